Context: an optimization exercise on an open-source flow, tuned for small area. The choices shown serve that exercise and are no tape-out recipe. At most, simulation tests tie the RTL to the original design; equivalence was not proved. Order is by start time. A run may have started before the one above it ended, and the first run may already hold edits. Some runs may be left out. An edit can pass the tests and still lose a function that they never use. Only the layout flow was run in run 3; the RTL was not checked for function there. In run 9 the design's own scripts or RTL, not TritonCTS, make the clock network. No driver is modelled on the clock port, so clock power and skew are understated where the tree is cut down; a real chip needs a root buffer or a tree. Power figures rest on the tool's default switching activity, not on a simulated workload.

==> design.v <==
`timescale 1ns / 1ps
module seq_mult(input wire clk,input wire rst, input [3:0] a, input [3:0] b, output reg [7:0] p, output reg rdy);
reg[3:0] operand_b, shift_count;
reg[7:0] partial_product, multiplicand;
reg [2:0] PS, NS;
parameter s0_idle = 0, s1_multiply = 1, s2_update_r = 2, s3_done = 3;
always@(posedge clk)
begin 
	if(rst) 
	PS<= s0_idle; 
	else
	PS <= NS;
end 
always@(posedge clk) begin
	if(rst) begin
		partial_product <= 8'b0;
		shift_count <= 4'b0;
		multiplicand <= 8'b0;
		operand_b <= 4'b0;
		p <= 8'b0;
		rdy <= 1'b0;
	end
	else begin
		case (PS)
		s0_idle: begin
			partial_product <= 8'b0;
			shift_count <= 4'b0;
			multiplicand <= {4'b0, a};  
			operand_b <= b;
			p <= 8'b0;
			rdy <= 1'b0;
		end
		s1_multiply: begin
			if(operand_b[0] == 0 && shift_count < 4) begin
				partial_product <= partial_product;
				multiplicand <= multiplicand << 1;
				shift_count <= shift_count + 1;
				operand_b <= operand_b >> 1;
			end
			else if (operand_b[0] == 1 && shift_count < 4) begin
				partial_product <= partial_product + multiplicand;
                multiplicand <= multiplicand << 1;
                operand_b <= operand_b >> 1;
                shift_count <= shift_count + 1;
			end
		end
		s2_update_r: begin
			p<= partial_product;
		end
		s3_done: begin
		  rdy <= 1;
		end
	endcase
end
end
always@(*)
begin 
	NS = PS;
	case(PS)
		s0_idle: begin
			NS = s1_multiply;
		end
		s1_multiply: begin
			if(shift_count < 4) begin
			    NS = s1_multiply;
			end
			else begin
				NS = s2_update_r;
			end
		end
		s2_update_r: begin
		    NS = s3_done;
		end
		s3_done: begin 
			NS = s0_idle;
		end
	endcase
end
endmodule
`timescale 1ns / 1ps
module bin2bcd(bin, en, clk,reset,  bcd_out, rdy);  
	input [11:0] bin;
	input clk;
	input en;
	output [15:0] bcd_out;
	output rdy;
	input reset;
	parameter IDLE = 3'd0, SETUP = 3'd1, ADD = 3'd2, SHIFT = 3'd3, DONE = 3'd4;
	reg busy;
	reg [27:0] bcd_data;  
	reg [2:0] state;
	reg [3:0] sh_counter;  
	reg [2:0] add_counter;  
	reg result_rdy;
	always @(posedge clk) begin
	   if(reset)begin
	       busy <= 1'b0;
	       bcd_data <= 28'd0;
	       state <= IDLE;
	       sh_counter <= 4'd0;
	       add_counter <= 3'd0;
	       result_rdy <= 1'b0;
	   end
	   else begin
		case (state)
			IDLE:
				begin
					result_rdy <= 0;
					busy <= 0;
					if (en) state <= SETUP;
					else state <= IDLE;
				end
			SETUP:
				begin
				    bcd_data <= bin;
					busy <= 1;
					state <= ADD;
				end
			ADD:
				begin
					case (add_counter)
						0:  
						begin
							if (bcd_data[15:12] > 4) begin  
								bcd_data[27:12] <= bcd_data[27:12] + 3;  
							end
							add_counter <= add_counter + 1;
						end
						1:  
						begin
							if (bcd_data[19:16] > 4) begin
								bcd_data[27:16] <= bcd_data[27:16] + 3;
							end
							add_counter <= add_counter + 1;
						end
						2:  
						begin
							if (bcd_data[23:20] > 4) begin
								bcd_data[27:20] <= bcd_data[27:20] + 3;
							end
							add_counter <= add_counter + 1;
						end
						3:  
						begin
							if (bcd_data[27:24] > 4) begin
								bcd_data[27:24] <= bcd_data[27:24] + 3;
							end
							add_counter <= 0;
							state <= SHIFT;
						end
					endcase
				end
			SHIFT:
				begin
					sh_counter <= sh_counter + 1; 
					bcd_data <= bcd_data << 1;
					if (sh_counter >= 11) begin
                        state <= DONE;
                        sh_counter <= 0;
					end
					else state <= ADD;
				end
			DONE:
				begin
					state <= IDLE;
					result_rdy <= 1;
				end
			default: state <= IDLE;
		endcase
	end
	end
	assign bcd_out = bcd_data[27:12];
	assign rdy = result_rdy;
endmodule
module multiseg_driver(
    input clk,
    input rst,
    input en,
    input [15:0] bcd_in,
    output [3:0] seg_anode,
    output [6:0] seg_cathode,
    output rdy  
    );
    wire [3:0] bcd_result;
	reg [15:0] anode_bcd_in;
    always @(posedge clk) begin
    	if(rst)
            anode_bcd_in<=16'd0;
    	else if(en)
            begin
            anode_bcd_in<=bcd_in;
            end
    end
	anode_generator anode_gen(.en(en), .clk(clk), .rst(rst), .bcd_in(bcd_in), .seg_anode(seg_anode), .bcd_out(bcd_result), .rdy(rdy));
	segment_7_binary cat_gen(.data_in(bcd_result), .seg(seg_cathode));
endmodule
module anode_generator(
    input clk,
    input rst,
    input en,
    input [15:0] bcd_in,
    output [3:0] seg_anode,
    output reg [3:0] bcd_out,  
    output rdy
    );
	reg [9:0] counter;  
	reg [3:0] anode;  
	reg [3:0] anode_buff;
	reg [11:0] anode_counter;
	reg [3:0] shift_en;
	reg anode_counter_en;
	always @(posedge clk) begin
	  if (rst) begin
		counter <= 10'd0;
		anode <= 4'b1110;
		anode_buff <= 4'b1111;
		anode_counter <= 12'd0;
		shift_en <= 4'd0;
		anode_counter_en <= 1'b0;
		bcd_out <= 4'd0;
	  end
	  else begin
		counter <= counter + 1;  
		shift_en <= shift_en << 1;
		if (anode_counter == 12'd4095) begin
		  shift_en <= 4'd1;
		  anode_counter <= 0;
		  anode_counter_en <=0;
		end
		if (en) begin
		  anode_counter_en <= 1;
		end
		if (counter == 1023) begin
		    anode_buff <= anode;
			anode <= {anode[2:0], anode[3]};  
			case (anode)
				4'b1110: bcd_out <= bcd_in[3:0];  
				4'b1101: bcd_out <= bcd_in[7:4];
				4'b1011: bcd_out <= bcd_in[11:8];
				4'b0111: bcd_out <= bcd_in[15:12];
				default: bcd_out <= 4'b0;
			endcase
			counter <= 0;
			if (anode_counter_en) anode_counter <= anode_counter + 1;
		end
	  end
	end
	assign seg_anode = anode_buff;
	assign rdy = |shift_en;
endmodule
module segment_7_binary(
    input [3:0] data_in,
    output reg [6:0] seg
    );
	always @* begin
		case (data_in)
			0: seg = 7'b0000001;  
			1'b0001: seg = 7'b1001111;  
			2: seg = 7'b0010010;
			3: seg = 7'b0000110;
			4: seg = 7'b1001100;
			5: seg = 7'b0100100;
			6: seg = 7'b0100000;
			7: seg = 7'b0001111;
			8: seg = 7'b0000000;
			9: seg = 7'b0000100;
			default: seg = 7'b1111111;  
		endcase
	end
endmodule
module top_seq_mult(
	input clk, rst,
	input [3:0] A, B,
	output wire [6:0] seg,
	output wire [3:0] an);
	wire [7:0] bin_result;
	wire mult_to_conv, conv_to_disp;
	wire [15:0] bcd_result;
	wire sys_rdy;
	reg [7:0] bin_in;
	reg [15:0] bcd_in;
	seq_mult mult(.clk(clk), .rst(rst), .a(A), .b(B), .p(bin_result), .rdy(mult_to_conv));
	bin2bcd conv(.clk(clk), .reset(rst), .bin({4'b0, bin_in}), .en(mult_to_conv), .bcd_out(bcd_result), .rdy(conv_to_disp)); 
	multiseg_driver display(.clk(clk), .rst(rst), .en(conv_to_disp), .bcd_in(bcd_in), .seg_anode(an), .seg_cathode(seg), .rdy(sys_rdy));
	always @(posedge clk) begin
	       if (rst) begin
	           bin_in <= 8'd0;
	           bcd_in <= 16'd0;
	       end
	       else begin
	           if (mult_to_conv) bin_in <= bin_result;
	           if (conv_to_disp) bcd_in <= bcd_result;
	       end
	   end
endmodule
==> run.sh <==
#!/bin/bash
# synth_recipe.tcl (not shown) runs the flow's synth.tcl, then flattens the netlist and writes it again
# the make line also repeats each setting of config.mk as NAME=value (left out here)
make -C /OpenROAD-flow-scripts/flow DESIGN_CONFIG=/design/flow/config.mk WORK_HOME=/design/flow/orfs CLKGATE_MAP_FILE= SYNTH_SCRIPT=/design/flow/synth_recipe.tcl finish
==> config.mk <==
export PLATFORM = sky130hd
export DESIGN_NAME = top_seq_mult
export DESIGN_NICKNAME = top_seq_mult
export VERILOG_FILES = /design/flow/design.v
export SDC_FILE = /design/flow/constraint.sdc
export NUM_CORES = 4
export LEC_CHECK = 0
export CAP_MARGIN = 20
export CORE_MARGIN = 2
export CORE_UTILIZATION = 40
export SLEW_MARGIN = 20
==> constraint.sdc <==
create_clock -name core_clock -period 5.0 [get_ports {clk}]
set_input_delay 1.0000 -clock core_clock [delete_from_list [all_inputs] [get_ports {clk}]]
set_output_delay 1.0000 -clock core_clock [all_outputs]
set_load 0.01 [all_outputs]
==> results.sh, run 1 <==
export IMPL_rsz0062_at_grt="no"
export IMPL_use_met1=0.2267
export IMPL_cts_repair_resized=0
export IMPL_whs_path_depth=1
export IMPL_post_route_period_util=0.5392
export IMPL_cpMaxStageDelayCell="nor2_1"
export IMPL_syn_area_per_cell_um2=8.537
export IMPL_top_usage_layer="met2"
export IMPL_clk_latency_ns=0.42
export IMPL_hold_viol=0
export IMPL_end_kind="register"
export IMPL_rows=46
export IMPL_drtIter0Drc=353
export IMPL_drc=0
export IMPL_post_cts_buffers=0
export IMPL_cpMostUsedCell="nor2_1"
export IMPL_clockBufferDepth=2
export IMPL_tightest_slew_ns=1.065
export IMPL_root_buffer="clkbuf_16"
export IMPL_routed_via_density=5.473
export IMPL_maxSlewViolCount=0
export IMPL_path_max_fanout=26
export IMPL_arrival_ns=2.96
export IMPL_grt_usage=0.1713
export IMPL_htree_levels=4
export IMPL_synth_area_um2=6548
export IMPL_synth_ff_type="dfxtp_1"
export IMPL_setup_violations=0
export IMPL_r2r_start="conv.state[0]"
export IMPL_leakagePower_nw=2.528
export IMPL_hp_start="display.anode_gen.counter[0]"
export IMPL_coreArea_um2=15940
export IMPL_synth_top_area_frac=0.3791
export IMPL_nets=797
export IMPL_start_kind="register"
export IMPL_hpwlAfterDp_um=9948
export IMPL_hold_class="register to register"
export IMPL_yosysWarnings=6
export IMPL_grt_pass1_vias=5150
export IMPL_fmax_mhz=370.9
export IMPL_finalClockSkew_ns=0.01314
export IMPL_cts_hold_buf=0
export IMPL_yosys_area_top_type="dfxtp_1"
export IMPL_synth_edf_count=0
export IMPL_slew_headroom=0.2877
export IMPL_top_register="conv.bcd_data"
export IMPL_cts_buffers=17
export IMPL_antenna_cells=0
export IMPL_synthDistinctLibCells=81
export IMPL_critPathRequiredTime_ns=5.27
export IMPL_grtUsageMet2=0.2760
export IMPL_setup_tns_ns=0
export IMPL_synth_area_leaders="dfxtp_1 38%, mux2i_1 6.6%, nor2_1 6.3%"
export IMPL_die_y_um=131.9
export IMPL_outcome="no timing/DRC/antenna violations"
export IMPL_vdd_drop_max_mv=0.2645
export IMPL_port_buffers=20
export IMPL_netlist_instances=767
export IMPL_reg2reg_depth=5
export IMPL_cp_startpoint="conv.state[0]"
export IMPL_ys_seq_area_frac=0.3791
export IMPL_post_drt_wl_per_cell_um=14.96
export IMPL_async_flop_share=0
export IMPL_critPathKind="register to register"
export IMPL_whs_ns=0.4510
export IMPL_layout_drive_gt1_share=0.07050
export IMPL_path_cells="inv_1 > nor2_1 > o21ai_0 > a32oi_1 > nor2_1"
export IMPL_cts_tree="done"
export IMPL_antenna_found_initial=0
export IMPL_yosys_register_bits=124
export IMPL_drtAntennaViolNets=0
export IMPL_largest_register_ffs=28
export IMPL_area_growth_pct=12.69
export IMPL_synth_nets=809
export IMPL_maxCapViolCount=0
export IMPL_finalWeightedCongestion=0.9133
export IMPL_grtUsageMet3=0.03537
export IMPL_critPathMaxStageDelay_ns=0.89
export IMPL_power_density_nw_per_um2=327.5
export IMPL_reg_top3="conv.bcd_data: 28 flops, bcd_in: 16 flops, display.anode_gen.counter: 10 flops"
export IMPL_io_pins=21
export IMPL_totalWireLength_um=14690
export IMPL_cts_clk_slew_worst_paths_ns=0.06
export IMPL_grt_overflow_total=0
export IMPL_die_area_um2=17410
export IMPL_initial_core_util=0.4107
export IMPL_fin_crit_ns=2.696
export IMPL_grt_first_pass_wirelength_um=24760
export IMPL_die_w_um=131.9
export IMPL_cts_sinks=124
export IMPL_routed_via_count=5374
export IMPL_grt_max_degree=95
export IMPL_drtPass1Iterations=5
logic make-up (layout without fill, tap and decap cells):
kind of cell / Yosys count / count (layout) / share of synthesized area
AO/OA/AOI/OAI: 189 / 189 / 0.2007
XOR/XNOR: 28 / 28 / 0.03745
adder cells (fa/ha/maj): 32 / 32 / 0.06230
buffers and inverters: 80 / 79 / 0.05159
flip-flops: 124 / 124 / 0.3791
multiplexers: 44 / 44 / 0.06746
AND/OR/NAND/NOR: 270 / 270 / 0.2014
metrics by stage:
stage	cells	utilization	total power [W]	instance area (um^2)	worst slack [ns]
global placement	952	0.4261	0.001208	6793	2.326
floorplan	767	-	0.001173	6548	2.770
finish	982	0.4628	0.002417	7378	2.304
detailed placement	952	0.4261	0.001212	6793	2.312
CTS	982	0.4628	0.002436	7378	2.314
global route	982	0.4628	0.002501	7378	2.031
worst paths after layout:
path	to	slack (ns)
hold reg to reg	display.anode_gen.counter[0]	0.45
setup / recovery	conv.sh_counter[2]	2.30
hold / removal	display.anode_gen.counter[0]	0.45
setup reg to reg	conv.sh_counter[2]	2.30
layout make-up:
type / count / area (um^2)
Clock buffer: 23 / 498.0
Clock inverter: 7 / 87.58
Fill cell: 1562 / 8564
Inverter: 28 / 107.6
Multi-Input combinational cell: 563 / 3727
Sequential cell: 124 / 2482
Tap cell: 216 / 270.3
Timing Repair Buffer: 21 / 205.2
Yosys cell counts (5+ instances only):
master    instances
a211o_1           5
nor2b_1          12
a31oi_1           8
o211ai_1          6
a211oi_1         17
buf_2            10
nor3_1           20
nand2b_1         11
or3_1             6
a21oi_1          65
xor2_1            6
a22oi_1          10
dfxtp_1         124
inv_1            26
buf_1             9
nor2_1          110
mux2i_1          43
clkbuf_1         29
ha_1             31
nand2_1          42
o21ai_0          21
nor3b_1          12
nand3_1          24
xnor2_1          22
layer usage:
| layer | vias to the layer above | part of all wire |
|---|---|---|
| li1 | 2707 | - |
| met1 | 2548 | 0.49 |
| met2 | 99 | 0.46 |
| met3 | 20 | 0.033 |
| met4 | 0 | 0.014 |
| met5 | - | 0 |
worst max-delay path: cells and delay by family (launching register included):
kind / cells / cell delay (ns)
flops: 1 / 0.85
buf+inv: 1 / 0.33
simple gates: 2 / 0.95
compound gates: 2 / 0.41
cells in the final DEF (no fill, tap or decap), types with 4 or more instances in the layout:
cell             count
a211o_1              5
a211oi_1            17
a21oi_1             65
a22oi_1             10
a31oi_1              8
a32oi_1              4
and2_1               4
and3_1               4
clkbuf_16           17
clkbuf_8             5
clkdlybuf4s50_1     19
clkinv_2             4
dfxtp_1            124
ha_1                31
inv_1               26
mux2i_1             43
nand2_1             42
nand2b_1            11
nand3_1             24
nor2_1             110
nor2b_1             12
nor3_1              20
nor3b_1             12
nor4_1               4
o211ai_1             6
o21ai_0             21
or3_1                6
xnor2_1             22
xor2_1               6
power breakdown:
group,switching (W),internal (W),total (W)
combinational,0.000103,0.0000547,0.000158
clock,0.000435,0.000790,0.00122
sequential,0.0000213,0.00101,0.00103
==> run 2: changes to the inputs <==
==> design.v (replaced) <==
module top_seq_mult(
	input clk, rst,
	input [3:0] A, B,
	output wire [6:0] seg,
	output wire [3:0] an);
	reg [9:0] c;
	reg [1:0] k;
	reg [7:0] pr;
	reg [3:0] dd;
	wire [3:0] dig;
	wire [7:0] pm;
	dig_sel u_dig(.k(k), .p(pr), .dig(dig));
	mul4 u_mul(.A(A), .B(B), .p(pm));
	always @(posedge clk) begin
		if (rst) begin
			c <= 10'd0;
			k <= 2'd0;
			dd <= 4'b1111;
		end else begin
			c <= c + 10'd1;
			if (c == 10'd1023) begin
				k <= k + 2'd1;
				dd <= dig;
			end
		end
		if (c == 10'd896) pr <= pm;
	end
	wire blank = dd[3] & dd[1];
	wire [1:0] j = k - 2'd1;    
	assign an[0] = blank | (j != 2'd0);
	assign an[1] = blank | (j != 2'd1);
	assign an[2] = blank | (j != 2'd2);
	assign an[3] = blank | (j != 2'd3);
	wire [6:0] s;
	wire [3:0] x = dd;
	wire [9:0] is;
	genvar gi;
	generate for (gi = 0; gi < 10; gi = gi + 1) begin : g_is
		assign is[gi] = (x == gi);
	end endgenerate
	assign s[6] = is[1] | is[4];
	assign s[5] = is[5] | is[6];
	assign s[4] = is[2];
	assign s[3] = is[1] | is[4] | is[7];
	assign s[2] = is[1] | is[3] | is[4] | is[5] | is[7] | is[9];
	assign s[1] = is[1] | is[2] | is[3] | is[7];
	assign s[0] = ~(is[2] | is[3] | is[4] | is[5] | is[6] | is[8] | is[9]);
	assign seg = s;
endmodule
module dig_sel(k, p, dig);
  input [1:0] k;
  wire [1:0] k;
  input [7:0] p;
  wire [7:0] p;
  output [3:0] dig;
  wire [3:0] dig;
  wire _0_;
  wire _10_;
  wire _11_;
  wire _12_;
  wire _13_;
  wire _14_;
  wire _15_;
  wire _16_;
  wire _17_;
  wire _18_;
  wire _19_;
  wire _1_;
  wire _20_;
  wire _21_;
  wire _22_;
  wire _23_;
  wire _24_;
  wire _25_;
  wire _26_;
  wire _27_;
  wire _28_;
  wire _29_;
  wire _2_;
  wire _30_;
  wire _31_;
  wire _32_;
  wire _33_;
  wire _34_;
  wire _35_;
  wire _36_;
  wire _37_;
  wire _38_;
  wire _39_;
  wire _3_;
  wire _40_;
  wire _41_;
  wire _42_;
  wire _43_;
  wire _44_;
  wire _45_;
  wire _46_;
  wire _47_;
  wire _48_;
  wire _49_;
  wire _4_;
  wire _50_;
  wire _51_;
  wire _52_;
  wire _53_;
  wire _54_;
  wire _55_;
  wire _56_;
  wire _57_;
  wire _58_;
  wire _59_;
  wire _5_;
  wire _60_;
  wire _61_;
  wire _62_;
  wire _63_;
  wire _64_;
  wire _65_;
  wire _66_;
  wire _67_;
  wire _68_;
  wire _69_;
  wire _6_;
  wire _70_;
  wire _71_;
  wire _72_;
  wire _73_;
  wire _74_;
  wire _75_;
  wire _76_;
  wire _77_;
  wire _78_;
  wire _79_;
  wire _7_;
  wire _80_;
  wire _81_;
  wire _82_;
  wire _83_;
  wire _84_;
  wire _85_;
  wire _86_;
  wire _87_;
  wire _8_;
  wire _9_;
  assign _61_ = 4'h8 >> { _63_, p[4] };
  assign _60_ = 4'h1 >> { _61_, _62_ };
  assign _59_ = 4'h4 >> { _60_, p[3] };
  assign _58_ = 4'h2 >> { _62_, _67_ };
  assign _57_ = 4'h4 >> { _62_, _67_ };
  assign _56_ = 4'h1 >> { _57_, _58_ };
  assign _55_ = 4'h1 >> { _56_, _59_ };
  assign _54_ = 4'h1 >> { _66_, _71_ };
  assign _53_ = 4'h1 >> { _65_, p[4] };
  assign _52_ = 4'h1 >> { _53_, _54_ };
  assign _51_ = 4'h2 >> { _52_, _56_ };
  assign _50_ = 4'h1 >> { _51_, _55_ };
  assign _49_ = 4'h1 >> { _52_, _55_ };
  assign _48_ = 4'h1 >> { _49_, p[3] };
  assign _47_ = 4'h8 >> { _51_, p[3] };
  assign _46_ = 4'h1 >> { _47_, _48_ };
  assign _45_ = 4'h4 >> { _46_, p[2] };
  assign _44_ = 4'h1 >> { _48_, _60_ };
  assign _43_ = 4'h8 >> { _52_, _59_ };
  assign _42_ = 4'h1 >> { _43_, _44_ };
  assign _41_ = 4'h1 >> { _42_, _45_ };
  assign _40_ = 4'h1 >> { _41_, _50_ };
  assign _39_ = 4'h1 >> { _40_, p[2] };
  assign _38_ = 4'h8 >> { _40_, p[2] };
  assign _37_ = 4'h1 >> { _38_, _39_ };
  assign _36_ = 4'h4 >> { _37_, p[1] };
  assign _35_ = 4'h1 >> { _39_, _46_ };
  assign _34_ = 4'h8 >> { _45_, _50_ };
  assign _33_ = 4'h1 >> { _34_, _35_ };
  assign _32_ = 4'h1 >> { _33_, _36_ };
  assign _31_ = 4'h2 >> { _45_, _50_ };
  assign _30_ = 4'h2 >> { _31_, _42_ };
  assign _29_ = 4'h1 >> { _30_, _41_ };
  assign _28_ = 4'h1 >> { _29_, _32_ };
  assign _27_ = 4'h1 >> { _28_, p[1] };
  assign _26_ = 4'h1 >> { _27_, _37_ };
  assign _25_ = 4'h8 >> { _29_, _36_ };
  assign _24_ = 4'h1 >> { _25_, _26_ };
  assign _23_ = 4'h2 >> { _24_, _73_ };
  assign _22_ = 4'h4 >> { _49_, _64_ };
  assign _21_ = 4'h2 >> { _22_, _70_ };
  assign _20_ = 4'h1 >> { _21_, _63_ };
  assign _19_ = 4'h8 >> { _22_, _70_ };
  assign _18_ = 4'h1 >> { _19_, _20_ };
  assign _17_ = 4'h1 >> { _49_, _70_ };
  assign _16_ = 4'h2 >> { _17_, _20_ };
  assign _15_ = 4'h8 >> { _16_, _40_ };
  assign _14_ = 4'h1 >> { _15_, _18_ };
  assign _13_ = 4'h8 >> { _14_, _40_ };
  assign _12_ = 4'h8 >> { _21_, _49_ };
  assign _11_ = 4'h1 >> { _12_, _17_ };
  assign _10_ = 4'h2 >> { _11_, _13_ };
  assign _9_ = 4'h2 >> k;
  assign _8_ = 4'h4 >> { _11_, _13_ };
  assign _7_ = 4'h2 >> { _8_, _9_ };
  assign _6_ = 4'h4 >> { _7_, _10_ };
  assign dig[2] = 4'he >> { _6_, _23_ };
  assign _5_ = 4'h4 >> { _9_, _28_ };
  assign _4_ = 4'h4 >> k;
  assign _3_ = 4'h8 >> { _4_, _14_ };
  assign _2_ = 4'h8 >> { _73_, p[0] };
  assign _1_ = 4'h1 >> { _2_, _3_ };
  assign dig[0] = 4'hb >> { _1_, _5_ };
  assign _0_ = 4'h4 >> { _19_, _40_ };
  assign _87_ = 4'h1 >> { _0_, _15_ };
  assign _86_ = 4'h2 >> { _87_, _9_ };
  assign _85_ = 4'h4 >> { _29_, _36_ };
  assign _84_ = 4'h2 >> { _85_, _33_ };
  assign _83_ = 4'h2 >> { _32_, _73_ };
  assign _82_ = 4'h4 >> { _83_, _84_ };
  assign dig[3] = 4'he >> { _82_, _86_ };
  assign _81_ = 4'h8 >> { _28_, p[1] };
  assign _80_ = 4'h1 >> { _81_, _27_ };
  assign _79_ = 4'h2 >> { _80_, _73_ };
  assign _78_ = 4'h8 >> { _4_, _21_ };
  assign _77_ = 4'h4 >> { _18_, _40_ };
  assign _76_ = 4'h1 >> { _77_, _13_ };
  assign _75_ = 4'h2 >> { _76_, _9_ };
  assign _74_ = 4'h1 >> { _75_, _78_ };
  assign dig[1] = 4'hb >> { _74_, _79_ };
  assign _73_ = 4'h1 >> k;
  assign _72_ = 4'h2 >> { p[5], p[7] };
  assign _71_ = 4'h4 >> { _72_, p[6] };
  assign _70_ = 4'h2 >> { _71_, p[7] };
  assign _69_ = 4'h1 >> { _70_, p[5] };
  assign _68_ = 4'h8 >> { _70_, p[5] };
  assign _67_ = 4'h1 >> { _68_, _69_ };
  assign _66_ = 4'h1 >> { _67_, p[4] };
  assign _65_ = 4'h2 >> { _72_, p[6] };
  assign _64_ = 4'h4 >> { _65_, _66_ };
  assign _63_ = 4'h1 >> { _64_, _71_ };
  assign _62_ = 4'h1 >> { _63_, p[4] };
endmodule
module mul4(A, B, p);
  input [3:0] A;
  wire [3:0] A;
  input [3:0] B;
  wire [3:0] B;
  output [7:0] p;
  wire [7:0] p;
  wire _0_;
  wire _10_;
  wire _11_;
  wire _12_;
  wire _13_;
  wire _14_;
  wire _15_;
  wire _16_;
  wire _17_;
  wire _18_;
  wire _19_;
  wire _1_;
  wire _20_;
  wire _21_;
  wire _22_;
  wire _23_;
  wire _24_;
  wire _25_;
  wire _26_;
  wire _27_;
  wire _28_;
  wire _29_;
  wire _2_;
  wire _30_;
  wire _31_;
  wire _32_;
  wire _33_;
  wire _34_;
  wire _35_;
  wire _36_;
  wire _37_;
  wire _38_;
  wire _39_;
  wire _3_;
  wire _40_;
  wire _41_;
  wire _42_;
  wire _43_;
  wire _44_;
  wire _45_;
  wire _46_;
  wire _47_;
  wire _48_;
  wire _49_;
  wire _4_;
  wire _50_;
  wire _51_;
  wire _52_;
  wire _53_;
  wire _54_;
  wire _55_;
  wire _56_;
  wire _57_;
  wire _58_;
  wire _59_;
  wire _5_;
  wire _60_;
  wire _61_;
  wire _62_;
  wire _63_;
  wire _64_;
  wire _65_;
  wire _66_;
  wire _67_;
  wire _68_;
  wire _69_;
  wire _6_;
  wire _70_;
  wire _71_;
  wire _7_;
  wire _8_;
  wire _9_;
  assign _27_ = 4'h8 >> { _34_, B[0] };
  assign _26_ = 4'h4 >> { _32_, _38_ };
  assign _25_ = 4'h1 >> { _26_, _31_ };
  assign _24_ = 4'h4 >> { _25_, _27_ };
  assign p[0] = 4'h8 >> { B[0], A[0] };
  assign _23_ = 4'h8 >> { A[0], B[2] };
  assign _22_ = 4'h8 >> { B[1], A[1] };
  assign _21_ = 4'h4 >> { _22_, _23_ };
  assign _20_ = 4'h8 >> { _21_, p[0] };
  assign _19_ = 4'h8 >> { B[0], A[2] };
  assign _18_ = 4'h4 >> { _21_, p[0] };
  assign _17_ = 4'h1 >> { _18_, _23_ };
  assign _16_ = 4'h2 >> { _17_, _19_ };
  assign _15_ = 4'h1 >> { _16_, _20_ };
  assign _14_ = 4'h2 >> { _15_, A[3] };
  assign _13_ = 4'h8 >> { B[0], A[3] };
  assign _12_ = 4'h2 >> { _13_, _15_ };
  assign _11_ = 4'h1 >> { _12_, _14_ };
  assign _10_ = 4'h8 >> { A[0], B[1] };
  assign _9_ = 4'h2 >> { _10_, _35_ };
  assign _8_ = 4'h2 >> { _9_, _36_ };
  assign _56_ = 4'h1 >> { _8_, _34_ };
  assign _57_ = 4'h4 >> { _9_, _36_ };
  assign _58_ = 4'h2 >> { _57_, _56_ };
  assign _59_ = 4'h8 >> { _58_, _11_ };
  assign _60_ = 4'h2 >> { _56_, _35_ };
  assign _61_ = 4'h1 >> { _60_, _14_ };
  assign _62_ = 4'h4 >> { _61_, _59_ };
  assign _63_ = 4'h1 >> { _62_, _24_ };
  assign _64_ = 4'h1 >> { _30_, _46_ };
  assign _65_ = 4'h1 >> { _64_, _28_ };
  assign _66_ = 4'h8 >> { _65_, _63_ };
  assign _67_ = 4'h1 >> { _66_, _28_ };
  assign _68_ = 4'h8 >> { _67_, _53_ };
  assign p[7] = 4'h2 >> { _68_, _55_ };
  assign _69_ = 4'h1 >> { _67_, _53_ };
  assign p[6] = 4'he >> { _69_, _68_ };
  assign _70_ = 4'h1 >> { _65_, _63_ };
  assign p[5] = 4'h1 >> { _70_, _66_ };
  assign _71_ = 4'h4 >> { _22_, B[0] };
  assign _0_ = 4'h2 >> { _71_, _23_ };
  assign _1_ = 4'h1 >> { _18_, _19_ };
  assign _2_ = 4'h4 >> { _1_, _0_ };
  assign p[2] = 4'h1 >> { _2_, _16_ };
  assign _3_ = 4'h8 >> { _62_, _25_ };
  assign p[4] = 4'h1 >> { _3_, _63_ };
  assign _4_ = 4'h1 >> { _58_, _11_ };
  assign p[3] = 4'h1 >> { _4_, _59_ };
  assign _5_ = 4'h8 >> { B[0], A[1] };
  assign _6_ = 4'h2 >> { _5_, _10_ };
  assign _7_ = 4'h4 >> { _5_, _10_ };
  assign p[1] = 4'he >> { _7_, _6_ };
  assign _55_ = 4'h8 >> { A[3], B[3] };
  assign _54_ = 4'h8 >> { B[2], A[2] };
  assign _53_ = 4'h2 >> { _54_, _55_ };
  assign _52_ = 4'h8 >> { B[2], A[3] };
  assign _51_ = 4'h8 >> { A[2], B[3] };
  assign _50_ = 4'h1 >> { _51_, _52_ };
  assign _49_ = 4'h8 >> { B[1], A[3] };
  assign _48_ = 4'h2 >> { _49_, _54_ };
  assign _47_ = 4'h8 >> { _48_, _55_ };
  assign _46_ = 4'h1 >> { _47_, _50_ };
  assign _45_ = 4'h8 >> { B[1], A[2] };
  assign _44_ = 4'h4 >> { _45_, B[3] };
  assign _43_ = 4'h4 >> { _49_, _54_ };
  assign _42_ = 4'h1 >> { _43_, _48_ };
  assign _41_ = 4'h8 >> { A[1], B[3] };
  assign _40_ = 4'h2 >> { _41_, _42_ };
  assign _39_ = 4'h4 >> { _41_, _42_ };
  assign _38_ = 4'h1 >> { _39_, _40_ };
  assign _37_ = 4'h8 >> { A[0], B[3] };
  assign _36_ = 4'h1 >> { _37_, _45_ };
  assign _35_ = 4'h8 >> { A[1], B[2] };
  assign _34_ = 4'h8 >> { _37_, _45_ };
  assign _33_ = 4'h1 >> { _34_, _35_ };
  assign _32_ = 4'h1 >> { _33_, _36_ };
  assign _31_ = 4'h2 >> { _32_, _38_ };
  assign _30_ = 4'h1 >> { _31_, _40_ };
  assign _29_ = 4'h1 >> { _30_, _44_ };
  assign _28_ = 4'h2 >> { _29_, _46_ };
endmodule
==> results.sh, run 2 <==
export IMPL_top_register="c"
export IMPL_end_kind="register"
export IMPL_die_y_um=77.44
export IMPL_arrival_ns=4.19
export IMPL_critPathRequiredTime_ns=5.19
export IMPL_holdPathEnd="c[0]"
export IMPL_area_growth_pct=13.92
export IMPL_reg2reg_depth=18
export IMPL_reg_top3="c: 10 flops, pr: 8 flops, dd: 4 flops"
export IMPL_io_pins=21
export IMPL_cts_repair_resized=0
export IMPL_clk_latency_ns=0.26
export IMPL_antenna_cells=0
export IMPL_yosys_area_top_type="dfxtp_1"
export IMPL_finalClockSkew_ns=0.002388
export IMPL_clockBufferDepth=2
export IMPL_routed_via_count=1894
export IMPL_rows=26
export IMPL_r2r_start="pr[7]"
export IMPL_hp_start="c[0]"
export IMPL_critPathKind="register to register"
export IMPL_synth_most_common_cell="nand2_1"
export IMPL_root_buffer="clkbuf_8"
export IMPL_r2r_end="dd[1]"
export IMPL_synth_area_um2=2157
export IMPL_post_cts_buffers=0
export IMPL_path_max_fanout=14
export IMPL_final_common_cell="nand2_1"
export IMPL_ys_top_cells_by_count="35 x nand2_1, 34 x nor2_1, 21 x a21oi_1"
export IMPL_grt_usage=0.1466
export IMPL_rsz0062_at_grt="no"
export IMPL_ys_seq_area_frac=0.2599
export IMPL_tightest_slew_ns=0.5667
export IMPL_yosys_register_bits=24
export IMPL_outcome="no timing/DRC/antenna violations"
export IMPL_post_route_period_util=0.8006
export IMPL_most_common_layout_cells="35 x nand2_1, 34 x nor2_1, 21 x a21oi_1"
export IMPL_power_density_nw_per_um2=166.9
export IMPL_yosysWarnings=1
export IMPL_setup_tns_ns=0
export IMPL_async_flop_share=0
export IMPL_finalWeightedCongestion=0.8530
export IMPL_cts_tree="done"
export IMPL_whs_ns=0.4823
export IMPL_grt_overflow_total=0
export IMPL_synth_area_leaders="dfxtp_1 15%, edfxtp_1 11%, ha_1 7.5%"
export IMPL_initial_core_util=0.4197
export IMPL_final_area_um2=2457
export IMPL_post_drt_wl_per_cell_um=11.51
export IMPL_vdd_drop_max_mv=0.08995
export IMPL_syn_area_per_cell_um2=7.516
export IMPL_maxCapViolCount=0
export IMPL_synthDistinctLibCells=51
export IMPL_grt_pass1_vias=1770
export IMPL_die_area_um2=5996
export IMPL_fin_crit_ns=4.003
export IMPL_fmax_mhz=249.8
export IMPL_synth_edf_count=8
export IMPL_maxSlewViolCount=0
export IMPL_start_kind="register"
export IMPL_synth_top_area_frac=0.1485
export IMPL_largest_register_ffs=10
export IMPL_synth_ff_type="dfxtp_1"
export IMPL_drc=0
export IMPL_antenna_found_initial=0
export IMPL_slew_headroom=0.6193
export IMPL_nets=322
export IMPL_netlist_instances=287
export IMPL_hold_class="register to register"
export IMPL_setup_violations=0
export IMPL_cts_buffers=3
export IMPL_synth_nets=311
export IMPL_grt_max_degree=16
export IMPL_cts_sinks=24
export IMPL_leakagePower_nw=0.9440
export IMPL_routed_via_density=5.161
export IMPL_hpwlAfterDp_um=3267
export IMPL_grt_first_pass_wirelength_um=7458
export IMPL_cts_hold_buf=0
export IMPL_r2r_setup_slack_ns=1.0
export IMPL_hold_viol=0
export IMPL_layout_drive_gt1_share=0.04714
export IMPL_coreArea_um2=5140
export IMPL_htree_levels=1
export IMPL_drtIter0Drc=65
export IMPL_place_area_um2=2391
export IMPL_drtPass1Iterations=4
export IMPL_port_buffers=20
export IMPL_totalWireLength_um=4224
export IMPL_cts_clk_slew_worst_paths_ns=0.08
export IMPL_drtAntennaViolNets=0
export IMPL_whs_path_depth=1
export IMPL_die_w_um=77.44
run 2: changes by cell type in the layout (fill, tap and decap cells not counted), sizes merged, moves of 11 or more:
cell / change
nor3: -12
a211oi: -16
clkbuf: -19
a21oi: -44
mux2i: -36
xnor2: -13
ha: -18
dfxtp: -108
nor2: -77
nor3b: -11
inv: -11
nand3: -14
o21ai: -13
run 2: worst max path at each step:
stage                from    end
global route        pr[7]  dd[1]
finish              pr[7]  dd[1]
detailed placement  pr[7]  dd[1]
CTS                 pr[7]  dd[1]
global placement    pr[5]  dd[1]
floorplan           pr[5]  dd[1]
run 2: cell families after synthesis:
group	after synthesis	synth area share
AO/OA/AOI/OAI	68	0.2135
XOR/XNOR	18	0.07309
adder cells (fa/ha/maj)	15	0.08991
buffers and inverters	32	0.05800
flip-flops	24	0.2599
multiplexers	8	0.03770
AND/OR/NAND/NOR	122	0.2680
run 2: per-layer routing:
layer	wire length, um	global-route usage	share of wire
met1	2171	0.1898	0.51
met2	1929	0.2522	0.46
met3	86	0.02209	0.020
met4	37	0.04286	0.0088
met5	0	0	0
run 2: worst max-delay path: stages, from the launching register on:
cell	delay (ns)
edfxtp_1	0.61
and2b_1	0.28
a21oi_1	0.12
mux2i_1	0.09
ha_1	0.27
or3_1	0.43
a21oi_1	0.21
a21oi_1	0.10
a21oi_2	0.27
inv_1	0.08
ha_1	0.22
mux2_1	0.28
o21ai_1	0.11
o31ai_1	0.12
o21ai_2	0.20
ha_1	0.25
inv_1	0.05
a21oi_1	0.06
a31oi_1	0.17
run 2: layout make-up:
type,instances,area (um^2)
fill,554,2683
timing repair buffer,21,207.7
multi-input combinational,231,1471
sequential,24,560.5
inverter,17,63.81
tap,70,87.58
clock buffer,4,66.31
run 2: power breakdown:
group          internal (W)  leakage [nW]  switching [W]  total (W)
sequential         0.000205         0.202     0.00000222   0.000207
combinational     0.0000259         0.708      0.0000295  0.0000554
clock             0.0000868        0.0339      0.0000605   0.000147
run 2: through the flow:
stage          setup WS, ns   power, W  cells    util
5_1_grt              0.5952  0.0004311    367  0.4781
2_1_floorplan         1.394  0.0002525    287       -
3_3_place_gp          1.077  0.0002668    363  0.4652
6_report             0.9969  0.0004101    367  0.4781
3_5_place_dp          1.046  0.0002675    363  0.4652
4_1_cts               1.009  0.0004171    367  0.4781
==> run 3: changes to the inputs <==
--- a/design.v
+++ b/design.v
@@ -11,19 +11,23 @@
 	wire [7:0] pm;
 	dig_sel u_dig(.k(k), .p(pr), .dig(dig));
 	mul4 u_mul(.A(A), .B(B), .p(pm));
+	wire z9 = ~|c[8:0];
+	wire fb = c[9] ^ c[6] ^ z9;
+	wire last = c[9] & z9;
+	wire grab = (c == 10'b0101001011);
 	always @(posedge clk) begin
 		if (rst) begin
 			c <= 10'd0;
 			k <= 2'd0;
 			dd <= 4'b1111;
 		end else begin
-			c <= c + 10'd1;
-			if (c == 10'd1023) begin
+			c <= {c[8:0], fb};
+			if (last) begin
 				k <= k + 2'd1;
 				dd <= dig;
 			end
 		end
-		if (c == 10'd896) pr <= pm;
+		if (grab) pr <= pm;
 	end
 	wire blank = dd[3] & dd[1];
 	wire [1:0] j = k - 2'd1;    
==> flow/run.sh (new file) <==
#!/bin/bash
# Standard layout with: no adder cells in synthesis (plain gates for ABC),
# ABC's area script, and the smallest buffer on each port.
set -euo pipefail
bash standard.sh ADDER_MAP_FILE= ABC_AREA=1 \
  BUFFER_PORTS_ARGS="-buffer_cell sky130_fd_sc_hd__buf_1" \
  finish > standard.log 2>&1
==> standard.sh (new file) <==
#!/bin/bash
# synth_recipe.tcl (not shown) runs the flow's synth.tcl, then flattens the netlist and writes it again
# the make line also repeats each setting of config.mk as NAME=value (left out here)
make -C /OpenROAD-flow-scripts/flow DESIGN_CONFIG=/design/flow/config.mk WORK_HOME=/design/flow/orfs CLKGATE_MAP_FILE= SYNTH_SCRIPT=/design/flow/synth_recipe.tcl "${@:-finish}"
removed: run.sh
==> results.sh, run 3 <==
export IMPL_outcome="no timing/DRC/antenna violations"
export IMPL_hpwlAfterDp_um=2601
export IMPL_grtUsageMet3=0.01443
export IMPL_synth_top_area_frac=0.1839
export IMPL_grt_usage=0.1379
export IMPL_synth_ff_type="dfxtp_1"
export IMPL_maxSlewViolCount=0
export IMPL_yosysWarnings=1
export IMPL_top_usage_layer="met2"
export IMPL_start_kind="input port"
export IMPL_finalWeightedCongestion=0.7935
export IMPL_path_max_fanout=5
export IMPL_cts_clk_slew_worst_paths_ns=0.08
export IMPL_critPathRequiredTime_ns=5.02
export IMPL_yosys_area_top_type="dfxtp_1"
export IMPL_rsz0062_at_grt="no"
export IMPL_finalClockSkew_ns=0.007530
export IMPL_final_common_cell="nand2_1"
export IMPL_io_pins=21
export IMPL_drtPass1Iterations=4
export IMPL_ys_top_cells_by_count="72 x nand2_1, 44 x inv_1, 20 x nor2_1"
export IMPL_nets=299
export IMPL_synthMuxAreaShare=0
export IMPL_async_flop_share=0
export IMPL_antenna_cells=0
export IMPL_hold_viol=0
export IMPL_synth_simple_area_share=0.4009
export IMPL_pre_cts_ws_ns=2.058
export IMPL_routed_via_density=4.722
export IMPL_post_drt_wl_per_cell_um=9.302
export IMPL_setup_tns_ns=0
export IMPL_use_met1=0.1945
export IMPL_area_growth_pct=11.93
export IMPL_reg_top3="c: 10 flops, pr: 8 flops, dd: 4 flops"
export IMPL_cts_hold_buf=0
export IMPL_drtAntennaViolNets=0
export IMPL_hold_class="register to register"
export IMPL_critPathKind="input port to register"
export IMPL_maxCapViolCount=0
export IMPL_critPathMaxStageDelay_ns=0.32
export IMPL_synth_nets=274
export IMPL_cts_tree="done"
export IMPL_most_common_layout_cells="72 x nand2_1, 44 x inv_1, 20 x nor2_1, 20 x buf_1, 16 x dfxtp_1"
export IMPL_power_density_nw_per_um2=204.6
export IMPL_yosys_register_bits=24
export IMPL_layout_drive_gt1_share=0.1076
export IMPL_clockBufferDepth=2
export IMPL_synth_area_leaders="dfxtp_1 18%, nand2_1 16%, edfxtp_1 14%"
export IMPL_routed_via_count=1596
export IMPL_post_route_period_util=0.5345
export IMPL_setup_violations=0
export IMPL_cpMaxStageDelayCell="a221o_1"
export IMPL_whs_ns=0.4537
export IMPL_place_area_um2=1883
export IMPL_htree_levels=1
export IMPL_synth_edf_count=8
export IMPL_post_cts_buffers=0
export IMPL_synth_most_common_cell="nand2_1"
export IMPL_coreArea_um2=4086
export IMPL_die_area_um2=4898
export IMPL_antenna_found_initial=0
export IMPL_total_power_w=0.0003989
export IMPL_slew_headroom=0.6451
export IMPL_grt_pass1_vias=1433
export IMPL_grt_max_degree=15
export IMPL_final_area_um2=1949
export IMPL_initial_core_util=0.4262
export IMPL_crit_buf_inv=3
export IMPL_synth_top_family_by_area="simple AND/OR/NAND/NOR gates"
export IMPL_synthAdderAreaFrac=0.005747
export IMPL_grt_overflow_total=0
export IMPL_root_buffer="clkbuf_8"
export IMPL_path_delay_family="compound AO/OA/AOI/OAI gates"
export IMPL_netlist_instances=264
export IMPL_fin_crit_ns=2.673
export IMPL_die_y_um=69.99
export IMPL_port_buffers=20
export IMPL_synth_compound_area_frac=0.1257
export IMPL_leakagePower_nw=0.9612
export IMPL_synth_xor_area_frac=0.04023
export IMPL_synth_area_um2=1742
export IMPL_syn_area_per_cell_um2=6.597
export IMPL_arrival_ns=2.69
export IMPL_drtIter0Drc=68
export IMPL_fmax_mhz=374.2
export IMPL_synthDistinctLibCells=30
export IMPL_totalWireLength_um=3144
export IMPL_top_register="c"
export IMPL_path_cells="buf_1 > nand2_1 > nor3_1 > o21bai_1 > nand2_1 > nand2_1 > inv_1 > a31oi_1 > a221o_1 > o21ai_1 > or2_1 > nand2_1 > o21bai_1 > inv_1"
export IMPL_clk_latency_ns=0.26
export IMPL_grt_first_pass_wirelength_um=5802
export IMPL_end_kind="register"
export IMPL_grtUsageMet2=0.2169
export IMPL_ys_seq_area_frac=0.3218
export IMPL_vdd_drop_max_mv=0.1109
export IMPL_cts_repair_resized=0
export IMPL_nFillCells=438
export IMPL_postLayoutSetupSlackWorst_ns=2.327
export IMPL_cts_buffers=3
export IMPL_drc=0
export IMPL_die_w_um=69.99
export IMPL_tightest_slew_ns=0.5323
export IMPL_cpMostUsedCell="nand2_1"
export IMPL_largest_register_ffs=10
export IMPL_cts_sinks=24
export IMPL_rows=23
[run 3: changes by cell type in the layout (fill, tap and decap cells not counted), sizes merged, moves of 8 or more]
cell,change
inv,+31
ha,-13
buf,+20
nand2,+54
nor2,-14
clkdlybuf4s50,-20
a21oi,-8
[run 3: power breakdown]
part,switching [W],internal (W)
registers,0.00000130,0.000206
logic,0.0000294,0.0000178
clock network,0.0000578,0.0000868
total,0.0000885,0.000310
[run 3: tightest hold or removal path: stages (launching register included)]
cell and delay (ns):
dfxtp_1 0.32, inv_1 0.07, nor2_1 0.04
[run 3: per-stage QoR]
| stage | utilization | instances |
|---|---|---|
| 6_report | 0.4770 | 338 |
| 5_1_grt | 0.4770 | 338 |
| 4_1_cts | 0.4770 | 338 |
| 3_5_place_dp | 0.4608 | 334 |
| 3_3_place_gp | 0.4608 | 334 |
| 2_1_floorplan | - | 264 |
[run 3: path summary, 6_finish.rpt]
kind,startpoint,endpoint,slack (ns),depth (start not counted)
hold reg to reg,c[7],c[8],0.45,2
setup reg to reg,pr[5],dd[2],2.62,26
hold / removal,c[7],c[8],0.45,2
setup / recovery,A[1],pr[7],2.33,14
[run 3: layout make-up]
type | count | area [um^2] | area share
tap | 50 | 62.56 | 0.03209
multi-input combinational | 191 | 997.2 | 0.5116
clock buffer | 4 | 66.31 | 0.03402
timing repair buffer | 21 | 82.58 | 0.04236
sequential | 24 | 560.5 | 0.2875
inverter | 48 | 180.2 | 0.09243
[run 3: logic make-up after synthesis]
family | Yosys count
fa+ha+maj | 1
buf+inv | 49
flops | 24
simple gates | 144
xor+xnor | 8
compound gates | 38
[run 3: metal layers]
layer  share of wire  up-vias  wire [um]
li1                -      891          -
met1            0.52      683       1628
met2            0.44       18       1394
met3           0.024        4         75
met4           0.015        0         46
met5               0        -          0
==> run 4: changes to the inputs <==
==> design.v (replaced) <==
module top_comb(A, B, c, rst, seg, an, k, dd, n19, pp, t, n18, n17, n16, n15, n14, n28, n27, n26, n25, n24
, n23, n22, n21, n20, n13, n12, n11, n10, n9, n8, n7, n6, n5, n4, n3, n2, n1);
  input [3:0] A;
  wire [3:0] A;
  input [3:0] B;
  wire [3:0] B;
  input [9:0] c;
  wire [9:0] c;
  input rst;
  wire rst;
  output [6:0] seg;
  wire [6:0] seg;
  output [3:0] an;
  wire [3:0] an;
  input [1:0] k;
  wire [1:0] k;
  input [3:0] dd;
  wire [3:0] dd;
  output n19;
  wire n19;
  input [7:0] pp;
  wire [7:0] pp;
  input [4:0] t;
  wire [4:0] t;
  output n18;
  wire n18;
  output n17;
  wire n17;
  output n16;
  wire n16;
  output n15;
  wire n15;
  output n14;
  wire n14;
  output n28;
  wire n28;
  output n27;
  wire n27;
  output n26;
  wire n26;
  output n25;
  wire n25;
  output n24;
  wire n24;
  output n23;
  wire n23;
  output n22;
  wire n22;
  output n21;
  wire n21;
  output n20;
  wire n20;
  output n13;
  wire n13;
  output n12;
  wire n12;
  output n11;
  wire n11;
  output n10;
  wire n10;
  output n9;
  wire n9;
  output n8;
  wire n8;
  output n7;
  wire n7;
  output n6;
  wire n6;
  output n5;
  wire n5;
  output n4;
  wire n4;
  output n3;
  wire n3;
  output n2;
  wire n2;
  output n1;
  wire n1;
  wire _0_;
  wire _100_;
  wire _101_;
  wire _102_;
  wire _103_;
  wire _104_;
  wire _105_;
  wire _106_;
  wire _107_;
  wire _108_;
  wire _109_;
  wire _10_;
  wire _110_;
  wire _111_;
  wire _112_;
  wire _113_;
  wire _114_;
  wire _115_;
  wire _116_;
  wire _117_;
  wire _118_;
  wire _119_;
  wire _11_;
  wire _120_;
  wire _121_;
  wire _122_;
  wire _123_;
  wire _124_;
  wire _125_;
  wire _126_;
  wire _127_;
  wire _128_;
  wire _129_;
  wire _12_;
  wire _130_;
  wire _131_;
  wire _132_;
  wire _133_;
  wire _134_;
  wire _135_;
  wire _136_;
  wire _137_;
  wire _138_;
  wire _139_;
  wire _13_;
  wire _140_;
  wire _141_;
  wire _142_;
  wire _143_;
  wire _144_;
  wire _145_;
  wire _146_;
  wire _147_;
  wire _148_;
  wire _149_;
  wire _14_;
  wire _150_;
  wire _151_;
  wire _152_;
  wire _153_;
  wire _154_;
  wire _155_;
  wire _156_;
  wire _157_;
  wire _158_;
  wire _159_;
  wire _15_;
  wire _160_;
  wire _161_;
  wire _162_;
  wire _163_;
  wire _164_;
  wire _165_;
  wire _166_;
  wire _167_;
  wire _168_;
  wire _169_;
  wire _16_;
  wire _170_;
  wire _171_;
  wire _172_;
  wire _173_;
  wire _174_;
  wire _175_;
  wire _176_;
  wire _177_;
  wire _178_;
  wire _179_;
  wire _17_;
  wire _180_;
  wire _181_;
  wire _182_;
  wire _183_;
  wire _184_;
  wire _18_;
  wire _19_;
  wire _1_;
  wire _20_;
  wire _21_;
  wire _22_;
  wire _23_;
  wire _24_;
  wire _25_;
  wire _26_;
  wire _27_;
  wire _28_;
  wire _29_;
  wire _2_;
  wire _30_;
  wire _31_;
  wire _32_;
  wire _33_;
  wire _34_;
  wire _35_;
  wire _36_;
  wire _37_;
  wire _38_;
  wire _39_;
  wire _3_;
  wire _40_;
  wire _41_;
  wire _42_;
  wire _43_;
  wire _44_;
  wire _45_;
  wire _46_;
  wire _47_;
  wire _48_;
  wire _49_;
  wire _4_;
  wire _50_;
  wire _51_;
  wire _52_;
  wire _53_;
  wire _54_;
  wire _55_;
  wire _56_;
  wire _57_;
  wire _58_;
  wire _59_;
  wire _5_;
  wire _60_;
  wire _61_;
  wire _62_;
  wire _63_;
  wire _64_;
  wire _65_;
  wire _66_;
  wire _67_;
  wire _68_;
  wire _69_;
  wire _6_;
  wire _70_;
  wire _71_;
  wire _72_;
  wire _73_;
  wire _74_;
  wire _75_;
  wire _76_;
  wire _77_;
  wire _78_;
  wire _79_;
  wire _7_;
  wire _80_;
  wire _81_;
  wire _82_;
  wire _83_;
  wire _84_;
  wire _85_;
  wire _86_;
  wire _87_;
  wire _88_;
  wire _89_;
  wire _8_;
  wire _90_;
  wire _91_;
  wire _92_;
  wire _93_;
  wire _94_;
  wire _95_;
  wire _96_;
  wire _97_;
  wire _98_;
  wire _99_;
  wire _9_;
  assign _108_ = 4'h4 >> { dd[1], dd[3] };
  assign _107_ = 4'h1 >> { dd[2], dd[0] };
  assign seg[4] = 4'h8 >> { _107_, _108_ };
  assign _106_ = 4'h8 >> dd[1:0];
  assign _105_ = 4'h4 >> { dd[2], dd[3] };
  assign _104_ = 4'h4 >> { _105_, _106_ };
  assign _103_ = 4'h1 >> { dd[1], dd[3] };
  assign _102_ = 4'h8 >> { dd[1], dd[3] };
  assign _101_ = 4'h1 >> { _102_, dd[2] };
  assign _100_ = 4'h4 >> { _101_, _103_ };
  assign seg[0] = 4'h1 >> { _100_, _104_ };
  assign _99_ = 4'h4 >> { _103_, _107_ };
  assign _98_ = 4'h1 >> { _99_, _108_ };
  assign seg[1] = 4'h1 >> { _98_, _104_ };
  assign _97_ = 4'h2 >> { seg[0], dd[0] };
  assign _96_ = 4'h8 >> { _105_, _106_ };
  assign seg[6] = 4'h2 >> { _97_, _99_ };
  assign seg[3] = 4'he >> { seg[6], _96_ };
  assign seg[2] = 4'he >> { seg[3], _97_ };
  assign seg[5] = 4'h2 >> { seg[6], _104_ };
  assign _95_ = 4'h1 >> k;
  assign an[3] = 4'hb >> { _95_, _102_ };
  assign _94_ = 4'h8 >> k;
  assign an[2] = 4'hb >> { _94_, _102_ };
  assign _93_ = 4'h4 >> k;
  assign an[1] = 4'hb >> { _93_, _102_ };
  assign _92_ = 4'h2 >> k;
  assign an[0] = 4'hb >> { _92_, _102_ };
  assign _91_ = 4'h8 >> { pp[7], c[0] };
  assign _90_ = 4'h8 >> { t[2], pp[0] };
  assign _89_ = 4'h1 >> { _90_, t[3] };
  assign _88_ = 4'h2 >> { _89_, _91_ };
  assign _87_ = 4'h8 >> { _90_, t[3] };
  assign _86_ = 4'h2 >> { _87_, _88_ };
  assign _85_ = 4'h4 >> { _86_, pp[1] };
  assign _84_ = 4'h2 >> { _85_, _88_ };
  assign _83_ = 4'h8 >> { _84_, t[4] };
  assign _82_ = 4'h8 >> { _91_, t[4] };
  assign _81_ = 4'h1 >> { _82_, _84_ };
  assign _80_ = 4'h1 >> { _81_, _83_ };
  assign _79_ = 4'h8 >> { _80_, pp[2] };
  assign _78_ = 4'h1 >> { _79_, _83_ };
  assign _77_ = 4'h2 >> { _78_, pp[3] };
  assign _76_ = 4'h8 >> { _77_, pp[4] };
  assign _75_ = 4'h1 >> { c[3], c[0] };
  assign _74_ = 4'h4 >> { _75_, c[7] };
  assign _73_ = 4'h1 >> { c[1], c[5] };
  assign _72_ = 4'h8 >> { c[2], c[0] };
  assign _71_ = 4'h8 >> { _72_, _73_ };
  assign _70_ = 4'h1 >> { _71_, _74_ };
  assign _69_ = 4'h1 >> { _77_, pp[4] };
  assign _68_ = 4'h1 >> { _69_, _70_ };
  assign _67_ = 4'h4 >> { _68_, _76_ };
  assign _66_ = 4'h2 >> { c[9], c[0] };
  assign _65_ = 4'h1 >> { c[4], c[2] };
  assign _64_ = 4'h8 >> { _65_, c[3] };
  assign _63_ = 4'h8 >> { _64_, _66_ };
  assign _62_ = 4'h2 >> { _63_, _70_ };
  assign _61_ = 4'h8 >> { _62_, pp[5] };
  assign _60_ = 4'h8 >> { _63_, B[1] };
  assign _59_ = 4'h1 >> { _60_, _61_ };
  assign n21 = 4'hb >> { _59_, _67_ };
  assign _58_ = 4'h4 >> { _78_, pp[3] };
  assign _57_ = 4'h1 >> { _70_, _77_ };
  assign _56_ = 4'h4 >> { _57_, _58_ };
  assign _55_ = 4'h8 >> { _62_, pp[4] };
  assign _54_ = 4'h8 >> { _63_, B[0] };
  assign _53_ = 4'h1 >> { _54_, _55_ };
  assign n17 = 4'hb >> { _53_, _56_ };
  assign _52_ = 4'h2 >> { _86_, pp[1] };
  assign _51_ = 4'h1 >> { _52_, _85_ };
  assign _50_ = 4'h1 >> { _51_, _70_ };
  assign _49_ = 4'h8 >> { _62_, pp[2] };
  assign n11 = 4'he >> { _49_, _50_ };
  assign _48_ = 4'h8 >> { _62_, pp[1] };
  assign _47_ = 4'h8 >> { _91_, t[2] };
  assign _46_ = 4'h8 >> { _47_, pp[0] };
  assign _45_ = 4'h1 >> { _47_, pp[0] };
  assign _44_ = 4'h1 >> { _45_, _70_ };
  assign _43_ = 4'h4 >> { _44_, _46_ };
  assign n24 = 4'he >> { _43_, _48_ };
  assign _42_ = 4'h1 >> { c[1], c[6] };
  assign _41_ = 4'h1 >> { _42_, _64_ };
  assign _40_ = 4'h4 >> { c[2], c[5] };
  assign _39_ = 4'h2 >> { _40_, _66_ };
  assign _38_ = 4'h4 >> { _39_, _41_ };
  assign _37_ = 4'h1 >> { _38_, _74_ };
  assign _36_ = 4'h1 >> { t[1], t[2] };
  assign _35_ = 4'h1 >> { _36_, t[3] };
  assign _34_ = 4'h8 >> { _35_, _74_ };
  assign _33_ = 4'h1 >> { _34_, _37_ };
  assign _32_ = 4'h2 >> { _33_, t[4] };
  assign _31_ = 4'h8 >> { _63_, A[3] };
  assign _30_ = 4'h8 >> { _36_, t[3] };
  assign _29_ = 4'h8 >> { _30_, _74_ };
  assign _28_ = 4'h1 >> { _29_, _31_ };
  assign n27 = 4'hb >> { _28_, _32_ };
  assign _27_ = 4'h8 >> { _62_, pp[0] };
  assign _26_ = 4'h1 >> { t[3], t[4] };
  assign _25_ = 4'h1 >> { _26_, c[0] };
  assign _24_ = 4'h8 >> { _91_, t[1] };
  assign _23_ = 4'h1 >> { _24_, _25_ };
  assign _22_ = 4'h4 >> { _36_, t[4] };
  assign _21_ = 4'h1 >> { _22_, _70_ };
  assign _20_ = 4'h4 >> { _21_, _23_ };
  assign n19 = 4'he >> { _20_, _27_ };
  assign _19_ = 4'h4 >> { _65_, c[8] };
  assign _18_ = 4'h8 >> { _19_, _73_ };
  assign _17_ = 4'h8 >> { _18_, _74_ };
  assign _16_ = 4'h1 >> { _17_, c[6] };
  assign _15_ = 4'h2 >> { _16_, c[9] };
  assign _14_ = 4'h4 >> { _15_, c[6] };
  assign _13_ = 4'h1 >> { _14_, rst };
  assign _12_ = 4'h4 >> { _13_, dd[2] };
  assign _11_ = 4'h4 >> { _14_, rst };
  assign _10_ = 4'h4 >> { pp[4], pp[2] };
  assign _9_ = 4'h4 >> { pp[1], pp[3] };
  assign _109_ = 4'h2 >> { _9_, _10_ };
  assign _110_ = 4'h2 >> { pp[1], pp[3] };
  assign _111_ = 4'h2 >> { pp[4], pp[2] };
  assign _112_ = 4'h4 >> { _111_, _110_ };
  assign _113_ = 4'h1 >> { _112_, _109_ };
  assign _114_ = 4'h2 >> { _113_, _92_ };
  assign _115_ = 4'h8 >> { _95_, t[3] };
  assign _116_ = 4'h1 >> { _115_, _114_ };
  assign _117_ = 4'h8 >> { _116_, _11_ };
  assign n12 = 4'h1 >> { _117_, _12_ };
  assign _118_ = 4'h4 >> { _13_, dd[1] };
  assign _119_ = 4'h1 >> { _10_, pp[3] };
  assign _120_ = 4'h1 >> pp[2:1];
  assign _121_ = 4'h1 >> { _120_, pp[4] };
  assign _122_ = 4'h2 >> { _121_, pp[3] };
  assign _123_ = 4'h1 >> { _122_, _119_ };
  assign _124_ = 4'h8 >> { _92_, pp[1] };
  assign _125_ = 4'h8 >> { _93_, pp[4] };
  assign _126_ = 4'h1 >> { _125_, _124_ };
  assign _127_ = 4'h1 >> { _126_, _123_ };
  assign _128_ = 4'h2 >> { _119_, _92_ };
  assign _129_ = 4'h4 >> { _128_, pp[1] };
  assign _130_ = 4'h4 >> { _129_, _122_ };
  assign _131_ = 4'h8 >> { _95_, t[2] };
  assign _132_ = 4'h1 >> { _131_, _130_ };
  assign _133_ = 4'h4 >> { _132_, _127_ };
  assign _134_ = 4'h8 >> { _133_, _11_ };
  assign n13 = 4'h1 >> { _134_, _118_ };
  assign _135_ = 4'h8 >> { _62_, pp[3] };
  assign _136_ = 4'h1 >> { _80_, pp[2] };
  assign _137_ = 4'h1 >> { _70_, _79_ };
  assign _138_ = 4'h4 >> { _137_, _136_ };
  assign n16 = 4'he >> { _138_, _135_ };
  assign _139_ = 4'h4 >> { _13_, dd[0] };
  assign _140_ = 4'h8 >> { _123_, _93_ };
  assign _141_ = 4'h8 >> { _92_, pp[0] };
  assign _142_ = 4'h8 >> { _95_, t[1] };
  assign _143_ = 4'h1 >> { _142_, _141_ };
  assign _144_ = 4'h4 >> { _143_, _140_ };
  assign _145_ = 4'h8 >> { _144_, _11_ };
  assign n26 = 4'h1 >> { _145_, _139_ };
  assign _146_ = 4'h8 >> { _37_, t[3] };
  assign _147_ = 4'h2 >> { t[1], t[2] };
  assign _148_ = 4'h4 >> { _147_, _26_ };
  assign _149_ = 4'h2 >> { t[1], t[4] };
  assign _150_ = 4'h1 >> { _149_, t[2] };
  assign _151_ = 4'h2 >> { _150_, _74_ };
  assign _152_ = 4'h4 >> { _151_, _148_ };
  assign _153_ = 4'h8 >> { _63_, A[2] };
  assign _154_ = 4'h1 >> { _153_, _152_ };
  assign n10 = 4'hb >> { _154_, _146_ };
  assign _155_ = 4'h8 >> { _37_, t[2] };
  assign _156_ = 4'h8 >> { _26_, t[1] };
  assign _157_ = 4'h1 >> { _149_, _148_ };
  assign _158_ = 4'h4 >> { _157_, _156_ };
  assign _159_ = 4'h2 >> { _158_, _74_ };
  assign _160_ = 4'h8 >> { _63_, A[1] };
  assign _161_ = 4'h1 >> { _160_, _159_ };
  assign n9 = 4'hb >> { _161_, _155_ };
  assign _162_ = 4'h8 >> { _63_, A[0] };
  assign _163_ = 4'h2 >> { _70_, pp[7] };
  assign _164_ = 4'h1 >> { _163_, _162_ };
  assign _165_ = 4'h4 >> { _164_, _37_ };
  assign _166_ = 4'h4 >> { _37_, t[1] };
  assign n18 = 4'h1 >> { _166_, _165_ };
  assign n22 = 4'h2 >> { rst, c[7] };
  assign n23 = 4'h2 >> { rst, c[6] };
  assign n8 = 4'h2 >> { rst, c[5] };
  assign n3 = 4'h2 >> { rst, c[4] };
  assign _167_ = 4'h8 >> { _76_, pp[5] };
  assign _168_ = 4'h8 >> { _167_, pp[6] };
  assign _169_ = 4'h1 >> { _167_, pp[6] };
  assign _170_ = 4'h1 >> { _169_, _70_ };
  assign _171_ = 4'h4 >> { _170_, _168_ };
  assign _172_ = 4'h8 >> { _62_, pp[7] };
  assign _173_ = 4'h8 >> { _63_, B[3] };
  assign _174_ = 4'h1 >> { _173_, _172_ };
  assign n1 = 4'hb >> { _174_, _171_ };
  assign n5 = 4'h2 >> { rst, c[3] };
  assign _175_ = 4'h1 >> { _92_, _93_ };
  assign _176_ = 4'h2 >> { _175_, _11_ };
  assign _177_ = 4'h8 >> { _13_, k[1] };
  assign n20 = 4'he >> { _177_, _176_ };
  assign n25 = 4'h2 >> { rst, c[2] };
  assign n15 = 4'h2 >> { rst, c[8] };
  assign n7 = 4'h2 >> { rst, c[1] };
  assign n14 = 4'h2 >> { rst, c[0] };
  assign _178_ = 4'h4 >> { _16_, c[9] };
  assign _179_ = 4'h1 >> { _15_, rst };
  assign n4 = 4'h4 >> { _179_, _178_ };
  assign _180_ = 4'h1 >> { _11_, k[0] };
  assign _181_ = 4'h2 >> { _13_, k[0] };
  assign n2 = 4'h1 >> { _181_, _180_ };
  assign _182_ = 4'h4 >> { _13_, dd[3] };
  assign _183_ = 4'h1 >> { _121_, _109_ };
  assign _184_ = 4'h8 >> { _183_, _128_ };
  assign _0_ = 4'h8 >> { _95_, t[4] };
  assign _1_ = 4'h1 >> { _0_, _184_ };
  assign _2_ = 4'h8 >> { _1_, _11_ };
  assign n6 = 4'h1 >> { _2_, _182_ };
  assign _3_ = 4'h1 >> { _76_, pp[5] };
  assign _4_ = 4'h1 >> { _167_, _70_ };
  assign _5_ = 4'h4 >> { _4_, _3_ };
  assign _6_ = 4'h8 >> { _62_, pp[6] };
  assign _7_ = 4'h8 >> { _63_, B[2] };
  assign _8_ = 4'h1 >> { _7_, _6_ };
  assign n28 = 4'hb >> { _8_, _5_ };
endmodule
module top_seq_mult(clk, rst, A, B, seg, an);
  input clk;
  wire clk;
  input rst;
  wire rst;
  input [3:0] A;
  wire [3:0] A;
  input [3:0] B;
  wire [3:0] B;
  output [6:0] seg;
  wire [6:0] seg;
  output [3:0] an;
  wire [3:0] an;
  wire [7:0] _000_;
  wire [3:0] _001_;
  wire _002_;
  wire _003_;
  wire _004_;
  wire _005_;
  wire _006_;
  wire _007_;
  wire _008_;
  wire _009_;
  wire _010_;
  wire _011_;
  wire _012_;
  wire _013_;
  wire _014_;
  wire _015_;
  wire _016_;
  wire _017_;
  wire _018_;
  wire _019_;
  wire _020_;
  wire _021_;
  wire _022_;
  wire _023_;
  wire _024_;
  wire _025_;
  wire _026_;
  wire _027_;
  wire _028_;
  wire _029_;
  wire _030_;
  wire _031_;
  wire _032_;
  wire _033_;
  wire _034_;
  wire _035_;
  wire _036_;
  wire _037_;
  wire _038_;
  wire _039_;
  wire _040_;
  wire _041_;
  wire _042_;
  wire _043_;
  wire _044_;
  wire _045_;
  wire _046_;
  wire _047_;
  wire _048_;
  wire _049_;
  wire _050_;
  wire _051_;
  wire _052_;
  wire _053_;
  wire _054_;
  wire _055_;
  wire _056_;
  wire _057_;
  wire _058_;
  wire _059_;
  wire _060_;
  wire _061_;
  wire _062_;
  wire _063_;
  wire _064_;
  wire _065_;
  wire _066_;
  wire _067_;
  wire _068_;
  wire _069_;
  wire _070_;
  wire _071_;
  wire _072_;
  wire _073_;
  wire _074_;
  wire _075_;
  wire _076_;
  wire _077_;
  wire _078_;
  wire _079_;
  wire _080_;
  wire _081_;
  wire _082_;
  wire _083_;
  wire _084_;
  wire _085_;
  wire _086_;
  wire _087_;
  wire _088_;
  wire _089_;
  wire _090_;
  wire _091_;
  wire _092_;
  wire _093_;
  wire _094_;
  wire _095_;
  wire _096_;
  wire _097_;
  wire _098_;
  wire _099_;
  wire _100_;
  wire _101_;
  wire _102_;
  wire _103_;
  wire _104_;
  wire _105_;
  wire _106_;
  wire _107_;
  wire _108_;
  wire _109_;
  wire _110_;
  wire _111_;
  wire _112_;
  wire _113_;
  wire _114_;
  wire _115_;
  wire _116_;
  wire _117_;
  wire _118_;
  wire _119_;
  wire _120_;
  wire _121_;
  wire _122_;
  wire _123_;
  wire _124_;
  wire _125_;
  wire _126_;
  wire _127_;
  wire _128_;
  wire _129_;
  wire _130_;
  wire _131_;
  wire _132_;
  wire _133_;
  wire _134_;
  wire _135_;
  wire _136_;
  wire _137_;
  wire _138_;
  wire _139_;
  wire _140_;
  wire _141_;
  wire _142_;
  wire _143_;
  wire _144_;
  wire _145_;
  wire _146_;
  wire _147_;
  wire _148_;
  wire _149_;
  wire _150_;
  wire _151_;
  wire _152_;
  wire _153_;
  wire _154_;
  wire _155_;
  wire _156_;
  wire _157_;
  wire [1:0] _158_;
  wire _159_;
  wire _160_;
  wire _161_;
  wire _162_;
  wire _163_;
  wire _164_;
  wire _165_;
  wire _166_;
  wire _167_;
  wire _168_;
  wire _169_;
  wire _170_;
  wire _171_;
  wire _172_;
  wire _173_;
  wire _174_;
  wire _175_;
  wire _176_;
  wire _177_;
  wire _178_;
  wire _179_;
  wire _180_;
  wire _181_;
  wire _182_;
  wire _183_;
  wire _184_;
  wire _185_;
  wire _186_;
  wire _187_;
  wire _188_;
  wire _189_;
  wire _190_;
  wire _191_;
  wire _192_;
  wire _193_;
  wire _194_;
  wire _195_;
  wire _196_;
  wire [3:0] addend;
  reg [9:0] c;
  reg [3:0] dd;
  wire [3:0] dig;
  wire fb;
  wire [1:0] j;
  reg [1:0] k;
  wire last;
  wire load;
  reg [7:0] pp;
  wire [7:0] sum;
  wire [4:0] t;
  reg \t_reg[1] ;
  always @(posedge clk)
    \t_reg[1]  <= _178_;
  assign t[1] = \t_reg[1] ;
  reg \t_reg[2] ;
  always @(posedge clk)
    \t_reg[2]  <= _177_;
  assign t[2] = \t_reg[2] ;
  reg \t_reg[3] ;
  always @(posedge clk)
    \t_reg[3]  <= _176_;
  assign t[3] = \t_reg[3] ;
  reg \t_reg[4] ;
  always @(posedge clk)
    \t_reg[4]  <= _165_;
  assign t[4] = \t_reg[4] ;
  always @(posedge clk)
    dd[0] <= _175_;
  always @(posedge clk)
    dd[1] <= _171_;
  always @(posedge clk)
    dd[2] <= _169_;
  always @(posedge clk)
    dd[3] <= _195_;
  always @(posedge clk)
    pp[0] <= _167_;
  always @(posedge clk)
    pp[1] <= _164_;
  always @(posedge clk)
    pp[2] <= _162_;
  always @(posedge clk)
    pp[3] <= _173_;
  always @(posedge clk)
    pp[4] <= _160_;
  always @(posedge clk)
    pp[5] <= _159_;
  always @(posedge clk)
    pp[6] <= _196_;
  always @(posedge clk)
    pp[7] <= _183_;
  always @(posedge clk)
    k[0] <= _193_;
  always @(posedge clk)
    k[1] <= _186_;
  always @(posedge clk)
    c[0] <= _191_;
  always @(posedge clk)
    c[1] <= _190_;
  always @(posedge clk)
    c[2] <= _189_;
  always @(posedge clk)
    c[3] <= _187_;
  always @(posedge clk)
    c[4] <= _184_;
  always @(posedge clk)
    c[5] <= _182_;
  always @(posedge clk)
    c[6] <= _181_;
  always @(posedge clk)
    c[7] <= _180_;
  always @(posedge clk)
    c[8] <= _179_;
  always @(posedge clk)
    c[9] <= _188_;
  top_comb top_comb (
    .A(A),
    .B(B),
    .an(an),
    .c(c),
    .dd(dd),
    .k(k),
    .n1(_183_),
    .n10(_176_),
    .n11(_162_),
    .n12(_169_),
    .n13(_171_),
    .n14(_190_),
    .n15(_188_),
    .n16(_173_),
    .n17(_160_),
    .n18(_178_),
    .n19(_167_),
    .n2(_193_),
    .n20(_186_),
    .n21(_159_),
    .n22(_179_),
    .n23(_180_),
    .n24(_164_),
    .n25(_187_),
    .n26(_175_),
    .n27(_165_),
    .n28(_196_),
    .n3(_182_),
    .n4(_191_),
    .n5(_184_),
    .n6(_195_),
    .n7(_189_),
    .n8(_181_),
    .n9(_177_),
    .pp(pp),
    .rst(rst),
    .seg(seg),
    .t({ t[4:1], pp[7] })
  );
  assign _158_[0] = j[0];
  assign sum[0] = addend[0];
  assign t[0] = pp[7];
endmodule
==> flow/run.sh (replaced) <==
#!/bin/bash
# The standard layout (standard.sh) with these changes:
#  - synthesis: the standard flow's own script, but no adder cells (plain gates for
#    ABC) and ABC's &nf area mapper in place of ORFS's abc script;
#  - the smallest buffer (buf_1) on each port;
#  - a clock tree of clkbuf_8 without dummy loads.
# Each tool's output goes to standard.log (and ORFS's own logs under orfs/).
set -euo pipefail
export FLOW_FLOW_DIR=$PWD/flow
{ head -n 1 synth_recipe.tcl; cat flow/abc_override.tcl; tail -n +2 synth_recipe.tcl; } > my_synth.tcl
bash standard.sh SYNTH_SCRIPT=$PWD/my_synth.tcl ADDER_MAP_FILE= ABC_AREA=1 \
  BUFFER_PORTS_ARGS="-buffer_cell sky130_fd_sc_hd__buf_1" \
  CTS_ARGS="-sink_clustering_enable -repair_clock_nets -dont_use_dummy_load -buf_list {sky130_fd_sc_hd__clkbuf_8} -root_buf sky130_fd_sc_hd__clkbuf_8" \
  ${EXTRA_MAKE_ARGS:-} finish > standard.log 2>&1
==> flow/abc_nf.script (new file) <==
&get -n
&st
&dch -f
&nf -R 1000
&put
==> flow/abc_override.tcl (new file) <==
# Map with ABC's &nf area mapper instead of ORFS's area script: only the
# -script argument of ORFS's abc call changes.
proc abc {args} {
  set i [lsearch -exact $args -script]
  if { $i >= 0 } { lset args [expr { $i + 1 }] $::env(FLOW_FLOW_DIR)/abc_nf.script }
  yosys abc {*}$args
}
==> results.sh, run 4 <==
export IMPL_outcome="no timing/DRC/antenna violations"
export IMPL_start_kind="register"
export IMPL_syn_area_per_cell_um2=7.978
export IMPL_reg_top3="c: 10 flops, pp: 8 flops"
export IMPL_post_route_period_util=0.5935
export IMPL_synth_nets=180
export IMPL_grt_usage=0.1631
export IMPL_path_cells="nor2b_1 > a21boi_0 > a21oi_1 > o21ba_1 > a31o_1 > o21bai_1 > buf_1"
export IMPL_fmax_mhz=337.0
export IMPL_clockBufferDepth=2
export IMPL_antenna_cells=0
export IMPL_vdd_drop_max_mv=0.2055
export IMPL_drc=0
export IMPL_ys_seq_area_frac=0.4133
export IMPL_initial_core_util=0.4130
export IMPL_routed_via_density=5.276
export IMPL_die_area_um2=3873
export IMPL_path_delay_family="compound AO/OA/AOI/OAI gates"
export IMPL_nFillCells=339
export IMPL_synth_most_common_cell="dfxtp_1"
export IMPL_root_buffer="clkbuf_8"
export IMPL_hold_class="register to register"
export IMPL_yosys_register_bits=28
export IMPL_totalWireLength_um=2962
export IMPL_critPathRequiredTime_ns=4.00
export IMPL_tightest_slew_ns=0.7999
export IMPL_layout_drive_gt1_share=0.01554
export IMPL_cts_hold_buf=0
export IMPL_holdPathEnd="c[5]"
export IMPL_final_common_cell="dfxtp_1"
export IMPL_clk_latency_ns=0.27
export IMPL_grt_first_pass_wirelength_um=5223
export IMPL_yosys_area_top_type="dfxtp_1"
export IMPL_hpwlAfterDp_um=2273
export IMPL_drtAntennaViolNets=0
export IMPL_total_power_w=0.0006404
export IMPL_r2r_end="k[1]"
export IMPL_finalClockSkew_ns=0.006795
export IMPL_async_flop_share=0
export IMPL_cts_sinks=28
export IMPL_synth_area_leaders="dfxtp_1 41%, nor2b_1 6.9%, o21ai_0 6.3%"
export IMPL_hp_start="c[4]"
export IMPL_io_pins=21
export IMPL_synth_ff_type="dfxtp_1"
export IMPL_reg2reg_depth=7
export IMPL_crit_buf_inv=1
export IMPL_power_density_nw_per_um2=418.5
export IMPL_cts_clk_slew_worst_paths_ns=0.09
export IMPL_drtPass1Iterations=4
export IMPL_arrival_ns=1.97
export IMPL_synth_area_um2=1356
export IMPL_maxCapViolCount=0
export IMPL_netlist_instances=170
export IMPL_grt_pass1_vias=1198
export IMPL_die_y_um=62.23
export IMPL_drtIter0Drc=106
export IMPL_rows=21
export IMPL_leakagePower_nw=0.5470
export IMPL_r2r_setup_slack_ns=2.78
export IMPL_slew_headroom=0.4643
export IMPL_rsz0062_at_grt="no"
export IMPL_synthDistinctLibCells=32
export IMPL_nets=205
export IMPL_cts_repair_resized=0
export IMPL_fin_crit_ns=2.968
export IMPL_r2r_start="c[0]"
export IMPL_synth_top_area_frac=0.4133
export IMPL_most_common_layout_cells="28 x dfxtp_1, 22 x nor2_1, 20 x buf_1"
export IMPL_antenna_found_initial=0
export IMPL_htree_levels=1
export IMPL_synth_edf_count=0
export IMPL_cpMaxStageDelayCell="dfxtp_1"
export IMPL_grt_overflow_total=0
export IMPL_coreArea_um2=3284
export IMPL_post_drt_wl_per_cell_um=12.39
export IMPL_cts_buffers=3
export IMPL_critPathMaxStageDelay_ns=0.39
export IMPL_top_register="c"
export IMPL_path_max_fanout=5
export IMPL_cts_tree="done"
export IMPL_whs_path_depth=1
export IMPL_finalWeightedCongestion=0.7540
export IMPL_yosysWarnings=1
export IMPL_critPathKind="register to output pin"
export IMPL_setup_violations=0
export IMPL_end_kind="output pin"
export IMPL_largest_register_ffs=10
export IMPL_area_growth_pct=12.82
export IMPL_hold_viol=0
export IMPL_maxSlewViolCount=0
export IMPL_port_buffers=20
export IMPL_setup_tns_ns=0
export IMPL_ys_top_cells_by_count="28 x dfxtp_1, 22 x nor2_1, 19 x nand2_1"
export IMPL_post_cts_buffers=0
export IMPL_grt_max_degree=17
export IMPL_routed_via_count=1261
export IMPL_die_w_um=62.23
[run 4: kinds of logic (layout without fill, tap and decap cells)]
group,after synthesis,count (layout),share of synthesized area
xor+xnor,5,5,0.03229
mux,2,2,0.01568
compound gates,52,52,0.2454
buf+inv,7,30,0.01938
flops,28,28,0.4133
simple gates,76,76,0.2740
[run 4: layer usage]
metal	share of wire	wire length, um	up-vias	track usage
met5	0	0	-	0
met1	0.50	1468	575	0.2139
met2	0.46	1368	25	0.2745
met4	0.015	45	0	0.05833
met3	0.027	80	5	0.02355
li1	-	-	656	-
[run 4: worst max path at each step]
stage | end | from | cells after the start | slack (ns)
2_1_floorplan | seg[2] | dd[2] | 6 | 2.42
3_3_place_gp | seg[2] | dd[2] | 7 | 2.45
3_5_place_dp | seg[2] | dd[2] | 7 | 2.34
4_1_cts | seg[2] | dd[2] | 7 | 2.02
5_1_grt | seg[2] | dd[2] | 7 | 1.85
6_report | seg[2] | dd[2] | 7 | 2.03
[run 4: layout make-up]
class / count / area (um^2) / area share
inverters: 7 / 26.28 / 0.01717
clock buffers: 3 / 41.29 / 0.02698
well taps: 46 / 57.56 / 0.03761
multi-input cells: 135 / 769.5 / 0.5029
repair buffers: 20 / 75.07 / 0.04906
flip-flops and latches: 28 / 560.5 / 0.3663
[run 4: stage by stage]
stage / hold WS, ns / setup slack (ns) / instances / cell area, um^2 / util
4_1_cts: 0.4711 / 2.016 / 239 / 1530 / 0.4659
6_report: 0.4694 / 2.032 / 239 / 1530 / 0.4659
5_1_grt: 0.4873 / 1.851 / 239 / 1530 / 0.4659
3_5_place_dp: 0.4544 / 2.337 / 236 / 1489 / 0.4533
2_1_floorplan: 0.4387 / 2.418 / 170 / 1356 / -
3_3_place_gp: 0.4584 / 2.451 / 236 / 1489 / 0.4533
[run 4: report_power, final]
group          switching [W]  internal [W]  leakage (nW)
combinational      0.0000877     0.0000819         0.296
clock              0.0000673     0.0000541        0.0216
sequential         0.0000787      0.000271         0.229
total               0.000234      0.000407         0.547
[run 4: worst register-to-register path, stage by stage, from the launching register on]
cell      delay, ns
dfxtp_1        0.41
nor3_1         0.60
nand3_1        0.16
o21bai_1       0.20
nand2_1        0.12
nor3_1         0.43
o21ai_0        0.15
o21ai_0        0.09
==> run 5: changes to the inputs <==
--- a/flow/run.sh
+++ b/flow/run.sh
@@ -11,4 +11,4 @@
 bash standard.sh SYNTH_SCRIPT=$PWD/my_synth.tcl ADDER_MAP_FILE= ABC_AREA=1 \
   BUFFER_PORTS_ARGS="-buffer_cell sky130_fd_sc_hd__buf_1" \
   CTS_ARGS="-sink_clustering_enable -repair_clock_nets -dont_use_dummy_load -buf_list {sky130_fd_sc_hd__clkbuf_8} -root_buf sky130_fd_sc_hd__clkbuf_8" \
-  ${EXTRA_MAKE_ARGS:-} finish > standard.log 2>&1
+  finish > standard.log 2>&1
==> results.sh, run 5 <==
export IMPL_drtAntennaViolNets=0
export IMPL_outcome="no timing/DRC/antenna violations"
export IMPL_arrival_ns=1.97
export IMPL_antenna_found_initial=0
export IMPL_fin_crit_ns=2.968
export IMPL_path_max_fanout=5
export IMPL_drtPass1Iterations=4
export IMPL_netlist_instances=170
export IMPL_synth_edf_count=0
export IMPL_slew_headroom=0.4643
export IMPL_clk_latency_ns=0.27
export IMPL_grt_first_pass_wirelength_um=5223
export IMPL_post_drt_wl_per_cell_um=12.39
export IMPL_placed_cells=236
export IMPL_multi_input_area_um2=769.5
export IMPL_stdcell_count=239
export IMPL_p_clk_frac=0.189
export IMPL_synth_area_leaders="dfxtp_1 41%, nor2b_1 6.9%, o21ai_0 6.3%"
export IMPL_totalWireLength_um=2962
export IMPL_grt_pass1_vias=1198
export IMPL_ys_top_cells_by_count="28 x dfxtp_1, 22 x nor2_1, 19 x nand2_1"
export IMPL_setup_tns_ns=0
export IMPL_cts_tree="done"
export IMPL_p_comb_frac=0.265
export IMPL_synth_most_common_cell="dfxtp_1"
export IMPL_htree_levels=1
export IMPL_end_kind="output pin"
export IMPL_grt_overflow_total=0
export IMPL_hpwlAfterDp_um=2273
export IMPL_die_w_um=62.23
export IMPL_maxCapViolCount=0
export IMPL_yosysWarnings=1
export IMPL_rsz0062_at_grt="no"
export IMPL_cts_hold_buf=0
export IMPL_synth_nets=180
export IMPL_rows=21
export IMPL_finalClockSkew_ns=0.006795
export IMPL_maxSlewViolCount=0
export IMPL_antenna_cells=0
export IMPL_final_area_um2=1530
export IMPL_routed_via_density=5.276
export IMPL_async_flop_share=0
export IMPL_start_kind="register"
export IMPL_p_sw_frac=0.3650
export IMPL_fmax_mhz=337.0
export IMPL_tightest_slew_ns=0.7999
export IMPL_synthDistinctLibCells=32
export IMPL_hold_class="register to register"
export IMPL_synth_ff_type="dfxtp_1"
export IMPL_power_net_switching_w=0.0002337
export IMPL_die_area_um2=3873
export IMPL_place_area_um2=1489
export IMPL_die_y_um=62.23
export IMPL_io_pins=21
export IMPL_coreArea_um2=3284
export IMPL_port_buffers=20
export IMPL_grt_usage=0.1631
export IMPL_syn_area_per_cell_um2=7.978
export IMPL_finalWeightedCongestion=0.7540
export IMPL_largest_register_ffs=10
export IMPL_grt_max_degree=17
export IMPL_post_cts_buffers=0
export IMPL_nFillCells=339
export IMPL_post_route_period_util=0.5935
export IMPL_final_common_cell="dfxtp_1"
export IMPL_critPathKind="register to output pin"
export IMPL_ys_seq_area_frac=0.4133
export IMPL_clockBufferDepth=2
export IMPL_drc=0
export IMPL_layout_drive_gt1_share=0.01554
export IMPL_root_buffer="clkbuf_8"
export IMPL_hold_viol=0
export IMPL_most_common_layout_cells="28 x dfxtp_1, 22 x nor2_1, 20 x buf_1"
export IMPL_cts_clk_slew_worst_paths_ns=0.09
export IMPL_area_growth_pct=12.82
export IMPL_vdd_drop_max_mv=0.2055
export IMPL_synth_area_um2=1356
export IMPL_seqPwrFrac=0.546
export IMPL_synth_top_area_frac=0.4133
export IMPL_top_register="c"
export IMPL_setup_violations=0
export IMPL_power_density_nw_per_um2=418.5
export IMPL_drtIter0Drc=106
export IMPL_yosys_register_bits=28
export IMPL_reg_top3="c: 10 flops, pp: 8 flops"
export IMPL_critPathRequiredTime_ns=4.00
export IMPL_nets=205
export IMPL_leakagePower_nw=0.5470
export IMPL_cts_repair_resized=0
export IMPL_cts_buffers=3
export IMPL_regArea_um2=560.5
export IMPL_yosys_area_top_type="dfxtp_1"
export IMPL_routed_via_count=1261
export IMPL_cellInternalPower_w=0.0004067
export IMPL_initial_core_util=0.4130
export IMPL_cts_sinks=28
==> run 5: cell counts in the layout (fill, tap and decap cells not counted) <==
Identical to the previous run, type by type.
==> run 5: metrics by stage <==
step                hold WS [ns]  setup WS (ns)  utilization  total power [W]
finish                    0.4694          2.032       0.4659        0.0006404
global route              0.4873          1.851       0.4659        0.0006938
floorplan                 0.4387          2.418            -        0.0004701
detailed placement        0.4544          2.337       0.4533        0.0005238
CTS                       0.4711          2.016       0.4659        0.0006445
global placement          0.4584          2.451       0.4533        0.0005147
==> run 5: path summary, 6_finish.rpt <==
path	startpoint	endpoint	slack, ns	cells after the start
worst max register to register	c[0]	k[1]	2.78	7
worst max-delay path	dd[2]	seg[2]	2.03	7
worst min register to register	c[4]	c[5]	0.47	1
worst min-delay path	c[4]	c[5]	0.47	1
==> run 5: cell families after synthesis <==
| logic type | share of synthesized area |
|---|---|
| and+or+nand+nor | 0.2740 |
| AOI/OAI and AO/OA | 0.2454 |
| DFF | 0.4133 |
| buffers and inverters | 0.01938 |
| xor gates and xnor gates | 0.03229 |
| muxes | 0.01568 |
==> run 5: critical path, stage by stage (launching register included) <==
cell      delay (ns)
dfxtp_1         0.39
nor2b_1         0.19
a21boi_0        0.31
a21oi_1         0.12
o21ba_1         0.21
a31o_1          0.19
o21bai_1        0.15
buf_1           0.13
==> run 5: metal layers <==
layer  global-route usage  up-vias  wire length, um
li1                     -      656                -
met1               0.2139      575             1468
met2               0.2745       25             1368
met3              0.02355        5               80
met4              0.05833        0               45
met5                    0        -                0
==> run 5: power by group through the flow <==
stage	sequential [W]	combinational [W]	clock, W
after floorplan	0.000329	0.000141	0
after global placement	0.000350	0.000164	0
after detailed placement	0.000352	0.000172	0
after CTS	0.000347	0.000172	0.000125
after global routing	0.000359	0.000198	0.000136
final	0.000349	0.000170	0.000121
==> run 5: cell type report <==
type	instances	area share
multi-input combinational	135	0.5029
sequential	28	0.3663
timing repair buffer	20	0.04906
tap	46	0.03761
clock buffer	3	0.02698
inverter	7	0.01717
==> run 6: changes to the inputs <==
==> design.v (replaced) <==
module top_comb(A, B, c, rst, seg, an, k, dd, x, pp, n22, n21, n20, n19, n18, n17, n16, n15, n14, n28, n27
, n26, n25, n24, n23, n13, n12, n11, n10, n9, n8, n7, n6, n5, n4, n3, n2, n1);
  input [3:0] A;
  wire [3:0] A;
  input [3:0] B;
  wire [3:0] B;
  input [9:0] c;
  wire [9:0] c;
  input rst;
  wire rst;
  output [6:0] seg;
  wire [6:0] seg;
  output [3:0] an;
  wire [3:0] an;
  input [1:0] k;
  wire [1:0] k;
  input [3:0] dd;
  wire [3:0] dd;
  input [3:0] x;
  wire [3:0] x;
  input [7:0] pp;
  wire [7:0] pp;
  output n22;
  wire n22;
  output n21;
  wire n21;
  output n20;
  wire n20;
  output n19;
  wire n19;
  output n18;
  wire n18;
  output n17;
  wire n17;
  output n16;
  wire n16;
  output n15;
  wire n15;
  output n14;
  wire n14;
  output n28;
  wire n28;
  output n27;
  wire n27;
  output n26;
  wire n26;
  output n25;
  wire n25;
  output n24;
  wire n24;
  output n23;
  wire n23;
  output n13;
  wire n13;
  output n12;
  wire n12;
  output n11;
  wire n11;
  output n10;
  wire n10;
  output n9;
  wire n9;
  output n8;
  wire n8;
  output n7;
  wire n7;
  output n6;
  wire n6;
  output n5;
  wire n5;
  output n4;
  wire n4;
  output n3;
  wire n3;
  output n2;
  wire n2;
  output n1;
  wire n1;
  wire _0_;
  wire _100_;
  wire _101_;
  wire _102_;
  wire _103_;
  wire _104_;
  wire _105_;
  wire _106_;
  wire _107_;
  wire _108_;
  wire _109_;
  wire _10_;
  wire _110_;
  wire _111_;
  wire _112_;
  wire _113_;
  wire _114_;
  wire _115_;
  wire _116_;
  wire _117_;
  wire _118_;
  wire _119_;
  wire _11_;
  wire _120_;
  wire _121_;
  wire _122_;
  wire _123_;
  wire _124_;
  wire _125_;
  wire _126_;
  wire _127_;
  wire _128_;
  wire _129_;
  wire _12_;
  wire _130_;
  wire _131_;
  wire _132_;
  wire _133_;
  wire _134_;
  wire _135_;
  wire _136_;
  wire _137_;
  wire _138_;
  wire _139_;
  wire _13_;
  wire _140_;
  wire _141_;
  wire _142_;
  wire _143_;
  wire _144_;
  wire _145_;
  wire _146_;
  wire _147_;
  wire _148_;
  wire _149_;
  wire _14_;
  wire _150_;
  wire _151_;
  wire _152_;
  wire _153_;
  wire _154_;
  wire _155_;
  wire _156_;
  wire _157_;
  wire _158_;
  wire _159_;
  wire _15_;
  wire _160_;
  wire _161_;
  wire _162_;
  wire _163_;
  wire _164_;
  wire _165_;
  wire _166_;
  wire _167_;
  wire _168_;
  wire _16_;
  wire _17_;
  wire _18_;
  wire _19_;
  wire _1_;
  wire _20_;
  wire _21_;
  wire _22_;
  wire _23_;
  wire _24_;
  wire _25_;
  wire _26_;
  wire _27_;
  wire _28_;
  wire _29_;
  wire _2_;
  wire _30_;
  wire _31_;
  wire _32_;
  wire _33_;
  wire _34_;
  wire _35_;
  wire _36_;
  wire _37_;
  wire _38_;
  wire _39_;
  wire _3_;
  wire _40_;
  wire _41_;
  wire _42_;
  wire _43_;
  wire _44_;
  wire _45_;
  wire _46_;
  wire _47_;
  wire _48_;
  wire _49_;
  wire _4_;
  wire _50_;
  wire _51_;
  wire _52_;
  wire _53_;
  wire _54_;
  wire _55_;
  wire _56_;
  wire _57_;
  wire _58_;
  wire _59_;
  wire _5_;
  wire _60_;
  wire _61_;
  wire _62_;
  wire _63_;
  wire _64_;
  wire _65_;
  wire _66_;
  wire _67_;
  wire _68_;
  wire _69_;
  wire _6_;
  wire _70_;
  wire _71_;
  wire _72_;
  wire _73_;
  wire _74_;
  wire _75_;
  wire _76_;
  wire _77_;
  wire _78_;
  wire _79_;
  wire _7_;
  wire _80_;
  wire _81_;
  wire _82_;
  wire _83_;
  wire _84_;
  wire _85_;
  wire _86_;
  wire _87_;
  wire _88_;
  wire _89_;
  wire _8_;
  wire _90_;
  wire _91_;
  wire _92_;
  wire _93_;
  wire _94_;
  wire _95_;
  wire _96_;
  wire _97_;
  wire _98_;
  wire _99_;
  wire _9_;
  assign _92_ = 4'h8 >> dd[1:0];
  assign _91_ = 4'h8 >> { _92_, dd[2] };
  assign _90_ = 4'h1 >> dd[1:0];
  assign _89_ = 4'h1 >> { dd[2], dd[3] };
  assign _88_ = 4'h4 >> { _89_, _90_ };
  assign seg[1] = 4'he >> { _88_, _91_ };
  assign _87_ = 4'h1 >> { _89_, _92_ };
  assign _86_ = 4'h8 >> { _89_, dd[1] };
  assign seg[0] = 4'h1 >> { _86_, _87_ };
  assign _85_ = 4'h2 >> { _92_, dd[2] };
  assign seg[5] = 4'h4 >> { _85_, _90_ };
  assign seg[4] = 4'h4 >> { _86_, dd[0] };
  assign _84_ = 4'h1 >> { dd[2], dd[0] };
  assign _83_ = 4'h8 >> { dd[2], dd[0] };
  assign _82_ = 4'h1 >> { _83_, dd[1] };
  assign _81_ = 4'h4 >> { _82_, _84_ };
  assign seg[6] = 4'h4 >> { _81_, dd[3] };
  assign _80_ = 4'h4 >> { dd[0], dd[3] };
  assign seg[2] = 4'he >> { _80_, _81_ };
  assign seg[3] = 4'he >> { seg[6], _91_ };
  assign _79_ = 4'h8 >> { dd[1], dd[3] };
  assign _78_ = 4'h1 >> k;
  assign an[3] = 4'hb >> { _78_, _79_ };
  assign _77_ = 4'h4 >> k;
  assign an[2] = 4'hb >> { _77_, _79_ };
  assign _76_ = 4'h2 >> { _79_, k[0] };
  assign an[1] = 4'h7 >> { _76_, k[1] };
  assign an[0] = 4'hb >> { _76_, k[1] };
  assign _75_ = 4'h8 >> { c[0], c[1] };
  assign _74_ = 4'h8 >> { _75_, c[2] };
  assign _73_ = 4'h8 >> { _74_, c[3] };
  assign _72_ = 4'h8 >> { _73_, c[4] };
  assign _71_ = 4'h8 >> { _72_, c[5] };
  assign _70_ = 4'h8 >> { _71_, c[6] };
  assign _69_ = 4'h8 >> { _70_, c[7] };
  assign _68_ = 4'h8 >> { _69_, c[8] };
  assign _67_ = 4'h8 >> { _68_, c[9] };
  assign _66_ = 4'h4 >> { _67_, rst };
  assign _65_ = 4'h8 >> { _66_, k[0] };
  assign _64_ = 4'h1 >> { _67_, rst };
  assign _63_ = 4'h8 >> { _64_, k[1] };
  assign n23 = 4'he >> { _63_, _65_ };
  assign _62_ = 4'h1 >> { _68_, c[9] };
  assign n16 = 4'h2 >> { _62_, _64_ };
  assign _61_ = 4'h1 >> { c[5], c[6] };
  assign _60_ = 4'h1 >> c[4:3];
  assign _59_ = 4'h8 >> { _60_, _61_ };
  assign _58_ = 4'h8 >> { _59_, c[2] };
  assign _57_ = 4'h2 >> { c[3], k[0] };
  assign _56_ = 4'h4 >> { c[4], k[1] };
  assign _55_ = 4'h4 >> { _56_, _57_ };
  assign _54_ = 4'h2 >> { _60_, _61_ };
  assign _53_ = 4'h4 >> { _54_, _55_ };
  assign _52_ = 4'h1 >> { _53_, _58_ };
  assign _51_ = 4'h8 >> { _58_, pp[7] };
  assign _50_ = 4'h8 >> { x[1], pp[0] };
  assign _49_ = 4'h1 >> { _50_, x[2] };
  assign _48_ = 4'h2 >> { _49_, _51_ };
  assign _47_ = 4'h8 >> { _50_, x[2] };
  assign _46_ = 4'h2 >> { _47_, _48_ };
  assign _45_ = 4'h4 >> { _46_, pp[1] };
  assign _44_ = 4'h2 >> { _45_, _48_ };
  assign _43_ = 4'h8 >> { _51_, x[3] };
  assign _42_ = 4'h1 >> { _43_, pp[2] };
  assign _41_ = 4'h8 >> { _43_, pp[2] };
  assign _40_ = 4'h1 >> { _41_, _42_ };
  assign _39_ = 4'h4 >> { _40_, _44_ };
  assign _38_ = 4'h2 >> { _40_, _44_ };
  assign _37_ = 4'h1 >> { _38_, _39_ };
  assign _36_ = 4'h1 >> { _37_, _52_ };
  assign _35_ = 4'h1 >> { c[0], c[1] };
  assign _34_ = 4'h4 >> { _35_, c[2] };
  assign _33_ = 4'h8 >> { _34_, _59_ };
  assign _93_ = 4'h2 >> { _33_, _52_ };
  assign _94_ = 4'h8 >> { _93_, pp[3] };
  assign n27 = 4'he >> { _94_, _36_ };
  assign _95_ = 4'h1 >> { _72_, c[5] };
  assign _96_ = 4'h1 >> { _71_, rst };
  assign n25 = 4'h4 >> { _96_, _95_ };
  assign _97_ = 4'h1 >> { _73_, c[4] };
  assign _98_ = 4'h1 >> { _72_, rst };
  assign n20 = 4'h4 >> { _98_, _97_ };
  assign _99_ = 4'h2 >> { _34_, _53_ };
  assign _100_ = 4'h1 >> { x[0], x[1] };
  assign _101_ = 4'h4 >> { _100_, x[2] };
  assign _102_ = 4'h2 >> { _100_, x[2] };
  assign _103_ = 4'h1 >> { x[2], x[3] };
  assign _104_ = 4'h1 >> { _103_, _102_ };
  assign _105_ = 4'h4 >> { _104_, _101_ };
  assign _106_ = 4'h8 >> { _105_, _99_ };
  assign _107_ = 4'h8 >> { _33_, A[3] };
  assign _108_ = 4'h1 >> { _33_, _53_ };
  assign _109_ = 4'h8 >> { _108_, x[3] };
  assign _110_ = 4'h1 >> { _109_, _107_ };
  assign n9 = 4'hb >> { _110_, _106_ };
  assign _111_ = 4'h1 >> { _74_, c[3] };
  assign _112_ = 4'h1 >> { _73_, rst };
  assign n15 = 4'h4 >> { _112_, _111_ };
  assign _113_ = 4'h1 >> { _75_, c[2] };
  assign _114_ = 4'h1 >> { _74_, rst };
  assign n2 = 4'h4 >> { _114_, _113_ };
  assign _115_ = 4'h1 >> { _75_, rst };
  assign n18 = 4'h4 >> { _115_, _35_ };
  assign n3 = 4'h1 >> { rst, c[0] };
  assign _116_ = 4'h8 >> { _64_, k[0] };
  assign _117_ = 4'h4 >> { _66_, k[1] };
  assign n4 = 4'he >> { _117_, _116_ };
  assign _118_ = 4'h8 >> { _64_, dd[2] };
  assign _119_ = 4'h2 >> { _77_, x[2] };
  assign _120_ = 4'h8 >> { _119_, _66_ };
  assign n7 = 4'he >> { _120_, _118_ };
  assign _121_ = 4'h2 >> { _77_, x[1] };
  assign _122_ = 4'h2 >> { _121_, _66_ };
  assign _123_ = 4'h4 >> { _64_, dd[1] };
  assign n10 = 4'h1 >> { _123_, _122_ };
  assign _124_ = 4'h2 >> { _77_, x[0] };
  assign _125_ = 4'h2 >> { _124_, _66_ };
  assign _126_ = 4'h4 >> { _64_, dd[0] };
  assign n17 = 4'h1 >> { _126_, _125_ };
  assign _127_ = 4'h1 >> { _103_, x[0] };
  assign _128_ = 4'h2 >> { _127_, x[1] };
  assign _129_ = 4'h8 >> { _100_, x[3] };
  assign _130_ = 4'h1 >> { _129_, _128_ };
  assign _131_ = 4'h1 >> { _130_, _34_ };
  assign _132_ = 4'h2 >> { _131_, _53_ };
  assign _133_ = 4'h4 >> { _33_, A[2] };
  assign _134_ = 4'h4 >> { _108_, x[2] };
  assign _135_ = 4'h1 >> { _134_, _133_ };
  assign n6 = 4'h4 >> { _135_, _132_ };
  assign _136_ = 4'h1 >> { _102_, x[3] };
  assign _137_ = 4'h4 >> { _136_, x[0] };
  assign _138_ = 4'h2 >> { _103_, x[0] };
  assign _139_ = 4'h2 >> { _138_, _99_ };
  assign _140_ = 4'h4 >> { _139_, _137_ };
  assign _141_ = 4'h8 >> { _108_, x[1] };
  assign _142_ = 4'h8 >> { _33_, A[1] };
  assign _143_ = 4'h1 >> { _142_, _141_ };
  assign n24 = 4'hb >> { _143_, _140_ };
  assign _144_ = 4'h8 >> { _108_, x[0] };
  assign _145_ = 4'h8 >> { _53_, pp[7] };
  assign _146_ = 4'h8 >> { _33_, A[0] };
  assign _147_ = 4'h1 >> { _146_, _145_ };
  assign n28 = 4'hb >> { _147_, _144_ };
  assign _148_ = 4'h1 >> { _39_, _42_ };
  assign _149_ = 4'h8 >> { _148_, pp[3] };
  assign _150_ = 4'h8 >> { _149_, pp[4] };
  assign _151_ = 4'h8 >> { _150_, pp[5] };
  assign _152_ = 4'h1 >> { _150_, pp[5] };
  assign _153_ = 4'h1 >> { _152_, _52_ };
  assign _154_ = 4'h4 >> { _153_, _151_ };
  assign _155_ = 4'h8 >> { _33_, B[2] };
  assign _156_ = 4'h8 >> { _93_, pp[6] };
  assign _157_ = 4'h1 >> { _156_, _155_ };
  assign n5 = 4'hb >> { _157_, _154_ };
  assign _158_ = 4'h1 >> { _149_, pp[4] };
  assign _159_ = 4'h1 >> { _150_, _52_ };
  assign _160_ = 4'h4 >> { _159_, _158_ };
  assign _161_ = 4'h8 >> { _33_, B[1] };
  assign _162_ = 4'h8 >> { _93_, pp[5] };
  assign _163_ = 4'h1 >> { _162_, _161_ };
  assign n14 = 4'hb >> { _163_, _160_ };
  assign _164_ = 4'h1 >> { _148_, pp[3] };
  assign _165_ = 4'h1 >> { _149_, _52_ };
  assign _166_ = 4'h4 >> { _165_, _164_ };
  assign _167_ = 4'h8 >> { _33_, B[0] };
  assign _168_ = 4'h8 >> { _93_, pp[4] };
  assign _0_ = 4'h1 >> { _168_, _167_ };
  assign n22 = 4'hb >> { _0_, _166_ };
  assign _1_ = 4'h2 >> { _46_, pp[1] };
  assign _2_ = 4'h1 >> { _1_, _45_ };
  assign _3_ = 4'h1 >> { _2_, _52_ };
  assign _4_ = 4'h8 >> { _93_, pp[2] };
  assign n1 = 4'he >> { _4_, _3_ };
  assign _5_ = 4'h8 >> { _93_, pp[1] };
  assign _6_ = 4'h8 >> { _51_, x[1] };
  assign _7_ = 4'h8 >> { _6_, pp[0] };
  assign _8_ = 4'h1 >> { _6_, pp[0] };
  assign _9_ = 4'h1 >> { _8_, _52_ };
  assign _10_ = 4'h4 >> { _9_, _7_ };
  assign n13 = 4'he >> { _10_, _5_ };
  assign _11_ = 4'h4 >> { _151_, pp[6] };
  assign _12_ = 4'h2 >> { _151_, pp[6] };
  assign _13_ = 4'h1 >> { _12_, _11_ };
  assign _14_ = 4'h1 >> { _13_, _52_ };
  assign _15_ = 4'h8 >> { _93_, pp[7] };
  assign _16_ = 4'h8 >> { _33_, B[3] };
  assign _17_ = 4'h1 >> { _16_, _15_ };
  assign n12 = 4'hb >> { _17_, _14_ };
  assign _18_ = 4'h1 >> { _34_, _58_ };
  assign _19_ = 4'h4 >> { _18_, _136_ };
  assign _20_ = 4'h8 >> { _51_, x[0] };
  assign _21_ = 4'h1 >> { _20_, _93_ };
  assign _22_ = 4'h4 >> { _21_, _19_ };
  assign _23_ = 4'h4 >> { _93_, pp[0] };
  assign n19 = 4'h1 >> { _23_, _22_ };
  assign _24_ = 4'h1 >> { _69_, c[8] };
  assign _25_ = 4'h1 >> { _68_, rst };
  assign n21 = 4'h4 >> { _25_, _24_ };
  assign _26_ = 4'h1 >> { _70_, c[7] };
  assign _27_ = 4'h1 >> { _69_, rst };
  assign n26 = 4'h4 >> { _27_, _26_ };
  assign _28_ = 4'h1 >> { _71_, c[6] };
  assign _29_ = 4'h1 >> { _70_, rst };
  assign n8 = 4'h4 >> { _29_, _28_ };
  assign _30_ = 4'h2 >> { _77_, x[3] };
  assign _31_ = 4'h2 >> { _30_, _66_ };
  assign _32_ = 4'h4 >> { _64_, dd[3] };
  assign n11 = 4'h1 >> { _32_, _31_ };
endmodule
module top_seq_mult(clk, rst, A, B, seg, an);
  input clk;
  wire clk;
  input rst;
  wire rst;
  input [3:0] A;
  wire [3:0] A;
  input [3:0] B;
  wire [3:0] B;
  output [6:0] seg;
  wire [6:0] seg;
  output [3:0] an;
  wire [3:0] an;
  wire [7:0] _000_;
  wire [3:0] _001_;
  wire _002_;
  wire _003_;
  wire _004_;
  wire _005_;
  wire _006_;
  wire _007_;
  wire _008_;
  wire _009_;
  wire _010_;
  wire _011_;
  wire _012_;
  wire _013_;
  wire _014_;
  wire _015_;
  wire _016_;
  wire _017_;
  wire _018_;
  wire _019_;
  wire _020_;
  wire _021_;
  wire _022_;
  wire _023_;
  wire _024_;
  wire _025_;
  wire _026_;
  wire _027_;
  wire _028_;
  wire _029_;
  wire _030_;
  wire _031_;
  wire _032_;
  wire _033_;
  wire _034_;
  wire _035_;
  wire _036_;
  wire _037_;
  wire _038_;
  wire _039_;
  wire _040_;
  wire _041_;
  wire _042_;
  wire _043_;
  wire _044_;
  wire _045_;
  wire _046_;
  wire _047_;
  wire _048_;
  wire _049_;
  wire _050_;
  wire _051_;
  wire _052_;
  wire _053_;
  wire _054_;
  wire _055_;
  wire _056_;
  wire _057_;
  wire _058_;
  wire _059_;
  wire _060_;
  wire _061_;
  wire _062_;
  wire _063_;
  wire _064_;
  wire _065_;
  wire _066_;
  wire _067_;
  wire _068_;
  wire _069_;
  wire _070_;
  wire _071_;
  wire _072_;
  wire _073_;
  wire _074_;
  wire _075_;
  wire _076_;
  wire _077_;
  wire _078_;
  wire _079_;
  wire _080_;
  wire _081_;
  wire _082_;
  wire _083_;
  wire _084_;
  wire _085_;
  wire _086_;
  wire _087_;
  wire _088_;
  wire _089_;
  wire _090_;
  wire _091_;
  wire _092_;
  wire _093_;
  wire _094_;
  wire _095_;
  wire _096_;
  wire _097_;
  wire _098_;
  wire _099_;
  wire _100_;
  wire _101_;
  wire _102_;
  wire _103_;
  wire _104_;
  wire _105_;
  wire _106_;
  wire _107_;
  wire _108_;
  wire _109_;
  wire _110_;
  wire _111_;
  wire _112_;
  wire _113_;
  wire _114_;
  wire _115_;
  wire _116_;
  wire _117_;
  wire _118_;
  wire _119_;
  wire [9:0] _120_;
  wire [9:0] _121_;
  wire _122_;
  wire _123_;
  wire _124_;
  wire _125_;
  wire _126_;
  wire _127_;
  wire _128_;
  wire _129_;
  wire _130_;
  wire _131_;
  wire _132_;
  wire _133_;
  wire _134_;
  wire _135_;
  wire _136_;
  wire _137_;
  wire _138_;
  wire _139_;
  wire _140_;
  wire _141_;
  wire _142_;
  wire _143_;
  wire _144_;
  wire _145_;
  wire _146_;
  wire _147_;
  wire _148_;
  wire _149_;
  wire _150_;
  wire _151_;
  wire _152_;
  wire _153_;
  wire _154_;
  wire _155_;
  wire _156_;
  wire _157_;
  wire _158_;
  wire _159_;
  wire [3:0] addend;
  reg [9:0] c;
  reg [3:0] dd;
  wire [3:0] dig;
  reg [1:0] k;
  wire last;
  reg [7:0] pp;
  wire [7:0] sum;
  reg [3:0] x;
  always @(posedge clk)
    x[0] <= _144_;
  always @(posedge clk)
    x[1] <= _143_;
  always @(posedge clk)
    x[2] <= _142_;
  always @(posedge clk)
    x[3] <= _129_;
  always @(posedge clk)
    dd[0] <= _141_;
  always @(posedge clk)
    dd[1] <= _139_;
  always @(posedge clk)
    dd[2] <= _137_;
  always @(posedge clk)
    dd[3] <= _159_;
  always @(posedge clk)
    k[0] <= _135_;
  always @(posedge clk)
    k[1] <= _123_;
  always @(posedge clk)
    c[0] <= _133_;
  always @(posedge clk)
    c[1] <= _132_;
  always @(posedge clk)
    c[2] <= _131_;
  always @(posedge clk)
    c[3] <= _130_;
  always @(posedge clk)
    c[4] <= _128_;
  always @(posedge clk)
    c[5] <= _127_;
  always @(posedge clk)
    c[6] <= _157_;
  always @(posedge clk)
    c[7] <= _156_;
  always @(posedge clk)
    c[8] <= _155_;
  always @(posedge clk)
    c[9] <= _124_;
  always @(posedge clk)
    pp[0] <= _154_;
  always @(posedge clk)
    pp[1] <= _151_;
  always @(posedge clk)
    pp[2] <= _149_;
  always @(posedge clk)
    pp[3] <= _126_;
  always @(posedge clk)
    pp[4] <= _147_;
  always @(posedge clk)
    pp[5] <= _146_;
  always @(posedge clk)
    pp[6] <= _145_;
  always @(posedge clk)
    pp[7] <= _152_;
  top_comb top_comb (
    .A(A),
    .B(B),
    .an(an),
    .c(c),
    .dd(dd),
    .k(k),
    .n1(_149_),
    .n10(_139_),
    .n11(_159_),
    .n12(_152_),
    .n13(_151_),
    .n14(_146_),
    .n15(_130_),
    .n16(_124_),
    .n17(_141_),
    .n18(_132_),
    .n19(_154_),
    .n2(_131_),
    .n20(_128_),
    .n21(_155_),
    .n22(_147_),
    .n23(_123_),
    .n24(_143_),
    .n25(_127_),
    .n26(_156_),
    .n27(_126_),
    .n28(_144_),
    .n3(_133_),
    .n4(_135_),
    .n5(_145_),
    .n6(_142_),
    .n7(_137_),
    .n8(_157_),
    .n9(_129_),
    .pp(pp),
    .rst(rst),
    .seg(seg),
    .x(x)
  );
  assign _121_[0] = _120_[0];
  assign _120_[9:1] = c[9:1];
  assign sum[0] = addend[0];
endmodule
==> results.sh, run 6 <==
export IMPL_synth_edf_count=0
export IMPL_setup_tns_ns=0
export IMPL_hold_class="register to register"
export IMPL_slew_headroom=0.4683
export IMPL_synth_most_common_cell="dfxtp_1"
export IMPL_tightest_slew_ns=0.7903
export IMPL_cellInternalPower_w=0.0003260
export IMPL_die_area_um2=3682
export IMPL_finalClockSkew_ns=0.005939
export IMPL_critPathRequiredTime_ns=5.14
export IMPL_cts_clk_slew_worst_paths_ns=0.09
export IMPL_outcome="no timing/DRC/antenna violations"
export IMPL_netlist_instances=163
export IMPL_synth_nets=173
export IMPL_drc=0
export IMPL_drtPass1Iterations=4
export IMPL_rows=20
export IMPL_fin_crit_ns=2.324
export IMPL_vdd_drop_max_mv=0.2271
export IMPL_post_route_period_util=0.4647
export IMPL_synth_area_leaders="dfxtp_1 44%, a21oi_1 7.8%, nor2_1 6.7%"
export IMPL_maxSlewViolCount=0
export IMPL_drtAntennaViolNets=0
export IMPL_start_kind="register"
export IMPL_routed_via_density=5.370
export IMPL_grt_overflow_total=0
export IMPL_end_kind="register"
export IMPL_power_density_nw_per_um2=307.7
export IMPL_cts_hold_buf=0
export IMPL_layout_drive_gt1_share=0.01613
export IMPL_finalWeightedCongestion=0.8178
export IMPL_area_growth_pct=13.34
export IMPL_maxCapViolCount=0
export IMPL_postLayoutSetupSlackWorst_ns=2.676
export IMPL_grt_usage=0.1683
export IMPL_leakagePower_nw=0.5299
export IMPL_clk_latency_ns=0.27
export IMPL_die_w_um=60.68
export IMPL_synth_top_area_frac=0.4362
export IMPL_io_pins=21
export IMPL_antenna_found_initial=0
export IMPL_syn_area_per_cell_um2=7.883
export IMPL_arrival_ns=2.47
export IMPL_critPathKind="register to register"
export IMPL_power_net_switching_w=0.0001221
export IMPL_ys_seq_area_frac=0.4362
export IMPL_initial_core_util=0.4209
export IMPL_synth_ff_type="dfxtp_1"
export IMPL_grt_first_pass_wirelength_um=4629
export IMPL_nFillCells=328
export IMPL_drtIter0Drc=35
export IMPL_port_buffers=20
export IMPL_rsz0062_at_grt="no"
export IMPL_cts_buffers=3
export IMPL_pre_cts_ws_ns=2.678
export IMPL_post_cts_buffers=0
export IMPL_top_register="c"
export IMPL_cts_tree="done"
export IMPL_path_max_fanout=6
export IMPL_coreArea_um2=3053
export IMPL_p_clk_frac=0.259
export IMPL_largest_register_ffs=10
export IMPL_reg_top3="c: 10 flops, pp: 8 flops"
export IMPL_cts_repair_resized=0
export IMPL_routed_via_count=1235
export IMPL_p_comb_frac=0.147
export IMPL_synthDistinctLibCells=25
export IMPL_setup_violations=0
export IMPL_final_common_cell="dfxtp_1"
export IMPL_ys_top_cells_by_count="28 x dfxtp_1, 23 x nor2_1, 20 x a21oi_1"
export IMPL_antenna_cells=0
export IMPL_fmax_mhz=430.4
export IMPL_most_common_layout_cells="28 x dfxtp_1, 23 x nor2_1, 20 x a21oi_1, 20 x buf_1, 15 x nand2_1"
export IMPL_die_y_um=60.68
export IMPL_post_drt_wl_per_cell_um=12.19
export IMPL_hold_viol=0
export IMPL_clockBufferDepth=2
export IMPL_nets=198
export IMPL_yosys_register_bits=28
export IMPL_yosys_area_top_type="dfxtp_1"
export IMPL_root_buffer="clkbuf_8"
export IMPL_cts_sinks=28
export IMPL_grt_max_degree=16
export IMPL_async_flop_share=0
export IMPL_hpwlAfterDp_um=2183
export IMPL_seqPwrFrac=0.593
export IMPL_totalWireLength_um=2804
export IMPL_yosysWarnings=1
export IMPL_grt_pass1_vias=1074
export IMPL_synth_area_um2=1285
export IMPL_p_sw_frac=0.2725
export IMPL_htree_levels=1
==> run 6: layer usage <==
| layer | track usage | wire length [um] |
|---|---|---|
| met5 | 0 | 0 |
| met1 | 0.2084 | 1316 |
| met4 | 0.04658 | 23 |
| met3 | 0.04264 | 108 |
| met2 | 0.2903 | 1357 |
==> run 6: worst paths after layout <==
check / startpoint / to / cells after the start / slack [ns]
hold reg to reg: pp[0] / pp[0] / 2 / 0.47
setup reg to reg: c[6] / pp[7] / 11 / 2.68
setup / recovery: c[6] / pp[7] / 11 / 2.68
hold / removal: pp[0] / pp[0] / 2 / 0.47
==> run 6: cell families (layout without fill, tap and decap cells) <==
logic type | count (synthesis) | in the layout | share of synthesized area
buffers and inverters | 5 | 28 | 0.01461
xor gates and xnor gates | 5 | 5 | 0.03409
and+or+nand+nor | 73 | 73 | 0.2726
DFF | 28 | 28 | 0.4362
AOI/OAI and AO/OA | 52 | 52 | 0.2425
==> run 6: worst max-delay path: stages (launching register included) <==
cell     delay [ns]
dfxtp_1        0.36
nor4_1         0.38
and3_1         0.28
o21ai_0        0.13
a21oi_1        0.20
a21oi_1        0.13
nor2_1         0.11
nor2_1         0.06
and3_1         0.23
nand2_1        0.09
xor2_1         0.13
o21ai_0        0.08
==> run 6: power by group through the flow <==
stage / clock (W) / combinational (W) / sequential (W)
finish: 0.000116 / 0.0000661 / 0.000266
global route: 0.000135 / 0.0000757 / 0.000269
CTS: 0.000124 / 0.0000664 / 0.000266
detailed placement: 0 / 0.0000663 / 0.000271
global placement: 0 / 0.0000652 / 0.000270
floorplan: 0 / 0.0000519 / 0.000264
==> run 6: layout make-up <==
type	count	area, um^2	share of cell area
multi-input cells	130	705.7	0.4845
flip-flops and latches	28	560.5	0.3849
clock buffers	3	41.29	0.02835
repair buffers	20	75.07	0.05155
well taps	44	55.05	0.03780
inverters	5	18.77	0.01289
==> run 6: through the flow <==
step	std cells	hold WS, ns	utilization	area (um^2)	total power, W
2_1_floorplan	163	0.4433	-	1285	0.0003160
3_3_place_gp	227	0.4574	0.4635	1415	0.0003353
3_5_place_dp	227	0.4641	0.4635	1415	0.0003373
4_1_cts	230	0.4778	0.4770	1456	0.0004564
5_1_grt	230	0.4959	0.4770	1456	0.0004801
6_report	230	0.4745	0.4770	1456	0.0004481
==> run 7: changes to the inputs <==
==> design.v (replaced) <==
module top_comb(A, B, c, rst, seg, an, k, dd, x, pp, n23, n22, n21, n20, n19, n18, n17, n16, n15, n25, n24
, n14, n13, n12, n11, n10, n9, n8, n7, n6, n5, n4, n3, n2, n1);
  input [3:0] A;
  wire [3:0] A;
  input [3:0] B;
  wire [3:0] B;
  input [9:0] c;
  wire [9:0] c;
  input rst;
  wire rst;
  output [6:0] seg;
  wire [6:0] seg;
  output [3:0] an;
  wire [3:0] an;
  input [1:0] k;
  wire [1:0] k;
  input [3:0] dd;
  wire [3:0] dd;
  input [3:0] x;
  wire [3:0] x;
  input [7:0] pp;
  wire [7:0] pp;
  output n23;
  wire n23;
  output n22;
  wire n22;
  output n21;
  wire n21;
  output n20;
  wire n20;
  output n19;
  wire n19;
  output n18;
  wire n18;
  output n17;
  wire n17;
  output n16;
  wire n16;
  output [4:0] n15;
  wire [4:0] n15;
  output n25;
  wire n25;
  output n24;
  wire n24;
  output n14;
  wire n14;
  output n13;
  wire n13;
  output n12;
  wire n12;
  output n11;
  wire n11;
  output n10;
  wire n10;
  output n9;
  wire n9;
  output n8;
  wire n8;
  output n7;
  wire n7;
  output n6;
  wire n6;
  output n5;
  wire n5;
  output n4;
  wire n4;
  output n3;
  wire n3;
  output n2;
  wire n2;
  output n1;
  wire n1;
  wire _0_;
  wire _100_;
  wire _101_;
  wire _102_;
  wire _103_;
  wire _104_;
  wire _105_;
  wire _106_;
  wire _107_;
  wire _108_;
  wire _109_;
  wire _10_;
  wire _110_;
  wire _111_;
  wire _112_;
  wire _113_;
  wire _114_;
  wire _115_;
  wire _116_;
  wire _117_;
  wire _118_;
  wire _119_;
  wire _11_;
  wire _120_;
  wire _121_;
  wire _122_;
  wire _123_;
  wire _124_;
  wire _125_;
  wire _126_;
  wire _127_;
  wire _128_;
  wire _129_;
  wire _12_;
  wire _130_;
  wire _131_;
  wire _132_;
  wire _133_;
  wire _134_;
  wire _135_;
  wire _136_;
  wire _137_;
  wire _138_;
  wire _139_;
  wire _13_;
  wire _140_;
  wire _141_;
  wire _142_;
  wire _143_;
  wire _144_;
  wire _145_;
  wire _146_;
  wire _147_;
  wire _148_;
  wire _14_;
  wire _15_;
  wire _16_;
  wire _17_;
  wire _18_;
  wire _19_;
  wire _1_;
  wire _20_;
  wire _21_;
  wire _22_;
  wire _23_;
  wire _24_;
  wire _25_;
  wire _26_;
  wire _27_;
  wire _28_;
  wire _29_;
  wire _2_;
  wire _30_;
  wire _31_;
  wire _32_;
  wire _33_;
  wire _34_;
  wire _35_;
  wire _36_;
  wire _37_;
  wire _38_;
  wire _39_;
  wire _3_;
  wire _40_;
  wire _41_;
  wire _42_;
  wire _43_;
  wire _44_;
  wire _45_;
  wire _46_;
  wire _47_;
  wire _48_;
  wire _49_;
  wire _4_;
  wire _50_;
  wire _51_;
  wire _52_;
  wire _53_;
  wire _54_;
  wire _55_;
  wire _56_;
  wire _57_;
  wire _58_;
  wire _59_;
  wire _5_;
  wire _60_;
  wire _61_;
  wire _62_;
  wire _63_;
  wire _64_;
  wire _65_;
  wire _66_;
  wire _67_;
  wire _68_;
  wire _69_;
  wire _6_;
  wire _70_;
  wire _71_;
  wire _72_;
  wire _73_;
  wire _74_;
  wire _75_;
  wire _76_;
  wire _77_;
  wire _78_;
  wire _79_;
  wire _7_;
  wire _80_;
  wire _81_;
  wire _82_;
  wire _83_;
  wire _84_;
  wire _85_;
  wire _86_;
  wire _87_;
  wire _88_;
  wire _89_;
  wire _8_;
  wire _90_;
  wire _91_;
  wire _92_;
  wire _93_;
  wire _94_;
  wire _95_;
  wire _96_;
  wire _97_;
  wire _98_;
  wire _99_;
  wire _9_;
  assign _72_ = 4'h1 >> c[6:5];
  assign _71_ = 4'h1 >> { c[3], c[4] };
  assign _70_ = 4'h8 >> { _71_, _72_ };
  assign _69_ = 4'h1 >> { c[0], c[1] };
  assign _68_ = 4'h4 >> { _69_, c[2] };
  assign _67_ = 4'h8 >> { _68_, _70_ };
  assign _66_ = 4'h4 >> { _67_, B[2] };
  assign _65_ = 4'h8 >> { _70_, pp[7] };
  assign _64_ = 4'h8 >> { pp[0], x[1] };
  assign _63_ = 4'h1 >> { _64_, x[2] };
  assign _62_ = 4'h2 >> { _63_, _65_ };
  assign _61_ = 4'h8 >> { _64_, x[2] };
  assign _60_ = 4'h2 >> { _61_, _62_ };
  assign _59_ = 4'h4 >> { _60_, pp[1] };
  assign _58_ = 4'h2 >> { _59_, _62_ };
  assign _57_ = 4'h8 >> { _65_, x[3] };
  assign _56_ = 4'h8 >> { _57_, pp[2] };
  assign _55_ = 4'h1 >> { _57_, pp[2] };
  assign _54_ = 4'h1 >> { _55_, _56_ };
  assign _53_ = 4'h2 >> { _54_, _58_ };
  assign _52_ = 4'h4 >> { _54_, _58_ };
  assign _51_ = 4'h1 >> { _52_, _67_ };
  assign _50_ = 4'h4 >> { _51_, _53_ };
  assign n15[3] = 4'h1 >> { _50_, _66_ };
  assign _49_ = 4'h1 >> { dd[2], dd[0] };
  assign _48_ = 4'h8 >> { dd[2], dd[0] };
  assign _47_ = 4'h1 >> { _48_, dd[1] };
  assign _46_ = 4'h4 >> { _47_, _49_ };
  assign seg[6] = 4'h4 >> { _46_, dd[3] };
  assign _45_ = 4'h8 >> dd[1:0];
  assign _44_ = 4'h8 >> { _45_, dd[2] };
  assign seg[3] = 4'he >> { _44_, seg[6] };
  assign _43_ = 4'h1 >> dd[3:2];
  assign _42_ = 4'h8 >> { _43_, dd[1] };
  assign _41_ = 4'h8 >> { seg[3], dd[0] };
  assign seg[1] = 4'he >> { _41_, _42_ };
  assign _40_ = 4'h1 >> { _43_, _45_ };
  assign seg[0] = 4'h1 >> { _40_, _42_ };
  assign seg[4] = 4'h4 >> { _42_, dd[0] };
  assign _39_ = 4'h8 >> { _67_, B[3] };
  assign _38_ = 4'h1 >> { _52_, _55_ };
  assign _37_ = 4'h1 >> { _38_, pp[3] };
  assign _36_ = 4'h8 >> { _38_, pp[3] };
  assign _35_ = 4'h1 >> { _36_, _67_ };
  assign _34_ = 4'h4 >> { _35_, _37_ };
  assign n15[4] = 4'he >> { _34_, _39_ };
  assign _33_ = 4'h8 >> { dd[3], dd[1] };
  assign _32_ = 4'h1 >> { _33_, k[0] };
  assign an[3] = 4'hb >> { _32_, k[1] };
  assign an[2] = 4'h7 >> { _32_, k[1] };
  assign _31_ = 4'h2 >> { _33_, k[0] };
  assign an[1] = 4'h7 >> { _31_, k[1] };
  assign an[0] = 4'hb >> { _31_, k[1] };
  assign _30_ = 4'h2 >> { dd[3], dd[0] };
  assign seg[2] = 4'he >> { _30_, _46_ };
  assign _29_ = 4'h2 >> { _45_, dd[2] };
  assign seg[5] = 4'h4 >> { _29_, _47_ };
  assign _28_ = 4'h4 >> { _67_, B[1] };
  assign _27_ = 4'h2 >> { _60_, pp[1] };
  assign _26_ = 4'h1 >> { _59_, _67_ };
  assign _25_ = 4'h4 >> { _26_, _27_ };
  assign n15[2] = 4'h1 >> { _25_, _28_ };
  assign _24_ = 4'h8 >> { _67_, B[0] };
  assign _23_ = 4'h8 >> { _65_, x[1] };
  assign _73_ = 4'h8 >> { _23_, pp[0] };
  assign _74_ = 4'h1 >> { _23_, pp[0] };
  assign _75_ = 4'h1 >> { _74_, _67_ };
  assign _76_ = 4'h4 >> { _75_, _73_ };
  assign n15[1] = 4'he >> { _76_, _24_ };
  assign _77_ = 4'h8 >> { c[0], c[1] };
  assign _78_ = 4'h8 >> { _77_, c[2] };
  assign _79_ = 4'h8 >> { _78_, c[3] };
  assign _80_ = 4'h8 >> { _79_, c[4] };
  assign _81_ = 4'h8 >> { _80_, c[5] };
  assign _82_ = 4'h8 >> { _81_, c[6] };
  assign _83_ = 4'h8 >> { _82_, c[7] };
  assign _84_ = 4'h8 >> { _83_, c[8] };
  assign _85_ = 4'h1 >> { _83_, c[8] };
  assign _86_ = 4'h1 >> { _85_, rst };
  assign n14 = 4'h4 >> { _86_, _84_ };
  assign _87_ = 4'h1 >> { _82_, c[7] };
  assign _88_ = 4'h1 >> { _83_, rst };
  assign n1 = 4'h4 >> { _88_, _87_ };
  assign _89_ = 4'h1 >> { _81_, c[6] };
  assign _90_ = 4'h1 >> { _82_, rst };
  assign n25 = 4'h4 >> { _90_, _89_ };
  assign _91_ = 4'h1 >> { _80_, c[5] };
  assign _92_ = 4'h1 >> { _81_, rst };
  assign n18 = 4'h4 >> { _92_, _91_ };
  assign _93_ = 4'h1 >> { _84_, c[9] };
  assign _94_ = 4'h8 >> { _84_, c[9] };
  assign _95_ = 4'h1 >> { _94_, rst };
  assign n5 = 4'h4 >> { _95_, _93_ };
  assign _96_ = 4'h4 >> { _94_, rst };
  assign _97_ = 4'h8 >> { _96_, k[0] };
  assign _98_ = 4'h8 >> { _95_, k[1] };
  assign n3 = 4'he >> { _98_, _97_ };
  assign _99_ = 4'h4 >> k;
  assign _100_ = 4'h2 >> { _99_, x[3] };
  assign _101_ = 4'h2 >> { _100_, _96_ };
  assign _102_ = 4'h4 >> { _95_, dd[3] };
  assign n6 = 4'h1 >> { _102_, _101_ };
  assign _103_ = 4'h2 >> { c[3], k[0] };
  assign _104_ = 4'h4 >> { c[4], k[1] };
  assign _105_ = 4'h4 >> { _104_, _103_ };
  assign _106_ = 4'h2 >> { _71_, _72_ };
  assign _107_ = 4'h4 >> { _106_, _105_ };
  assign _108_ = 4'h1 >> { _107_, _67_ };
  assign _109_ = 4'h1 >> { x[0], x[1] };
  assign _110_ = 4'h1 >> { _109_, x[2] };
  assign _111_ = 4'h4 >> { _110_, _68_ };
  assign _112_ = 4'h1 >> { _111_, _108_ };
  assign _113_ = 4'h2 >> { _112_, x[3] };
  assign _114_ = 4'h8 >> { _67_, A[3] };
  assign _115_ = 4'h4 >> { _107_, _68_ };
  assign _116_ = 4'h8 >> { _109_, x[2] };
  assign _117_ = 4'h8 >> { _116_, _115_ };
  assign _118_ = 4'h1 >> { _117_, _114_ };
  assign n19 = 4'hb >> { _118_, _113_ };
  assign _119_ = 4'h1 >> { _79_, c[4] };
  assign _120_ = 4'h1 >> { _80_, rst };
  assign n12 = 4'h4 >> { _120_, _119_ };
  assign _121_ = 4'h1 >> { _78_, c[3] };
  assign _122_ = 4'h1 >> { _79_, rst };
  assign n13 = 4'h4 >> { _122_, _121_ };
  assign _123_ = 4'h1 >> { _77_, c[2] };
  assign _124_ = 4'h1 >> { _78_, rst };
  assign n7 = 4'h4 >> { _124_, _123_ };
  assign _125_ = 4'h1 >> { _69_, rst };
  assign n8 = 4'h4 >> { _125_, _77_ };
  assign n4 = 4'h1 >> { rst, c[0] };
  assign _126_ = 4'h8 >> { _95_, k[0] };
  assign _127_ = 4'h4 >> { _96_, k[1] };
  assign n22 = 4'he >> { _127_, _126_ };
  assign _128_ = 4'h8 >> { _95_, dd[2] };
  assign _129_ = 4'h2 >> { _99_, x[2] };
  assign _130_ = 4'h8 >> { _129_, _96_ };
  assign n24 = 4'he >> { _130_, _128_ };
  assign _131_ = 4'h2 >> { _99_, x[1] };
  assign _132_ = 4'h2 >> { _131_, _96_ };
  assign _133_ = 4'h4 >> { _95_, dd[1] };
  assign n9 = 4'h1 >> { _133_, _132_ };
  assign _134_ = 4'h2 >> { _99_, x[0] };
  assign _135_ = 4'h2 >> { _134_, _96_ };
  assign _136_ = 4'h4 >> { _95_, dd[0] };
  assign n2 = 4'h1 >> { _136_, _135_ };
  assign _137_ = 4'h8 >> { _109_, x[3] };
  assign _138_ = 4'h1 >> { x[2], x[3] };
  assign _139_ = 4'h1 >> { _138_, x[0] };
  assign _140_ = 4'h2 >> { _139_, x[1] };
  assign _141_ = 4'h1 >> { _140_, _137_ };
  assign _142_ = 4'h2 >> { _141_, _115_ };
  assign _143_ = 4'h8 >> { _108_, x[2] };
  assign _144_ = 4'h8 >> { _67_, A[2] };
  assign _145_ = 4'h1 >> { _144_, _143_ };
  assign n23 = 4'hb >> { _145_, _142_ };
  assign _146_ = 4'h4 >> { _108_, x[1] };
  assign _147_ = 4'h2 >> { _109_, x[2] };
  assign _148_ = 4'h1 >> { _147_, x[3] };
  assign _0_ = 4'h1 >> { _148_, _68_ };
  assign _1_ = 4'h4 >> { _0_, x[0] };
  assign _2_ = 4'h8 >> { _67_, A[1] };
  assign _3_ = 4'h2 >> { _68_, x[0] };
  assign _4_ = 4'h8 >> { _3_, _148_ };
  assign _5_ = 4'h1 >> { _4_, _108_ };
  assign _6_ = 4'h4 >> { _5_, _2_ };
  assign _7_ = 4'h4 >> { _6_, _1_ };
  assign n20 = 4'h1 >> { _7_, _146_ };
  assign _8_ = 4'h8 >> { _108_, x[0] };
  assign _9_ = 4'h8 >> { _107_, pp[7] };
  assign _10_ = 4'h8 >> { _67_, A[0] };
  assign _11_ = 4'h1 >> { _10_, _9_ };
  assign n10 = 4'hb >> { _11_, _8_ };
  assign _12_ = 4'h8 >> { _36_, pp[4] };
  assign _13_ = 4'h1 >> { _12_, pp[5] };
  assign _14_ = 4'h8 >> { _12_, pp[5] };
  assign _15_ = 4'h1 >> { _14_, _67_ };
  assign n16 = 4'h4 >> { _15_, _13_ };
  assign _16_ = 4'h8 >> { _14_, pp[6] };
  assign _17_ = 4'h1 >> { _14_, pp[6] };
  assign _18_ = 4'h1 >> { _17_, _67_ };
  assign n21 = 4'h4 >> { _18_, _16_ };
  assign _19_ = 4'h1 >> { _36_, pp[4] };
  assign _20_ = 4'h1 >> { _12_, _67_ };
  assign n11 = 4'h4 >> { _20_, _19_ };
  assign _21_ = 4'h4 >> { _0_, _70_ };
  assign _22_ = 4'h8 >> { _3_, _65_ };
  assign n17 = 4'he >> { _22_, _21_ };
endmodule
module top_seq_mult(clk, rst, A, B, seg, an);
  input clk;
  wire clk;
  input rst;
  wire rst;
  input [3:0] A;
  wire [3:0] A;
  input [3:0] B;
  wire [3:0] B;
  output [6:0] seg;
  wire [6:0] seg;
  output [3:0] an;
  wire [3:0] an;
  wire [4:0] _000_;
  wire [3:0] _001_;
  wire _002_;
  wire _003_;
  wire _004_;
  wire _005_;
  wire _006_;
  wire _007_;
  wire _008_;
  wire _009_;
  wire _010_;
  wire _011_;
  wire _012_;
  wire _013_;
  wire _014_;
  wire _015_;
  wire _016_;
  wire _017_;
  wire _018_;
  wire _019_;
  wire _020_;
  wire _021_;
  wire _022_;
  wire _023_;
  wire _024_;
  wire _025_;
  wire _026_;
  wire _027_;
  wire _028_;
  wire _029_;
  wire _030_;
  wire _031_;
  wire _032_;
  wire _033_;
  wire _034_;
  wire _035_;
  wire _036_;
  wire _037_;
  wire _038_;
  wire _039_;
  wire _040_;
  wire _041_;
  wire _042_;
  wire _043_;
  wire _044_;
  wire _045_;
  wire _046_;
  wire _047_;
  wire _048_;
  wire _049_;
  wire _050_;
  wire _051_;
  wire _052_;
  wire _053_;
  wire _054_;
  wire _055_;
  wire _056_;
  wire _057_;
  wire _058_;
  wire _059_;
  wire _060_;
  wire _061_;
  wire _062_;
  wire _063_;
  wire _064_;
  wire _065_;
  wire _066_;
  wire _067_;
  wire _068_;
  wire _069_;
  wire _070_;
  wire _071_;
  wire _072_;
  wire _073_;
  wire _074_;
  wire _075_;
  wire _076_;
  wire _077_;
  wire _078_;
  wire _079_;
  wire _080_;
  wire _081_;
  wire _082_;
  wire _083_;
  wire _084_;
  wire _085_;
  wire _086_;
  wire _087_;
  wire _088_;
  wire _089_;
  wire _090_;
  wire _091_;
  wire _092_;
  wire _093_;
  wire _094_;
  wire _095_;
  wire _096_;
  wire _097_;
  wire _098_;
  wire _099_;
  wire _100_;
  wire _101_;
  wire _102_;
  wire _103_;
  wire _104_;
  wire _105_;
  wire _106_;
  wire _107_;
  wire _108_;
  wire _109_;
  wire _110_;
  wire _111_;
  wire _112_;
  wire _113_;
  wire _114_;
  wire [9:0] _115_;
  wire [9:0] _116_;
  wire _117_;
  wire _118_;
  wire _119_;
  wire _120_;
  wire _121_;
  wire _122_;
  wire _123_;
  wire _124_;
  wire _125_;
  wire _126_;
  wire _127_;
  wire _128_;
  wire _129_;
  wire _130_;
  wire _131_;
  wire _132_;
  wire _133_;
  wire _134_;
  wire _135_;
  wire _136_;
  wire _137_;
  wire _138_;
  wire _139_;
  wire _140_;
  wire _141_;
  wire _142_;
  wire _143_;
  wire _144_;
  wire _145_;
  wire _146_;
  wire _147_;
  wire [3:0] addend;
  reg [9:0] c;
  reg [3:0] dd;
  wire [3:0] dig;
  reg [1:0] k;
  wire last;
  reg [7:0] pp;
  wire [7:0] sum;
  reg [3:0] x;
  always @(posedge clk)
    x[0] <= _142_;
  always @(posedge clk)
    x[1] <= _141_;
  always @(posedge clk)
    x[2] <= _140_;
  always @(posedge clk)
    x[3] <= _126_;
  always @(posedge clk)
    dd[0] <= _139_;
  always @(posedge clk)
    dd[1] <= _137_;
  always @(posedge clk)
    dd[2] <= _135_;
  always @(posedge clk)
    dd[3] <= _125_;
  always @(posedge clk)
    k[0] <= _133_;
  always @(posedge clk)
    k[1] <= _123_;
  always @(posedge clk)
    c[0] <= _131_;
  always @(posedge clk)
    c[1] <= _130_;
  always @(posedge clk)
    c[2] <= _129_;
  always @(posedge clk)
    c[3] <= _128_;
  always @(posedge clk)
    c[4] <= _127_;
  always @(posedge clk)
    c[5] <= _120_;
  always @(posedge clk)
    c[6] <= _119_;
  always @(posedge clk)
    c[7] <= _118_;
  always @(posedge clk)
    c[8] <= _117_;
  always @(posedge clk)
    c[9] <= _121_;
  always @(posedge clk)
    pp[1] <= _000_[1];
  always @(posedge clk)
    pp[2] <= _000_[2];
  always @(posedge clk)
    pp[3] <= _000_[3];
  always @(posedge clk)
    pp[4] <= _000_[4];
  always @(posedge clk)
    pp[0] <= _146_;
  always @(posedge clk)
    pp[5] <= _145_;
  always @(posedge clk)
    pp[6] <= _143_;
  always @(posedge clk)
    pp[7] <= _144_;
  top_comb top_comb (
    .A(A),
    .B(B),
    .an(an),
    .c(c),
    .dd(dd),
    .k(k),
    .n1(_118_),
    .n10(_142_),
    .n11(_145_),
    .n12(_127_),
    .n13(_128_),
    .n14(_117_),
    .n15({ _000_[4:1], _147_ }),
    .n16(_143_),
    .n17(_146_),
    .n18(_120_),
    .n19(_126_),
    .n2(_139_),
    .n20(_141_),
    .n21(_144_),
    .n22(_133_),
    .n23(_140_),
    .n24(_135_),
    .n25(_119_),
    .n3(_123_),
    .n4(_131_),
    .n5(_121_),
    .n6(_125_),
    .n7(_129_),
    .n8(_130_),
    .n9(_137_),
    .pp(pp),
    .rst(rst),
    .seg(seg),
    .x(x)
  );
  assign _116_[0] = _115_[0];
  assign _115_[9:1] = c[9:1];
  assign sum[0] = addend[0];
endmodule
--- a/flow/run.sh
+++ b/flow/run.sh
@@ -3,10 +3,12 @@
 #  - synthesis: the standard flow's own script, but no adder cells (plain gates for
 #    ABC) and ABC's &nf area mapper in place of ORFS's abc script;
 #  - the smallest buffer (buf_1) on each port;
-#  - a clock tree of clkbuf_8 without dummy loads.
+#  - a clock tree of clkbuf_8 without dummy loads, whose root buffer is then
+#    removed (post_cts.tcl): the clock port drives the two leaf buffers.
 # Each tool's output goes to standard.log (and ORFS's own logs under orfs/).
 set -euo pipefail
 export FLOW_FLOW_DIR=$PWD/flow
+export POST_CTS_TCL=$PWD/flow/post_cts.tcl
 { head -n 1 synth_recipe.tcl; cat flow/abc_override.tcl; tail -n +2 synth_recipe.tcl; } > my_synth.tcl
 bash standard.sh SYNTH_SCRIPT=$PWD/my_synth.tcl ADDER_MAP_FILE= ABC_AREA=1 \
   BUFFER_PORTS_ARGS="-buffer_cell sky130_fd_sc_hd__buf_1" \
==> flow/post_cts.tcl (new file) <==
set block [ord::get_db_block]
set root [$block findInst clkbuf_0_clk]
if { $root != "NULL" } {
  set in_net [[$root findITerm A] getNet]
  set out_net [[$root findITerm X] getNet]
  set sinks {}
  foreach it [$out_net getITerms] {
    if { [[$it getInst] getName] ne "clkbuf_0_clk" } { lappend sinks $it }
  }
  if { [llength $sinks] <= 4 } {
    foreach it $sinks { $it disconnect; $it connect $in_net }
    odb::dbInst_destroy $root
    odb::dbNet_destroy $out_net
  }
}
==> results.sh, run 7 <==
export IMPL_hold_viol=0
export IMPL_rsz0062_at_grt="no"
export IMPL_hpwlAfterDp_um=1911
export IMPL_most_common_layout_cells="28 x dfxtp_1, 20 x buf_1, 19 x a21oi_1"
export IMPL_fmax_mhz=350.2
export IMPL_start_kind="register"
export IMPL_area_growth_pct=11.66
export IMPL_vdd_drop_max_mv=0.1624
export IMPL_die_area_um2=3544
export IMPL_slew_headroom=0.4909
export IMPL_yosysWarnings=1
export IMPL_post_drt_wl_per_cell_um=12.28
export IMPL_maxSlewViolCount=0
export IMPL_grt_overflow_total=0
export IMPL_drtPass1Iterations=4
export IMPL_finalClockSkew_ns=0.009705
export IMPL_setup_tns_ns=0
export IMPL_final_common_cell="dfxtp_1"
export IMPL_critPathRequiredTime_ns=5.06
export IMPL_path_max_fanout=7
export IMPL_antenna_found_initial=0
export IMPL_routed_via_count=1170
export IMPL_cts_sinks=28
export IMPL_synth_edf_count=0
export IMPL_power_density_nw_per_um2=317.4
export IMPL_maxCapViolCount=0
export IMPL_synth_area_leaders="dfxtp_1 45%, a21oi_1 7.7%, nand2_1 5.5%"
export IMPL_coreArea_um2=3003
export IMPL_hp_start="c[0]"
export IMPL_cpMaxStageDelayCell="nor4_1"
export IMPL_synth_most_common_cell="dfxtp_1"
export IMPL_synth_nets=162
export IMPL_synthDistinctLibCells=31
export IMPL_yosys_area_top_type="dfxtp_1"
export IMPL_async_flop_share=0
export IMPL_drtAntennaViolNets=0
export IMPL_crit_buf_inv=0
export IMPL_clk_latency_ns=0.15
export IMPL_die_y_um=59.54
export IMPL_regArea_um2=560.5
export IMPL_cp_startpoint="c[3]"
export IMPL_synth_area_um2=1234
export IMPL_nets=186
export IMPL_nFillCells=302
export IMPL_syn_area_per_cell_um2=8.116
export IMPL_totalWireLength_um=2541
export IMPL_routed_via_density=5.652
export IMPL_outcome="no timing/DRC/antenna violations"
export IMPL_antenna_cells=0
export IMPL_critPathMaxStageDelay_ns=0.47
export IMPL_pre_cts_ws_ns=2.172
export IMPL_setup_violations=0
export IMPL_yosys_register_bits=28
export IMPL_end_kind="register"
export IMPL_rows=20
export IMPL_synth_ff_type="dfxtp_1"
export IMPL_layout_drive_gt1_share=0.01149
export IMPL_leakagePower_nw=0.5268
export IMPL_grt_pass1_vias=1016
export IMPL_final_core_util=0.4588
export IMPL_die_w_um=59.54
export IMPL_arrival_ns=2.92
export IMPL_multi_input_area_um2=661.9
export IMPL_r2r_start="c[3]"
export IMPL_initial_core_util=0.4108
export IMPL_grt_usage=0.1552
export IMPL_fin_crit_ns=2.855
export IMPL_path_delay_family="simple AND/OR/NAND/NOR gates"
export IMPL_tightest_slew_ns=0.7632
export IMPL_reg_top3="c: 10 flops, pp: 8 flops"
export IMPL_netlist_instances=152
export IMPL_grt_max_degree=17
export IMPL_postLayoutSetupSlackWorst_ns=2.145
export IMPL_port_buffers=20
export IMPL_post_route_period_util=0.5710
export IMPL_finalWeightedCongestion=0.7617
export IMPL_path_cells="nor4_1 > and2_0 > o21ai_0 > a21oi_1 > a21oi_1 > or2_0 > and3_1 > and2_0 > and3_1 > nor3_1"
export IMPL_whs_ns=0.4901
export IMPL_io_pins=21
export IMPL_top_register="c"
export IMPL_hold_class="register to register"
export IMPL_grt_first_pass_wirelength_um=4284
export IMPL_ys_seq_area_frac=0.4544
export IMPL_ys_top_cells_by_count="28 x dfxtp_1, 19 x a21oi_1, 18 x nand2_1, 18 x nor2_1, 9 x nor3_1"
export IMPL_critPathKind="register to register"
export IMPL_drc=0
export IMPL_synth_top_area_frac=0.4544
export IMPL_cts_clk_slew_worst_paths_ns=0.09
export IMPL_drtIter0Drc=45
export IMPL_largest_register_ffs=10
run 7: cell count changes after synthesis, sizes merged, moves of 2 or more:
cell / delta
nand3: +2
nand2: +3
nand2b: -2
a22o: +2
clkinv: -2
o21ai: -6
a22oi: -5
nor2: -5
run 7: logic make-up after synthesis:
family / Yosys count / synth area share
AND/OR/NAND/NOR: 73 / 0.2850
XOR/XNOR: 3 / 0.02130
AO/OA/AOI/OAI: 45 / 0.2302
flip-flops: 28 / 0.4544
buffers and inverters: 3 / 0.009127
run 7: final cells by class:
type | count | share of cell area
Clock buffer | 2 | 0.01998
Timing Repair Buffer | 20 | 0.05450
Tap cell | 33 | 0.02997
Multi-Input combinational cell | 121 | 0.4805
Inverter | 3 | 0.008174
Sequential cell | 28 | 0.4069
run 7: layer usage:
| layer | GRT usage | up-vias | part of all wire |
|---|---|---|---|
| met5 | 0 | - | 0 |
| met4 | 0.03810 | 0 | 0.011 |
| met3 | 0.02838 | 4 | 0.045 |
| met2 | 0.2716 | 32 | 0.47 |
| met1 | 0.1967 | 538 | 0.47 |
| li1 | - | 596 | - |
run 7: worst register-to-register path, stage by stage, from the launching register on:
cell	delay [ns]
dfxtp_1	0.37
nor4_1	0.47
and2_0	0.34
o21ai_0	0.17
a21oi_1	0.22
a21oi_1	0.13
or2_0	0.25
and3_1	0.21
and2_0	0.23
and3_1	0.22
nor3_1	0.17
run 7: final timing paths:
check / endpoint / slack (ns) / cells past startpoint
worst max register to register: pp[7] / 2.14 / 10
worst min-delay path: c[0] / 0.49 / 1
worst min register to register: c[0] / 0.49 / 1
worst max-delay path: pp[7] / 2.14 / 10
run 7: power breakdown:
group           total, W  internal, W  switching, W  leakage, nW
clock          0.0000931    0.0000369     0.0000563       0.0144
sequential      0.000271     0.000246     0.0000249        0.230
combinational  0.0000732    0.0000309     0.0000423        0.283
run 7: stage by stage:
| step | cells | cell area, um^2 | power [W] |
|---|---|---|---|
| 6_report | 207 | 1378 | 0.0004373 |
| 5_1_grt | 207 | 1378 | 0.0004654 |
| 3_5_place_dp | 205 | 1350 | 0.0003470 |
| 3_3_place_gp | 205 | 1350 | 0.0003445 |
| 2_1_floorplan | 152 | 1234 | 0.0003256 |
==> run 8: changes to the inputs <==
==> design.v (replaced) <==
module top_comb(A, B, c, rst, seg, an, k, dd, x, pp, n23, n22, n21, n20, n19, n18, n17, n16, n15, n25, n24
, n14, n13, n12, n11, n10, n9, n8, n7, n6, n5, n4, n3, n2, n1);
  input [3:0] A;
  wire [3:0] A;
  input [3:0] B;
  wire [3:0] B;
  input [9:0] c;
  wire [9:0] c;
  input rst;
  wire rst;
  output [6:0] seg;
  wire [6:0] seg;
  output [3:0] an;
  wire [3:0] an;
  input [1:0] k;
  wire [1:0] k;
  input [3:0] dd;
  wire [3:0] dd;
  input [3:0] x;
  wire [3:0] x;
  input [7:0] pp;
  wire [7:0] pp;
  output n23;
  wire n23;
  output n22;
  wire n22;
  output n21;
  wire n21;
  output n20;
  wire n20;
  output n19;
  wire n19;
  output n18;
  wire n18;
  output n17;
  wire n17;
  output n16;
  wire n16;
  output n15;
  wire n15;
  output n25;
  wire n25;
  output n24;
  wire n24;
  output n14;
  wire n14;
  output n13;
  wire n13;
  output n12;
  wire n12;
  output n11;
  wire n11;
  output n10;
  wire n10;
  output n9;
  wire n9;
  output n8;
  wire n8;
  output n7;
  wire n7;
  output n6;
  wire n6;
  output n5;
  wire n5;
  output [4:0] n4;
  wire [4:0] n4;
  output n3;
  wire n3;
  output n2;
  wire n2;
  output n1;
  wire n1;
  wire _0_;
  wire _100_;
  wire _101_;
  wire _102_;
  wire _103_;
  wire _104_;
  wire _105_;
  wire _106_;
  wire _107_;
  wire _108_;
  wire _109_;
  wire _10_;
  wire _110_;
  wire _111_;
  wire _112_;
  wire _113_;
  wire _114_;
  wire _115_;
  wire _116_;
  wire _117_;
  wire _118_;
  wire _119_;
  wire _11_;
  wire _120_;
  wire _121_;
  wire _122_;
  wire _123_;
  wire _124_;
  wire _125_;
  wire _126_;
  wire _127_;
  wire _128_;
  wire _129_;
  wire _12_;
  wire _130_;
  wire _131_;
  wire _132_;
  wire _133_;
  wire _134_;
  wire _135_;
  wire _136_;
  wire _137_;
  wire _138_;
  wire _139_;
  wire _13_;
  wire _140_;
  wire _141_;
  wire _142_;
  wire _143_;
  wire _144_;
  wire _145_;
  wire _146_;
  wire _147_;
  wire _148_;
  wire _149_;
  wire _14_;
  wire _15_;
  wire _16_;
  wire _17_;
  wire _18_;
  wire _19_;
  wire _1_;
  wire _20_;
  wire _21_;
  wire _22_;
  wire _23_;
  wire _24_;
  wire _25_;
  wire _26_;
  wire _27_;
  wire _28_;
  wire _29_;
  wire _2_;
  wire _30_;
  wire _31_;
  wire _32_;
  wire _33_;
  wire _34_;
  wire _35_;
  wire _36_;
  wire _37_;
  wire _38_;
  wire _39_;
  wire _3_;
  wire _40_;
  wire _41_;
  wire _42_;
  wire _43_;
  wire _44_;
  wire _45_;
  wire _46_;
  wire _47_;
  wire _48_;
  wire _49_;
  wire _4_;
  wire _50_;
  wire _51_;
  wire _52_;
  wire _53_;
  wire _54_;
  wire _55_;
  wire _56_;
  wire _57_;
  wire _58_;
  wire _59_;
  wire _5_;
  wire _60_;
  wire _61_;
  wire _62_;
  wire _63_;
  wire _64_;
  wire _65_;
  wire _66_;
  wire _67_;
  wire _68_;
  wire _69_;
  wire _6_;
  wire _70_;
  wire _71_;
  wire _72_;
  wire _73_;
  wire _74_;
  wire _75_;
  wire _76_;
  wire _77_;
  wire _78_;
  wire _79_;
  wire _7_;
  wire _80_;
  wire _81_;
  wire _82_;
  wire _83_;
  wire _84_;
  wire _85_;
  wire _86_;
  wire _87_;
  wire _88_;
  wire _89_;
  wire _8_;
  wire _90_;
  wire _91_;
  wire _92_;
  wire _93_;
  wire _94_;
  wire _95_;
  wire _96_;
  wire _97_;
  wire _98_;
  wire _99_;
  wire _9_;
  assign _73_ = 4'h1 >> c[6:5];
  assign _72_ = 4'h1 >> { c[3], c[4] };
  assign _71_ = 4'h8 >> { _72_, _73_ };
  assign _70_ = 4'h1 >> { c[0], c[1] };
  assign _69_ = 4'h4 >> { _70_, c[2] };
  assign _68_ = 4'h8 >> { _69_, _71_ };
  assign _67_ = 4'h8 >> { _68_, B[2] };
  assign _66_ = 4'h8 >> { _71_, pp[7] };
  assign _65_ = 4'h8 >> { pp[0], x[1] };
  assign _64_ = 4'h1 >> { _65_, x[2] };
  assign _63_ = 4'h2 >> { _64_, _66_ };
  assign _62_ = 4'h8 >> { _65_, x[2] };
  assign _61_ = 4'h2 >> { _62_, _63_ };
  assign _60_ = 4'h4 >> { _61_, pp[1] };
  assign _59_ = 4'h2 >> { _60_, _63_ };
  assign _58_ = 4'h8 >> { _66_, x[3] };
  assign _57_ = 4'h1 >> { _58_, pp[2] };
  assign _56_ = 4'h8 >> { _58_, pp[2] };
  assign _55_ = 4'h1 >> { _56_, _57_ };
  assign _54_ = 4'h1 >> { _55_, _59_ };
  assign _53_ = 4'h8 >> { _55_, _59_ };
  assign _52_ = 4'h1 >> { _53_, _68_ };
  assign _51_ = 4'h4 >> { _52_, _54_ };
  assign n4[3] = 4'he >> { _51_, _67_ };
  assign _50_ = 4'h4 >> { _68_, B[1] };
  assign _49_ = 4'h2 >> { _61_, pp[1] };
  assign _48_ = 4'h1 >> { _60_, _68_ };
  assign _47_ = 4'h4 >> { _48_, _49_ };
  assign n4[2] = 4'h1 >> { _47_, _50_ };
  assign _46_ = 4'h8 >> { dd[2], dd[0] };
  assign _45_ = 4'h1 >> { dd[2], dd[0] };
  assign _44_ = 4'h1 >> { _45_, dd[1] };
  assign _43_ = 4'h4 >> { _44_, _46_ };
  assign seg[6] = 4'h4 >> { _43_, dd[3] };
  assign _42_ = 4'h8 >> { _68_, B[0] };
  assign _41_ = 4'h8 >> { _66_, x[1] };
  assign _40_ = 4'h8 >> { _41_, pp[0] };
  assign _39_ = 4'h1 >> { _41_, pp[0] };
  assign _38_ = 4'h1 >> { _39_, _68_ };
  assign _37_ = 4'h4 >> { _38_, _40_ };
  assign n4[1] = 4'he >> { _37_, _42_ };
  assign _36_ = 4'h1 >> dd[1:0];
  assign _35_ = 4'h8 >> dd[1:0];
  assign _34_ = 4'h2 >> { _35_, dd[2] };
  assign seg[5] = 4'h4 >> { _34_, _36_ };
  assign _33_ = 4'h8 >> { _46_, dd[1] };
  assign _32_ = 4'h1 >> dd[3:2];
  assign _31_ = 4'h1 >> { _32_, _33_ };
  assign seg[1] = 4'h1 >> { _31_, _36_ };
  assign _30_ = 4'h2 >> { dd[3], dd[0] };
  assign seg[2] = 4'he >> { _30_, _43_ };
  assign seg[3] = 4'he >> { _33_, seg[6] };
  assign _29_ = 4'h8 >> { _68_, B[3] };
  assign _28_ = 4'h1 >> { _53_, _56_ };
  assign _27_ = 4'h2 >> { _28_, pp[3] };
  assign _26_ = 4'h4 >> { _28_, pp[3] };
  assign _25_ = 4'h1 >> { _26_, _68_ };
  assign _74_ = 4'h4 >> { _25_, _27_ };
  assign n4[4] = 4'he >> { _74_, _29_ };
  assign _75_ = 4'h8 >> { dd[3], dd[1] };
  assign _76_ = 4'h1 >> { _75_, k[1] };
  assign an[3] = 4'hb >> { _76_, k[0] };
  assign _77_ = 4'h8 >> { k[0], k[1] };
  assign an[2] = 4'hb >> { _77_, _75_ };
  assign _78_ = 4'h2 >> { k[0], k[1] };
  assign an[1] = 4'hb >> { _78_, _75_ };
  assign an[0] = 4'h7 >> { _76_, k[0] };
  assign _79_ = 4'h8 >> { _32_, dd[1] };
  assign seg[4] = 4'h4 >> { _79_, dd[0] };
  assign _80_ = 4'h1 >> { _32_, _35_ };
  assign seg[0] = 4'h1 >> { _80_, _79_ };
  assign _81_ = 4'h8 >> { c[0], c[1] };
  assign _82_ = 4'h8 >> { _81_, c[2] };
  assign _83_ = 4'h8 >> { _82_, c[3] };
  assign _84_ = 4'h1 >> { _82_, c[3] };
  assign _85_ = 4'h1 >> { _84_, rst };
  assign n15 = 4'h4 >> { _85_, _83_ };
  assign _86_ = 4'h1 >> { _81_, c[2] };
  assign _87_ = 4'h1 >> { _82_, rst };
  assign n19 = 4'h4 >> { _87_, _86_ };
  assign _88_ = 4'h1 >> { _70_, rst };
  assign n12 = 4'h4 >> { _88_, _81_ };
  assign n3 = 4'h1 >> { rst, c[0] };
  assign _89_ = 4'h8 >> { _83_, c[4] };
  assign _90_ = 4'h8 >> { _89_, c[5] };
  assign _91_ = 4'h8 >> { _90_, c[6] };
  assign _92_ = 4'h8 >> { _91_, c[7] };
  assign _93_ = 4'h8 >> { _92_, c[8] };
  assign _94_ = 4'h8 >> { _93_, c[9] };
  assign _95_ = 4'h8 >> { _94_, k[0] };
  assign _96_ = 4'h1 >> { _94_, k[0] };
  assign _97_ = 4'h1 >> { _96_, rst };
  assign n2 = 4'h4 >> { _97_, _95_ };
  assign _98_ = 4'h1 >> { _94_, rst };
  assign _99_ = 4'h1 >> { _93_, c[9] };
  assign n21 = 4'h2 >> { _99_, _98_ };
  assign _100_ = 4'h1 >> { _95_, k[1] };
  assign _101_ = 4'h4 >> { _94_, rst };
  assign _102_ = 4'h4 >> { _101_, _77_ };
  assign _103_ = 4'h1 >> { _102_, _98_ };
  assign n6 = 4'h1 >> { _103_, _100_ };
  assign _104_ = 4'h2 >> { _77_, x[3] };
  assign _105_ = 4'h2 >> { _104_, _101_ };
  assign _106_ = 4'h4 >> { _98_, dd[3] };
  assign n22 = 4'h1 >> { _106_, _105_ };
  assign _107_ = 4'h2 >> { c[3], k[0] };
  assign _108_ = 4'h4 >> { c[4], k[1] };
  assign _109_ = 4'h4 >> { _108_, _107_ };
  assign _110_ = 4'h2 >> { _72_, _73_ };
  assign _111_ = 4'h4 >> { _110_, _109_ };
  assign _112_ = 4'h1 >> { _111_, _68_ };
  assign _113_ = 4'h1 >> { x[0], x[1] };
  assign _114_ = 4'h1 >> { _113_, x[2] };
  assign _115_ = 4'h4 >> { _114_, _69_ };
  assign _116_ = 4'h1 >> { _115_, _112_ };
  assign _117_ = 4'h2 >> { _116_, x[3] };
  assign _118_ = 4'h8 >> { _68_, A[3] };
  assign _119_ = 4'h4 >> { _111_, _69_ };
  assign _120_ = 4'h8 >> { _113_, x[2] };
  assign _121_ = 4'h8 >> { _120_, _119_ };
  assign _122_ = 4'h1 >> { _121_, _118_ };
  assign n7 = 4'hb >> { _122_, _117_ };
  assign _123_ = 4'h8 >> { _98_, dd[2] };
  assign _124_ = 4'h8 >> { _102_, x[2] };
  assign n5 = 4'he >> { _124_, _123_ };
  assign _125_ = 4'h2 >> { _77_, x[1] };
  assign _126_ = 4'h2 >> { _125_, _101_ };
  assign _127_ = 4'h4 >> { _98_, dd[1] };
  assign n23 = 4'h1 >> { _127_, _126_ };
  assign _128_ = 4'h2 >> { _77_, x[0] };
  assign _129_ = 4'h2 >> { _128_, _101_ };
  assign _130_ = 4'h4 >> { _98_, dd[0] };
  assign n16 = 4'h1 >> { _130_, _129_ };
  assign _131_ = 4'h8 >> { _113_, x[3] };
  assign _132_ = 4'h1 >> { x[2], x[3] };
  assign _133_ = 4'h1 >> { _132_, x[0] };
  assign _134_ = 4'h2 >> { _133_, x[1] };
  assign _135_ = 4'h1 >> { _134_, _131_ };
  assign _136_ = 4'h2 >> { _135_, _119_ };
  assign _137_ = 4'h8 >> { _112_, x[2] };
  assign _138_ = 4'h8 >> { _68_, A[2] };
  assign _139_ = 4'h1 >> { _138_, _137_ };
  assign n17 = 4'hb >> { _139_, _136_ };
  assign _140_ = 4'h4 >> { _113_, x[3] };
  assign _141_ = 4'h8 >> { _132_, x[0] };
  assign _142_ = 4'h1 >> { _141_, _133_ };
  assign _143_ = 4'h1 >> { _142_, _140_ };
  assign _144_ = 4'h8 >> { _143_, _119_ };
  assign _145_ = 4'h8 >> { _112_, x[1] };
  assign _146_ = 4'h8 >> { _68_, A[1] };
  assign _147_ = 4'h1 >> { _146_, _145_ };
  assign n20 = 4'hb >> { _147_, _144_ };
  assign _148_ = 4'h8 >> { _112_, x[0] };
  assign _149_ = 4'h8 >> { _111_, pp[7] };
  assign _0_ = 4'h8 >> { _68_, A[0] };
  assign _1_ = 4'h1 >> { _0_, _149_ };
  assign n10 = 4'hb >> { _1_, _148_ };
  assign _2_ = 4'h8 >> { _27_, pp[4] };
  assign _3_ = 4'h8 >> { _2_, pp[5] };
  assign _4_ = 4'h1 >> { _2_, pp[5] };
  assign _5_ = 4'h1 >> { _4_, _68_ };
  assign n24 = 4'h4 >> { _5_, _3_ };
  assign _6_ = 4'h1 >> { _27_, pp[4] };
  assign _7_ = 4'h1 >> { _2_, _68_ };
  assign n8 = 4'h4 >> { _7_, _6_ };
  assign _8_ = 4'h8 >> { _66_, x[0] };
  assign _9_ = 4'h1 >> { _132_, _71_ };
  assign _10_ = 4'h4 >> { _9_, _140_ };
  assign _11_ = 4'h1 >> { _10_, _8_ };
  assign n9 = 4'h1 >> { _11_, _69_ };
  assign _12_ = 4'h8 >> { _3_, pp[6] };
  assign _13_ = 4'h1 >> { _3_, pp[6] };
  assign _14_ = 4'h1 >> { _13_, _68_ };
  assign n1 = 4'h4 >> { _14_, _12_ };
  assign _15_ = 4'h1 >> { _92_, c[8] };
  assign _16_ = 4'h1 >> { _93_, rst };
  assign n18 = 4'h4 >> { _16_, _15_ };
  assign _17_ = 4'h1 >> { _91_, c[7] };
  assign _18_ = 4'h1 >> { _92_, rst };
  assign n14 = 4'h4 >> { _18_, _17_ };
  assign _19_ = 4'h1 >> { _90_, c[6] };
  assign _20_ = 4'h1 >> { _91_, rst };
  assign n25 = 4'h4 >> { _20_, _19_ };
  assign _21_ = 4'h1 >> { _89_, c[5] };
  assign _22_ = 4'h1 >> { _90_, rst };
  assign n13 = 4'h4 >> { _22_, _21_ };
  assign _23_ = 4'h1 >> { _83_, c[4] };
  assign _24_ = 4'h1 >> { _89_, rst };
  assign n11 = 4'h4 >> { _24_, _23_ };
  assign n4[0] = 1'h0;
endmodule
module top_seq_mult(clk, rst, A, B, seg, an);
  input clk;
  wire clk;
  input rst;
  wire rst;
  input [3:0] A;
  wire [3:0] A;
  input [3:0] B;
  wire [3:0] B;
  output [6:0] seg;
  wire [6:0] seg;
  output [3:0] an;
  wire [3:0] an;
  wire [4:0] _00_;
  wire _01_;
  wire _02_;
  wire _03_;
  wire _04_;
  wire _05_;
  wire _06_;
  wire _07_;
  wire _08_;
  wire _09_;
  wire _10_;
  wire _11_;
  wire _12_;
  wire _13_;
  wire _14_;
  wire _15_;
  wire _16_;
  wire _17_;
  wire _18_;
  wire _19_;
  wire _20_;
  wire _21_;
  wire _22_;
  wire _23_;
  wire _24_;
  wire _25_;
  reg [9:0] c;
  reg [3:0] dd;
  reg [1:0] k;
  reg [7:0] pp;
  reg [3:0] x;
  always @(posedge clk)
    x[0] <= _15_;
  always @(posedge clk)
    x[1] <= _14_;
  always @(posedge clk)
    x[2] <= _13_;
  always @(posedge clk)
    x[3] <= _09_;
  always @(posedge clk)
    dd[0] <= _12_;
  always @(posedge clk)
    dd[1] <= _11_;
  always @(posedge clk)
    dd[2] <= _10_;
  always @(posedge clk)
    dd[3] <= _08_;
  always @(posedge clk)
    k[0] <= _05_;
  always @(posedge clk)
    k[1] <= _07_;
  always @(posedge clk)
    c[0] <= _04_;
  always @(posedge clk)
    c[1] <= _03_;
  always @(posedge clk)
    c[2] <= _02_;
  always @(posedge clk)
    c[3] <= _01_;
  always @(posedge clk)
    c[4] <= _24_;
  always @(posedge clk)
    c[5] <= _23_;
  always @(posedge clk)
    c[6] <= _22_;
  always @(posedge clk)
    c[7] <= _21_;
  always @(posedge clk)
    c[8] <= _20_;
  always @(posedge clk)
    c[9] <= _06_;
  always @(posedge clk)
    pp[1] <= _00_[1];
  always @(posedge clk)
    pp[2] <= _00_[2];
  always @(posedge clk)
    pp[3] <= _00_[3];
  always @(posedge clk)
    pp[4] <= _00_[4];
  always @(posedge clk)
    pp[0] <= _18_;
  always @(posedge clk)
    pp[5] <= _17_;
  always @(posedge clk)
    pp[6] <= _16_;
  always @(posedge clk)
    pp[7] <= _19_;
  top_comb top_comb (
    .A(A),
    .B(B),
    .an(an),
    .c(c),
    .dd(dd),
    .k(k),
    .n1(_19_),
    .n10(_15_),
    .n11(_24_),
    .n12(_03_),
    .n13(_23_),
    .n14(_21_),
    .n15(_01_),
    .n16(_12_),
    .n17(_13_),
    .n18(_20_),
    .n19(_02_),
    .n2(_05_),
    .n20(_14_),
    .n21(_06_),
    .n22(_08_),
    .n23(_11_),
    .n24(_16_),
    .n25(_22_),
    .n3(_04_),
    .n4({ _00_[4:1], _25_ }),
    .n5(_10_),
    .n6(_07_),
    .n7(_09_),
    .n8(_17_),
    .n9(_18_),
    .pp(pp),
    .rst(rst),
    .seg(seg),
    .x(x)
  );
endmodule
==> results.sh, run 8 <==
export IMPL_hp_start="pp[7]"
export IMPL_yosysWarnings=1
export IMPL_clk_latency_ns=0.15
export IMPL_synth_ff_type="dfxtp_1"
export IMPL_antenna_cells=0
export IMPL_cp_startpoint="c[3]"
export IMPL_slew_headroom=0.5151
export IMPL_most_common_layout_cells="28 x dfxtp_1, 23 x a21oi_1, 20 x nor2_1, 20 x buf_1, 14 x nor3_1"
export IMPL_drtIter0Drc=55
export IMPL_yosys_area_top_type="dfxtp_1"
export IMPL_reg_top3="c: 10 flops, pp: 8 flops"
export IMPL_netlist_instances=151
export IMPL_r2r_start="c[3]"
export IMPL_synth_most_common_cell="dfxtp_1"
export IMPL_routed_via_count=1132
export IMPL_power_density_nw_per_um2=296.2
export IMPL_initial_core_util=0.4122
export IMPL_maxSlewViolCount=0
export IMPL_drtAntennaViolNets=0
export IMPL_vdd_drop_max_mv=0.1250
export IMPL_drc=0
export IMPL_synth_simple_area_share=0.2895
export IMPL_finalClockSkew_ns=0.004413
export IMPL_yosys_register_bits=28
export IMPL_cts_clk_slew_worst_paths_ns=0.09
export IMPL_grt_usage=0.1556
export IMPL_ys_seq_area_frac=0.4567
export IMPL_top_register="c"
export IMPL_outcome="no timing/DRC/antenna violations"
export IMPL_nFillCells=297
export IMPL_finalWeightedCongestion=0.7533
export IMPL_antenna_found_initial=0
export IMPL_critPathRequiredTime_ns=5.07
export IMPL_totalWireLength_um=2502
export IMPL_hpwlAfterDp_um=1900
export IMPL_synth_area_leaders="dfxtp_1 46%, a21oi_1 9.4%, nor2_1 6.1%"
export IMPL_synthAdderAreaFrac=0
export IMPL_synthDistinctLibCells=28
export IMPL_cts_sinks=28
export IMPL_rsz0062_at_grt="no"
export IMPL_regArea_um2=560.5
export IMPL_synth_area_um2=1227
export IMPL_maxCapViolCount=0
export IMPL_synth_top_family_by_area="simple AND/OR/NAND/NOR gates"
export IMPL_synth_nets=161
export IMPL_arrival_ns=2.84
export IMPL_ys_top_cells_by_count="28 x dfxtp_1, 23 x a21oi_1, 20 x nor2_1"
export IMPL_path_max_fanout=7
export IMPL_nets=185
export IMPL_post_route_period_util=0.5525
export IMPL_leakagePower_nw=0.5136
export IMPL_pre_cts_ws_ns=2.303
export IMPL_critPathKind="register to register"
export IMPL_io_pins=21
export IMPL_hold_viol=0
export IMPL_hold_class="register to register"
export IMPL_fin_crit_ns=2.763
export IMPL_grt_pass1_vias=1012
export IMPL_grt_max_degree=17
export IMPL_area_growth_pct=11.72
export IMPL_final_common_cell="dfxtp_1"
export IMPL_grt_overflow_total=0
export IMPL_grt_first_pass_wirelength_um=4312
export IMPL_syn_area_per_cell_um2=8.129
export IMPL_postLayoutSetupSlackWorst_ns=2.237
export IMPL_setup_violations=0
export IMPL_fmax_mhz=362.0
export IMPL_drtPass1Iterations=4
export IMPL_start_kind="register"
export IMPL_layout_drive_gt1_share=0.01156
export IMPL_routed_via_density=5.495
export IMPL_die_y_um=59.40
export IMPL_synth_compound_area_frac=0.2365
export IMPL_port_buffers=20
export IMPL_synth_top_area_frac=0.4567
export IMPL_async_flop_share=0
export IMPL_tightest_slew_ns=0.7269
export IMPL_post_drt_wl_per_cell_um=12.15
export IMPL_place_area_um2=1344
export IMPL_setup_tns_ns=0
export IMPL_synth_edf_count=0
export IMPL_end_kind="register"
export IMPL_final_area_um2=1371
export IMPL_multi_input_area_um2=663.1
export IMPL_coreArea_um2=2978
export IMPL_synthMuxAreaShare=0
export IMPL_rows=20
export IMPL_largest_register_ffs=10
export IMPL_die_w_um=59.40
export IMPL_synth_xor_area_frac=0.01427
export IMPL_die_area_um2=3528
==> run 8: logic make-up (layout without fill, tap and decap cells) <==
family	after synthesis	after routing
AO/OA/AOI/OAI	48	48
XOR/XNOR	2	2
buffers and inverters	1	23
flip-flops	28	28
AND/OR/NAND/NOR	72	72
==> run 8: final timing paths <==
kind	cells after the start	end	slack, ns
min reg2reg	2	x[0]	0.48
max reg2reg	10	pp[7]	2.24
max	10	pp[7]	2.24
min	2	x[0]	0.48
==> run 8: report_power, final <==
part / total (W) / internal, W / leakage (nW) / switching [W]
Clock: 0.0000933 / 0.0000369 / 0.0144 / 0.0000564
Sequential: 0.000262 / 0.000241 / 0.230 / 0.0000206
Combinational: 0.0000512 / 0.0000234 / 0.270 / 0.0000278
Total: 0.000406 / 0.000301 / 0.514 / 0.000105
==> run 8: metal layers <==
| layer | vias up | part of all wire | routed length, um | global-route usage |
|---|---|---|---|---|
| met3 | 2 | 0.038 | 94 | 0.02402 |
| met2 | 16 | 0.46 | 1142 | 0.2669 |
| li1 | 599 | - | - | - |
| met5 | - | 0 | 0 | 0 |
| met1 | 515 | 0.50 | 1248 | 0.2016 |
| met4 | 0 | 0.0064 | 16 | 0.04221 |
==> run 8: per-stage QoR <==
stage | utilization | cells | power (W) | hold WS, ns
6_report | 0.4605 | 206 | 0.0004062 | 0.4812
5_1_grt | 0.4605 | 206 | 0.0004310 | 0.5162
3_5_place_dp | 0.4513 | 204 | 0.0003178 | 0.4746
3_3_place_gp | 0.4513 | 204 | 0.0003167 | 0.4567
2_1_floorplan | - | 151 | 0.0003009 | 0.4391
==> run 8: cell type report <==
cell class,count,share of cell area
sequential,28,0.4088
multi-input combinational,122,0.4836
inverter,1,0.002737
clock buffer,2,0.02007
tap,33,0.03011
timing repair buffer,20,0.05474
==> run 8: critical path, stage by stage, from the launching register on <==
cell     delay [ns]
dfxtp_1        0.37
nor4_1         0.48
and2_0         0.34
o21ai_0        0.19
a21oi_1        0.22
nor2b_1        0.22
nor4_1         0.10
o21a_1         0.21
and2_0         0.22
and3_1         0.20
nor3_1         0.14
==> run 9: changes to the inputs <==
--- a/flow/run.sh
+++ b/flow/run.sh
@@ -3,12 +3,14 @@
 #  - synthesis: the standard flow's own script, but no adder cells (plain gates for
 #    ABC) and ABC's &nf area mapper in place of ORFS's abc script;
 #  - the smallest buffer (buf_1) on each port;
-#  - a clock tree of clkbuf_8 without dummy loads, whose root buffer is then
-#    removed (post_cts.tcl): the clock port drives the two leaf buffers.
+#  - after CTS, the clock tree is rebuilt (post_cts.tcl) as three clkbuf_4
+#    buffers fed straight from the clock port, each driving a third of the
+#    flip-flops (split by x position).
 # Each tool's output goes to standard.log (and ORFS's own logs under orfs/).
 set -euo pipefail
 export FLOW_FLOW_DIR=$PWD/flow
 export POST_CTS_TCL=$PWD/flow/post_cts.tcl
+export CLK_N=3 CLK_CELL=sky130_fd_sc_hd__clkbuf_4
 { head -n 1 synth_recipe.tcl; cat flow/abc_override.tcl; tail -n +2 synth_recipe.tcl; } > my_synth.tcl
 bash standard.sh SYNTH_SCRIPT=$PWD/my_synth.tcl ADDER_MAP_FILE= ABC_AREA=1 \
   BUFFER_PORTS_ARGS="-buffer_cell sky130_fd_sc_hd__buf_1" \
==> flow/post_cts.tcl (replaced) <==
# Replace the clock tree by N buffers of one type, each driving a group of
# flip-flops next to each other, all fed straight from the clock port.
set N $::env(CLK_N)
set T $::env(CLK_CELL)
set block [ord::get_db_block]
set db [ord::get_db]
set port_net [$block findNet clk]
# remove the clock buffers CTS made, putting their sinks on the port net
foreach inst [$block getInsts] {
  if { [string match clkbuf_* [$inst getName]] } {
    set out [[$inst findITerm X] getNet]
    foreach it [$out getITerms] {
      if { [[$it getInst] getName] ne [$inst getName] } { $it disconnect; $it connect $port_net }
    }
    odb::dbInst_destroy $inst
    odb::dbNet_destroy $out
  }
}
# flip-flop clock pins on the port net, sorted by x then split in N groups
set sinks {}
foreach it [$port_net getITerms] {
  set inst [$it getInst]
  set loc [$inst getLocation]
  lappend sinks [list [lindex $loc 0] [lindex $loc 1] $it]
}
set sinks [lsort -integer -index 0 $sinks]
set n [llength $sinks]
set master [$db findMaster $T]
for { set g 0 } { $g < $N } { incr g } {
  set lo [expr { $g * $n / $N }]
  set hi [expr { ($g + 1) * $n / $N }]
  set grp [lrange $sinks $lo [expr { $hi - 1 }]]
  set sx 0; set sy 0
  foreach s $grp { incr sx [lindex $s 0]; incr sy [lindex $s 1] }
  set cx [expr { $sx / [llength $grp] }]
  set cy [expr { $sy / [llength $grp] }]
  set buf [odb::dbInst_create $block $master clkbuf_leaf_$g]
  set net [odb::dbNet_create $block clk_leaf_$g]
  $net setSigType CLOCK
  $buf setLocation $cx $cy
  $buf setPlacementStatus PLACED
  [$buf findITerm A] connect $port_net
  [$buf findITerm X] connect $net
  foreach s $grp { set it [lindex $s 2]; $it disconnect; $it connect $net }
}
detailed_placement
==> results.sh, run 9 <==
export IMPL_outcome="no timing/DRC/antenna violations"
export IMPL_synth_ff_type="dfxtp_1"
export IMPL_initial_core_util=0.4122
export IMPL_port_buffers=20
export IMPL_place_area_um2=1344
export IMPL_yosysWarnings=1
export IMPL_setup_violations=0
export IMPL_finalWeightedCongestion=0.7533
export IMPL_clk_latency_ns=0.17
export IMPL_largest_register_ffs=10
export IMPL_drtAntennaViolNets=0
export IMPL_drc=0
export IMPL_antenna_cells=0
export IMPL_maxSlewViolCount=0
export IMPL_critPathKind="register to register"
export IMPL_synth_top_area_frac=0.4567
export IMPL_die_y_um=59.40
export IMPL_rsz0062_at_grt="no"
export IMPL_rows=20
export IMPL_start_kind="register"
export IMPL_top_register="c"
export IMPL_coreArea_um2=2978
export IMPL_setup_tns_ns=0
export IMPL_synth_edf_count=0
export IMPL_p_comb_frac=0.130
export IMPL_layout_drive_gt1_share=0.01724
export IMPL_path_max_fanout=7
export IMPL_critPathRequiredTime_ns=5.09
export IMPL_routed_via_density=5.599
export IMPL_die_w_um=59.40
export IMPL_antenna_found_initial=0
export IMPL_synth_area_um2=1227
export IMPL_vdd_drop_max_mv=0.1945
export IMPL_arrival_ns=2.83
export IMPL_grt_max_degree=17
export IMPL_synth_nets=161
export IMPL_p_sw_frac=0.2629
export IMPL_slew_headroom=0.4998
export IMPL_nets=186
export IMPL_cellInternalPower_w=0.0002933
export IMPL_post_drt_wl_per_cell_um=12.26
export IMPL_final_common_cell="dfxtp_1"
export IMPL_netlist_instances=151
export IMPL_leakagePower_nw=0.5130
export IMPL_yosys_register_bits=28
export IMPL_routed_via_count=1159
export IMPL_totalWireLength_um=2537
export IMPL_hpwlAfterDp_um=1900
export IMPL_grt_overflow_total=0
export IMPL_drtIter0Drc=46
export IMPL_end_kind="register"
export IMPL_maxCapViolCount=0
export IMPL_syn_area_per_cell_um2=8.129
export IMPL_area_growth_pct=11.31
export IMPL_ys_seq_area_frac=0.4567
export IMPL_hold_class="register to register"
export IMPL_final_area_um2=1366
export IMPL_async_flop_share=0
export IMPL_grt_pass1_vias=1025
export IMPL_seqPwrFrac=0.658
export IMPL_cts_clk_slew_worst_paths_ns=0.11
export IMPL_reg_top3="c: 10 flops, pp: 8 flops"
export IMPL_drtPass1Iterations=4
export IMPL_cts_sinks=28
export IMPL_p_clk_frac=0.212
export IMPL_synth_area_leaders="dfxtp_1 46%, a21oi_1 9.4%, nor2_1 6.1%"
export IMPL_fin_crit_ns=2.749
export IMPL_synthDistinctLibCells=28
export IMPL_io_pins=21
export IMPL_ys_top_cells_by_count="28 x dfxtp_1, 23 x a21oi_1, 20 x nor2_1"
export IMPL_grt_first_pass_wirelength_um=4388
export IMPL_synth_most_common_cell="dfxtp_1"
export IMPL_finalClockSkew_ns=0.01573
export IMPL_grt_usage=0.1583
export IMPL_power_net_switching_w=0.0001046
export IMPL_fmax_mhz=363.8
export IMPL_yosys_area_top_type="dfxtp_1"
export IMPL_power_density_nw_per_um2=291.3
export IMPL_most_common_layout_cells="28 x dfxtp_1, 23 x a21oi_1, 20 x nor2_1, 20 x buf_1, 14 x nor3_1"
export IMPL_hold_viol=0
export IMPL_whs_ns=0.4743
export IMPL_tightest_slew_ns=0.7498
export IMPL_die_area_um2=3528
export IMPL_post_route_period_util=0.5497
-- run 9: cell types whose count changed in the layout (fill, tap and decap cells not counted), sizes merged --
cell    before  now
clkbuf       2    3
-- run 9: final cells by class --
type / count / area, um^2
inverters: 1 / 3.754
flip-flops and latches: 28 / 560.5
plain buffers: 3 / 22.52
well taps: 33 / 41.29
multi-input cells: 122 / 663.1
fillers: 299 / 1612
repair buffers: 20 / 75.07
-- run 9: cells by family (layout without fill, tap and decap cells) --
kind of cell | after synthesis | after routing | synth area share
DFF | 28 | 28 | 0.4567
buffers and inverters | 1 | 24 | 0.003055
AOI/OAI and AO/OA | 48 | 48 | 0.2365
xor gates and xnor gates | 2 | 2 | 0.01427
and+or+nand+nor | 72 | 72 | 0.2895
-- run 9: worst paths after layout --
check / from / end / slack, ns / depth (start not counted)
max: c[3] / pp[7] / 2.25 / 10
min: pp[7] / x[0] / 0.47 / 2
max reg2reg: c[3] / pp[7] / 2.25 / 10
min reg2reg: pp[7] / x[0] / 0.47 / 2
-- run 9: metrics by stage --
step           total power (W)  setup WS [ns]  cells    util
3_3_place_gp         0.0003167          2.436    204  0.4513
5_1_grt              0.0004230          1.968    207  0.4588
2_1_floorplan        0.0003009          2.636    151       -
6_report             0.0003980          2.251    207  0.4588
3_5_place_dp         0.0003178          2.303    204  0.4513
-- run 9: routing by layer --
metal / track usage / share of wire
met1: 0.1976 / 0.47
met2: 0.2747 / 0.47
met3: 0.03712 / 0.052
met4: 0.03571 / 0.0075
met5: 0 / 0
-- run 9: critical path, stage by stage, from the launching register on --
cell	delay, ns
dfxtp_1	0.37
nor4_1	0.48
and2_0	0.34
o21ai_0	0.19
a21oi_1	0.22
nor2b_1	0.21
nor4_1	0.10
o21a_1	0.21
and2_0	0.22
and3_1	0.20
nor3_1	0.14
-- run 9: power by group through the flow --
stage	clock [W]	combinational, W	sequential (W)
final	0.0000845	0.0000515	0.000262
after global routing	0.0000980	0.0000598	0.000265
after detailed placement	0	0.0000515	0.000266
after global placement	0	0.0000501	0.000267
after floorplan	0	0.0000404	0.000261

[re-timing with driven ports]
The flow's constraints put no driver on any port. The routed layouts listed below were extracted and timed again, unchanged, in two steps.
Step 1 sets driving cells, clkbuf_16 on the clock port and buf_2 on the other inputs (assumed; they add their load-dependent delay and slew).
Step 2, shift: input delay + t, output delay - t, t = (earliest + latest rising clock arrival at the registers) / 2. This alone moves slack from input paths to output paths.
Three values: no drivers, after step 1, after step 2; two values: the first two.
run | t, ns | setup WS [ns] | pins driven straight from the clock port
run 1 | 0.459 | 2.304 / 2.304 / 2.304 | 1
run 2 | 0.289 | 0.997 / 0.997 / 0.997 | 1
run 3 | 0.284 | 2.327 / 2.332 / 2.048 | 1
run 4 | 0.292 | 2.032 / 2.008 / 2.300 | 1
run 5 | 0.292 | 2.032 / 2.008 / 2.300 | 1
run 6 | 0.289 | 2.676 / 2.676 / 2.676 | 1
run 7 | 0.175 | 2.145 / 2.145 / 2.145 | 2
run 8 | 0.176 | 2.237 / 2.237 / 2.237 | 2
run 9 | 0.190 | 2.251 / 2.251 / 2.251 | 3
After both steps every run listed still meets setup and hold. The setup slack of run 3, which loses most, moves by +0.005 ns with the drivers and by -0.279 ns with both steps.
